This is an optimization exercise on Yosys and OpenROAD, whose aim is small area and few clock cycles, not a production implementation. At most, simulation tests tie the RTL to the original design; equivalence was not proved. The runs stand in the order in which they began. Some may have run side by side, so a run need not build on the results above it, and the first need not be the original design. The series may have gaps, and a smaller design here may also do less where the tests do not look. Function not checked in runs 2 and 6: the RTL went through the layout flow alone.

==> design/flow/run.sh <==
#!/bin/bash
# synth_recipe.tcl (not shown) runs the flow's synth.tcl, then flattens the netlist and writes it again
# the make line also repeats each setting of config.mk as NAME=value (left out here)
make -C /OpenROAD-flow-scripts/flow DESIGN_CONFIG=/design/flow/config.mk WORK_HOME=/design/flow/orfs CLKGATE_MAP_FILE= SYNTH_SCRIPT=/design/flow/synth_recipe.tcl finish
==> design/flow/config.mk <==
export PLATFORM = sky130hd
export DESIGN_NAME = connect4_engine
export DESIGN_NICKNAME = connect4_engine
export VERILOG_FILES = /design/flow/design.v
export SDC_FILE = /design/flow/constraint.sdc
export NUM_CORES = 4
export LEC_CHECK = 0
export CAP_MARGIN = 20
export CORE_MARGIN = 2
export CORE_UTILIZATION = 30
export PLACE_DENSITY = 0.42
export SLEW_MARGIN = 20
==> design/flow/constraint.sdc <==
create_clock -name core_clock -period 10.0 [get_ports {clk}]
set_input_delay 2.0000 -clock core_clock [delete_from_list [all_inputs] [get_ports {clk}]]
set_output_delay 2.0000 -clock core_clock [all_outputs]
set_load 0.01 [all_outputs]
==> design/flow/design.v <==
module main_control(reset,       
					response,    
					coluna_in,   
					player_in,   
					active,      
					addr,        
					q,           
					rden,        
					wren,        
					ready,        
					data_in,
					clk   
					); 
input               reset, active, ready, clk;
input [1:0]         player_in;
input [2:0]         coluna_in;
input [13:0]        data_in;
output reg [1:0]    response, q;
output reg [5:0]    addr;
output reg          rden, wren;
reg [3:0]           state, next_state;
reg [2:0]           coluna_atual;
reg [1:0]           player;
reg [1:0]           vetor[41:0];
reg                 player1_won, player2_won;
reg					fix;
integer             k;  
integer             h;
parameter           IDLE = 0,
					RECEIVE = 1,
					CONFIG_RD = 2,
					WAIT_RD = 3,
					CHECK = 4,
					CONFIG_WR = 5,
					WAIT_WR= 6,
					GEN_RESP = 7,
					CHECK_VICTORY = 8,
					WON = 9,
					CONFIG_WR_W = 10,
					WAIT_WR_W = 11,
					CLEAR_M = 12,
					CONFIG_WR_C =  13,
					WAIT_WR_C = 14;
always @(*)
begin
	next_state = state;
	case(state)
		IDLE:
		begin
			if(active == 1)
				next_state = RECEIVE;    
			else
				next_state = IDLE;
		end
		RECEIVE: next_state = CONFIG_RD;
		CLEAR_M:
		begin
			if(h < 42)
				next_state = CONFIG_WR_C;    
			else
				next_state = IDLE;           
		end
		CONFIG_RD: next_state = WAIT_RD;
		WAIT_RD:
		begin
			if(ready == 1)
				next_state = CHECK;          
			else
				next_state = WAIT_RD;        
		end
		CHECK:
		begin
			if(vetor[coluna_atual + k] != 00)  
			begin
				if(k > 0)
					next_state = CONFIG_RD;   
				else
					next_state = GEN_RESP;
			end
			else  
			begin
				next_state = CONFIG_WR;
			end
		end
		CONFIG_WR: next_state = WAIT_WR;
		WAIT_WR:
		begin
			if(ready == 1)
				next_state = GEN_RESP;
			else
				next_state = WAIT_WR;
		end
		WAIT_WR_C:
		begin
			if(ready == 1)
				next_state = CLEAR_M;
			else
				next_state = WAIT_WR_C;
		end
		CONFIG_WR_C: next_state = WAIT_WR_C;
		GEN_RESP: next_state = CHECK_VICTORY;
		CHECK_VICTORY:
		begin
			if(player1_won == 1 || player2_won == 1)
				next_state = WON;
			else
				next_state = IDLE;
		end
		WON:
		begin
			if(!reset) 
				next_state = CLEAR_M;
			else
			begin
				if(h < 42)
					next_state = CONFIG_WR_W;
				else
					next_state = WON;
			end
		end
		CONFIG_WR_W: next_state = WAIT_WR_W;
		WAIT_WR_W:
		begin
			if(ready == 1)
				next_state = WON;
			else
				next_state = WAIT_WR_W;
		end
	endcase
end
always@(posedge clk)
begin
	if (!reset)
	begin
		player <= 1;
		coluna_atual <= 0;
		state <= CLEAR_M;
		k <= 0;
		h <= 0;
		fix <= 0;
		player1_won <= 0;
		player2_won <= 0;
		vetor[0] <= 0;
		vetor[1] <= 0;
		vetor[2] <= 0;
		vetor[3] <= 0;
		vetor[4] <= 0;
		vetor[5] <= 0;
		vetor[6] <= 0;
		vetor[7] <= 0;
		vetor[8] <= 0;
		vetor[9] <= 0;
		vetor[10] <= 0;
		vetor[11] <= 0;
		vetor[12] <= 0;
		vetor[13] <= 0;
		vetor[14] <= 0;
		vetor[15] <= 0;
		vetor[16] <= 0;
		vetor[17] <= 0;
		vetor[18] <= 0;
		vetor[19] <= 0;
		vetor[20] <= 0;
		vetor[21] <= 0;
		vetor[22] <= 0;
		vetor[23] <= 0;
		vetor[24] <= 0;
		vetor[25] <= 0; 
		vetor[26] <= 0;
		vetor[27] <= 0;
		vetor[28] <= 0;
		vetor[29] <= 0;
		vetor[30] <= 0;
		vetor[31] <= 0;
		vetor[32] <= 0;
		vetor[33] <= 0;
		vetor[34] <= 0;
		vetor[35] <= 0;
		vetor[36] <= 0;
		vetor[37] <= 0;
		vetor[38] <= 0;
		vetor[39] <= 0; 
		vetor[40] <= 0; 
		vetor[41] <= 0;
	end
	else
	begin
		state <= next_state;
		player <= player;
		coluna_atual <= coluna_atual;
		player1_won <= player1_won;
		player2_won <= player2_won;
		fix <= fix;
		if(state == RECEIVE)
		begin
			coluna_atual <= coluna_in;
			player <= player_in;
			h <= 0;
			k <= 35;
		end
		else if(state == CONFIG_WR)
		begin
			vetor[coluna_atual + k] <= player;
			fix <= 1;
		end
		else if(state == GEN_RESP)
		begin
			player1_won <= ((vetor[0] == 2'b01 && vetor[1] == 2'b01 && vetor[2] == 2'b01 && vetor[3] == 2'b01) ||  
						(vetor[1] == 2'b01 && vetor[2] == 2'b01 && vetor[3] == 2'b01 && vetor[4] == 2'b01) ||
						(vetor[2] == 2'b01 && vetor[3] == 2'b01 && vetor[4] == 2'b01 && vetor[5] == 2'b01) ||
						(vetor[3] == 2'b01 && vetor[4] == 2'b01 && vetor[5] == 2'b01 && vetor[6] == 2'b01) ||  
						(vetor[7] == 2'b01 && vetor[8] == 2'b01 && vetor[9] == 2'b01 && vetor[10] == 2'b01) ||
						(vetor[8] == 2'b01 && vetor[9] == 2'b01 && vetor[10] == 2'b01 && vetor[11] == 2'b01) || 
						(vetor[9] == 2'b01 && vetor[10] == 2'b01 && vetor[11] == 2'b01 && vetor[12] == 2'b01) ||
						(vetor[10] == 2'b01 && vetor[11] == 2'b01 && vetor[12] == 2'b01 && vetor[13] == 2'b01) ||  
						(vetor[14] == 2'b01 && vetor[15] == 2'b01 && vetor[16] == 2'b01 && vetor[17] == 2'b01) ||   
						(vetor[15] == 2'b01 && vetor[16] == 2'b01 && vetor[17] == 2'b01 && vetor[18] == 2'b01) ||
						(vetor[16] == 2'b01 && vetor[17] == 2'b01 && vetor[18] == 2'b01 && vetor[19] == 2'b01) ||
						(vetor[17] == 2'b01 && vetor[18] == 2'b01 && vetor[19] == 2'b01 && vetor[20] == 2'b01) ||  
						(vetor[21] == 2'b01 && vetor[22] == 2'b01 && vetor[23] == 2'b01 && vetor[24] == 2'b01) ||
						(vetor[22] == 2'b01 && vetor[23] == 2'b01 && vetor[24] == 2'b01 && vetor[25] == 2'b01) ||
						(vetor[23] == 2'b01 && vetor[24] == 2'b01 && vetor[25] == 2'b01 && vetor[26] == 2'b01) ||
						(vetor[24] == 2'b01 && vetor[25] == 2'b01 && vetor[26] == 2'b01 && vetor[27] == 2'b01) ||  
						(vetor[28] == 2'b01 && vetor[29] == 2'b01 && vetor[30] == 2'b01 && vetor[31] == 2'b01) ||
						(vetor[29] == 2'b01 && vetor[30] == 2'b01 && vetor[31] == 2'b01 && vetor[32] == 2'b01) ||
						(vetor[30] == 2'b01 && vetor[31] == 2'b01 && vetor[32] == 2'b01 && vetor[33] == 2'b01) ||
						(vetor[31] == 2'b01 && vetor[32] == 2'b01 && vetor[33] == 2'b01 && vetor[34] == 2'b01) ||  
						(vetor[35] == 2'b01 && vetor[36] == 2'b01 && vetor[37] == 2'b01 && vetor[38] == 2'b01) ||
						(vetor[36] == 2'b01 && vetor[37] == 2'b01 && vetor[38] == 2'b01 && vetor[39] == 2'b01) ||
						(vetor[37] == 2'b01 && vetor[38] == 2'b01 && vetor[39] == 2'b01 && vetor[40] == 2'b01) ||
						(vetor[38] == 2'b01 && vetor[39] == 2'b01 && vetor[40] == 2'b01 && vetor[41] == 2'b01) ||  
						(vetor[0] == 2'b01 && vetor[7] == 2'b01 && vetor[14] == 2'b01 && vetor[21] == 2'b01)   ||  
						(vetor[7] == 2'b01 && vetor[14] == 2'b01 && vetor[21] == 2'b01 && vetor[28] == 2'b01)  ||
						(vetor[14] == 2'b01 && vetor[21] == 2'b01 && vetor[28] == 2'b01 && vetor[35] == 2'b01) ||
						(vetor[1] == 2'b01 && vetor[8] == 2'b01 && vetor[15] == 2'b01 && vetor[22] == 2'b01)   ||  
						(vetor[8] == 2'b01 && vetor[15] == 2'b01 && vetor[22] == 2'b01 && vetor[29] == 2'b01)  || 
						(vetor[15] == 2'b01 && vetor[22] == 2'b01 && vetor[29] == 2'b01 && vetor[36] == 2'b01) || 
						(vetor[2] == 2'b01 && vetor[9] == 2'b01 && vetor[16] == 2'b01 && vetor[23] == 2'b01)   ||  
						(vetor[9] == 2'b01 && vetor[16] == 2'b01 && vetor[23] == 2'b01 && vetor[30] == 2'b01)  ||
						(vetor[16] == 2'b01 && vetor[23] == 2'b01 && vetor[30] == 2'b01 && vetor[37] == 2'b01) ||   
						(vetor[3] == 2'b01 && vetor[10] == 2'b01 && vetor[17] == 2'b01 && vetor[24] == 2'b01)  ||  
						(vetor[10] == 2'b01 && vetor[17] == 2'b01 && vetor[24] == 2'b01 && vetor[31] == 2'b01) || 
						(vetor[17] == 2'b01 && vetor[24] == 2'b01 && vetor[31] == 2'b01 && vetor[38] == 2'b01) ||
						(vetor[4] == 2'b01 && vetor[11] == 2'b01 && vetor[18] == 2'b01 && vetor[25] == 2'b01)  ||  
						(vetor[11] == 2'b01 && vetor[18] == 2'b01 && vetor[25] == 2'b01 && vetor[32] == 2'b01) ||
						(vetor[18] == 2'b01 && vetor[25] == 2'b01 && vetor[32] == 2'b01 && vetor[39] == 2'b01) ||
						(vetor[5] == 2'b01 && vetor[12] == 2'b01 && vetor[19] == 2'b01 && vetor[26] == 2'b01)  ||  
						(vetor[12] == 2'b01 && vetor[19] == 2'b01 && vetor[26] == 2'b01 && vetor[33] == 2'b01) ||
						(vetor[19] == 2'b01 && vetor[26] == 2'b01 && vetor[33] == 2'b01 && vetor[40] == 2'b01) || 
						(vetor[6] == 2'b01 && vetor[13] == 2'b01 && vetor[20] == 2'b01 && vetor[27] == 2'b01)  ||  
						(vetor[13] == 2'b01 && vetor[20] == 2'b01 && vetor[27] == 2'b01 && vetor[34] == 2'b01) ||
						(vetor[20] == 2'b01 && vetor[27] == 2'b01 && vetor[34] == 2'b01 && vetor[41] == 2'b01) ||  
						(vetor[21] == 2'b01 && vetor[15] == 2'b01 && vetor[9] == 2'b01 && vetor[3] == 2'b01)   ||  
						(vetor[28] == 2'b01 && vetor[22] == 2'b01 && vetor[16] == 2'b01 && vetor[10] == 2'b01) ||
						(vetor[22] == 2'b01 && vetor[16] == 2'b01 && vetor[10] == 2'b01 && vetor[4] == 2'b01)  || 
						(vetor[35] == 2'b01 && vetor[29] == 2'b01 && vetor[23] == 2'b01 && vetor[17] == 2'b01) ||
						(vetor[29] == 2'b01 && vetor[23] == 2'b01 && vetor[17] == 2'b01 && vetor[11] == 2'b01) ||
						(vetor[23] == 2'b01 && vetor[17] == 2'b01 && vetor[11] == 2'b01 && vetor[5] == 2'b01)  || 
						(vetor[36] == 2'b01 && vetor[30] == 2'b01 && vetor[24] == 2'b01 && vetor[18] == 2'b01) ||
						(vetor[30] == 2'b01 && vetor[24] == 2'b01 && vetor[18] == 2'b01 && vetor[12] == 2'b01) ||
						(vetor[24] == 2'b01 && vetor[18] == 2'b01 && vetor[12] == 2'b01 && vetor[6] == 2'b01)  || 
						(vetor[37] == 2'b01 && vetor[31] == 2'b01 && vetor[25] == 2'b01 && vetor[19] == 2'b01) ||
						(vetor[31] == 2'b01 && vetor[25] == 2'b01 && vetor[19] == 2'b01 && vetor[13] == 2'b01) || 
						(vetor[38] == 2'b01 && vetor[32] == 2'b01 && vetor[26] == 2'b01 && vetor[20] == 2'b01) ||  
						(vetor[14] == 2'b01 && vetor[22] == 2'b01 && vetor[30] == 2'b01 && vetor[38] == 2'b01) ||  
						(vetor[7] == 2'b01 && vetor[15] == 2'b01 && vetor[23] == 2'b01 && vetor[31] == 2'b01)  || 
						(vetor[15] == 2'b01 && vetor[23] == 2'b01 && vetor[31] == 2'b01 && vetor[39] == 2'b01) ||
						(vetor[0] == 2'b01 && vetor[8] == 2'b01 && vetor[16] == 2'b01 && vetor[24] == 2'b01)   || 
						(vetor[8] == 2'b01 && vetor[16] == 2'b01 && vetor[24] == 2'b01 && vetor[32] == 2'b01)  ||
						(vetor[16] == 2'b01 && vetor[24] == 2'b01 && vetor[32] == 2'b01 && vetor[40] == 2'b01) || 
						(vetor[1] == 2'b01 && vetor[9] == 2'b01 && vetor[17] == 2'b01 && vetor[25] == 2'b01)   ||
						(vetor[9] == 2'b01 && vetor[17] == 2'b01 && vetor[25] == 2'b01 && vetor[33] == 2'b01)  ||
						(vetor[17] == 2'b01 && vetor[25] == 2'b01 && vetor[33] == 2'b01 && vetor[41] == 2'b01) ||   
						(vetor[2] == 2'b01 && vetor[10] == 2'b01 && vetor[18] == 2'b01 && vetor[26] == 2'b01)  ||
						(vetor[10] == 2'b01 && vetor[18] == 2'b01 && vetor[26] == 2'b01 && vetor[34] == 2'b01) || 
						(vetor[3] == 2'b01 && vetor[11] == 2'b01 && vetor[19] == 2'b01 && vetor[27] == 2'b01)  
						);
		player2_won <= ((vetor[0] == 2'b10 && vetor[1] == 2'b10 && vetor[2] == 2'b10 && vetor[3] == 2'b10) ||  
						(vetor[1] == 2'b10 && vetor[2] == 2'b10 && vetor[3] == 2'b10 && vetor[4] == 2'b10) ||
						(vetor[2] == 2'b10 && vetor[3] == 2'b10 && vetor[4] == 2'b10 && vetor[5] == 2'b10) ||
						(vetor[3] == 2'b10 && vetor[4] == 2'b10 && vetor[5] == 2'b10 && vetor[6] == 2'b10) ||  
						(vetor[7] == 2'b10 && vetor[8] == 2'b10 && vetor[9] == 2'b10 && vetor[10] == 2'b10) ||
						(vetor[8] == 2'b10 && vetor[9] == 2'b10 && vetor[10] == 2'b10 && vetor[11] == 2'b10) || 
						(vetor[9] == 2'b10 && vetor[10] == 2'b10 && vetor[11] == 2'b10 && vetor[12] == 2'b10) ||
						(vetor[10] == 2'b10 && vetor[11] == 2'b10 && vetor[12] == 2'b10 && vetor[13] == 2'b10) ||  
						(vetor[14] == 2'b10 && vetor[15] == 2'b10 && vetor[16] == 2'b10 && vetor[17] == 2'b10) ||   
						(vetor[15] == 2'b10 && vetor[16] == 2'b10 && vetor[17] == 2'b10 && vetor[18] == 2'b10) ||
						(vetor[16] == 2'b10 && vetor[17] == 2'b10 && vetor[18] == 2'b10 && vetor[19] == 2'b10) ||
						(vetor[17] == 2'b10 && vetor[18] == 2'b10 && vetor[19] == 2'b10 && vetor[20] == 2'b10) ||  
						(vetor[21] == 2'b10 && vetor[22] == 2'b10 && vetor[23] == 2'b10 && vetor[24] == 2'b10) ||
						(vetor[22] == 2'b10 && vetor[23] == 2'b10 && vetor[24] == 2'b10 && vetor[25] == 2'b10) ||
						(vetor[23] == 2'b10 && vetor[24] == 2'b10 && vetor[25] == 2'b10 && vetor[26] == 2'b10) ||
						(vetor[24] == 2'b10 && vetor[25] == 2'b10 && vetor[26] == 2'b10 && vetor[27] == 2'b10) ||  
						(vetor[28] == 2'b10 && vetor[29] == 2'b10 && vetor[30] == 2'b10 && vetor[31] == 2'b10) ||
						(vetor[29] == 2'b10 && vetor[30] == 2'b10 && vetor[31] == 2'b10 && vetor[32] == 2'b10) ||
						(vetor[30] == 2'b10 && vetor[31] == 2'b10 && vetor[32] == 2'b10 && vetor[33] == 2'b10) ||
						(vetor[31] == 2'b10 && vetor[32] == 2'b10 && vetor[33] == 2'b10 && vetor[34] == 2'b10) ||  
						(vetor[35] == 2'b10 && vetor[36] == 2'b10 && vetor[37] == 2'b10 && vetor[38] == 2'b10) ||
						(vetor[36] == 2'b10 && vetor[37] == 2'b10 && vetor[38] == 2'b10 && vetor[39] == 2'b10) ||
						(vetor[37] == 2'b10 && vetor[38] == 2'b10 && vetor[39] == 2'b10 && vetor[40] == 2'b10) ||
						(vetor[38] == 2'b10 && vetor[39] == 2'b10 && vetor[40] == 2'b10 && vetor[41] == 2'b10) ||  
						(vetor[0] == 2'b10 && vetor[7] == 2'b10 && vetor[14] == 2'b10 && vetor[21] == 2'b10)   ||  
						(vetor[7] == 2'b10 && vetor[14] == 2'b10 && vetor[21] == 2'b10 && vetor[28] == 2'b10)  ||
						(vetor[14] == 2'b10 && vetor[21] == 2'b10 && vetor[28] == 2'b10 && vetor[35] == 2'b10) ||
						(vetor[1] == 2'b10 && vetor[8] == 2'b10 && vetor[15] == 2'b10 && vetor[22] == 2'b10)   ||  
						(vetor[8] == 2'b10 && vetor[15] == 2'b10 && vetor[22] == 2'b10 && vetor[29] == 2'b10)  || 
						(vetor[15] == 2'b10 && vetor[22] == 2'b10 && vetor[29] == 2'b10 && vetor[36] == 2'b10) || 
						(vetor[2] == 2'b10 && vetor[9] == 2'b10 && vetor[16] == 2'b10 && vetor[23] == 2'b10)   ||  
						(vetor[9] == 2'b10 && vetor[16] == 2'b10 && vetor[23] == 2'b10 && vetor[30] == 2'b10)  ||
						(vetor[16] == 2'b10 && vetor[23] == 2'b10 && vetor[30] == 2'b10 && vetor[37] == 2'b10) ||   
						(vetor[3] == 2'b10 && vetor[10] == 2'b10 && vetor[17] == 2'b10 && vetor[24] == 2'b10)  ||  
						(vetor[10] == 2'b10 && vetor[17] == 2'b10 && vetor[24] == 2'b10 && vetor[31] == 2'b10) || 
						(vetor[17] == 2'b10 && vetor[24] == 2'b10 && vetor[31] == 2'b10 && vetor[38] == 2'b10) ||
						(vetor[4] == 2'b10 && vetor[11] == 2'b10 && vetor[18] == 2'b10 && vetor[25] == 2'b10)  ||  
						(vetor[11] == 2'b10 && vetor[18] == 2'b10 && vetor[25] == 2'b10 && vetor[32] == 2'b10) ||
						(vetor[18] == 2'b10 && vetor[25] == 2'b10 && vetor[32] == 2'b10 && vetor[39] == 2'b10) ||
						(vetor[5] == 2'b10 && vetor[12] == 2'b10 && vetor[19] == 2'b10 && vetor[26] == 2'b10)  ||  
						(vetor[12] == 2'b10 && vetor[19] == 2'b10 && vetor[26] == 2'b10 && vetor[33] == 2'b10) ||
						(vetor[19] == 2'b10 && vetor[26] == 2'b10 && vetor[33] == 2'b10 && vetor[40] == 2'b10) || 
						(vetor[6] == 2'b10 && vetor[13] == 2'b10 && vetor[20] == 2'b10 && vetor[27] == 2'b10)  ||  
						(vetor[13] == 2'b10 && vetor[20] == 2'b10 && vetor[27] == 2'b10 && vetor[34] == 2'b10) ||
						(vetor[20] == 2'b10 && vetor[27] == 2'b10 && vetor[34] == 2'b10 && vetor[41] == 2'b10) ||  
						(vetor[21] == 2'b10 && vetor[15] == 2'b10 && vetor[9] == 2'b10 && vetor[3] == 2'b10)   ||  
						(vetor[28] == 2'b10 && vetor[22] == 2'b10 && vetor[16] == 2'b10 && vetor[10] == 2'b10) ||
						(vetor[22] == 2'b10 && vetor[16] == 2'b10 && vetor[10] == 2'b10 && vetor[4] == 2'b10)  || 
						(vetor[35] == 2'b10 && vetor[29] == 2'b10 && vetor[23] == 2'b10 && vetor[17] == 2'b10) ||
						(vetor[29] == 2'b10 && vetor[23] == 2'b10 && vetor[17] == 2'b10 && vetor[11] == 2'b10) ||
						(vetor[23] == 2'b10 && vetor[17] == 2'b10 && vetor[11] == 2'b10 && vetor[5] == 2'b10)  || 
						(vetor[36] == 2'b10 && vetor[30] == 2'b10 && vetor[24] == 2'b10 && vetor[18] == 2'b10) ||
						(vetor[30] == 2'b10 && vetor[24] == 2'b10 && vetor[18] == 2'b10 && vetor[12] == 2'b10) ||
						(vetor[24] == 2'b10 && vetor[18] == 2'b10 && vetor[12] == 2'b10 && vetor[6] == 2'b10)  || 
						(vetor[37] == 2'b10 && vetor[31] == 2'b10 && vetor[25] == 2'b10 && vetor[19] == 2'b10) ||
						(vetor[31] == 2'b10 && vetor[25] == 2'b10 && vetor[19] == 2'b10 && vetor[13] == 2'b10) || 
						(vetor[38] == 2'b10 && vetor[32] == 2'b10 && vetor[26] == 2'b10 && vetor[20] == 2'b10) ||  
						(vetor[14] == 2'b10 && vetor[22] == 2'b10 && vetor[30] == 2'b10 && vetor[38] == 2'b10) ||  
						(vetor[7] == 2'b10 && vetor[15] == 2'b10 && vetor[23] == 2'b10 && vetor[31] == 2'b10)  || 
						(vetor[15] == 2'b10 && vetor[23] == 2'b10 && vetor[31] == 2'b10 && vetor[39] == 2'b10) ||
						(vetor[0] == 2'b10 && vetor[8] == 2'b10 && vetor[16] == 2'b10 && vetor[24] == 2'b10)   || 
						(vetor[8] == 2'b10 && vetor[16] == 2'b10 && vetor[24] == 2'b10 && vetor[32] == 2'b10)  ||
						(vetor[16] == 2'b10 && vetor[24] == 2'b10 && vetor[32] == 2'b10 && vetor[40] == 2'b10) || 
						(vetor[1] == 2'b10 && vetor[9] == 2'b10 && vetor[17] == 2'b10 && vetor[25] == 2'b10)   ||
						(vetor[9] == 2'b10 && vetor[17] == 2'b10 && vetor[25] == 2'b10 && vetor[33] == 2'b10)  ||
						(vetor[17] == 2'b10 && vetor[25] == 2'b10 && vetor[33] == 2'b10 && vetor[41] == 2'b10) ||   
						(vetor[2] == 2'b10 && vetor[10] == 2'b10 && vetor[18] == 2'b10 && vetor[26] == 2'b10)  ||
						(vetor[10] == 2'b10 && vetor[18] == 2'b10 && vetor[26] == 2'b10 && vetor[34] == 2'b10) || 
						(vetor[3] == 2'b10 && vetor[11] == 2'b10 && vetor[19] == 2'b10 && vetor[27] == 2'b10)      
						);
		end
		else if(state == IDLE)
		begin
			k <= 35;
			fix <= 0;
		end
		else if(state == WAIT_RD)
		begin 
			if(ready == 1)  
			begin
				vetor[k] <= {data_in[1], data_in[0]};
				vetor[k+1] <= {data_in[3], data_in[2]};
				vetor[k+2] <= {data_in[5], data_in[4]};
				vetor[k+3] <= {data_in[7], data_in[6]};
				vetor[k+4] <= {data_in[9], data_in[8]};
				vetor[k+5] <= {data_in[11], data_in[10]};
				vetor[k+6] <= {data_in[13], data_in[12]};                
			end
		end
		else if(state == CHECK)
		begin
			if(k > 0 && vetor[coluna_atual + k] != 00)  
				k <= k - 7;
		end
		else if(state == CLEAR_M)
		begin
			vetor[h] <= 0;
			if(h < 42)
				h <= h + 1;
		end
		else if(state == WON)
		begin
			if(!reset)
				h <= 0;
			else if(h < 42)
				h <= h + 1;
			else
				h <= h;
		end
		else if(state == CONFIG_WR_W)
		begin
			h <= h;
		end
		else if(state == WAIT_WR_W)
		begin
			h <= h;
		end
		else if(state == CONFIG_WR_C)
		begin
			h <= h;
		end
		else if(state == WAIT_WR_C)
		begin
			h <= h;
		end
		else
		begin
			h <= h;
			k <= k;     
			vetor[0] <= vetor[0];
			vetor[1] <= vetor[1];
			vetor[2] <= vetor[2];
			vetor[3] <= vetor[3];
			vetor[4] <= vetor[4];
			vetor[5] <= vetor[5];
			vetor[6] <= vetor[6];
			vetor[7] <= vetor[7];
			vetor[8] <= vetor[8];
			vetor[9] <= vetor[9];
			vetor[10] <= vetor[10];
			vetor[11] <= vetor[11];
			vetor[12] <= vetor[12];
			vetor[13] <= vetor[13];
			vetor[14] <= vetor[14];
			vetor[15] <= vetor[15]; 
			vetor[16] <= vetor[16]; 
			vetor[17] <= vetor[17]; 
			vetor[18] <= vetor[18];
			vetor[19] <= vetor[19];
			vetor[20] <= vetor[20];
			vetor[21] <= vetor[21];
			vetor[22] <= vetor[22];
			vetor[23] <= vetor[23];
			vetor[24] <= vetor[24];
			vetor[25] <= vetor[25]; 
			vetor[26] <= vetor[26]; 
			vetor[27] <= vetor[27]; 
			vetor[28] <= vetor[28];
			vetor[29] <= vetor[29];
			vetor[30] <= vetor[30];
			vetor[31] <= vetor[31];
			vetor[32] <= vetor[32];
			vetor[33] <= vetor[33];
			vetor[34] <= vetor[34];
			vetor[35] <= vetor[35];
			vetor[36] <= vetor[36];
			vetor[37] <= vetor[37];
			vetor[38] <= vetor[38];
			vetor[39] <= vetor[39]; 
			vetor[40] <= vetor[40]; 
			vetor[41] <= vetor[41]; 
		end
	end
end 
always@(*)
begin
	case(state)
		IDLE:
		begin
			q = 0;
			response = 0;
			addr = 0;
			rden = 0;
			wren = 0;
		end
		RECEIVE: 
		begin
			q = 0;
			response = 0;
			addr = 0;
			rden = 0;
			wren = 0;
		end
		CONFIG_RD:
		begin
			q = 0;
			response = 0;
			addr = k;
			rden = 0;
			wren = 0;
		end
		WAIT_RD:
		begin
			q = 0;
			response = 0;
			addr = k;   
			rden = 1;
			wren = 0;
		end
		CHECK: 
		begin
			q = 0;
			response = 0;
			addr = 0;
			rden = 0;
			wren = 0;
		end
		CONFIG_WR:
		begin 
			q = player; 
			response = 0;
			addr = coluna_atual + k;
			rden = 0;
			wren = 0;
		end
		WAIT_WR:
		begin
			q = player;
			response = 0;
			addr = coluna_atual + k;
			rden = 0;
			wren = 1;
		end
		GEN_RESP:
		begin
			q = 0;
			if(fix == 1)
				response = 2;  
			else
				response = 1;  
			addr = 0;
			rden = 0;
			wren = 0;
		end
		CHECK_VICTORY:
		begin
			q = 0;
			response = 0;
			addr = 0;
			rden = 0;
			wren = 0;
		end
		WON:
		begin
			q = 0;
			response = 0;
			addr = 0;
			rden = 0;
			wren = 0;
		end
		CONFIG_WR_W:
		begin
			q = player;
			response = 0;
			addr = h - 1;
			rden = 0;
			wren = 0;
		end
		WAIT_WR_W:
		begin
			q = player;
			response = 0;
			addr = h - 1;
			rden = 0;
			wren = 1;
		end
		CLEAR_M:
		begin
			q = 0;
			response = 0;
			addr = 0;
			rden = 0;
			wren = 0;
		end
		CONFIG_WR_C:
		begin
			q = 0;
			response = 0;
			addr = h - 1;
			rden = 0;
			wren = 0;
		end
		WAIT_WR_C:
		begin
			q = 0;
			response = 0;
			addr = h - 1;
			rden = 0;
			wren = 1;
		end
		default:
		begin
			q = 0;
			response = 0;
			addr = 0;
			rden = 0;
			wren = 0;
		end
	endcase     
end
endmodule
module mem_control( reset,
					wren_ctl,
					rden_ctl,
					rden_vga,
					addr_vga,
					addr_ctl,
					ready_vga,
					ready_ctl,
					data_c_m,
					q,
					q_in,
					q_out,
					w_en,
					addr,
					r_en,
					clk_m,
					clk
					);
input				reset, clk, rden_vga, rden_ctl, wren_ctl;
input [1:0]			q, q_in;
input [5:0] 		addr_vga, addr_ctl;
output reg 			ready_vga, ready_ctl, clk_m, r_en, w_en;
output reg [1:0]	q_out;
output reg [13:0]	data_c_m;
output reg [5:0] 	addr;
reg					who_rd_from;
reg [2:0]			k;
reg [1:0] 			vetor[6:0];
parameter			IDLE			= 0,
					CONFIG_RD 		= 1,
					READ			= 2,
					TRANSFER		= 3,
					READY			= 4,
					CONFIG_WR		= 5,
					WRITE			= 6,
					SEND_DATA		= 7,
					CONFIG_DEST		= 8,
					WRITE_D			= 10,
					FADE			= 11,
					CHECK			= 12;
reg [3:0]			state;
reg	[3:0]			next_state;
always @ (*)
begin
	case(state)
		IDLE:
		begin
			if (rden_vga == 1)
				next_state = CONFIG_DEST;
			else if(rden_ctl == 1)
				next_state = CONFIG_DEST;
			else if (wren_ctl == 1)
				next_state = CONFIG_WR;
			else 
				next_state = IDLE;
		end
		CONFIG_DEST : next_state = CONFIG_RD;
		CONFIG_RD : next_state = READ;
		READ : next_state = TRANSFER;
		TRANSFER: next_state = CHECK;
		CHECK:
		begin
			if (k == 7)
				next_state = SEND_DATA;
			else
				next_state = CONFIG_RD;
		end
		SEND_DATA : next_state = READY;
		CONFIG_WR : next_state = WRITE;
		WRITE : next_state = WRITE_D;
		WRITE_D : next_state = FADE;
		FADE : next_state = IDLE;
		READY : next_state = IDLE;
		default: next_state = IDLE;
	endcase
end
always @ (posedge clk)
begin
	if (!reset)
	begin
		state <= IDLE;
		vetor[0] <= 0;
		vetor[1] <= 0;
		vetor[2] <= 0;
		vetor[3] <= 0;
		vetor[4] <= 0;
		vetor[5] <= 0;
		vetor[6] <= 0;
		k <= 0;
		who_rd_from <= 0;
	end
	else
	begin
		state <= next_state;
		vetor[0] <= vetor[0];
		vetor[1] <= vetor[1];
		vetor[2] <= vetor[2];
		vetor[3] <= vetor[3];
		vetor[4] <= vetor[4];
		vetor[5] <= vetor[5];
		vetor[6] <= vetor[6];
		k <= k;
		who_rd_from <= who_rd_from;
		if(state == IDLE)
		begin
			k <= 0;
		end
		else if(state == TRANSFER)  
		begin
			vetor[k-1] <= q;
		end
		else if(state == CONFIG_DEST)
		begin
			if(rden_vga == 1)
				who_rd_from <= 1;
			else
				who_rd_from <= 0;
		end
		else if(state == CHECK)
		begin
			if(k != 7)
				k <= k + 1;
		end
	end
end
always @ (*)
begin
	r_en = 0;
	w_en = 0;
	addr = 0;
	clk_m = 0;
	ready_vga = 0;
	ready_ctl = 0;
	data_c_m = 0;
	q_out = 0;
	case(state)
		CONFIG_RD:
		begin
			if(who_rd_from == 1)
				addr = addr_vga + k;
			else
				addr = addr_ctl + k;
			r_en = 1;
			w_en = 0;
			clk_m = 0;
		end
		READ:
		begin
			if(who_rd_from == 1)
				addr = addr_vga + k;
			else
				addr = addr_ctl + k;
			r_en = 1;
			w_en = 0;
			clk_m = 1;
		end
		TRANSFER:
		begin
			if(who_rd_from == 1)
				addr = addr_vga + k;
			else
				addr = addr_ctl + k;
			r_en = 1;
			w_en = 0;
			clk_m = 0;
		end
		SEND_DATA:
		begin
			{data_c_m[1], data_c_m[0]} = vetor[0];
			{data_c_m[3], data_c_m[2]} = vetor[1];
			{data_c_m[5], data_c_m[4]} = vetor[2];
			{data_c_m[7], data_c_m[6]} = vetor[3];
			{data_c_m[9], data_c_m[8]} = vetor[4];
			{data_c_m[11], data_c_m[10]} = vetor[5];
			{data_c_m[13], data_c_m[12]} = vetor[6];
		end
		READY:
		begin
			{data_c_m[1], data_c_m[0]} = vetor[0];
			{data_c_m[3], data_c_m[2]} = vetor[1];
			{data_c_m[5], data_c_m[4]} = vetor[2];
			{data_c_m[7], data_c_m[6]} = vetor[3];
			{data_c_m[9], data_c_m[8]} = vetor[4];
			{data_c_m[11], data_c_m[10]} = vetor[5];
			{data_c_m[13], data_c_m[12]} = vetor[6];
			if(who_rd_from == 1)
				ready_vga = 1;
			else
				ready_ctl = 1;
		end
		CONFIG_WR:
		begin
			addr =  addr_ctl;
			r_en =  1'b0;
			w_en =  1'b1;
			clk_m = 1'b0;
			q_out = q_in;
		end
		WRITE:
		begin
			addr =  addr_ctl;
			r_en =  1'b0;
			w_en =  1'b1;
			clk_m = 1'b1;
			q_out = q_in;
		end
		WRITE_D:  
		begin
			addr =  addr_ctl;
			r_en =  1'b0;
			w_en =  1'b1;
			clk_m = 1'b1;
			q_out = q_in;
		end
		FADE:	 
		begin
			addr =  addr_ctl;
			r_en =  1'b0;
			w_en =  1'b1;
			clk_m = 1'b0;
			q_out = q_in;
			ready_ctl = 1'b1;
		end
		CONFIG_DEST:
		begin
			clk_m = 1;
		end
		default:
		begin
			r_en = 0;
			w_en = 0;
			addr = 0;
			clk_m = 0;
			ready_vga = 0;
			ready_ctl = 0;
			data_c_m = 0;
		end
	endcase
end
endmodule
module ram (
	address,
	clock,
	clk_m,
	data,
	rden,
	wren,
	q);
	input	[5:0]  address;
	input	  clock;
	input	  clk_m;
	input	[1:0]  data;
	input	  rden;
	input	  wren;
	output	reg [1:0]  q;
	reg [1:0] mem [0:63];
	reg [1:0] q_int;
	reg       clk_m_q;
	wire      en = clk_m & ~clk_m_q;
	always @(posedge clock)
	begin
		clk_m_q <= clk_m;
		if (en)
		begin
			if (wren)
			begin
				mem[address] <= data;
				q_int <= data;
			end
			else if (rden)
				q_int <= mem[address];
			q <= q_int;
		end
	end
endmodule
module connect4_engine (
	input         clk,
	input         reset,         
	input         active,        
	input  [2:0]  coluna_in,     
	input  [1:0]  player_in,     
	output [1:0]  response,      
	input         rden_vga,      
	input  [5:0]  addr_vga,      
	output        ready_vga,
	output [13:0] data_vga
);
	wire [5:0]  addr_ctl, addr_m;
	wire [1:0]  q_ctl, q_ram, q_out;
	wire        rden_ctl, wren_ctl, ready_ctl;
	wire        clk_m, r_en, w_en;
	wire [13:0] data_c_m;
	main_control inst_ctl (
		.reset    (reset),
		.response (response),
		.coluna_in(coluna_in),
		.player_in(player_in),
		.active   (active),
		.addr     (addr_ctl),
		.q        (q_ctl),
		.rden     (rden_ctl),
		.wren     (wren_ctl),
		.ready    (ready_ctl),
		.data_in  (data_c_m),
		.clk      (clk)
	);
	mem_control inst_mem (
		.reset    (reset),
		.wren_ctl (wren_ctl),
		.rden_ctl (rden_ctl),
		.rden_vga (rden_vga),
		.addr_vga (addr_vga),
		.addr_ctl (addr_ctl),
		.ready_vga(ready_vga),
		.ready_ctl(ready_ctl),
		.data_c_m (data_c_m),
		.q        (q_ram),
		.q_in     (q_ctl),
		.q_out    (q_out),
		.w_en     (w_en),
		.addr     (addr_m),
		.r_en     (r_en),
		.clk_m    (clk_m),
		.clk      (clk)
	);
	ram inst_ram (
		.address(addr_m),
		.clock  (clk),
		.clk_m  (clk_m),
		.data   (q_out),
		.rden   (r_en),
		.wren   (w_en),
		.q      (q_ram)
	);
	assign data_vga = data_c_m;
endmodule
==> results_dict.tcl, run 1 <==
set metrics [dict create \
    outcome "no timing/DRC/antenna violations" \
    final_cells 4805 \
    holdBufCountCts 0 \
    finalSetupTns_ns 0 \
    r2r_setup_slack_ns 3.75 \
    end_kind "flop" \
    synthXorXnorAreaFrac_pct 3.111 \
    skew_ns 0.04038 \
    overflow 0 \
    synth_edf_count 274 \
    multi_input_comb_area_mm2 0.01744 \
    grt_max_degree 67 \
    synth.most_common_cell "nand2_1" \
    fin_crit_sh_pct 62.79 \
    whs_path_depth 0 \
    dieArea_mm2 0.09697 \
    tightestPinTransition_ns 1.328 \
    synth-async-reset-ratio_pct 0 \
    drt_first_pass_iters 10 \
    htreeDepth 2 \
    die_w_um 311.4 \
    post-route-min-period_ns 6.279 \
    hp-start "inst_ram.q_int[1]" \
    synthMuxAreaShare_pct 2.692 \
    synth_ff_type "edfxtp_1" \
    start_kind "primary input" \
    post_dp_cell_area_mm2 0.03034 \
    r2r_start "inst_ctl.k[0]" \
    yosys_warnings 3 \
    area_growth_pct 12.80 \
    io_buffers 31 \
    dp.cells 4708 \
    gr-usage-all-layers_pct 32.84 \
    finalMaxSlewViolations 0 \
    rsz0062_at_grt "false" \
    cap_viol_max_count 0 \
    path_class "in2reg" \
    place_hpwl_mm 111.6 \
    hold_end "inst_ram.q[1]" \
    clk_pin_slew_ns 0.07 \
    cts_sinks 359 \
    seq_area_frac_synth_pct 35.03 \
    synth_top_cell_area_share_pct 29.02 \
    drc 0 \
    max_freq_mhz 159.3 \
    cts_buffer_depth 3 \
    ys_ff_latch 359 \
    syn_area_per_cell_um2 7.959 \
    nFillCells 9820 \
    r2r_cells 17 \
    clock-root-buffer "clkbuf_16" \
    synth.largest_area_cell "edfxtp_1" \
    crit_fanout 48 \
    yosys-top-cells-count "nand2_1 (497), nor2_1 (451), edfxtp_1 (274), clkbuf_1 (226), o211ai_1 (184)" \
    grt_pass1_vias 30683 \
    coreArea_mm2 0.09347 \
    seqCellArea_mm2 0.009930 \
    cts_tree "built" \
    drtIter0Drc 5223 \
    wire_per_inst_um 34.64 \
    synth-adder-area-share_pct 0.9357 \
    finalHoldViolations 0 \
    yosys.area_share.simple_pct 26.23 \
    critical_path_required_ns 10.45 \
    slew_headroom_pct 11.17 \
    syn-num-nets 3597 \
    hold_class "reg2reg" \
    final_area_mm2 0.03198 \
    routed_wirelength_mm 166.5 \
    drive_above_1_share_pct 8.009 \
    post_cts_buffers 0 \
    synth-compound-area-share_pct 27.91 \
    postRouteAntennaNets 0 \
    via_count 32494 \
    synth_area_leaders "edfxtp_1 (29%), nand2_1 (6.6%), dfxtp_1 (6.0%)" \
    reg2reg_to "inst_ram.q_int[1]" \
    rows 112 \
    synth_top_family_by_area "compound AO/OA/AOI/OAI gates" \
    synthCells 3562 \
    clk_latency_ns 0.66 \
    routabilityCongestion 1.011 \
    syn_area_mm2 0.02835 \
    final-setup-viol-count 0 \
    grt_pass1_wl_mm 231.7 \
    synth_cell_types 94 \
    start_util_pct 30.33 \
    vias_per_cell 6.763 \
    cts_inserted_buffers 48 \
    die_y_um 311.4 \
    cts_resized 0 \
    io-pin-count 32 \
    critPathArrivalTime_ns 6.73 \
    final_net_count 3541 \
    antenna_found_initial 6 \
]
worst max-delay path: stages:
cell	delay (ns)
buf_2	0.47
buf_4	0.72
nand2_1	0.22
or3_1	0.52
o221ai_1	0.48
o211ai_1	0.16
buf_4	0.32
nor2_1	0.97
a21oi_1	0.22
o21ai_1	0.18
o21ai_0	0.09
a222oi_1	0.34
metal layers:
layer,GRT usage [%],wire [um]
met5,0,34
met4,18.70,11380
met3,10.51,21240
met2,48.77,69900
met1,41.81,63900
cell families (layout without fill, tap and decap cells):
logic type      Yosys count  after routing
xor+xnor                 99             99
fa+ha+maj                20             20
simple gates           1593           1593
buf+inv                 305            289
flops                   359            359
other cells               0              5
mux                      63             63
compound gates         1123           1123
state kept, by name (all words and copies together) (netlist names), 4 cells and up:
signal and count:
inst_ctl.h 32, inst_ctl.k 32, inst_ctl.state 4, inst_ctl.vetor 128, inst_mem.state 4, inst_mem.vetor 14, inst_ram.mem 128
stage by stage:
stage | util, % | setup WS (ns) | hold slack, ns
floorplan | - | 4.938 | 0.4003
CTS | 34.18 | 3.692 | 0.4372
global placement | 32.45 | 3.420 | 0.4210
detailed placement | 32.46 | 3.357 | 0.4306
global route | 34.20 | 3.395 | 0.4550
finish | 34.21 | 3.721 | 0.4347
worst max-delay path by stage:
| stage | start | to | slack, ns | cells past startpoint |
|---|---|---|---|---|
| 2_1_floorplan | addr_vga[0] | inst_ram.q_int[1] | 4.94 | 15 |
| 5_1_grt | inst_ctl.k[0] | inst_ram.q_int[1] | 3.39 | 17 |
| 3_5_place_dp | reset | inst_ctl.vetor[11][1] | 3.36 | 11 |
| 3_3_place_gp | reset | inst_ctl.vetor[11][1] | 3.42 | 12 |
| 4_1_cts | inst_ctl.k[0] | inst_ram.q_int[1] | 3.69 | 17 |
| 6_report | reset | inst_ctl.vetor[32][1] | 3.72 | 12 |
cell type report:
class,instances,share of cell area [%]
diodes,5,0.03913
well taps,1254,4.906
clock buffers,63,4.038
repair buffers,159,3.971
clock inverters,27,0.9782
flip-flops and latches,359,31.05
inverters,40,0.4695
multi-input cells,2898,54.55
cells in the final DEF (no fill, tap or decap), types with 12 or more instances in the layout:
cell type / count
nand2_1: 495
nor2_1: 448
edfxtp_1: 274
o211ai_1: 184
a21oi_1: 161
o21ai_0: 138
nand3_1: 130
buf_4: 127
nor3_1: 123
o22ai_1: 98
o221ai_1: 93
nor2b_1: 91
dfxtp_1: 85
a221oi_1: 56
xor2_1: 54
a31oi_1: 52
a211oi_1: 48
clkbuf_16: 48
mux2i_1: 47
o2111ai_1: 45
xnor2_1: 43
nand4_1: 39
nand2b_1: 37
nor4_1: 37
and2_1: 36
and3_1: 34
a22oi_1: 33
inv_1: 30
clkdlybuf4s50_1: 30
o21ai_1: 24
a32oi_1: 22
or3_1: 22
o31ai_1: 21
ha_1: 18
clkinv_1: 13
nor3b_1: 12
nor3_2: 12
nor4_2: 12
Testbench counts, summed over its fixed seeds: cycles 848,014.
Power of run 1 is not shown: the default activity estimate is doubtful for this run.
==> run 2, diff against run 1 <==
==> design/flow/design.v (replaced) <==
module main_control (
	input             clk,
	input             reset,
	input             active,
	input      [2:0]  coluna_in,
	input      [1:0]  player_in,
	output reg [1:0]  response,
	output     [48:0] board,      
	output            won,
	output reg        lp          
);
	reg  [6:0] col [0:6];
	wire [6:0] above [0:6];      
	wire       p = player_in[1];
	wire       mv = active & ~won;
	genvar j, i;
	generate
		for (j = 0; j < 7; j = j + 1) begin : g_col
			assign board[7*j +: 7] = col[j];
			assign above[j][6] = 1'b0;
			for (i = 0; i < 6; i = i + 1) begin : g_above
				assign above[j][i] = above[j][i+1] | col[j][i+1];
			end
			wire wr = mv & (coluna_in == j) & ~col[j][6];
			always @(posedge clk) begin
				if (!reset)
					col[j] <= 7'b0000001;
				else if (wr)
					col[j] <= (col[j] & ~(~above[j] & {7{~p}})) | ({col[j][5:0] & ~above[j][5:0], 1'b0});
			end
		end
	endgenerate
	wire [41:0] mm;
	generate
		for (i = 0; i < 6; i = i + 1) begin : g_mr
			for (j = 0; j < 7; j = j + 1) begin : g_mc
				assign mm[i*7+j] = above[j][i] & (col[j][i] == lp);
			end
		end
	endgenerate
	wire [68:0] lines;
	generate
		for (i = 0; i < 6; i = i + 1) begin : g_h
			for (j = 0; j < 4; j = j + 1) begin : g_hc
				assign lines[i*4+j] = mm[(i)*7+j] & mm[(i)*7+j+1] & mm[(i)*7+j+2] & mm[(i)*7+j+3];
			end
		end
		for (j = 0; j < 7; j = j + 1) begin : g_v
			for (i = 0; i < 3; i = i + 1) begin : g_vr
				assign lines[24+j*3+i] = mm[(i)*7+j] & mm[(i+1)*7+j] & mm[(i+2)*7+j] & mm[(i+3)*7+j];
			end
		end
		for (i = 0; i < 3; i = i + 1) begin : g_d
			for (j = 0; j < 4; j = j + 1) begin : g_dc
				assign lines[45+i*4+j] = mm[(i)*7+j] & mm[(i+1)*7+j+1] & mm[(i+2)*7+j+2] & mm[(i+3)*7+j+3];
				assign lines[57+i*4+j] = mm[(i)*7+j+3] & mm[(i+1)*7+j+2] & mm[(i+2)*7+j+1] & mm[(i+3)*7+j];
			end
		end
	endgenerate
	assign won = |lines;
	wire full = col[coluna_in][6];
	always @(posedge clk) begin
		response <= mv ? (full ? 2'd1 : 2'd2) : 2'd0;
		if (mv)
			lp <= p;
	end
endmodule
module mem_control (
	input             clk,
	input             rden_vga,
	input      [5:0]  addr_vga,
	output reg        ready_vga,
	output     [13:0] data_vga,
	input      [48:0] board,
	input             won,
	input             lp
);
	wire [5:0] sel;
	assign sel[5] = (addr_vga[5:3] == 3'd0) & ~addr_vga[0];   
	assign sel[4] = (addr_vga[5:3] == 3'd0) &  addr_vga[0];   
	assign sel[3] = (addr_vga[5:3] == 3'd1);                  
	assign sel[2] = (addr_vga[5:3] == 3'd2);                  
	assign sel[1] = (addr_vga[5:3] == 3'd3);                  
	assign sel[0] = addr_vga[5];                              
	genvar j;
	generate
		for (j = 0; j < 7; j = j + 1) begin : g_cell
			wire [6:0] c = board[7*j +: 7];
			wire [5:0] above = {c[6], c[6] | c[5], |c[6:4], |c[6:3], |c[6:2], |c[6:1]};
			wire occ = |(sel & above);
			wire pl  = |(sel & c[5:0]);
			assign data_vga[2*j +: 2] = won ? {lp, ~lp} : {occ & pl, occ & ~pl};
		end
	endgenerate
	always @(posedge clk)
		ready_vga <= rden_vga & ~ready_vga;
endmodule
module connect4_engine (
	input         clk,
	input         reset,         
	input         active,        
	input  [2:0]  coluna_in,     
	input  [1:0]  player_in,     
	output [1:0]  response,      
	input         rden_vga,      
	input  [5:0]  addr_vga,      
	output        ready_vga,
	output [13:0] data_vga
);
	wire [48:0] board;
	wire        won;
	wire        lp;
	main_control inst_ctl (
		.clk      (clk),
		.reset    (reset),
		.active   (active),
		.coluna_in(coluna_in),
		.player_in(player_in),
		.response (response),
		.board    (board),
		.won      (won),
		.lp       (lp)
	);
	mem_control inst_mem (
		.clk      (clk),
		.rden_vga (rden_vga),
		.addr_vga (addr_vga),
		.ready_vga(ready_vga),
		.data_vga (data_vga),
		.board    (board),
		.won      (won),
		.lp       (lp)
	);
endmodule
--- a/design/flow/config.mk
+++ b/design/flow/config.mk
@@ -5,6 +5,7 @@
 export SDC_FILE = /design/flow/constraint.sdc
 export NUM_CORES = 4
 export LEC_CHECK = 0
+export ABC_AREA = 1
 export CAP_MARGIN = 20
 export CORE_MARGIN = 2
 export CORE_UTILIZATION = 30
==> run 2 against run 1 <==
Against the previous run: area after synthesis is 83% lower; global-route usage is 9.0 points lower; wire length is 88% lower; hold slack worse by 0.012 ns; die area is 82% lower; non-clock buffer count is 125 lower; synthesized cell count is 76% lower; final area is 83% lower; clock skew is 0.029 ns lower; first-iteration DRC count is 91% lower; critical endpoint is now data_vga[0].
==> results_dict.tcl, run 2 <==
set metrics [dict create \
    grt.met1_usage_pct 31.61 \
    coreArea_mm2 0.01577 \
    finalHoldViolations 0 \
    gr-usage-all-layers_pct 23.88 \
    final_cell_mix "nand2_1 (263), nor2_1 (107), inv_1 (103), nand3_1 (81), o21ai_0 (80)" \
    final_net_count 899 \
    synth.most_common_cell "nand2_1" \
    area_growth_pct 12.73 \
    die_w_um 130.6 \
    cts_inserted_buffers 5 \
    cts_tree "built" \
    grtUsageMet3_pct 4.235 \
    cts_sinks 53 \
    synth-async-reset-ratio_pct 0 \
    critPathArrivalTime_ns 5.20 \
    routed_wirelength_mm 19.77 \
    cts_resized 0 \
    ys_ff_latch 53 \
    top_regs "inst_ctl.col: 49 flops, inst_ctl.response: 2 flops" \
    critical_path_required_ns 8.00 \
    overflow 0 \
    grt_max_degree 32 \
    postRouteAntennaNets 0 \
    synth_area_leaders "dfxtp_1 (22%), nand2_1 (21%), nand3_1 (8.4%)" \
    final_common_cell "nand2_1" \
    path_cells "clkdlybuf4s50_1 -> nor2_1 -> nand3b_1 -> o22ai_1 -> nor4_1 -> inv_1 -> o21ai_0 -> clkdlybuf4s50_1" \
    yosys_warnings 3 \
    largest_register_ff_count 49 \
    end_kind "output port" \
    place_hpwl_mm 14.61 \
    yosys-top-cells-count "nand2_1 (263), nor2_1 (107), inv_1 (103), nand3_1 (81), o21ai_0 (80)" \
    multi_input_comb_area_mm2 0.003151 \
    met2_usage_pct 39.12 \
    syn-num-nets 882 \
    dieArea_mm2 0.01705 \
    synth_edf_count 1 \
    outcome "no timing/DRC/antenna violations" \
    max_freq_mhz 138.9 \
    cts_buffer_depth 2 \
    start_kind "primary input" \
    clk_pin_slew_ns 0.08 \
    seqCellArea_mm2 0.001071 \
    final_cells 1101 \
    antenna_found_initial 0 \
    slew_headroom_pct 27.30 \
    antenna_cells 0 \
    setup_slack_ns 2.800 \
    drt_first_pass_iters 5 \
    crit_slowest_cell "clkdlybuf4s50_1" \
    rows 46 \
    vias_per_cell 5.167 \
    post_dp_cell_area_mm2 0.005250 \
    max_stage_delay_ns 0.83 \
    place_ws_ns 2.858 \
    tightestPinTransition_ns 1.091 \
    rsz0062_at_grt "false" \
    io_buffers 28 \
    syn_area_mm2 0.004806 \
    dp.cells 1093 \
    grt-busiest-layer "met2" \
    top_register "inst_ctl.col" \
    fin_crit_sh_pct 72.00 \
    finalMaxSlewViolations 0 \
    drtIter0Drc 486 \
    grt_pass1_wl_mm 30.88 \
    synthCells 867 \
    wire_per_inst_um 17.96 \
    grt_pass1_vias 5449 \
    nFillCells 1812 \
    final-setup-viol-count 0 \
    critical_path.top_delay_family "buffers and inverters" \
    finalSetupTns_ns 0 \
    die_y_um 130.6 \
    post_cts_buffers 0 \
    synth.largest_area_cell "dfxtp_1" \
    synth_cell_types 33 \
    routabilityCongestion 0.9492 \
    hold_class "reg2reg" \
    io-pin-count 32 \
    clock-root-buffer "clkbuf_16" \
    path_class "in2out" \
    seq_area_frac_synth_pct 22.29 \
    htreeDepth 2 \
    drive_above_1_share_pct 4.407 \
    crit_fanout 14 \
    post-route-min-period_ns 7.200 \
    cap_viol_max_count 0 \
    crit_path_frequent_cell "clkdlybuf4s50_1" \
    holdBufCountCts 0 \
    via_count 5689 \
    final_area_mm2 0.005418 \
    clk_latency_ns 0.31 \
    drc 0 \
    synth_top_cell_area_share_pct 21.66 \
    syn_area_per_cell_um2 5.543 \
    path_buf_inv 3 \
    start_util_pct 30.47 \
    skew_ns 0.01132 \
    synth_ff_type "dfxtp_1" \
]
[run 2: layout make-up]
class / count / share of cell area, %
clock buffer: 6 / 2.379
inverter: 110 / 7.621
timing repair buffer: 34 / 6.374
tap: 216 / 4.988
clock inverter: 2 / 0.7159
multi-input combinational: 680 / 58.15
sequential: 53 / 19.77
[run 2: worst paths after layout]
check | from | to | slack [ns] | cells after the start
setup / recovery | addr_vga[5] | data_vga[0] | 2.80 | 8
hold / removal | inst_mem.ready_vga | inst_mem.ready_vga | 0.42 | 1
hold reg to reg | inst_mem.ready_vga | inst_mem.ready_vga | 0.42 | 1
setup reg to reg | inst_ctl.lp | inst_ctl.col[3][0] | 5.64 | 19
[run 2: cells by family (layout without fill, tap and decap cells)]
kind of cell,after synthesis,count (layout),share of synthesized area (%)
simple gates,500,500,44.65
compound gates,167,167,18.54
buf+inv,134,152,12.16
flops,53,53,22.29
xor+xnor,13,13,2.369
[run 2: worst reg2reg max path: cells and delay by family, from the launching register on]
kind | cells | cell delay [ns]
and+or+nand+nor | 14 | 1.85
DFF | 1 | 1.07
buffers and inverters | 4 | 1.14
AOI/OAI and AO/OA | 1 | 0.17
[run 2: stage by stage]
stage               utilization [%]  hold slack [ns]
global route                  34.35           0.4504
finish                        34.35           0.4229
floorplan                         -           0.4426
global placement              33.12           0.4017
CTS                           34.35           0.4197
detailed placement            33.29           0.4083
[run 2: layer usage]
layer | share of wire [%] | vias to the layer above | wire length (um)
li1 | - | 2863 | -
met3 | 5.5 | 36 | 1094
met2 | 46 | 141 | 9057
met4 | 2.6 | 0 | 515
met5 | 0 | - | 0
met1 | 46 | 2649 | 9106
Power of run 2 is not shown: the default activity estimate is doubtful for this run.
==> run 3, diff against run 2 <==
==> design/flow/design.v (replaced) <==
module main_control (
	input             clk,
	input             active,
	input      [2:0]  coluna_in,
	input             p,
	input      [41:0] occ,
	input      [41:0] clr,
	input      [6:0]  full,
	output     [6:0]  wr,
	output reg [1:0]  response,
	output            won,
	output reg        lp          
);
	wire mv = active & ~won;
	genvar j, i;
	generate
		for (j = 0; j < 7; j = j + 1) begin : g_wr
			assign wr[j] = mv & (coluna_in == j) & ~full[j];
		end
	endgenerate
	wire [41:0] m = occ & ~(clr ^ {42{lp}});
	wire [68:0] lines;
	generate
		for (i = 0; i < 6; i = i + 1) begin : g_h
			for (j = 0; j < 4; j = j + 1) begin : g_hc
				assign lines[i*4+j] = m[i*7+j] & m[i*7+j+1] & m[i*7+j+2] & m[i*7+j+3];
			end
		end
		for (j = 0; j < 7; j = j + 1) begin : g_v
			for (i = 0; i < 3; i = i + 1) begin : g_vr
				assign lines[24+j*3+i] = m[i*7+j] & m[(i+1)*7+j] & m[(i+2)*7+j] & m[(i+3)*7+j];
			end
		end
		for (i = 0; i < 3; i = i + 1) begin : g_d
			for (j = 0; j < 4; j = j + 1) begin : g_dc
				assign lines[45+i*4+j] = m[i*7+j] & m[(i+1)*7+j+1] & m[(i+2)*7+j+2] & m[(i+3)*7+j+3];
				assign lines[57+i*4+j] = m[i*7+j+3] & m[(i+1)*7+j+2] & m[(i+2)*7+j+1] & m[(i+3)*7+j];
			end
		end
	endgenerate
	assign won = |lines;
	wire fullc = |(full & (7'd1 << coluna_in));
	always @(posedge clk) begin
		response <= mv ? (fullc ? 2'd1 : 2'd2) : 2'd0;
		if (mv)
			lp <= p;
	end
endmodule
module mem_control (
	input             clk,
	input             rden_vga,
	input      [5:0]  addr_vga,
	output reg        ready_vga,
	output     [13:0] data_vga,
	input      [41:0] occ,
	input      [41:0] clr,
	input             won,
	input             lp
);
	wire [5:0] sel;
	assign sel[5] = (addr_vga[5:3] == 3'd0) & ~addr_vga[0];   
	assign sel[4] = (addr_vga[5:3] == 3'd0) &  addr_vga[0];   
	assign sel[3] = (addr_vga[5:3] == 3'd1);                  
	assign sel[2] = (addr_vga[5:3] == 3'd2);                  
	assign sel[1] = (addr_vga[5:3] == 3'd3);                  
	assign sel[0] = addr_vga[5];                              
	genvar j, h;
	generate
		for (j = 0; j < 7; j = j + 1) begin : g_cell
			wire [5:0] o, c;
			for (h = 0; h < 6; h = h + 1) begin : g_h
				assign o[h] = occ[h*7+j];
				assign c[h] = clr[h*7+j];
			end
			wire oc = |(sel & o);
			wire pl = |(sel & c);
			assign data_vga[2*j +: 2] = won ? {lp, ~lp} : {oc & pl, oc & ~pl};
		end
	endgenerate
	always @(posedge clk)
		ready_vga <= rden_vga & ~ready_vga;
endmodule
module ram (
	input             clk,
	input             reset,
	input      [6:0]  wr,        
	input             p,
	output     [41:0] occ,
	output     [41:0] clr,
	output     [6:0]  full
);
	genvar j, i;
	generate
		for (j = 0; j < 7; j = j + 1) begin : g_col
			reg  [6:0] col;
			wire [6:0] above;    
			assign above[6] = 1'b0;
			for (i = 0; i < 6; i = i + 1) begin : g_cell
				assign above[i] = above[i+1] | col[i+1];
				assign occ[i*7+j] = above[i];
				assign clr[i*7+j] = col[i];
			end
			assign full[j] = col[6];
			wire [6:0] k  = {7{wr[j]}} & ~above;
			wire [6:0] sh = {col[5:0], 1'b0};
			always @(posedge clk) begin
				if (!reset)
					col <= 7'b0000001;
				else
					col <= (col & (~k | {7{p}})) | (~col & k & sh);
			end
		end
	endgenerate
endmodule
module connect4_engine (
	input         clk,
	input         reset,         
	input         active,        
	input  [2:0]  coluna_in,     
	input  [1:0]  player_in,     
	output [1:0]  response,      
	input         rden_vga,      
	input  [5:0]  addr_vga,      
	output        ready_vga,
	output [13:0] data_vga
);
	wire [41:0] occ, clr;        
	wire [6:0]  full;
	wire [6:0]  wr;
	wire        p = player_in[1];
	wire        won, lp;
	main_control inst_ctl (
		.clk      (clk),
		.active   (active),
		.coluna_in(coluna_in),
		.p        (p),
		.occ      (occ),
		.clr      (clr),
		.full     (full),
		.wr       (wr),
		.response (response),
		.won      (won),
		.lp       (lp)
	);
	ram inst_ram (
		.clk  (clk),
		.reset(reset),
		.wr   (wr),
		.p    (p),
		.occ  (occ),
		.clr  (clr),
		.full (full)
	);
	mem_control inst_mem (
		.clk      (clk),
		.rden_vga (rden_vga),
		.addr_vga (addr_vga),
		.ready_vga(ready_vga),
		.data_vga (data_vga),
		.occ      (occ),
		.clr      (clr),
		.won      (won),
		.lp       (lp)
	);
endmodule
==> run 3 against run 2 <==
Against the previous run: non-clock buffer count is 1 lower; die area down 4.0%; sequential share of layout area rose by 1.0 points.
==> results_dict.tcl, run 3 <==
set metrics [dict create \
    synth_ff_type "dfxtp_1" \
    routed_wirelength_mm 18.69 \
    grt_pass1_vias 4930 \
    ys_ff_latch 53 \
    final-setup-viol-count 0 \
    max_stage_delay_ns 0.71 \
    area_growth_pct 11.84 \
    final_area_mm2 0.005154 \
    hold_class "reg2reg" \
    yosys_warnings 3 \
    cts_sinks 53 \
    synth-async-reset-ratio_pct 0 \
    crit_fanout 11 \
    clk_pin_slew_ns 0.07 \
    final_net_count 839 \
    hp-start "inst_mem.ready_vga" \
    routabilityCongestion 0.9861 \
    drive_above_1_share_pct 4.970 \
    grt_pass1_wl_mm 28.77 \
    synth_edf_count 1 \
    syn_area_per_cell_um2 5.675 \
    max_freq_mhz 131.8 \
    grt_max_degree 35 \
    die_w_um 127.9 \
    drtIter0Drc 299 \
    post_dp_cell_area_mm2 0.004981 \
    synth.most_common_cell "nand2_1" \
    synth_area_leaders "dfxtp_1 (23%), nand2_1 (18%), nand3_1 (9.2%)" \
    cap_viol_max_count 0 \
    final_common_cell "nand2_1" \
    place_hpwl_mm 13.76 \
    seq_area_frac_synth_pct 23.24 \
    end_kind "output port" \
    synthCells 812 \
    reg2reg_to "inst_ram.g_col[3].col[5]" \
    path_class "in2out" \
    vias_per_cell 5.284 \
    rows 45 \
    cts_tree "built" \
    finalSetupTns_ns 0 \
    nFillCells 1738 \
    postRouteAntennaNets 0 \
    r2r_start "inst_ctl.lp" \
    clock-root-buffer "clkbuf_16" \
    r2r_cells 16 \
    hold_end "inst_mem.ready_vga" \
    crit_slowest_cell "clkinv_1" \
    path_cells "clkdlybuf4s50_1 -> buf_4 -> nor2_1 -> nand2_1 -> nor2_1 -> clkinv_1 -> o22ai_1 -> a21oi_1 -> o21ai_0 -> o211ai_1 -> o21ai_0 -> clkdlybuf4s50_1" \
    io-pin-count 32 \
    dieArea_mm2 0.01637 \
    whs_path_depth 1 \
    cts_resized 0 \
    antenna_cells 0 \
    startpoint "addr_vga[5]" \
    r2r_setup_slack_ns 5.90 \
    slew_headroom_pct 32.15 \
    post_cts_buffers 0 \
    synth_cell_types 35 \
    syn_area_mm2 0.004608 \
    die_y_um 127.9 \
    synth_top_cell_area_share_pct 22.59 \
    yosys-top-cells-count "nand2_1 (222), inv_1 (113), nor2_1 (102), nand3_1 (85), dfxtp_1 (52)" \
    rsz0062_at_grt "false" \
    drt_first_pass_iters 5 \
    via_count 5353 \
    synth.largest_area_cell "dfxtp_1" \
    fin_crit_sh_pct 75.90 \
    clk_latency_ns 0.31 \
    start_util_pct 30.54 \
    syn-num-nets 827 \
    post-route-min-period_ns 7.590 \
    outcome "no timing/DRC/antenna violations" \
    final_cell_mix "nand2_1 (222), inv_1 (113), nor2_1 (102), nand3_1 (85), dfxtp_1 (52)" \
    start_kind "primary input" \
    overflow 0 \
    top_register "inst_ram.g_col.col" \
    gr-usage-all-layers_pct 23.33 \
    largest_register_ff_count 49 \
    finalMaxSlewViolations 0 \
    holdBufCountCts 0 \
    tightestPinTransition_ns 1.015 \
    critical_path_required_ns 8.00 \
    io_buffers 28 \
    antenna_found_initial 0 \
    finalHoldViolations 0 \
    coreArea_mm2 0.01509 \
    top_regs "inst_ram.g_col.col: 49 flops, inst_ctl.response: 2 flops" \
    critPathArrivalTime_ns 5.59 \
    cts_inserted_buffers 5 \
    skew_ns 0.006777 \
    drc 0 \
    wire_per_inst_um 18.45 \
    cts_buffer_depth 2 \
    htreeDepth 2 \
]
-- run 3: changes by cell type in the layout (fill, tap and decap cells not counted), sizes merged, moves of 5 or more --
cell     delta
nand2      -50
o21ai      -50
inv        +12
and3        -7
nor3        +7
nand3       +5
o2111ai     -5
o311ai      +5
-- run 3: area by class of cell --
type / instances / area, um2 / area share, %
multi-input combinational: 607 / 2898 / 56.23
sequential: 53 / 1071 / 20.78
inverter: 124 / 466.7 / 9.056
timing repair buffer: 33 / 325.3 / 6.312
tap: 188 / 235.2 / 4.564
clock buffer: 7 / 152.6 / 2.962
clock inverter: 1 / 5.005 / 0.09711
-- run 3: metal layers --
layer	global-route usage, %	part of all wire, %	vias up
li1	-	-	2650
met1	31.39	47	2505
met2	38.09	46	169
met3	3.548	5.0	29
met4	8.080	2.9	0
met5	0	0	-
-- run 3: worst max-delay path by stage --
stage                  end  cells past startpoint
6_report       data_vga[4]                     12
5_1_grt        data_vga[4]                     12
4_1_cts        data_vga[5]                     12
3_5_place_dp   data_vga[5]                     12
3_3_place_gp   data_vga[5]                     12
2_1_floorplan  data_vga[0]                      8
-- run 3: metrics by stage --
stage | utilization (%) | cells | setup slack, ns | hold slack (ns)
global placement | 33.00 | 1004 | 2.435 | 0.3944
global route | 34.15 | 1013 | 2.224 | 0.4534
CTS | 34.05 | 1012 | 2.431 | 0.4151
detailed placement | 33.01 | 1004 | 2.435 | 0.4045
finish | 34.15 | 1013 | 2.410 | 0.4129
floorplan | - | 812 | 4.366 | 0.4426
-- run 3: worst max-delay path: cells and delay by family --
| family | cells | cell delay [ns] |
|---|---|---|
| AND/OR/NAND/NOR | 3 | 0.83 |
| AO/OA/AOI/OAI | 5 | 0.84 |
| buffers and inverters | 4 | 1.91 |
-- run 3: cell families (layout without fill, tap and decap cells) --
logic type | count (synthesis) | in the layout | synth area share (%)
XOR/XNOR | 18 | 18 | 3.421
buffers and inverters | 152 | 165 | 13.87
AO/OA/AOI/OAI | 128 | 128 | 16.07
AND/OR/NAND/NOR | 461 | 461 | 43.39
flip-flops | 53 | 53 | 23.24
Testbench counts for the RTL of run 3, summed over its fixed seeds: cycles 11,028.
Power of run 3 is not shown: the default activity estimate is doubtful for this run.
==> run 4, diff against run 3 <==
==> design/flow/design.v (replaced) <==
module connect4_engine (
	input         clk,
	input         reset,         
	input         active,        
	input  [2:0]  coluna_in,     
	input  [1:0]  player_in,     
	output reg [1:0] response,   
	input         rden_vga,      
	input  [5:0]  addr_vga,      
	output reg    ready_vga,
	output [13:0] data_vga
);
	wire       p = player_in[1];
	reg        lp;               
	wire       won;
	wire       mv = active & ~won;
	wire [41:0] occ, clr;        
	wire [6:0]  full;
	genvar j, i;
	generate
		for (j = 0; j < 7; j = j + 1) begin : g_col
			reg  [6:0] col;
			wire [6:0] above;    
			assign above[6] = 1'b0;
			for (i = 0; i < 6; i = i + 1) begin : g_cell
				assign above[i] = above[i+1] | col[i+1];
				assign occ[i*7+j] = above[i];
				assign clr[i*7+j] = col[i];
			end
			assign full[j] = col[6];
			wire wr = mv & (coluna_in == j) & ~col[6];
			wire [6:0] k  = {7{wr}} & ~above;
			wire [6:0] sh = {col[5:0], 1'b0};
			always @(posedge clk) begin
				if (!reset)
					col <= 7'b0000001;
				else
					col <= (col & (~k | {7{p}})) | (~col & k & sh);
			end
		end
	endgenerate
	wire fullc = |(full & (7'd1 << coluna_in));
	always @(posedge clk) begin
		response <= mv ? (fullc ? 2'd1 : 2'd2) : 2'd0;
		if (mv)
			lp <= p;
	end
	wire [41:0] m = occ & ~(clr ^ {42{lp}});
	wire [68:0] lines;
	generate
		for (i = 0; i < 6; i = i + 1) begin : g_h
			for (j = 0; j < 4; j = j + 1) begin : g_hc
				assign lines[i*4+j] = m[i*7+j] & m[i*7+j+1] & m[i*7+j+2] & m[i*7+j+3];
			end
		end
		for (j = 0; j < 7; j = j + 1) begin : g_v
			for (i = 0; i < 3; i = i + 1) begin : g_vr
				assign lines[24+j*3+i] = m[i*7+j] & m[(i+1)*7+j] & m[(i+2)*7+j] & m[(i+3)*7+j];
			end
		end
		for (i = 0; i < 3; i = i + 1) begin : g_d
			for (j = 0; j < 4; j = j + 1) begin : g_dc
				assign lines[45+i*4+j] = m[i*7+j] & m[(i+1)*7+j+1] & m[(i+2)*7+j+2] & m[(i+3)*7+j+3];
				assign lines[57+i*4+j] = m[i*7+j+3] & m[(i+1)*7+j+2] & m[(i+2)*7+j+1] & m[(i+3)*7+j];
			end
		end
	endgenerate
	assign won = |lines;
	wire [5:0] sel;
	assign sel[5] = (addr_vga[5:3] == 3'd0) & ~addr_vga[0];   
	assign sel[4] = (addr_vga[5:3] == 3'd0) &  addr_vga[0];   
	assign sel[3] = (addr_vga[5:3] == 3'd1);                  
	assign sel[2] = (addr_vga[5:3] == 3'd2);                  
	assign sel[1] = (addr_vga[5:3] == 3'd3);                  
	assign sel[0] = addr_vga[5];                              
	generate
		for (j = 0; j < 7; j = j + 1) begin : g_rd
			wire [5:0] o, c;
			for (i = 0; i < 6; i = i + 1) begin : g_h
				assign o[i] = occ[i*7+j];
				assign c[i] = clr[i*7+j];
			end
			wire oc = |(sel & o);
			wire pl = |(sel & c);
			assign data_vga[2*j +: 2] = won ? {lp, ~lp} : {oc & pl, oc & ~pl};
		end
	endgenerate
	always @(posedge clk)
		ready_vga <= rden_vga & ~ready_vga;
endmodule
==> design/flow/flow/run.sh (new file) <==
#!/bin/bash
# Layout: the standard flow (standard.sh), with synthesis mapped by the
# ABC script in abc_own.script (synth_own.tcl is synth_recipe.tcl with only the
# ABC script replaced) and the ports buffered with the smallest buffer.
# Each tool's log is in orfs/logs/; make's output is in standard.log.
set -euo pipefail
work=$(pwd)
bash standard.sh \
	"SYNTH_SCRIPT=$work/flow/synth_own.tcl" \
	"BUFFER_PORTS_ARGS=-buffer_cell sky130_fd_sc_hd__buf_1" \
	finish > "$work/standard.log" 2>&1
==> design/flow/flow/abc_own.script (new file) <==
strash
dch -f
amap
==> design/flow/flow/synth_own.tcl (new file) <==
# The standard synthesis (synth_recipe.tcl), with ABC's mapping script
# replaced by flow/abc_own.script: the steps before and after ABC, and so the
# registers and their names, are the standard synthesis's.
proc synth {args} { yosys synth -nofsm -noshare {*}$args }
set own_abc [file join [file dirname [file normalize [info script]]] abc_own.script]
set f [open $::env(SCRIPTS_DIR)/synth.tcl]
set synth_text [read $f]
close $f
set from {log_cmd abc {*}$abc_args}
if { [string first $from $synth_text] < 0 } { error "synth.tcl has no ABC call to replace" }
set synth_text [string map [list $from {log_cmd abc {*}[lreplace $abc_args 1 1 $own_abc]}] $synth_text]
eval $synth_text
# left out here: clear keep_hierarchy, flatten, clean up, hide names made inside functions, write 1_2_yosys.v
==> design/flow/standard.sh (new file) <==
#!/bin/bash
# synth_recipe.tcl (not shown) runs the flow's synth.tcl, then flattens the netlist and writes it again
# the make line also repeats each setting of config.mk as NAME=value (left out here)
make -C /OpenROAD-flow-scripts/flow DESIGN_CONFIG=/design/flow/config.mk WORK_HOME=/design/flow/orfs CLKGATE_MAP_FILE= SYNTH_SCRIPT=/design/flow/synth_recipe.tcl "${@:-finish}"
removed: design/flow/run.sh
==> run 4 against run 3 <==
Against the previous run: first-iteration DRC count is 49% higher; non-clock buffer count stayed put; still clean on timing, DRC and antenna; clock skew up 0.0015 ns; maximum frequency fell by 1.6%; count of clock-buffer cells in the layout up 1; critical path depth increased by 5; die area shrank 17%; critical path type is now reg2out.
==> results_dict.tcl, run 4 <==
set metrics [dict create \
    outcome "no timing/DRC/antenna violations" \
    post-route-min-period_ns 7.712 \
    yosys_warnings 1 \
    io-pin-count 32 \
    synth_cell_types 34 \
    antenna_cells 0 \
    final_common_cell "clkinv_1" \
    coreArea_mm2 0.01247 \
    io_buffers 28 \
    syn_area_per_cell_um2 6.696 \
    cap_viol_max_count 0 \
    routabilityCongestion 0.9565 \
    rows 41 \
    rsz0062_at_grt "false" \
    ys_ff_latch 53 \
    htreeDepth 2 \
    cts_tree "built" \
    synthXorXnorAreaFrac_pct 0 \
    synth_top_cell_area_share_pct 27.47 \
    synth-compound-area-share_pct 35.59 \
    utilization_pct 34.50 \
    synth_top_family_by_area "compound AO/OA/AOI/OAI gates" \
    skew_ns 0.008249 \
    finalHoldViolations 0 \
    postRouteAntennaNets 0 \
    cts_inserted_buffers 5 \
    final_cell_mix "clkinv_1 (111), nor2_1 (109), dfxtp_1 (52), o22ai_1 (44), o221ai_1 (35)" \
    crit_fanout 42 \
    cts_buffer_depth 2 \
    grt_pass1_wl_mm 23.24 \
    dieArea_mm2 0.01355 \
    drc 0 \
    routed_wirelength_mm 15.12 \
    critical_path_required_ns 8.00 \
    cts_sinks 53 \
    synth-adder-area-share_pct 0 \
    holdBufCountCts 0 \
    area_growth_pct 13.47 \
    synth_ff_type "dfxtp_1" \
    setup_slack_ns 2.288 \
    drt_first_pass_iters 5 \
    clk_latency_ns 0.31 \
    final_area_mm2 0.004300 \
    hold_class "reg2reg" \
    slew_headroom_pct 33.10 \
    place_hpwl_mm 11.02 \
    die_w_um 116.4 \
    clk_pin_slew_ns 0.07 \
    finalMaxSlewViolations 0 \
    final_net_count 621 \
    drive_above_1_share_pct 1.977 \
    wire_per_inst_um 19.40 \
    grt_max_degree 43 \
    max_freq_mhz 129.7 \
    seq_area_frac_synth_pct 28.26 \
    path_class "reg2out" \
    synthCells 566 \
    end_kind "output port" \
    finalSetupTns_ns 0 \
    synth-async-reset-ratio_pct 0 \
    grt_pass1_vias 4150 \
    syn_area_mm2 0.003790 \
    top_regs "g_col.col: 49 flops, response: 2 flops" \
    synthMuxAreaShare_pct 0 \
    clock-root-buffer "clkbuf_16" \
    synth_area_leaders "dfxtp_1 (27%), clkinv_1 (11%), nor2_1 (11%)" \
    largest_register_ff_count 49 \
    drtIter0Drc 445 \
    gr-usage-all-layers_pct 22.92 \
    fin_crit_sh_pct 77.12 \
    post_cts_buffers 0 \
    via_count 4637 \
    cts_resized 0 \
    final-setup-viol-count 0 \
    top_register "g_col.col" \
    nFillCells 1406 \
    start_kind "flop" \
    critPathArrivalTime_ns 5.71 \
    tightestPinTransition_ns 0.9958 \
    synth.largest_area_cell "dfxtp_1" \
    overflow 0 \
    whs_path_depth 1 \
    place_ws_ns 2.725 \
    post_dp_cell_area_mm2 0.004154 \
    start_util_pct 30.40 \
    die_y_um 116.4 \
    yosys.area_share.simple_pct 25.16 \
    vias_per_cell 5.953 \
    r2r_cells 21 \
    antenna_found_initial 0 \
    syn-num-nets 581 \
    synth_edf_count 1 \
    yosys-top-cells-count "clkinv_1 (111), nor2_1 (109), dfxtp_1 (52), o22ai_1 (44), o221ai_1 (35)" \
    synth.most_common_cell "clkinv_1" \
]
## run 4: stage by stage
stage | instances | hold WS, ns
2_1_floorplan | 566 | 0.4495
3_3_place_gp | 771 | 0.3974
3_5_place_dp | 771 | 0.4076
4_1_cts | 779 | 0.4206
5_1_grt | 779 | 0.4412
6_report | 779 | 0.4169
## run 4: cell type report
cell class	instances	area [um2]	area share, %
Sequential cell	53	1071	24.91
Timing Repair Buffer	33	142.6	3.317
Tap cell	172	215.2	5.004
Clock buffer	8	146.4	3.404
Multi-Input combinational cell	402	2308	53.68
Inverter	111	416.7	9.689
## run 4: path summary, 6_finish.rpt
path / from / to / slack, ns
max: lp / data_vga[3] / 2.29
min reg2reg: ready_vga / ready_vga / 0.42
max reg2reg: lp / g_col[1].col[3] / 3.46
min: ready_vga / ready_vga / 0.42
## run 4: logic make-up after synthesis
kind of cell	count (synthesis)
compound gates	190
buf+inv	111
flops	53
simple gates	212
## run 4: metal layers
layer | vias to the layer above | track usage (%) | wire length, um
met5 | - | 0 | 0
met2 | 197 | 35.19 | 6703
li1 | 2222 | - | -
met4 | 0 | 9.921 | 527
met3 | 36 | 5.189 | 957
met1 | 2182 | 30.83 | 6928
## run 4: worst max-delay path, cell delays in order (launching register included)
cell and delay, ns:
edfxtp_1 0.32, buf_4 0.42, clkinv_1 0.72, buf_4 0.47, o221ai_1 0.47, clkinv_1 0.23
nand3_1 0.18, nor2_1 0.06, nor4_1 0.30, o311ai_0 0.19, nor3_1 0.19, nand4_1 0.14
nor4_2 0.51, buf_4 0.29, clkinv_1 0.09, nand2_1 0.39, o21ai_0 0.23, buf_1 0.17
Testbench counts for the RTL of run 4, summed over its fixed seeds: cycles 11,028.
Power of run 4 is not shown: the default activity estimate is doubtful for this run.
==> run 5, diff against run 4 <==
--- a/design/flow/config.mk
+++ b/design/flow/config.mk
@@ -8,6 +8,7 @@
 export ABC_AREA = 1
 export CAP_MARGIN = 20
 export CORE_MARGIN = 2
-export CORE_UTILIZATION = 30
-export PLACE_DENSITY = 0.42
+export CORE_UTILIZATION = 60
+export CTS_BUF_LIST = sky130_fd_sc_hd__clkbuf_4 sky130_fd_sc_hd__clkbuf_8
+export PLACE_DENSITY = 0.7
 export SLEW_MARGIN = 20
==> run 5 against run 4 <==
Against the previous run: still clean on timing, DRC and antenna; sequential share of layout area up 1.0 points; core utilization up 34 points; clock skew down 0.00093 ns; first-iteration DRC count up 51%; wire length down 13%; highest routed layer unchanged.
==> results_dict.tcl, run 5 <==
set metrics [dict create \
    routed_wirelength_mm 13.23 \
    finalSetupTns_ns 0 \
    seqCellArea_mm2 0.001071 \
    drc 0 \
    syn_area_mm2 0.003790 \
    synth.largest_area_cell "dfxtp_1" \
    synth_edf_count 1 \
    synthMuxAreaShare_pct 0 \
    cts_tree "built" \
    seq_area_frac_synth_pct 28.26 \
    cts_resized 0 \
    top_layer_used "met4" \
    final_cell_mix "clkinv_1 (111), nor2_1 (109), dfxtp_1 (52), o22ai_1 (44), o221ai_1 (35)" \
    start_util_pct 62.89 \
    grt_max_degree 46 \
    wl_met2_mm 5.877 \
    multi_input_comb_area_mm2 0.002308 \
    largest_register_ff_count 49 \
    dieArea_mm2 0.006968 \
    slew_headroom_pct 25.21 \
    via_count 4769 \
    path_class "reg2out" \
    wl_met3_mm 1.616 \
    synthXorXnorAreaFrac_pct 0 \
    reg2reg_to "g_col[1].col[3]" \
    synth.most_common_cell "clkinv_1" \
    holdBufCountCts 0 \
    drive_above_1_share_pct 2.306 \
    final_cells 682 \
    place_hpwl_mm 9.518 \
    finalHoldViolations 0 \
    routabilityCongestion 1.070 \
    cap_viol_max_count 0 \
    die_w_um 83.48 \
    syn_area_per_cell_um2 6.696 \
    synth-compound-area-share_pct 35.59 \
    final_area_mm2 0.004133 \
    antenna_cells 0 \
    vias_per_cell 6.993 \
    area_growth_pct 9.046 \
    clk_latency_ns 0.32 \
    cts_buffer_depth 2 \
    grt_pass1_wl_mm 21.34 \
    cts_sinks 53 \
    wire_per_inst_um 19.39 \
    start_kind "flop" \
    post_cts_buffers 0 \
    drtIter0Drc 670 \
    overflow 0 \
    synth_top_family_by_area "compound AO/OA/AOI/OAI gates" \
    synth_top_cell_area_share_pct 27.47 \
    max_freq_mhz 150.1 \
    whs_path_depth 1 \
    htreeDepth 2 \
    yosys.area_share.simple_pct 25.16 \
    post_dp_cell_area_mm2 0.004033 \
    post-route-min-period_ns 6.663 \
    crit_fanout 45 \
    clock-root-buffer "clkbuf_8" \
    rsz0062_at_grt "false" \
    grt_pass1_vias 4326 \
    finalMaxSlewViolations 0 \
    drt_first_pass_iters 6 \
    top_regs "g_col.col: 49 flops, response: 2 flops" \
    synth_ff_type "dfxtp_1" \
    skew_ns 0.007316 \
    nFillCells 572 \
    synthCells 566 \
    syn-num-nets 581 \
    critical_path_required_ns 8.00 \
    hold_class "reg2reg" \
    dp.cells 674 \
    synth_cell_types 34 \
    final_common_cell "clkinv_1" \
    ys_ff_latch 53 \
    synth-async-reset-ratio_pct 0 \
    hp-start "ready_vga" \
    gr-usage-all-layers_pct 37.48 \
    r2r_start "lp" \
    coreArea_mm2 0.006026 \
    r2r_cells 21 \
    top_register "g_col.col" \
    final_net_count 621 \
    r2r_setup_slack_ns 4.19 \
    final-setup-viol-count 0 \
    io_buffers 28 \
    critPathArrivalTime_ns 4.66 \
    postRouteAntennaNets 0 \
    yosys-top-cells-count "clkinv_1 (111), nor2_1 (109), dfxtp_1 (52), o22ai_1 (44), o221ai_1 (35)" \
    hold_end "ready_vga" \
    yosys_warnings 1 \
    end_kind "output port" \
    antenna_found_initial 0 \
    holdWs_ns 0.4320 \
    clk_pin_slew_ns 0.10 \
    die_y_um 83.48 \
    drt-met1-wl_mm 5.217 \
    cts_inserted_buffers 5 \
    fin_crit_sh_pct 66.63 \
    io-pin-count 32 \
    rows 28 \
    outcome "no timing/DRC/antenna violations" \
    synth_area_leaders "dfxtp_1 (27%), clkinv_1 (11%), nor2_1 (11%)" \
    synth-adder-area-share_pct 0 \
    tightestPinTransition_ns 1.122 \
]
## run 5: changes by cell type in the layout (fill, tap and decap cells not counted)
cell	change
clkbuf_1	-2
or2_0	+1
clkbuf_16	-5
inv_6	+1
clkbuf_8	+5
or2_1	-1
clkinv_4	+1
## run 5: worst max-delay path, cell delays in order (launching register included)
cell and delay [ns]:
edfxtp_1 0.35, buf_4 0.41, clkinv_1 0.13, buf_4 0.30, o221ai_1 0.50, clkinv_1 0.28, nand3_1 0.19, nor2_1 0.05
nor4_1 0.31, o311ai_0 0.24, nor3_1 0.30, nand4_1 0.16, nor4_2 0.22, clkinv_1 0.13, nand2_1 0.39, o21ai_0 0.21
buf_1 0.17
## run 5: cell families (layout without fill, tap and decap cells)
logic type,count (synthesis),count (layout)
flops,53,53
buf+inv,111,152
simple gates,212,212
compound gates,190,190
## run 5: per-stage QoR
step / utilization [%] / setup slack (ns)
2_1_floorplan: - / 3.381
3_3_place_gp: 66.92 / 3.611
3_5_place_dp: 66.92 / 3.588
4_1_cts: 68.58 / 3.562
5_1_grt: 68.58 / 3.136
6_report: 68.58 / 3.337
## run 5: cell type report
class                           count  area share (%)
Tap cell                           75           2.271
Clock inverter                      2          0.4239
Clock buffer                        6           1.998
Multi-Input combinational cell    402           55.86
Timing Repair Buffer               33           3.451
Inverter                          111           10.08
Sequential cell                    53           25.92
## run 5: routing by layer
layer,up-vias,GRT usage [%]
li1,2226,-
met1,2141,49.57
met2,342,59.02
met3,60,9.397
met4,0,14.52
met5,-,0
## run 5: worst max path at each step
stage / cells past startpoint / from / endpoint
floorplan: 13 / lp / data_vga[0]
global placement: 8 / addr_vga[5] / data_vga[8]
detailed placement: 8 / addr_vga[5] / data_vga[8]
CTS: 16 / lp / data_vga[12]
global route: 8 / addr_vga[5] / data_vga[8]
finish: 16 / lp / data_vga[3]
Power of run 5 is not shown: the default activity estimate is doubtful for this run.
==> run 6, diff against run 5 <==
--- a/design/flow/design.v
+++ b/design/flow/design.v
@@ -66,23 +66,27 @@
 		end
 	endgenerate
 	assign won = |lines;
+	wire [5:0] a = addr_vga;
 	wire [5:0] sel;
-	assign sel[5] = (addr_vga[5:3] == 3'd0) & ~addr_vga[0];   
-	assign sel[4] = (addr_vga[5:3] == 3'd0) &  addr_vga[0];   
-	assign sel[3] = (addr_vga[5:3] == 3'd1);                  
-	assign sel[2] = (addr_vga[5:3] == 3'd2);                  
-	assign sel[1] = (addr_vga[5:3] == 3'd3);                  
-	assign sel[0] = addr_vga[5];                              
+	wire [6:1] thr;
+	assign sel[0] = a[5];
+	assign sel[1] = a[4] & a[3];
+	assign sel[2] = a[4] & ~a[3];
+	assign sel[3] = a[3] & ~a[4];
+	assign sel[4] = a[0] & ~(a[5] | a[4] | a[3]);
+	assign sel[5] = ~(a[5] | a[4] | a[3] | a[0]);
+	assign thr[1] = a[5];
+	assign thr[2] = a[5] | (a[4] & a[3]);
+	assign thr[3] = a[5] | a[4];
+	assign thr[4] = a[5] | a[4] | a[3];
+	assign thr[5] = a[5] | a[4] | a[3] | a[0];
+	assign thr[6] = 1'b1;
 	generate
 		for (j = 0; j < 7; j = j + 1) begin : g_rd
-			wire [5:0] o, c;
-			for (i = 0; i < 6; i = i + 1) begin : g_h
-				assign o[i] = occ[i*7+j];
-				assign c[i] = clr[i*7+j];
-			end
-			wire oc = |(sel & o);
-			wire pl = |(sel & c);
-			assign data_vga[2*j +: 2] = won ? {lp, ~lp} : {oc & pl, oc & ~pl};
+			wire [6:0] w = g_col[j].col;
+			wire oc = won | |(thr & w[6:1]);
+			wire pl = (won & lp) | (|(sel & w[5:0]) & ~won);
+			assign data_vga[2*j +: 2] = {oc & pl, oc & ~pl};
 		end
 	endgenerate
 	always @(posedge clk)
==> design/flow/flow/run.sh (replaced) <==
#!/bin/bash
# Layout: the standard flow (standard.sh), with
#  - synthesis mapped by the ABC script in abc_own.script (synth_own.tcl is
#    synth_recipe.tcl with only the ABC script replaced),
#  - the ports buffered with the smallest buffer,
#  - a clock tree of few sink clusters and no dummy loads.
# Each tool's log is in orfs/logs/; make's output is in standard.log.
set -euo pipefail
work=$(pwd)
bash standard.sh \
	"SYNTH_SCRIPT=$work/flow/synth_own.tcl" \
	"BUFFER_PORTS_ARGS=-buffer_cell sky130_fd_sc_hd__buf_1" \
	"CTS_ARGS=-sink_clustering_enable -sink_clustering_size 30 -sink_clustering_max_diameter 200 -buf_list sky130_fd_sc_hd__clkbuf_8 -root_buf sky130_fd_sc_hd__clkbuf_8 -repair_clock_nets -dont_use_dummy_load" \
	finish > "$work/standard.log" 2>&1
==> design/flow/flow/abc_own.script (replaced) <==
strash
&get -n
&deepsyn -T 20
&put
dch -f
amap
--- a/design/flow/config.mk
+++ b/design/flow/config.mk
@@ -9,6 +9,5 @@
 export CAP_MARGIN = 20
 export CORE_MARGIN = 2
 export CORE_UTILIZATION = 60
-export CTS_BUF_LIST = sky130_fd_sc_hd__clkbuf_4 sky130_fd_sc_hd__clkbuf_8
 export PLACE_DENSITY = 0.7
 export SLEW_MARGIN = 20
==> run 6 against run 5 <==
Against the previous run: still clean on timing, DRC and antenna; register-to-register slack got worse by 0.70 ns; non-clock buffer count unchanged; final area about the same; synthesized cell count increased by 0.35%; area after synthesis increased by 0.69%; critical path depth unchanged; wire length increased by 0.61%; maximum frequency decreased by 14%; first-iteration DRC count decreased by 13%.
==> results_dict.tcl, run 6 <==
set metrics [dict create \
    clk_latency_ns 0.31 \
    syn_area_mm2 0.003816 \
    synth-async-reset-ratio_pct 0 \
    rows 29 \
    path_class "reg2out" \
    gr-usage-all-layers_pct 37.61 \
    post_cts_buffers 0 \
    critical_path_required_ns 8.00 \
    slew_headroom_pct 31.56 \
    startpoint "lp" \
    holdWs_ns 0.4196 \
    final_net_count 623 \
    postRouteAntennaNets 0 \
    antenna_found_initial 0 \
    crit_fanout 44 \
    largest_register_ff_count 49 \
    synth_area_leaders "dfxtp_1 (27%), nor2_1 (12%), clkinv_1 (8.0%)" \
    finalSetupTns_ns 0 \
    post_dp_cell_area_mm2 0.004048 \
    seq_area_frac_synth_pct 28.07 \
    max_freq_mhz 129.8 \
    drt_first_pass_iters 6 \
    synth_edf_count 1 \
    post-route-min-period_ns 7.706 \
    finalMaxSlewViolations 0 \
    wire_per_inst_um 19.48 \
    outcome "no timing/DRC/antenna violations" \
    final_common_cell "nor2_1" \
    die_w_um 83.75 \
    grt-busiest-layer "met2" \
    holdBufCountCts 0 \
    drtIter0Drc 581 \
    synth_top_cell_area_share_pct 27.28 \
    rsz0062_at_grt "false" \
    grt.met1_usage_pct 49.17 \
    drc 0 \
    finalHoldViolations 0 \
    via_count 4840 \
    clock-root-buffer "clkbuf_8" \
    clk_pin_slew_ns 0.10 \
    critPathArrivalTime_ns 5.71 \
    hp-start "ready_vga" \
    io-pin-count 32 \
    syn-num-nets 583 \
    synth.largest_area_cell "dfxtp_1" \
    syn_area_per_cell_um2 6.719 \
    synth.most_common_cell "nor2_1" \
    die_y_um 83.75 \
    end_kind "output port" \
    top_regs "g_col.col: 49 flops, response: 2 flops" \
    drive_above_1_share_pct 1.650 \
    final_area_mm2 0.004131 \
    grt_pass1_wl_mm 21.45 \
    synth_cell_types 34 \
    top_register "g_col.col" \
    cts_tree "built" \
    vias_per_cell 7.086 \
    cts_buffer_depth 2 \
    r2r_start "lp" \
    io_buffers 28 \
    final-setup-viol-count 0 \
    routabilityCongestion 1.121 \
    area_growth_pct 8.262 \
    skew_ns 0.01754 \
    met2_usage_pct 58.33 \
    hold_class "reg2reg" \
    synthCells 568 \
    cap_viol_max_count 0 \
    tightestPinTransition_ns 1.027 \
    synth_ff_type "dfxtp_1" \
    yosys_warnings 1 \
    htreeDepth 2 \
    antenna_cells 0 \
    grtUsageMet3_pct 6.528 \
    grt_max_degree 45 \
    dieArea_mm2 0.007014 \
    fin_crit_sh_pct 77.06 \
    routed_wirelength_mm 13.31 \
    place_hpwl_mm 9.611 \
    start_util_pct 61.15 \
    coreArea_mm2 0.006241 \
    grt_pass1_vias 4373 \
    cts_resized 0 \
    start_kind "flop" \
    ys_ff_latch 53 \
    overflow 0 \
    yosys-top-cells-count "nor2_1 (121), clkinv_1 (81), dfxtp_1 (52), nor3_1 (38)" \
    cts_sinks 53 \
    final_cell_mix "nor2_1 (121), clkinv_1 (81), dfxtp_1 (52), nor3_1 (38)" \
    cts_inserted_buffers 5 \
]
-- run 6: layout make-up --
| type | instances | area [um2] |
|---|---|---|
| clock buffers | 5 | 68.82 |
| fillers | 575 | 2110 |
| inverters | 81 | 304.0 |
| multi-input cells | 434 | 2441 |
| flip-flops and latches | 53 | 1071 |
| well taps | 77 | 96.34 |
| repair buffers | 33 | 150.1 |
-- run 6: layer usage --
metal  routed length, um  vias up
met1                5421     2226
met5                   0        -
met4                 612        0
met3                1386       62
li1                    -     2207
met2                5885      345
-- run 6: worst max-delay path: stages (launching register included) --
cell and delay (ns):
edfxtp_1 0.34, buf_4 0.42, clkinv_1 0.63, buf_4 0.43
o221ai_1 0.51, nor2_1 0.15, a32o_1 0.30, nor4_1 0.30
o221ai_1 0.17, or4_1 0.52, a2111oi_0 0.28, o21ai_0 0.19
clkinv_1 0.25, nor2_1 0.24, a31oi_1 0.29, nor2b_1 0.18
buf_1 0.16
-- run 6: worst paths after layout --
| path | slack (ns) | end | cells after the start |
|---|---|---|---|
| max | 2.29 | data_vga[7] | 16 |
| max reg2reg | 3.49 | g_col[5].col[1] | 18 |
| min reg2reg | 0.42 | ready_vga | 1 |
| min | 0.42 | ready_vga | 1 |
-- run 6: cells by family (layout without fill, tap and decap cells) --
logic type	count (synthesis)	in the layout	share of synthesized area, %
AOI/OAI and AO/OA	170	170	32.62
buffers and inverters	81	119	7.967
DFF	53	53	28.07
and+or+nand+nor	264	264	31.34
-- run 6: stage by stage --
stage | worst slack (ns) | util, % | std cells
final | 2.294 | 66.20 | 683
after global routing | 1.823 | 66.20 | 683
after CTS | 2.547 | 65.96 | 682
after detailed placement | 2.929 | 64.86 | 677
after global placement | 2.898 | 64.86 | 677
after floorplan | 2.924 | - | 568
Power of run 6 is not shown: the default activity estimate is doubtful for this run.
==> run 7, diff against run 6 <==
--- a/design/flow/design.v
+++ b/design/flow/design.v
@@ -46,26 +46,42 @@
 			lp <= p;
 	end
 	wire [41:0] m = occ & ~(clr ^ {42{lp}});
-	wire [68:0] lines;
+	function f7;
+		input [6:0] x;
+		f7 = x[3] & ((x[1] & x[2] & (x[0] | x[4])) | (x[4] & x[5] & (x[2] | x[6])));
+	endfunction
+	function f6;
+		input [5:0] x;
+		f6 = x[2] & x[3] & ((x[0] & x[1]) | (x[1] & x[4]) | (x[4] & x[5]));
+	endfunction
+	function f5;
+		input [4:0] x;
+		f5 = x[1] & x[2] & x[3] & (x[0] | x[4]);
+	endfunction
+	wire [5:0] hz;
+	wire [6:0] vt;
+	wire [5:0] du, dd;
 	generate
 		for (i = 0; i < 6; i = i + 1) begin : g_h
-			for (j = 0; j < 4; j = j + 1) begin : g_hc
-				assign lines[i*4+j] = m[i*7+j] & m[i*7+j+1] & m[i*7+j+2] & m[i*7+j+3];
-			end
+			assign hz[i] = f7(m[i*7 +: 7]);
 		end
 		for (j = 0; j < 7; j = j + 1) begin : g_v
-			for (i = 0; i < 3; i = i + 1) begin : g_vr
-				assign lines[24+j*3+i] = m[i*7+j] & m[(i+1)*7+j] & m[(i+2)*7+j] & m[(i+3)*7+j];
-			end
-		end
-		for (i = 0; i < 3; i = i + 1) begin : g_d
-			for (j = 0; j < 4; j = j + 1) begin : g_dc
-				assign lines[45+i*4+j] = m[i*7+j] & m[(i+1)*7+j+1] & m[(i+2)*7+j+2] & m[(i+3)*7+j+3];
-				assign lines[57+i*4+j] = m[i*7+j+3] & m[(i+1)*7+j+2] & m[(i+2)*7+j+1] & m[(i+3)*7+j];
-			end
+			assign vt[j] = f6({m[35+j], m[28+j], m[21+j], m[14+j], m[7+j], m[j]});
 		end
 	endgenerate
-	assign won = |lines;
+	assign du[0] = m[0*7+3] & m[1*7+4] & m[2*7+5] & m[3*7+6];
+	assign du[1] = f5({m[4*7+6], m[3*7+5], m[2*7+4], m[1*7+3], m[0*7+2]});
+	assign du[2] = f6({m[5*7+6], m[4*7+5], m[3*7+4], m[2*7+3], m[1*7+2], m[0*7+1]});
+	assign du[3] = f6({m[5*7+5], m[4*7+4], m[3*7+3], m[2*7+2], m[1*7+1], m[0*7+0]});
+	assign du[4] = f5({m[5*7+4], m[4*7+3], m[3*7+2], m[2*7+1], m[1*7+0]});
+	assign du[5] = m[2*7+0] & m[3*7+1] & m[4*7+2] & m[5*7+3];
+	assign dd[0] = m[0*7+3] & m[1*7+2] & m[2*7+1] & m[3*7+0];
+	assign dd[1] = f5({m[4*7+0], m[3*7+1], m[2*7+2], m[1*7+3], m[0*7+4]});
+	assign dd[2] = f6({m[5*7+0], m[4*7+1], m[3*7+2], m[2*7+3], m[1*7+4], m[0*7+5]});
+	assign dd[3] = f6({m[5*7+1], m[4*7+2], m[3*7+3], m[2*7+4], m[1*7+5], m[0*7+6]});
+	assign dd[4] = f5({m[5*7+2], m[4*7+3], m[3*7+4], m[2*7+5], m[1*7+6]});
+	assign dd[5] = m[2*7+6] & m[3*7+5] & m[4*7+4] & m[5*7+3];
+	assign won = |{hz, vt, du, dd};
 	wire [5:0] a = addr_vga;
 	wire [5:0] sel;
 	wire [6:1] thr;
==> design/flow/flow/abc_own.script (replaced) <==
strash
balance -l
 resub -K 6 -l
 rewrite -l
 resub -K 6 -N 2 -l
 refactor -l
 resub -K 8 -l
 balance -l
 resub -K 8 -N 2 -l
 rewrite -l
 resub -K 10 -l
 rewrite -z -l
 resub -K 10 -N 2 -l
 balance -l
 resub -K 12 -l
 refactor -z -l
 resub -K 12 -N 2 -l
 rewrite -z -l
 balance -l
balance -l
 resub -K 6 -l
 rewrite -l
 resub -K 6 -N 2 -l
 refactor -l
 resub -K 8 -l
 balance -l
 resub -K 8 -N 2 -l
 rewrite -l
 resub -K 10 -l
 rewrite -z -l
 resub -K 10 -N 2 -l
 balance -l
 resub -K 12 -l
 refactor -z -l
 resub -K 12 -N 2 -l
 rewrite -z -l
 balance -l
balance -l
 resub -K 6 -l
 rewrite -l
 resub -K 6 -N 2 -l
 refactor -l
 resub -K 8 -l
 balance -l
 resub -K 8 -N 2 -l
 rewrite -l
 resub -K 10 -l
 rewrite -z -l
 resub -K 10 -N 2 -l
 balance -l
 resub -K 12 -l
 refactor -z -l
 resub -K 12 -N 2 -l
 rewrite -z -l
 balance -l
&get -n
&dch -f
&put
amap
==> run 7 against run 6 <==
Against the previous run: still clean on timing, DRC and antenna; final area down 1.7%; wire length up 1.7%; global-route usage up 0.40 points; die area down 2.0%; count of clock-buffer cells in the layout unchanged; first-iteration DRC count up 27%; critical path depth down 3; register-to-register slack better by 0.23 ns; synthesized cell count down 2.5%; clock skew down 0.0058 ns.
==> results_dict.tcl, run 7 <==
set metrics [dict create \
    outcome "no timing/DRC/antenna violations" \
    cts_buffer_depth 2 \
    overflow 0 \
    reg2reg_to "g_col[6].col[2]" \
    final_common_cell "nor2_1" \
    final-setup-viol-count 0 \
    critPathArrivalTime_ns 5.54 \
    dieArea_mm2 0.006872 \
    antenna_found_initial 0 \
    yosys_warnings 1 \
    top_register "g_col.col" \
    cts_resized 0 \
    cap_viol_max_count 0 \
    finalSetupTns_ns 0 \
    cts_sinks 53 \
    end_kind "output port" \
    io-pin-count 32 \
    via_count 4729 \
    io_buffers 28 \
    final_area_mm2 0.004060 \
    rows 28 \
    cts_tree "built" \
    crit_fanout 44 \
    grt_max_degree 45 \
    synth_area_leaders "dfxtp_1 (28%), nor2_1 (13%), clkinv_1 (8.3%)" \
    area_growth_pct 8.710 \
    r2r_start "lp" \
    path_class "reg2out" \
    max_freq_mhz 132.6 \
    grt_pass1_wl_mm 21.29 \
    coreArea_mm2 0.005956 \
    seq_area_frac_synth_pct 28.68 \
    top_regs "g_col.col: 49 flops, response: 2 flops" \
    clk_latency_ns 0.30 \
    vias_per_cell 7.090 \
    grt_pass1_vias 4248 \
    hp-start "ready_vga" \
    syn-num-nets 569 \
    final_net_count 609 \
    syn_area_mm2 0.003735 \
    htreeDepth 2 \
    largest_register_ff_count 49 \
    synth_edf_count 1 \
    final_cell_mix "nor2_1 (127), clkinv_1 (83), dfxtp_1 (52), o22ai_1 (36), a21oi_1 (32)" \
    cts_inserted_buffers 5 \
    post-route-min-period_ns 7.543 \
    synth.most_common_cell "nor2_1" \
    yosys-top-cells-count "nor2_1 (127), clkinv_1 (83), dfxtp_1 (52), o22ai_1 (36), a21oi_1 (32)" \
    post_dp_cell_area_mm2 0.003991 \
    fin_crit_sh_pct 75.43 \
    r2r_cells 20 \
    nFillCells 522 \
    start_util_pct 62.71 \
    skew_ns 0.01178 \
    postRouteAntennaNets 0 \
    critical_path_required_ns 8.00 \
    r2r_setup_slack_ns 3.72 \
    holdWs_ns 0.4155 \
    synth-async-reset-ratio_pct 0 \
    ys_ff_latch 53 \
    routed_wirelength_mm 13.53 \
    synth_cell_types 37 \
    synth.largest_area_cell "dfxtp_1" \
    utilization_pct 68.17 \
    drc 0 \
    start_kind "flop" \
    gr-usage-all-layers_pct 38.01 \
    holdBufCountCts 0 \
    whs_path_depth 1 \
    drive_above_1_share_pct 1.689 \
    finalHoldViolations 0 \
    rsz0062_at_grt "false" \
    routabilityCongestion 1.020 \
    clk_pin_slew_ns 0.09 \
    drtIter0Drc 736 \
    synthCells 554 \
    drt_first_pass_iters 8 \
    clock-root-buffer "clkbuf_8" \
    slew_headroom_pct 39.68 \
    hold_class "reg2reg" \
    antenna_cells 0 \
    post_cts_buffers 0 \
    die_y_um 82.90 \
    synth_top_cell_area_share_pct 27.87 \
    die_w_um 82.90 \
    tightestPinTransition_ns 0.9014 \
    hold_end "ready_vga" \
    wire_per_inst_um 20.29 \
    place_hpwl_mm 9.994 \
    synth_ff_type "dfxtp_1" \
    finalMaxSlewViolations 0 \
    syn_area_per_cell_um2 6.742 \
]
## run 7: changes by cell type after synthesis, moves of 5 or more
| cell | change |
|---|---|
| o211ai_1 | +5 |
| nor2_1 | +6 |
| or3_1 | -16 |
| a211oi_1 | +5 |
| nor3_1 | -10 |
| o221ai_1 | -10 |
| nand3_1 | -6 |
| nand2_1 | -8 |
| a32oi_1 | +7 |
| o22ai_1 | +13 |
## run 7: how the worst max path moves through the flow
stage	slack [ns]	from	depth (start not counted)	to
5_1_grt	2.23	lp	13	data_vga[13]
3_3_place_gp	2.67	lp	12	data_vga[13]
3_5_place_dp	2.90	addr_vga[5]	8	data_vga[13]
6_report	2.46	lp	13	data_vga[3]
4_1_cts	2.75	lp	13	data_vga[13]
2_1_floorplan	3.08	lp	11	data_vga[0]
## run 7: final cells by class
cell class | instances | area, um2 | share of cell area (%)
multi-input cells | 418 | 2352 | 57.94
repair buffers | 33 | 162.7 | 4.006
clock buffers | 5 | 68.82 | 1.695
well taps | 75 | 93.84 | 2.311
inverters | 83 | 311.5 | 7.673
flip-flops and latches | 53 | 1071 | 26.38
## run 7: metrics by stage
step	setup slack, ns	cells
after floorplan	3.080	554
after global placement	2.671	661
after detailed placement	2.902	662
after CTS	2.755	667
after global routing	2.233	667
final	2.457	667
## run 7: logic make-up after synthesis
logic type	after synthesis	synth area share (%)
AOI/OAI and AO/OA	186	35.71
buffers and inverters	83	8.342
DFF	53	28.68
and+or+nand+nor	232	27.27
## run 7: worst max-delay path: stages (launching register included)
cell	delay (ns)
edfxtp_1	0.34
buf_4	0.42
clkinv_1	0.65
buf_16	0.38
o221ai_1	0.58
o22a_1	0.26
nor3_1	0.05
nor4_1	0.47
o311ai_0	0.22
nor4_1	0.37
clkinv_1	0.47
a2111oi_0	0.76
nor2b_1	0.10
buf_1	0.15
## run 7: layer usage
layer | track usage, % | share of wire (%) | vias up
met1 | 49.97 | 38 | 2117
li1 | - | - | 2164
met5 | 0 | 0 | -
met3 | 7.654 | 13 | 76
met2 | 60.63 | 45 | 372
met4 | 16.24 | 4.4 | 0
Testbench counts for the RTL of run 7, summed over its fixed seeds: cycles 11,028.
Power of run 7 is not shown: the default activity estimate is doubtful for this run.
==> run 8, diff against run 7 <==
--- a/design/flow/config.mk
+++ b/design/flow/config.mk
@@ -6,8 +6,8 @@
 export NUM_CORES = 4
 export LEC_CHECK = 0
 export ABC_AREA = 1
-export CAP_MARGIN = 20
+export CAP_MARGIN = 5
 export CORE_MARGIN = 2
 export CORE_UTILIZATION = 60
 export PLACE_DENSITY = 0.7
-export SLEW_MARGIN = 20
+export SLEW_MARGIN = 5
==> run 8 against run 7 <==
Against the previous run: area after synthesis stayed put; critical path depth down 1; die area did not move; cell count is 0.15% lower; critical endpoint is now data_vga[13]; still clean; critical path type unchanged; final area down 0.68%.
==> results_dict.tcl, run 8 <==
set metrics [dict create \
    outcome "no timing/DRC/antenna violations" \
    fin_crit_sh_pct 80.55 \
    routed_wirelength_mm 13.33 \
    wl_met3_mm 1.769 \
    largest_register_ff_count 49 \
    top_layer_used "met4" \
    yosys-top-cells-count "nor2_1 (127), clkinv_1 (83), dfxtp_1 (52), o22ai_1 (36), a21oi_1 (32)" \
    nFillCells 531 \
    io-pin-count 32 \
    cts_tree "built" \
    path_cells "buf_4 -> clkinv_1 -> o221ai_1 -> o22a_1 -> nor3_1 -> nor4_1 -> o311ai_0 -> nor4_1 -> clkinv_1 -> a2111oi_0 -> nor2b_1 -> buf_1" \
    synth-async-reset-ratio_pct 0 \
    via_count 4793 \
    io_buffers 28 \
    cts_buffer_depth 2 \
    final-setup-viol-count 0 \
    drt-met1-wl_mm 5.121 \
    top_register "g_col.col" \
    crit_fanout 44 \
    clk_pin_slew_ns 0.09 \
    routabilityCongestion 1.020 \
    place_hpwl_mm 9.915 \
    place_ws_ns 2.662 \
    grt_max_degree 45 \
    max_stage_delay_ns 1.07 \
    drive_above_1_share_pct 1.523 \
    drt_first_pass_iters 6 \
    synth_cell_types 37 \
    synth.largest_area_cell "dfxtp_1" \
    clk_latency_ns 0.31 \
    finalMaxSlewViolations 0 \
    seqCellArea_mm2 0.001071 \
    top_regs "g_col.col: 49 flops, response: 2 flops" \
    clock-root-buffer "clkbuf_8" \
    syn-num-nets 569 \
    die_y_um 82.90 \
    tightestPinTransition_ns 1.201 \
    die_w_um 82.90 \
    ys_ff_latch 53 \
    drtIter0Drc 550 \
    wire_per_inst_um 20.01 \
    rows 28 \
    post_cts_buffers 0 \
    grt_pass1_wl_mm 21.19 \
    synthCells 554 \
    cts_inserted_buffers 5 \
    critPathArrivalTime_ns 6.06 \
    yosys_warnings 1 \
    r2r_setup_slack_ns 3.20 \
    wl_met2_mm 5.786 \
    htreeDepth 2 \
    crit_slowest_cell "clkinv_1" \
    synth_ff_type "dfxtp_1" \
    postRouteAntennaNets 0 \
    rsz0062_at_grt "false" \
    critical_path_required_ns 8.00 \
    cts_sinks 53 \
    synth_area_leaders "dfxtp_1 (28%), nor2_1 (13%), clkinv_1 (8.3%)" \
    final_net_count 608 \
    post-route-min-period_ns 8.055 \
    final_common_cell "nor2_1" \
    skew_ns 0.01130 \
    vias_per_cell 7.197 \
    final_cell_mix "nor2_1 (127), clkinv_1 (83), dfxtp_1 (52), o22ai_1 (36), a21oi_1 (32)" \
    start_util_pct 62.71 \
    path_class "reg2out" \
    setup_slack_ns 1.945 \
    finalHoldViolations 0 \
    synth.most_common_cell "nor2_1" \
    coreArea_mm2 0.005956 \
    max_freq_mhz 124.1 \
    gr-usage-all-layers_pct 37.88 \
    dieArea_mm2 0.006872 \
    drc 0 \
    overflow 0 \
    grt_pass1_vias 4231 \
    hold_class "reg2reg" \
    holdBufCountCts 0 \
    finalSetupTns_ns 0 \
    synth_top_cell_area_share_pct 27.87 \
    antenna_cells 0 \
    end_kind "output port" \
    synth_edf_count 1 \
    cap_viol_max_count 0 \
    multi_input_comb_area_mm2 0.002352 \
    slew_headroom_pct 19.42 \
    holdWs_ns 0.4163 \
    seq_area_frac_synth_pct 28.68 \
    syn_area_mm2 0.003735 \
    cts_resized 0 \
    syn_area_per_cell_um2 6.742 \
    start_kind "flop" \
    area_growth_pct 7.973 \
    antenna_found_initial 0 \
]
run 8: stage by stage:
stage	std cells	instance area, um2	util [%]
finish	666	4033	67.71
global route	666	4033	67.71
CTS	666	4033	67.71
detailed placement	661	3964	66.55
global placement	661	3964	66.55
floorplan	554	3735	-
run 8: path summary, 6_finish.rpt:
check                  from         endpoint  cells after the start
setup / recovery         lp     data_vga[13]                     12
hold / removal    ready_vga        ready_vga                      1
setup reg to reg         lp  g_col[3].col[2]                     17
hold reg to reg   ready_vga        ready_vga                      1
run 8: worst max-delay path, delay by kind of cell (launching register included):
family	cells	cell delay, ns
compound gates	4	2.22
buf+inv	4	2.11
flops	1	0.34
simple gates	4	1.05
run 8: area by class of cell:
type / instances / share of cell area, %
tap: 75 / 2.327
clock buffer: 5 / 1.706
sequential: 53 / 26.56
timing repair buffer: 32 / 3.351
inverter: 83 / 7.726
multi-input combinational: 418 / 58.33
run 8: cells by family after synthesis:
| group | synth area share (%) |
|---|---|
| AOI/OAI and AO/OA | 35.71 |
| buffers and inverters | 8.342 |
| DFF | 28.68 |
| and+or+nand+nor | 27.27 |
run 8: routing by layer:
layer / up-vias / GRT usage (%)
met5: - / 0
met4: 0 / 16.99
met3: 83 / 6.958
met2: 412 / 59.16
met1: 2135 / 50.96
li1: 2163 / -
Power of run 8 is not shown: the default activity estimate is doubtful for this run.
==> run 9, diff against run 8 <==
--- a/design/flow/flow/abc_own.script
+++ b/design/flow/flow/abc_own.script
@@ -56,4 +56,4 @@
 &get -n
 &dch -f
 &put
-amap
+amap -A 1000 -F 1000
==> run 9 against run 8 <==
Against the previous run: still clean; maximum frequency is 6.5% higher; global-route usage is 1.1 points higher; sequential share of layout area is 0.48 points higher; sequential cell count stayed put.
==> results_dict.tcl, run 9 <==
set metrics [dict create \
    outcome "no timing/DRC/antenna violations" \
    slew_headroom_pct 32.91 \
    vias_per_cell 7.073 \
    die_y_um 82.22 \
    critical_path_required_ns 8.00 \
    final_cell_mix "nor2_1 (124), clkinv_1 (82), dfxtp_1 (52), o22ai_1 (49)" \
    holdBufCountCts 0 \
    crit_fanout 9 \
    synth_ff_type "dfxtp_1" \
    dieArea_mm2 0.006760 \
    max_freq_mhz 132.3 \
    antenna_cells 0 \
    finalHoldViolations 0 \
    synth.largest_area_cell "dfxtp_1" \
    cts_tree "built" \
    finalMaxSlewViolations 0 \
    rsz0062_at_grt "false" \
    cap_viol_max_count 0 \
    path_buf_inv 3 \
    skew_ns 0.01341 \
    htreeDepth 2 \
    final_common_cell "nor2_1" \
    drtIter0Drc 607 \
    cts_buffer_depth 2 \
    io-pin-count 32 \
    start_util_pct 62.00 \
    routabilityCongestion 1.039 \
    coreArea_mm2 0.005921 \
    final-setup-viol-count 0 \
    end_kind "output port" \
    routed_wirelength_mm 13.12 \
    post_cts_buffers 0 \
    fin_crit_sh_pct 75.61 \
    critical_path.top_delay_family "simple AND/OR/NAND/NOR gates" \
    clk_latency_ns 0.31 \
    hold_class "reg2reg" \
    synth_top_cell_area_share_pct 28.36 \
    drc 0 \
    grt_pass1_wl_mm 19.80 \
    io_buffers 28 \
    cts_sinks 53 \
    crit_slowest_cell "nor2_1" \
    start_kind "primary input" \
    yosys-top-cells-count "nor2_1 (124), clkinv_1 (82), dfxtp_1 (52), o22ai_1 (49)" \
    synth.most_common_cell "nor2_1" \
    synthCells 545 \
    largest_register_ff_count 49 \
    synth-async-reset-ratio_pct 0 \
    critPathArrivalTime_ns 5.56 \
    cts_inserted_buffers 5 \
    top_register "g_col.col" \
    syn_area_per_cell_um2 6.736 \
    via_count 4640 \
    overflow 0 \
    tightestPinTransition_ns 1.003 \
    drive_above_1_share_pct 1.377 \
    synth_area_leaders "dfxtp_1 (28%), nor2_1 (13%), clkinv_1 (8.4%)" \
    ys_ff_latch 53 \
    cts_resized 0 \
    syn_area_mm2 0.003671 \
    seq_area_frac_synth_pct 29.18 \
    wire_per_inst_um 20.00 \
    max_stage_delay_ns 0.77 \
    grt_pass1_vias 3933 \
    place_hpwl_mm 9.401 \
    clock-root-buffer "clkbuf_8" \
    finalSetupTns_ns 0 \
    drt_first_pass_iters 7 \
    die_w_um 82.22 \
    syn-num-nets 560 \
    gr-usage-all-layers_pct 38.94 \
    synth_cell_types 36 \
    clk_pin_slew_ns 0.09 \
    post-route-min-period_ns 7.561 \
    postRouteAntennaNets 0 \
    rows 28 \
    path_class "in2out" \
    yosys_warnings 1 \
    top_regs "g_col.col: 49 flops, response: 2 flops" \
    area_growth_pct 7.907 \
    synth_edf_count 1 \
    path_cells "buf_1 -> nor2_1 -> nand2_1 -> nor2_1 -> clkinv_1 -> a2111oi_0 -> nor2b_1 -> buf_1" \
    grt_max_degree 44 \
    antenna_found_initial 0 \
    final_net_count 598 \
]
## run 9: cell types whose count changed after synthesis, moves of 7 or more
| cell | before | now |
|---|---|---|
| o221ai_1 | 22 | 34 |
| o21ai_0 | 18 | 26 |
| nor3_1 | 28 | 20 |
| o22ai_1 | 36 | 49 |
| nand3_1 | 21 | 14 |
## run 9: final timing paths
path,slack (ns),cells after the start,endpoint,startpoint
hold / removal,0.42,1,ready_vga,ready_vga
setup / recovery,2.44,8,data_vga[12],addr_vga[4]
hold reg to reg,0.42,1,ready_vga,ready_vga
setup reg to reg,4.60,20,g_col[3].col[1],lp
## run 9: through the flow
stage / utilization, % / worst slack, ns / cell area [um2] / hold WS, ns / instances
CTS: 66.91 / 2.759 / 3961 / 0.4223 / 656
global route: 66.91 / 2.484 / 3961 / 0.4402 / 656
global placement: 65.74 / 2.876 / 3892 / 0.3973 / 651
floorplan: - / 3.455 / 3671 / 0.4495 / 545
finish: 66.91 / 2.439 / 3961 / 0.4249 / 656
detailed placement: 65.74 / 2.760 / 3892 / 0.4093 / 651
## run 9: cells by family (layout without fill, tap and decap cells)
family	Yosys count	after routing	share of synthesized area, %
buffers and inverters	82	118	8.385
AND/OR/NAND/NOR	212	212	24.81
AO/OA/AOI/OAI	198	198	37.63
flip-flops	53	53	29.18
## run 9: layout make-up
type,count,area (um2)
Inverter,82,307.8
Sequential cell,53,1071
Tap cell,75,93.84
Clock buffer,5,68.82
Timing Repair Buffer,31,127.6
Multi-Input combinational cell,410,2292
Fill cell,558,1959
## run 9: metal layers
layer / track usage (%) / share of wire, % / vias to the layer above
met3: 10.11 / 12 / 85
met4: 17.83 / 5.3 / 0
met5: 0 / 0 / -
met1: 50.13 / 39 / 2066
li1: - / - / 2142
met2: 60.81 / 43 / 347
Power of run 9 is not shown: the default activity estimate is doubtful for this run.
==> run 10, diff against run 9 <==
--- a/design/flow/design.v
+++ b/design/flow/design.v
@@ -19,7 +19,8 @@
 	genvar j, i;
 	generate
 		for (j = 0; j < 7; j = j + 1) begin : g_col
-			reg  [6:0] col;
+			reg  [6:0] ncol;     
+			wire [6:0] col = ~ncol;
 			wire [6:0] above;    
 			assign above[6] = 1'b0;
 			for (i = 0; i < 6; i = i + 1) begin : g_cell
@@ -33,9 +34,9 @@
 			wire [6:0] sh = {col[5:0], 1'b0};
 			always @(posedge clk) begin
 				if (!reset)
-					col <= 7'b0000001;
+					ncol <= 7'b1111110;
 				else
-					col <= (col & (~k | {7{p}})) | (~col & k & sh);
+					ncol <= ~((col & (~k | {7{p}})) | (~col & k & sh));
 			end
 		end
 	endgenerate
==> run 10 against run 9 <==
Against the previous run: synthesized cell count up 0.18%; sequential cell count unchanged; core utilization about the same; via count down 1.0%; critical path type is now reg2out.
==> results_dict.tcl, run 10 <==
set metrics [dict create \
    rsz0062_at_grt "false" \
    synth.largest_area_cell "dfxtp_1" \
    grt_pass1_wl_mm 19.86 \
    final_common_cell "nor2_1" \
    rows 28 \
    drt_first_pass_iters 8 \
    crit_fanout 46 \
    path_cells "buf_4 -> clkinv_1 -> buf_4 -> o221ai_1 -> clkinv_1 -> a22oi_1 -> a2111oi_0 -> a221oi_1 -> o2111ai_1 -> a2111o_1 -> a221oi_1 -> clkinv_1 -> nand2_1 -> o21ai_0 -> nor2b_1 -> buf_1" \
    seq_area_frac_synth_pct 29.45 \
    vias_per_cell 6.980 \
    synthCells 546 \
    via_count 4593 \
    top_register "g_col.ncol" \
    io_buffers 28 \
    holdBufCountCts 0 \
    clk_latency_ns 0.30 \
    final-setup-viol-count 0 \
    grt_max_degree 47 \
    finalMaxSlewViolations 0 \
    start_kind "flop" \
    syn_area_per_cell_um2 6.662 \
    grt.met1_usage_pct 48.93 \
    drc 0 \
    wire_per_inst_um 19.20 \
    outcome "no timing/DRC/antenna violations" \
    end_kind "output port" \
    r2r_cells 17 \
    post-route-min-period_ns 8.127 \
    met2_usage_pct 60.98 \
    max_freq_mhz 123.1 \
    whs_path_depth 1 \
    final_cell_mix "nor2_1 (106), clkinv_1 (71), o21ai_0 (69), dfxtp_1 (52), a21oi_1 (34)" \
    hp-start "ready_vga" \
    yosys_warnings 1 \
    finalHoldViolations 0 \
    syn-num-nets 561 \
    skew_ns 0.01139 \
    cap_viol_max_count 0 \
    crit_slowest_cell "clkinv_1" \
    crit_cells 16 \
    hold_end "ready_vga" \
    cts_sinks 53 \
    place_ws_ns 2.424 \
    postRouteAntennaNets 0 \
    yosys-top-cells-count "nor2_1 (106), clkinv_1 (71), o21ai_0 (69), dfxtp_1 (52), a21oi_1 (34)" \
    ys_ff_latch 53 \
    grtUsageMet3_pct 9.011 \
    cts_buffer_depth 2 \
    coreArea_mm2 0.005886 \
    antenna_found_initial 0 \
    io-pin-count 32 \
    die_y_um 81.86 \
    synth_top_cell_area_share_pct 28.62 \
    finalSetupTns_ns 0 \
    slew_headroom_pct 27.11 \
    drive_above_1_share_pct 1.544 \
    critical_path.top_delay_family "buffers and inverters" \
    cts_tree "built" \
    dieArea_mm2 0.006701 \
    critical_path_required_ns 8.00 \
    reg2reg_to "g_col[4].ncol[4]" \
    antenna_cells 0 \
    cts_inserted_buffers 5 \
    synth_cell_types 32 \
    cts_resized 0 \
    drtIter0Drc 749 \
    overflow 0 \
    synth.most_common_cell "nor2_1" \
    tightestPinTransition_ns 1.093 \
    clock-root-buffer "clkbuf_8" \
    max_stage_delay_ns 0.68 \
    hold_class "reg2reg" \
    routed_wirelength_mm 12.63 \
    top_regs "g_col.ncol: 49 flops, response: 2 flops" \
    path_buf_inv 6 \
    syn_area_mm2 0.003637 \
    die_w_um 81.86 \
    post_cts_buffers 0 \
    setup_slack_ns 1.873 \
    r2r_start "lp" \
    fin_crit_sh_pct 81.27 \
    gr-usage-all-layers_pct 38.79 \
    start_util_pct 61.80 \
    path_class "reg2out" \
    critPathArrivalTime_ns 6.13 \
    crit_path_frequent_cell "clkinv_1" \
    nFillCells 512 \
    synth_ff_type "dfxtp_1" \
    htreeDepth 2 \
    place_hpwl_mm 9.099 \
    final_net_count 600 \
    clk_pin_slew_ns 0.09 \
    routabilityCongestion 1.009 \
    grt-busiest-layer "met2" \
    area_growth_pct 8.187 \
    synth_edf_count 1 \
    synth_area_leaders "dfxtp_1 (29%), nor2_1 (11%), o21ai_0 (9.5%)" \
    grt_pass1_vias 4060 \
    synth-async-reset-ratio_pct 0 \
    largest_register_ff_count 49 \
    r2r_setup_slack_ns 4.12 \
]
[run 10: cell count changes in the layout (fill, tap and decap cells not counted), sizes merged, moves of 6 or more]
cell,before,now
nor2,124,106
a32oi,8,1
o22ai,49,30
clkinv,82,71
o21ai,26,69
a222oi,2,8
nand3,14,26
o221ai,34,26
o311ai,2,14
o211ai,0,7
[run 10: metal layers]
layer  routed length, um  vias up
met4                 783        0
met3                1508       75
met5                   0        -
li1                    -     2138
met2                5479      344
met1                4860     2036
[run 10: worst reg2reg max path, stage by stage (launching register included)]
cell and delay, ns:
edfxtp_1 0.33, buf_4 0.41, clkinv_1 0.59, buf_4 0.42, o221ai_1 0.42, clkinv_1 0.17, a22oi_1 0.19, a2111oi_0 0.08
a221oi_1 0.26, o2111ai_1 0.18, a2111o_1 0.36, a221oi_1 0.64, nand2_1 0.53, nor3_1 0.52, clkinv_1 0.19, nor2_1 0.25
a21oi_1 0.11, o21ai_0 0.16
[run 10: cell type report]
class                   count  area [um2]  share of cell area, %
flip-flops and latches     53        1071                  27.22
repair buffers             32       135.1                  3.434
inverters                  71       266.5                  6.773
well taps                  75       93.84                  2.385
multi-input cells         422        2300                  58.44
clock buffers               5       68.82                  1.749
[run 10: worst max-delay path by stage]
| stage | from | end | slack (ns) |
|---|---|---|---|
| floorplan | lp | data_vga[0] | 3.16 |
| global placement | lp | data_vga[8] | 2.53 |
| detailed placement | lp | data_vga[8] | 2.42 |
| CTS | lp | data_vga[8] | 2.08 |
| global route | lp | data_vga[8] | 1.56 |
| finish | lp | data_vga[8] | 1.87 |
[run 10: cells by family after synthesis]
group | after synthesis | share of synthesized area, %
AOI/OAI and AO/OA | 213 | 38.29
and+or+nand+nor | 209 | 24.94
DFF | 53 | 29.45
buffers and inverters | 71 | 7.327
[run 10: stage by stage]
step           instances  utilization (%)  instance area, um2  hold slack, ns
3_5_place_dp         653            65.69                3866          0.4042
4_1_cts              658            66.86                3935          0.4178
6_report             658            66.86                3935          0.4170
2_1_floorplan        546                -                3637          0.4495
3_3_place_gp         653            65.69                3866          0.3974
5_1_grt              658            66.86                3935          0.4477
Testbench counts for the RTL of run 10, summed over its fixed seeds: cycles 11,028.
Power of run 10 is not shown: the default activity estimate is doubtful for this run.
==> run 11, diff against run 10 <==
--- a/design/flow/design.v
+++ b/design/flow/design.v
@@ -13,7 +13,7 @@
 	wire       p = player_in[1];
 	reg        lp;               
 	wire       won;
-	wire       mv = active & ~won;
+	wire       mv = active & ~won & ~|response;
 	wire [41:0] occ, clr;        
 	wire [6:0]  full;
 	genvar j, i;
==> run 11 against run 10 <==
Against the previous run: sequential share of layout area is the same; register-to-register slack lost 0.35 ns; non-clock buffer count shrank 1; maximum frequency shrank 2.6%; global-route usage shrank 0.48 points; hold slack gained 0.021 ns; largest cell class unchanged.
==> results_dict.tcl, run 11 <==
set metrics [dict create \
    overflow 0 \
    met2_usage_pct 60.41 \
    hold_class "reg2reg" \
    drtIter0Drc 465 \
    rsz0062_at_grt "false" \
    drc 0 \
    clock-root-buffer "clkbuf_8" \
    critical_path.top_delay_family "compound AO/OA/AOI/OAI gates" \
    max_stage_delay_ns 0.72 \
    critical_path_required_ns 8.00 \
    final_common_cell "nor2_1" \
    io_buffers 28 \
    htreeDepth 2 \
    synth_ff_type "dfxtp_1" \
    cts_sinks 53 \
    path_class "reg2out" \
    cts_tree "built" \
    clk_latency_ns 0.31 \
    start_util_pct 61.93 \
    routed_wirelength_mm 12.59 \
    synth_area_leaders "dfxtp_1 (29%), nor2_1 (11%), o21ai_0 (9.9%)" \
    rows 28 \
    path_buf_inv 6 \
    grt.met1_usage_pct 48.16 \
    synth.most_common_cell "nor2_1" \
    end_kind "output port" \
    finalMaxSlewViolations 0 \
    coreArea_mm2 0.005886 \
    start_kind "flop" \
    syn_area_mm2 0.003645 \
    top_regs "g_col.ncol: 49 flops, response: 2 flops" \
    drive_above_1_share_pct 1.370 \
    post-route-min-period_ns 8.342 \
    grt_pass1_wl_mm 19.58 \
    vias_per_cell 6.926 \
    die_w_um 81.94 \
    ys_ff_latch 53 \
    r2r_setup_slack_ns 3.77 \
    wire_per_inst_um 19.10 \
    area_growth_pct 7.964 \
    top_register "g_col.ncol" \
    synth_cell_types 32 \
    die_y_um 81.94 \
    critPathArrivalTime_ns 6.34 \
    place_hpwl_mm 8.991 \
    seq_area_frac_synth_pct 29.39 \
    crit_slowest_cell "clkinv_1" \
    crit_fanout 46 \
    cap_viol_max_count 0 \
    grt_pass1_vias 4066 \
    slew_headroom_pct 22.78 \
    largest_register_ff_count 49 \
    outcome "no timing/DRC/antenna violations" \
    postRouteAntennaNets 0 \
    max_freq_mhz 119.9 \
    clk_pin_slew_ns 0.09 \
    cts_buffer_depth 2 \
    holdBufCountCts 0 \
    dieArea_mm2 0.006714 \
    final_cell_mix "nor2_1 (109), o21ai_0 (72), clkinv_1 (71), dfxtp_1 (52), a21oi_1 (34)" \
    gr-usage-all-layers_pct 38.31 \
    tightestPinTransition_ns 1.158 \
    grt-busiest-layer "met2" \
    skew_ns 0.01293 \
    antenna_found_initial 0 \
    syn-num-nets 563 \
    drt_first_pass_iters 8 \
    grtUsageMet3_pct 9.451 \
    synth_top_cell_area_share_pct 28.56 \
    io-pin-count 32 \
    synth.largest_area_cell "dfxtp_1" \
    yosys_warnings 1 \
    syn_area_per_cell_um2 6.651 \
    antenna_cells 0 \
    cts_resized 0 \
    fin_crit_sh_pct 83.42 \
    synthCells 548 \
    routabilityCongestion 1.089 \
    synth_edf_count 1 \
    via_count 4564 \
    yosys-top-cells-count "nor2_1 (109), o21ai_0 (72), clkinv_1 (71), dfxtp_1 (52), a21oi_1 (34)" \
    path_cells "buf_4 -> clkinv_1 -> buf_4 -> o221ai_1 -> clkinv_1 -> a22oi_1 -> a2111oi_0 -> a221oi_1 -> o2111ai_1 -> a2111o_1 -> a221oi_1 -> clkinv_1 -> nand2_1 -> o21ai_0 -> nor2b_1 -> buf_1" \
    final_net_count 601 \
    synth-async-reset-ratio_pct 0 \
    crit_path_frequent_cell "clkinv_1" \
    finalSetupTns_ns 0 \
    final-setup-viol-count 0 \
    finalHoldViolations 0 \
    grt_max_degree 47 \
    cts_inserted_buffers 5 \
    post_cts_buffers 0 \
]
run 11: worst reg2reg max path: cells and delay by family, from the launching register on:
family                 cells  cell delay, ns
AO/OA/AOI/OAI              9            2.62
buffers and inverters      5            1.78
flip-flops                 1            0.33
AND/OR/NAND/NOR            3            1.45
run 11: final timing paths:
check / depth (start not counted) / to / startpoint
worst max register to register: 17 / g_col[6].ncol[4] / lp
worst min register to register: 1 / ready_vga / ready_vga
worst max-delay path: 16 / data_vga[8] / lp
worst min-delay path: 1 / ready_vga / ready_vga
run 11: routing by layer:
metal	wire [um]	share of wire (%)
met5	0	0
met4	614	4.9
met3	1564	12
met2	5432	43
met1	4977	40
run 11: logic make-up after synthesis:
family          Yosys count  synth area share, %
buf+inv                  71                7.312
simple gates            209                24.96
compound gates          215                38.35
flops                    53                29.39
run 11: area by class of cell:
class | instances | area, um2
clock buffers | 5 | 68.82
well taps | 75 | 93.84
fillers | 570 | 1951
repair buffers | 31 | 127.6
inverters | 71 | 266.5
multi-input cells | 424 | 2307
flip-flops and latches | 53 | 1071
run 11: metrics by stage:
stage / instance area [um2] / instances / hold WS [ns] / utilization (%) / setup WS (ns)
after global placement: 3866 / 654 / 0.3974 / 65.69 / 2.312
after floorplan: 3645 / 548 / 0.4495 / - / 3.215
final: 3935 / 659 / 0.4382 / 66.86 / 1.658
after CTS: 3935 / 659 / 0.4433 / 66.86 / 1.984
after global routing: 3935 / 659 / 0.4502 / 66.86 / 1.490
after detailed placement: 3866 / 654 / 0.4268 / 65.69 / 2.329
Testbench counts for the RTL of run 11, summed over its fixed seeds: cycles 11,028.
Power of run 11 is not shown: the default activity estimate is doubtful for this run.
==> run 12, diff against run 11 <==
--- a/design/flow/config.mk
+++ b/design/flow/config.mk
@@ -6,8 +6,8 @@
 export NUM_CORES = 4
 export LEC_CHECK = 0
 export ABC_AREA = 1
-export CAP_MARGIN = 5
+export CAP_MARGIN = 0
 export CORE_MARGIN = 2
 export CORE_UTILIZATION = 60
 export PLACE_DENSITY = 0.7
-export SLEW_MARGIN = 5
+export SLEW_MARGIN = 0
==> run 12 against run 11 <==
Against the previous run: non-clock buffer count unchanged; critical path depth unchanged; via count did not move; wire length stayed put; cell count did not move; highest routed layer unchanged; sequential share of layout area unchanged; clock skew unchanged; die area unchanged; hold slack did not move; register-to-register slack about the same; core utilization did not move; global-route usage unchanged.
==> results_dict.tcl, run 12 <==
set metrics [dict create \
    gr-usage-all-layers_pct 38.31 \
    fin_crit_sh_pct 83.42 \
    cts_resized 0 \
    synth_ff_type "dfxtp_1" \
    routabilityCongestion 1.089 \
    drive_above_1_share_pct 1.370 \
    critical_path_required_ns 8.00 \
    largest_register_ff_count 49 \
    finalHoldViolations 0 \
    grt_pass1_vias 4066 \
    r2r_start "lp" \
    seq_area_frac_synth_pct 29.39 \
    hold_class "reg2reg" \
    hold_end "ready_vga" \
    dieArea_mm2 0.006714 \
    crit_slowest_cell "clkinv_1" \
    cts_tree "built" \
    io-pin-count 32 \
    grt_max_degree 47 \
    syn_area_mm2 0.003645 \
    place_hpwl_mm 8.991 \
    max_freq_mhz 119.9 \
    crit_path_frequent_cell "clkinv_1" \
    drtIter0Drc 465 \
    overflow 0 \
    skew_ns 0.01293 \
    outcome "no timing/DRC/antenna violations" \
    synthCells 548 \
    final-setup-viol-count 0 \
    synth.most_common_cell "nor2_1" \
    path_cells "buf_4 -> clkinv_1 -> buf_4 -> o221ai_1 -> clkinv_1 -> a22oi_1 -> a2111oi_0 -> a221oi_1 -> o2111ai_1 -> a2111o_1 -> a221oi_1 -> clkinv_1 -> nand2_1 -> o21ai_0 -> nor2b_1 -> buf_1" \
    finalSetupTns_ns 0 \
    cts_sinks 53 \
    end_kind "output port" \
    tightestPinTransition_ns 1.158 \
    clk_latency_ns 0.31 \
    crit_fanout 46 \
    htreeDepth 2 \
    slew_headroom_pct 22.78 \
    syn_area_per_cell_um2 6.651 \
    reg2reg_to "g_col[6].ncol[4]" \
    rows 28 \
    postRouteAntennaNets 0 \
    antenna_cells 0 \
    synth-async-reset-ratio_pct 0 \
    place_ws_ns 2.329 \
    clock-root-buffer "clkbuf_8" \
    final_common_cell "nor2_1" \
    synth_top_cell_area_share_pct 28.56 \
    post_cts_buffers 0 \
    routed_wirelength_mm 12.59 \
    start_kind "flop" \
    via_count 4564 \
    nFillCells 570 \
    yosys_warnings 1 \
    holdBufCountCts 0 \
    critPathArrivalTime_ns 6.34 \
    r2r_cells 17 \
    r2r_setup_slack_ns 3.77 \
    die_w_um 81.94 \
    hp-start "ready_vga" \
    top_register "g_col.ncol" \
    final_net_count 601 \
    synth_edf_count 1 \
    rsz0062_at_grt "false" \
    final_cell_mix "nor2_1 (109), o21ai_0 (72), clkinv_1 (71), dfxtp_1 (52), a21oi_1 (34)" \
    syn-num-nets 563 \
    coreArea_mm2 0.005886 \
    post-route-min-period_ns 8.342 \
    yosys-top-cells-count "nor2_1 (109), o21ai_0 (72), clkinv_1 (71), dfxtp_1 (52), a21oi_1 (34)" \
    cts_inserted_buffers 5 \
    grt_pass1_wl_mm 19.58 \
    die_y_um 81.94 \
    wire_per_inst_um 19.10 \
    multi_input_comb_area_mm2 0.002307 \
    seqCellArea_mm2 0.001071 \
    cap_viol_max_count 0 \
    ys_ff_latch 53 \
    start_util_pct 61.93 \
    drc 0 \
    io_buffers 28 \
    antenna_found_initial 0 \
    whs_path_depth 1 \
    path_class "reg2out" \
    drt_first_pass_iters 8 \
    vias_per_cell 6.926 \
    max_stage_delay_ns 0.72 \
    cts_buffer_depth 2 \
    finalMaxSlewViolations 0 \
    setup_slack_ns 1.658 \
    top_regs "g_col.ncol: 49 flops, response: 2 flops" \
    synth_cell_types 32 \
    synth.largest_area_cell "dfxtp_1" \
    area_growth_pct 7.964 \
    clk_pin_slew_ns 0.09 \
    synth_area_leaders "dfxtp_1 (29%), nor2_1 (11%), o21ai_0 (9.9%)" \
]
==> run 12: cell counts after synthesis <==
No cell type changed its count.
==> run 12: cell type report <==
class                   count  area share, %
clock buffers               5          1.749
inverters                  71          6.773
multi-input cells         424          58.63
flip-flops and latches     53          27.22
well taps                  75          2.385
repair buffers             31          3.243
==> run 12: logic make-up after synthesis <==
kind of cell,share of synthesized area (%)
simple gates,24.96
buf+inv,7.312
flops,29.39
compound gates,38.35
==> run 12: metrics by stage <==
stage | area [um2] | hold slack, ns | instances | utilization, %
floorplan | 3645 | 0.4495 | 548 | -
global placement | 3866 | 0.3974 | 654 | 65.69
detailed placement | 3866 | 0.4268 | 654 | 65.69
CTS | 3935 | 0.4433 | 659 | 66.86
global route | 3935 | 0.4502 | 659 | 66.86
finish | 3935 | 0.4382 | 659 | 66.86
==> run 12: worst max path at each step <==
stage                     startpoint     endpoint  slack (ns)  cells past startpoint
after CTS                         lp  data_vga[8]        1.98                     16
after floorplan                   lp  data_vga[0]        3.21                     12
final                             lp  data_vga[8]        1.66                     16
after global routing              lp  data_vga[8]        1.49                     16
after global placement            lp  data_vga[8]        2.31                     16
after detailed placement          lp  data_vga[8]        2.33                     16
==> run 12: worst max-delay path: cells and delay by family, from the launching register on <==
family | cells | cell delay [ns]
compound gates | 8 | 2.55
buf+inv | 6 | 2.41
simple gates | 2 | 0.73
flops | 1 | 0.33
==> run 12: per-layer routing <==
layer	part of all wire (%)	GRT usage, %	up-vias	wire (um)
met5	0	0	-	0
met1	40	48.16	2068	4977
met2	43	60.41	303	5432
met3	12	9.451	57	1564
li1	-	-	2136	-
met4	4.9	20.00	0	614
Power of run 12 is not shown: the default activity estimate is doubtful for this run.
==> run 13, diff against run 12 <==
--- a/design/flow/flow/run.sh
+++ b/design/flow/flow/run.sh
@@ -10,5 +10,5 @@
 bash standard.sh \
 	"SYNTH_SCRIPT=$work/flow/synth_own.tcl" \
 	"BUFFER_PORTS_ARGS=-buffer_cell sky130_fd_sc_hd__buf_1" \
-	"CTS_ARGS=-sink_clustering_enable -sink_clustering_size 30 -sink_clustering_max_diameter 200 -buf_list sky130_fd_sc_hd__clkbuf_8 -root_buf sky130_fd_sc_hd__clkbuf_8 -repair_clock_nets -dont_use_dummy_load" \
+	"CTS_ARGS=-buf_list sky130_fd_sc_hd__clkbuf_8 -root_buf sky130_fd_sc_hd__clkbuf_8 -repair_clock_nets -dont_use_dummy_load" \
 	finish > "$work/standard.log" 2>&1
--- a/design/flow/config.mk
+++ b/design/flow/config.mk
@@ -6,8 +6,8 @@
 export NUM_CORES = 4
 export LEC_CHECK = 0
 export ABC_AREA = 1
-export CAP_MARGIN = 0
+export CAP_MARGIN = 5
 export CORE_MARGIN = 2
 export CORE_UTILIZATION = 60
 export PLACE_DENSITY = 0.7
-export SLEW_MARGIN = 0
+export SLEW_MARGIN = 5
==> run 13 against run 12 <==
Against the previous run: sequential share of layout area stayed put; via count stayed put; critical path type unchanged; count of clock-buffer cells in the layout stayed put; largest cell class unchanged; still clean on timing, DRC and antenna.
==> results_dict.tcl, run 13 <==
set metrics [dict create \
    synth_edf_count 1 \
    cts_tree "built" \
    drtIter0Drc 465 \
    rows 28 \
    max_freq_mhz 119.9 \
    synth_cell_types 32 \
    cts_resized 0 \
    grt_pass1_vias 4066 \
    holdBufCountCts 0 \
    syn_area_per_cell_um2 6.651 \
    crit_fanout 46 \
    largest_register_ff_count 49 \
    die_y_um 81.94 \
    synth.largest_area_cell "dfxtp_1" \
    overflow 0 \
    post_cts_buffers 0 \
    antenna_found_initial 0 \
    dp.cells 654 \
    cap_viol_max_count 0 \
    hold_class "reg2reg" \
    place_hpwl_mm 8.991 \
    htreeDepth 2 \
    syn-num-nets 563 \
    finalHoldViolations 0 \
    post-route-min-period_ns 8.342 \
    final_common_cell "nor2_1" \
    top_regs "g_col.ncol: 49 flops, response: 2 flops" \
    routabilityCongestion 1.089 \
    crit_path_frequent_cell "clkinv_1" \
    grt_max_degree 47 \
    final-setup-viol-count 0 \
    io_buffers 28 \
    critical_path_required_ns 8.00 \
    area_growth_pct 7.964 \
    synth.most_common_cell "nor2_1" \
    finalMaxSlewViolations 0 \
    rsz0062_at_grt "false" \
    cts_buffer_depth 2 \
    path_cells "buf_4 -> clkinv_1 -> buf_4 -> o221ai_1 -> clkinv_1 -> a22oi_1 -> a2111oi_0 -> a221oi_1 -> o2111ai_1 -> a2111o_1 -> a221oi_1 -> clkinv_1 -> nand2_1 -> o21ai_0 -> nor2b_1 -> buf_1" \
    wire_per_inst_um 19.10 \
    fin_crit_sh_pct 83.42 \
    critPathArrivalTime_ns 6.34 \
    postRouteAntennaNets 0 \
    tightestPinTransition_ns 1.158 \
    setup_slack_ns 1.658 \
    dieArea_mm2 0.006714 \
    clk_pin_slew_ns 0.09 \
    finalSetupTns_ns 0 \
    antenna_cells 0 \
    ys_ff_latch 53 \
    gr-usage-all-layers_pct 38.31 \
    drt_first_pass_iters 8 \
    synth_area_leaders "dfxtp_1 (29%), nor2_1 (11%), o21ai_0 (9.9%)" \
    slew_headroom_pct 22.78 \
    final_net_count 601 \
    drc 0 \
    coreArea_mm2 0.005886 \
    via_count 4564 \
    clock-root-buffer "clkbuf_8" \
    final_area_mm2 0.003935 \
    end_kind "output port" \
    vias_per_cell 6.926 \
    cts_sinks 53 \
    place_ws_ns 2.329 \
    clk_latency_ns 0.31 \
    post_dp_cell_area_mm2 0.003866 \
    final_cells 659 \
    routed_wirelength_mm 12.59 \
    outcome "no timing/DRC/antenna violations" \
    seq_area_frac_synth_pct 29.39 \
    synth_top_cell_area_share_pct 28.56 \
    synth-async-reset-ratio_pct 0 \
    crit_slowest_cell "clkinv_1" \
    skew_ns 0.01293 \
    nFillCells 570 \
    max_stage_delay_ns 0.72 \
    io-pin-count 32 \
    start_kind "flop" \
    start_util_pct 61.93 \
    top_register "g_col.ncol" \
    syn_area_mm2 0.003645 \
    die_w_um 81.94 \
    final_cell_mix "nor2_1 (109), o21ai_0 (72), clkinv_1 (71), dfxtp_1 (52), a21oi_1 (34)" \
    cts_inserted_buffers 5 \
    yosys_warnings 1 \
    grt_pass1_wl_mm 19.58 \
    drive_above_1_share_pct 1.370 \
    path_class "reg2out" \
    synthCells 548 \
    synth_ff_type "dfxtp_1" \
    yosys-top-cells-count "nor2_1 (109), o21ai_0 (72), clkinv_1 (71), dfxtp_1 (52), a21oi_1 (34)" \
]
run 13: cell counts after synthesis:
No cell type changed its count.
run 13: final timing paths:
check / slack, ns / to / depth (start not counted) / startpoint
hold / removal: 0.44 / ready_vga / 1 / ready_vga
setup reg to reg: 3.77 / g_col[6].ncol[4] / 17 / lp
hold reg to reg: 0.44 / ready_vga / 1 / ready_vga
setup / recovery: 1.66 / data_vga[8] / 16 / lp
run 13: per-layer routing:
metal	track usage, %	share of wire, %
met1	48.16	40
met2	60.41	43
met3	9.451	12
met4	20.00	4.9
met5	0	0
run 13: area by class of cell:
class / instances / area, um2 / area share, %
multi-input combinational: 424 / 2307 / 58.63
sequential: 53 / 1071 / 27.22
inverter: 71 / 266.5 / 6.773
timing repair buffer: 31 / 127.6 / 3.243
tap: 75 / 93.84 / 2.385
clock buffer: 5 / 68.82 / 1.749
run 13: per-stage QoR:
stage	utilization [%]	hold slack, ns
floorplan	-	0.4495
global placement	65.69	0.3974
detailed placement	65.69	0.4268
CTS	66.86	0.4433
global route	66.86	0.4502
finish	66.86	0.4382
run 13: logic make-up (layout without fill, tap and decap cells):
group           after synthesis  after routing  synth area share (%)
simple gates                209            209                 24.96
buf+inv                      71            107                 7.312
flops                        53             53                 29.39
compound gates              215            215                 38.35
run 13: critical path: cells and delay by family (launching register included):
kind,cells,cell delay [ns]
AO/OA/AOI/OAI,8,2.55
buffers and inverters,6,2.41
flip-flops,1,0.33
AND/OR/NAND/NOR,2,0.73
Power of run 13 is not shown: the default activity estimate is doubtful for this run.
==> run 14, diff against run 13 <==
==> design/flow/run.sh (new file) <==
#!/bin/bash
# synth_recipe.tcl (not shown) runs the flow's synth.tcl, then flattens the netlist and writes it again
# the make line also repeats each setting of config.mk as NAME=value (left out here)
make -C /OpenROAD-flow-scripts/flow DESIGN_CONFIG=/design/flow/config.mk WORK_HOME=/design/flow/orfs CLKGATE_MAP_FILE= SYNTH_SCRIPT=/design/flow/synth_recipe.tcl finish
--- a/design/flow/config.mk
+++ b/design/flow/config.mk
@@ -9,5 +9,6 @@
 export CAP_MARGIN = 5
 export CORE_MARGIN = 2
 export CORE_UTILIZATION = 60
+export CTS_BUF_LIST = sky130_fd_sc_hd__clkbuf_8
 export PLACE_DENSITY = 0.7
 export SLEW_MARGIN = 5
removed: design/flow/flow/run.sh
removed: design/flow/flow/abc_own.script
removed: design/flow/flow/synth_own.tcl
removed: design/flow/standard.sh
==> run 14 against run 13 <==
Against the previous run: critical path depth down 5; maximum frequency rose by 5.6%; first-iteration DRC count up 27%; core utilization increased by 1.2 points; largest cell class unchanged.
==> results_dict.tcl, run 14 <==
set metrics [dict create \
    outcome "no timing/DRC/antenna violations" \
    yosys_warnings 1 \
    whs_path_depth 1 \
    hold_end "ready_vga" \
    drive_above_1_share_pct 6.472 \
    synth_area_leaders "dfxtp_1 (23%), nand2_1 (20%), nand3_1 (11%)" \
    gr-usage-all-layers_pct 38.49 \
    area_growth_pct 9.349 \
    synth_top_cell_area_share_pct 22.95 \
    cts_resized 0 \
    top_regs "g_col.ncol: 49 flops, response: 2 flops" \
    antenna_cells 0 \
    synth-async-reset-ratio_pct 0 \
    cts_inserted_buffers 5 \
    crit_fanout 12 \
    synth_ff_type "dfxtp_1" \
    hold_class "reg2reg" \
    drtIter0Drc 590 \
    max_freq_mhz 126.6 \
    reg2reg_to "g_col[3].ncol[4]" \
    final-setup-viol-count 0 \
    final_net_count 802 \
    final_cell_mix "nand2_1 (243), nand3_1 (103), inv_1 (89), nor2_1 (80), dfxtp_1 (52)" \
    post-route-min-period_ns 7.901 \
    syn-num-nets 788 \
    hp-start "ready_vga" \
    cts_sinks 53 \
    rsz0062_at_grt "false" \
    antenna_found_initial 0 \
    grt_pass1_vias 5041 \
    fin_crit_sh_pct 79.01 \
    synthCells 773 \
    grt_pass1_wl_mm 25.25 \
    final_common_cell "nand2_1" \
    critical_path_required_ns 8.00 \
    r2r_cells 16 \
    grt_max_degree 40 \
    finalMaxSlewViolations 0 \
    cap_viol_max_count 0 \
    seq_area_frac_synth_pct 23.61 \
    setup_slack_ns 2.099 \
    yosys-top-cells-count "nand2_1 (243), nand3_1 (103), inv_1 (88), nor2_1 (80), dfxtp_1 (52)" \
    synth_cell_types 40 \
    wire_per_inst_um 18.00 \
    synth_edf_count 1 \
    drt_first_pass_iters 6 \
    r2r_setup_slack_ns 5.71 \
    die_w_um 90.96 \
    post_cts_buffers 0 \
    holdBufCountCts 0 \
    dieArea_mm2 0.008273 \
    synth.largest_area_cell "dfxtp_1" \
    finalHoldViolations 0 \
    routabilityCongestion 1.046 \
    syn_area_per_cell_um2 5.869 \
    die_y_um 90.96 \
    htreeDepth 2 \
    rows 31 \
    slew_headroom_pct 22.73 \
    vias_per_cell 6.154 \
    clk_latency_ns 0.32 \
    overflow 0 \
    critPathArrivalTime_ns 5.90 \
    syn_area_mm2 0.004537 \
    start_kind "primary input" \
    synth.most_common_cell "nand2_1" \
    largest_register_ff_count 49 \
    postRouteAntennaNets 0 \
    start_util_pct 62.22 \
    coreArea_mm2 0.007292 \
    place_hpwl_mm 11.58 \
    io-pin-count 32 \
    io_buffers 28 \
    clk_pin_slew_ns 0.11 \
    skew_ns 0.007139 \
    top_register "g_col.ncol" \
    via_count 5459 \
    place_ws_ns 2.257 \
    path_class "in2out" \
    clock-root-buffer "clkbuf_8" \
    cts_tree "built" \
    routed_wirelength_mm 15.97 \
    ys_ff_latch 53 \
    finalSetupTns_ns 0 \
    drc 0 \
    tightestPinTransition_ns 1.159 \
    end_kind "output port" \
    r2r_start "lp" \
    cts_buffer_depth 2 \
]
-- run 14: through the flow --
step	cells	hold WS (ns)	instance area (um2)	util [%]
finish	887	0.4150	4961	68.03
global route	887	0.4443	4961	68.03
CTS	887	0.4180	4961	68.03
detailed placement	879	0.4028	4845	66.44
global placement	879	0.3970	4845	66.44
floorplan	773	0.4426	4537	-
-- run 14: logic make-up after synthesis --
family	count (synthesis)	synth area share (%)
xor+xnor	17	3.282
simple gates	495	50.74
compound gates	90	11.91
flops	53	23.61
buf+inv	118	10.45
-- run 14: final cells by class --
class	count	area (um2)
Tap cell	99	123.9
Clock inverter	2	33.78
Fill cell	657	2331
Sequential cell	53	1071
Multi-Input combinational cell	602	2992
Clock buffer	6	82.58
Inverter	94	355.3
Timing Repair Buffer	31	302.8
-- run 14: worst max path at each step --
stage | from | slack, ns | end | cells after the start
after floorplan | addr_vga[5] | 4.68 | data_vga[11] | 7
final | addr_vga[5] | 2.10 | data_vga[13] | 11
after global placement | addr_vga[5] | 2.33 | data_vga[13] | 11
after CTS | addr_vga[5] | 2.25 | data_vga[13] | 11
after global routing | addr_vga[5] | 2.01 | data_vga[13] | 11
after detailed placement | addr_vga[5] | 2.26 | data_vga[13] | 11
-- run 14: metal layers --
metal	track usage [%]	part of all wire, %	up-vias
met3	8.133	11	73
met4	17.80	4.8	0
met1	47.81	39	2442
li1	-	-	2569
met5	0	0	-
met2	63.77	45	375
-- run 14: critical path, stage by stage --
cell             delay (ns)
clkdlybuf4s50_1        0.46
nor2_1                 0.83
nand2_1                0.16
nor2_1                 0.90
inv_1                  0.34
o211ai_1               0.26
a21oi_1                0.06
o211ai_1               0.17
nand2_1                0.09
nor2_1                 0.10
clkdlybuf4s50_1        0.54
Power of run 14 is not shown: the default activity estimate is doubtful for this run.

==> afterwards: timing with drivers on the ports <==
How much do the figures lean on ideal ports? The routed layouts below were timed once more, with nothing changed but the port constraints. Step 1 (the two cells are an assumption about what drives the block):
set clk [get_ports {clk}]
set_driving_cell -lib_cell sky130_fd_sc_hd__clkbuf_16 $clk
set_driving_cell -lib_cell sky130_fd_sc_hd__buf_2 [delete_from_list [all_inputs] $clk]
Step 2 times the ports against the registers' clock, not the clock port: input delays grow and output delays shrink by t, the midpoint of the rising clock arrivals with the driver on. Slacks: ideal ports / drivers / drivers and shift; pairs: ideal ports / drivers.
run	t, ns	setup slack, ns	clock arrival spread, ns	worst register clock-pin slew, ns	cell pins on the clock port's net
run 1	0.710	3.721 / 3.702 / 3.051	0.042 / 0.043	0.08 / 0.08	1
run 2	0.344	2.800 / 2.772 / 2.772	0.011 / 0.011	0.08 / 0.08	1
run 3	0.348	2.410 / 2.388 / 2.388	0.007 / 0.007	0.07 / 0.07	1
run 4	0.350	2.288 / 2.243 / 2.593	0.008 / 0.008	0.07 / 0.07	1
run 5	0.340	3.337 / 3.309 / 3.351	0.008 / 0.008	0.10 / 0.10	1
run 6	0.331	2.294 / 2.262 / 2.593	0.017 / 0.018	0.10 / 0.10	1
run 7	0.330	2.457 / 2.426 / 2.487	0.012 / 0.012	0.09 / 0.09	1
run 8	0.332	1.945 / 1.914 / 2.245	0.011 / 0.011	0.09 / 0.09	1
run 9	0.331	2.439 / 2.419 / 2.419	0.013 / 0.013	0.09 / 0.09	1
run 10	0.328	1.873 / 1.843 / 2.171	0.011 / 0.012	0.09 / 0.09	1
run 11	0.337	1.658 / 1.626 / 1.963	0.013 / 0.013	0.09 / 0.09	1
run 12	0.337	1.658 / 1.626 / 1.963	0.013 / 0.013	0.09 / 0.09	1
run 13	0.337	1.658 / 1.626 / 1.963	0.013 / 0.013	0.09 / 0.09	1
run 14	0.349	2.099 / 2.076 / 2.076	0.007 / 0.007	0.11 / 0.11	1
After both steps every run listed still meets setup and hold. The setup slack of run 1, which loses most, moves by -0.019 ns with the drivers and by -0.670 ns with both steps.
